This is an optimization exercise on Yosys and OpenROAD, whose aim is small area, not a production implementation. RTL that was checked went through simulation tests only; none was proved equivalent to the original. Order is by start time. A run may have started before the one above it ended, and the first run may already hold edits. Not every run is shown, and edits may drop behaviour that the tests do not exercise. No functional check of the RTL was part of runs 12 and 14. The clock input has no modelled driver; a real chip could not lean on it and would need a root buffer or a full tree.

**constraint.sdc**
```tcl
create_clock -name core_clock -period 10.0 [get_ports {clk}]
set_input_delay 2.0000 -clock core_clock [delete_from_list [all_inputs] [get_ports {clk}]]
set_output_delay 2.0000 -clock core_clock [all_outputs]
set_load 0.01 [all_outputs]
```
**config.mk**
```make
export PLATFORM = sky130hd
export DESIGN_NAME = top
export DESIGN_NICKNAME = top
export VERILOG_FILES = /design/flow/design.v
export SDC_FILE = /design/flow/constraint.sdc
export NUM_CORES = 4
export LEC_CHECK = 0
export CAP_MARGIN = 20
export CORE_MARGIN = 2
export CORE_UTILIZATION = 40
export SLEW_MARGIN = 20
```
**design.v**
```verilog
module circular_buffer
#(
    parameter BUFFER_SIZE = 16,
    parameter BIT_PER_WORD = 7   
)
(
	input clk,
	input rst,
	input enableIn,
	input enableOut,
	input [BIT_PER_WORD: 0] dataIn,
	output [BIT_PER_WORD: 0] dataOut,
	output full,
	output empty
);
	reg [BIT_PER_WORD:0] bufferMemory [BUFFER_SIZE-1:0];
	reg [7:0]writeCnt;
	reg [7:0]readCnt;
	reg [BIT_PER_WORD:0]regOut;
	always @(posedge clk) begin
		if ((enableIn == 1) && (full == 0)) begin
			bufferMemory[writeCnt] <= dataIn;
		end
	end
	always @(posedge clk) begin
		if (rst) begin
			writeCnt <= 0;
			readCnt <= 0;
			regOut <= 0;
		end
		else begin
		if ((enableIn == 1) && (full == 0)) begin
			if (writeCnt == (BUFFER_SIZE-1)) begin
				writeCnt <= 0;
			end
			else begin
				writeCnt <= writeCnt + 1;
			end
		end
		if ((enableOut == 1) && (empty == 0)) begin
			regOut <= bufferMemory[readCnt];
			if (readCnt == (BUFFER_SIZE-1)) begin
				readCnt <= 0;
			end
			else begin
				readCnt <= readCnt + 1;
			end
		end
		end
	end
	assign empty = (writeCnt == readCnt);
	assign full = ((readCnt - 1) == writeCnt) || ((readCnt == 0) && (writeCnt == (BUFFER_SIZE - 1)));
	assign dataOut = regOut;
endmodule
module uart_rx
#(
    parameter DELAY_FRAMES = 2812,  
    parameter BIT_PER_WORD = 7 
)
(
    input rx_pin,
    output [3:0] led,
    input clk,
    input rst,
    output [BIT_PER_WORD:0] data,
    output data_ready,
    output comm_err
);
localparam HALF_DELAY_FRAMES = DELAY_FRAMES/2 - 1;
localparam UART_RX_STATE_WAIT       = 0;
localparam UART_RX_STATE_START_BIT  = 1;
localparam UART_RX_STATE_RECEIVE    = 2;
localparam UART_RX_STATE_STOP_BIT   = 3;
localparam UART_RX_STATE_DONE       = 4;
reg [3:0] state;
reg [24:0] rx_counter;
reg [7:0] bit_counter;
reg [BIT_PER_WORD:0] data_reg;
reg data_ready_reg;
reg [3:0] ledReg;
reg err_reg;
always @(posedge clk) begin
    if (rst) begin
        state <= UART_RX_STATE_WAIT;
        rx_counter <= 0;
        bit_counter <= 0;
        data_reg <= 0;
        data_ready_reg <= 0;
        ledReg <= 1;
        err_reg <= 0;
    end
    else
    case (state)
        UART_RX_STATE_WAIT: begin
            ledReg <= 2;
            if (rx_pin == 0) begin
                state <= UART_RX_STATE_START_BIT;
                rx_counter <= 0;
                bit_counter <= 0;
                ledReg <= 4;
            end
        end
        UART_RX_STATE_START_BIT: begin
            if ((rx_counter + 1) >= HALF_DELAY_FRAMES) begin
                if (rx_pin == 0) begin
                    state <= UART_RX_STATE_RECEIVE;
                end
                else begin
                    err_reg <= 1;
                    state <= UART_RX_STATE_STOP_BIT;
                    ledReg <= 8;
                end
                rx_counter <= 0;
                data_ready_reg <= 0;
            end else
                rx_counter <= rx_counter + 1;
        end
        UART_RX_STATE_RECEIVE : begin
            if ((rx_counter + 1) == DELAY_FRAMES) begin
                data_reg[bit_counter] <= rx_pin;
                if (bit_counter == BIT_PER_WORD) begin
                    state <= UART_RX_STATE_STOP_BIT;
                end else
                    bit_counter <= bit_counter + 1;
                rx_counter <= 0;
            end else
                rx_counter <= rx_counter + 1;
        end
        UART_RX_STATE_STOP_BIT : begin
            if ((rx_counter + 1) == DELAY_FRAMES) begin
                state <= UART_RX_STATE_WAIT;
                if (rx_pin == 1) begin
                    err_reg <= 0;
                    if (err_reg == 0) begin
                        data_ready_reg <= 1;
                    end
                end
                else
                    err_reg <= 1;
            end else
                rx_counter <= rx_counter + 1;
        end
    endcase
end
assign led = ledReg;
assign data_ready = data_ready_reg;
assign data = data_reg;
assign comm_err = err_reg;
endmodule
module uart_tx
#(
    parameter DELAY_FRAMES = 2812,  
    parameter BIT_PER_WORD = 7 
)
(
    output tx_pin,
    output [1:0] led,
    input clk,
    input rst,
    input [BIT_PER_WORD:0] data,
    input data_ready,
    output sampled
);
localparam DEBOUNCE_DELAY   = 23'b111111111111111111;
localparam UART_TX_STATE_WAIT       = 0;
localparam UART_TX_STATE_INIT       = 1;
localparam UART_TX_STATE_START_BIT  = 2;
localparam UART_TX_STATE_TRANSMIT   = 3;
localparam UART_TX_STATE_STOP_BIT   = 4;
localparam UART_TX_STATE_DONE       = 5;
reg [3:0] state;
reg [24:0] tx_counter;
reg [7:0] bit_counter;
reg [BIT_PER_WORD:0] data_reg;
reg out;
reg new_data;
reg [1:0] ledReg;
reg semple_reg;
reg old_data_ready;
always @(posedge clk) begin
    if (rst) begin
        state <= UART_TX_STATE_WAIT;
        tx_counter <= 0;
        bit_counter <= 0;
        data_reg <= 0;
        out <= 1;
        new_data <= 0;
        ledReg <= 0;
        semple_reg <= 0;
        old_data_ready <= 0;
    end
    else begin
    if (old_data_ready == 0 && data_ready == 1) begin
        new_data <= 1;
    end
    old_data_ready <= data_ready;
    case (state)
        UART_TX_STATE_WAIT: begin
            if (new_data == 1) begin
                state <= UART_TX_STATE_INIT;
            end
        end
        UART_TX_STATE_INIT: begin
            tx_counter <= 0;
            if (new_data == 1) begin
                data_reg <= data;
                state <= UART_TX_STATE_START_BIT;
                ledReg <= 2;
                new_data <= 0;
            end else begin
                ledReg <= 3;
                state <= UART_TX_STATE_WAIT;
            end
        end
        UART_TX_STATE_START_BIT : begin
            out <= 0;
            if ((tx_counter + 1) == DELAY_FRAMES) begin
                semple_reg <= 0;
                state <= UART_TX_STATE_TRANSMIT;
                tx_counter <= 0;
                bit_counter <= 0;
            end else begin
                semple_reg <= 1;
                tx_counter <= tx_counter + 1;
            end          
        end
        UART_TX_STATE_TRANSMIT : begin
            out <= data_reg[bit_counter];
            if ((tx_counter + 1) == DELAY_FRAMES) begin
                if (bit_counter == BIT_PER_WORD) begin
                    state <= UART_TX_STATE_STOP_BIT;
                end else
                    bit_counter <= bit_counter + 1;
                tx_counter <= 0;
            end else
                tx_counter <= tx_counter + 1;
        end
        UART_TX_STATE_STOP_BIT : begin
            out <= 1;
            if ((tx_counter + 1) == DELAY_FRAMES) begin
                state <= UART_TX_STATE_INIT;
                tx_counter <= 0;
            end else
                tx_counter <= tx_counter + 1;
        end
        UART_TX_STATE_DONE : begin
            if ((tx_counter + 1) == DEBOUNCE_DELAY) begin
                state <= UART_TX_STATE_WAIT;
                ledReg <= 1;
            end else
                tx_counter <= tx_counter + 1;
        end
    endcase
    end
end
assign tx_pin = out;
assign led = ledReg;
assign sampled = semple_reg;
endmodule
module top_tx
#(
    parameter BUFFER_SIZE = 16,
    parameter BIT_PER_WORD = 7,
	parameter DELAY_FRAMES = 2812  
)
(
    input clk,
    input rst,
    output [1:0] led,
    output uartTx,
	input [BIT_PER_WORD:0] dataIn,
	input data_clk,
	output busy,
	output idle,
	output [2:0] state_out
);
localparam STATE_INIT       = 0;
localparam STATE_LOAD       = 1;
localparam STATE_SEND       = 2;
localparam STATE_WAIT       = 3;
localparam STATE_END_CHK    = 4;
wire done;
wire newBuffer;
wire send;
reg new_data;
wire [BIT_PER_WORD:0] data;
reg [2:0] state;
reg old_data_clk;
reg old_done;
reg buffer_write;
reg buffer_read;
wire empty;
reg idle_reg;
uart_tx #(
	.BIT_PER_WORD(BIT_PER_WORD),
	.DELAY_FRAMES(DELAY_FRAMES)
)
u(  .clk(clk),
.rst(rst),
.led(led),
.tx_pin(uartTx),
.data(data),
.data_ready(new_data),
.sampled(done));
circular_buffer #(
	.BIT_PER_WORD(BIT_PER_WORD),
	.BUFFER_SIZE(BUFFER_SIZE)
)
buffer(.clk(clk),
.rst(rst),
.enableIn(buffer_write),
.enableOut(buffer_read),
.dataIn(dataIn),
.dataOut(data),
.full(busy),
.empty(empty)
);
always @(posedge clk) begin
    if (rst) begin
        new_data <= 0;
        state <= STATE_INIT;
        old_data_clk <= 0;
        old_done <= 0;
        buffer_write <= 0;
        buffer_read <= 0;
        idle_reg <= 1;
    end
    else begin
    old_data_clk <= data_clk;
	old_done <= done;
	if ((newBuffer == 1) && (busy == 0)) begin 
		buffer_write <= 1;
	end
	else begin
		buffer_write <= 0;
	end
    case (state)
        STATE_INIT: begin
            if (empty == 0) begin
                state <= STATE_LOAD;
				idle_reg <= 0;
            end
			else begin
				idle_reg <= 1;
			end
        end
		STATE_LOAD: begin
			if (buffer_read == 0) begin
				buffer_read <= 1;
			end
			else begin
				buffer_read <= 0;
				state <= STATE_SEND;
			end
		end
        STATE_SEND: begin
			state <= STATE_WAIT;
			new_data <= 1;
        end
        STATE_WAIT : begin
            if (send == 1 ) begin
                state <= STATE_END_CHK;
                new_data <= 0;
            end
        end
        STATE_END_CHK : begin
            if (empty == 1) begin
                state <= STATE_INIT;
            end else
                state <= STATE_LOAD;       
        end
    endcase
    end
end
assign newBuffer = data_clk && !old_data_clk;
assign send = done && !old_done;
assign state_out = state;
assign idle = idle_reg;
endmodule
module top
#(
    parameter TX_BUFFER_SIZE = 16,
    parameter BIT_PER_WORD = 7,
	parameter DELAY_FRAMES = 2812  
)
(
    input clk,
    input rst,
    output [5:0] led,
    output uartTx,
	input uartRx,
    input btn
);
localparam STATE_INIT       			= 0;
localparam STATE_LOAD_QUERY				= 1;
localparam STATE_SEND					= 2;
localparam STATE_RECIEVE_QUERY			= 3;
localparam STATE_COMPARE				= 4;
localparam STATE_LOAD_ANSWER_CORRECT	= 5;
localparam STATE_LOAD_ANSWER_WRONG		= 6;
localparam DELAY = 2;
localparam PASS_LENGTH = 4;
reg [7:0] passMemory [PASS_LENGTH-1:0];
localparam [8*PASS_LENGTH-1:0] PASS_CHECK = "1a2B";
localparam QUERY_LENGTH = 12;
localparam [8*QUERY_LENGTH-1:0] QUERY_TEXT = "Enter Pass: ";
localparam POSITIVE_ANS_LENGTH = 9;
localparam [8*POSITIVE_ANS_LENGTH-1:0] POSITIVE_ANS_TEXT = "Correct! ";
localparam NEGATIVE_ANS_LENGTH = 7;
localparam [8*NEGATIVE_ANS_LENGTH-1:0] NEGATIVE_ANS_TEXT = "Wrong! ";
integer i;
reg done_loading;
reg data_clk;
reg [7:0] data;
reg [5:0] load_cnt;
reg [5:0] pass_cnt;
reg [3:0] state;
reg [3:0] old_state;
reg old_btn;
wire new_click;
wire new_rx;
wire busy_tx;
wire idle_tx;
wire ready_rx;
reg old_ready_rx;
wire [7:0] dataOut;
reg pass_check;
wire [2:0] tx_state;
uart_rx
#(
	.BIT_PER_WORD(BIT_PER_WORD),
	.DELAY_FRAMES(DELAY_FRAMES)
) 
u2(  .clk(clk),
.rst(rst),
.led(led[5:2]),
.rx_pin(uartRx),
.data(dataOut),
.data_ready(ready_rx),
.comm_err());
top_tx
#(
	.BIT_PER_WORD(BIT_PER_WORD),
	.DELAY_FRAMES(DELAY_FRAMES),
	.BUFFER_SIZE(TX_BUFFER_SIZE)
) 
u1(  .clk(clk),
.rst(rst),
.led(led[1:0]),
.uartTx(uartTx),
.dataIn(data),
.data_clk(data_clk),
.busy(busy_tx),
.idle(idle_tx),
.state_out(tx_state));
always @(posedge clk) begin
    if (rst) begin
        done_loading <= 0;
        data_clk <= 0;
        data <= 0;
        load_cnt <= 0;
        pass_cnt <= 0;
        state <= STATE_INIT;
        old_state <= STATE_INIT;
        old_btn <= 1;
        old_ready_rx <= 1;
    end
    else begin
    old_btn <= btn;
	old_ready_rx <= ready_rx;
    case (state)
        STATE_INIT: begin
            if (new_click == 1) begin
                state <= STATE_LOAD_QUERY;
				load_cnt <= 0;
            end
        end
        STATE_LOAD_QUERY: begin
			if (busy_tx == 0) begin
				if (data_clk == 0) begin
					if (load_cnt < QUERY_LENGTH) begin
						load_cnt <= load_cnt + 1;
						data <= QUERY_TEXT[8*(QUERY_LENGTH-1-load_cnt) +: 8];
					end
					data_clk <=  1;
				end
				else begin
					data_clk <=  0;
					if (load_cnt == QUERY_LENGTH) begin
						old_state <= STATE_LOAD_QUERY;
						state <= STATE_SEND;
					end	
				end
			end
        end
        STATE_SEND: begin
            if (idle_tx == 1 ) begin
                if (old_state == STATE_LOAD_QUERY) begin
					state <= STATE_RECIEVE_QUERY;
					pass_cnt <= 0;
					pass_check <= 1;
					load_cnt <= 0;
				end else begin
					state <= STATE_INIT;
					load_cnt <= 0;
				end
            end
        end
        STATE_RECIEVE_QUERY: begin
            if (new_rx == 1) begin
				if ((dataOut >= " ") && (dataOut <= "~")) begin
        			passMemory[pass_cnt] <= dataOut;
					pass_cnt <= pass_cnt + 1;
					done_loading <= 0;
				end
				else
					state <= STATE_INIT;
			end
			if (pass_cnt == PASS_LENGTH) begin
				for (i = 0; i < PASS_LENGTH; i = i + 1) begin
					if (passMemory[i] != PASS_CHECK[8*(PASS_LENGTH-1-i) +: 8])
						pass_check <= 0;
				end
				state <= STATE_COMPARE;
			end
        end
		STATE_COMPARE: begin
			if (pass_check == 1)
				state <= STATE_LOAD_ANSWER_CORRECT;
			else
				state <= STATE_LOAD_ANSWER_WRONG;
			load_cnt <= 0;
		end
		STATE_LOAD_ANSWER_CORRECT: begin
			if (busy_tx == 0) begin
				if (data_clk == 0) begin
					load_cnt <= load_cnt + 1;
					data <= POSITIVE_ANS_TEXT[8*(POSITIVE_ANS_LENGTH-1-load_cnt) +: 8];
					data_clk <=  1;
				end
				else begin
					data_clk <=  0;
					if (load_cnt == POSITIVE_ANS_LENGTH) begin
						state <= STATE_SEND;
						old_state <= STATE_LOAD_ANSWER_CORRECT;
					end
				end
			end
        end
		STATE_LOAD_ANSWER_WRONG: begin
			if (busy_tx == 0) begin
				if (data_clk == 0) begin
					load_cnt <= load_cnt + 1;
					data <= NEGATIVE_ANS_TEXT[8*(NEGATIVE_ANS_LENGTH-1-load_cnt) +: 8];
					data_clk <=  1;
				end
				else begin
					data_clk <=  0;
					if (load_cnt == NEGATIVE_ANS_LENGTH) begin
						state <= STATE_SEND;
						old_state <= STATE_LOAD_ANSWER_WRONG;
					end
				end
			end
        end
    endcase
    end
end
assign new_click = !btn && old_btn;
assign new_rx = ready_rx && !old_ready_rx;
endmodule
```
**run.sh**
```bash
#!/bin/bash
# synth_recipe.tcl (not shown) runs the flow's synth.tcl, then flattens the netlist and writes it again
# the make line also repeats each setting of config.mk as NAME=value (left out here)
make -C /OpenROAD-flow-scripts/flow DESIGN_CONFIG=/design/flow/config.mk WORK_HOME=/design/flow/orfs CLKGATE_MAP_FILE= SYNTH_SCRIPT=/design/flow/synth_recipe.tcl finish
```
==> metrics.md, run 1 <==
| Metric | Value |
|---|---|
| Status | complete, no violations |
| WL final | 32800 µm |
| Post-synth top flop | dfxtp_1 |
| Post-Synthesis Cell Area | 0.0152 mm² |
| Pre-Repair DR Iteration Count | 5 |
| # rows | 71 |
| Library cells used by synthesis | 84 |
| Largest Register | u1.buffer.bufferMemory |
| DR vias | 11.0k |
| Worst-Margin Slew | 1050 ps |
| Maximum number of pins on one net before global-route repair | 47 |
| Port bufs | 10 |
| TritonCTS clock tree | yes |
| # IOs | 11 |
| Final Slew Violations | 0 |
| Layout area overhead | 10.2% |
| Vias in the first global route | 10.5k |
| Clock latency (worst-skew pair) | 530 ps |
| Busiest layer in global routing | met2 |
| Initial core utilization | 0.405 |
| Final Skew | 20.9 ps |
| Initial antenna violation count | 0 |
| Setup_tns | 0 ps |
| CTS resizes | 0 |
| Critical Path RT | 10160 ps |
| DIE AREA | 0.0396 mm² |
| DR WL/cell | 16.5 µm |
| Cells after synthesis | 1501 |
| Drt via density | 5.55 |
| First-pass GRT wire length | 54600 µm |
| Min-Delay Path Class | reg -> reg |
| Antenna diodes | 0 |
| Final Util | 0.446 |
| GRT met1 Usage | 0.232 |
| Global placer's final weighted congestion | 0.820 |
| Ratio of final minimum period to clock period | 0.413 |
| CP Class | reg -> reg |
| Max reg flops | 112 |
| DRC | 0 |
| Die height | 199 µm |
| Biggest regs | u1.buffer.bufferMemory (112), passMemory (32) |
| RSZ-0062 raised after global routing | false |
| Setup fix buffers added after clock tree synthesis | 0 |
| Share of cells above drive strength 1 | 0.0940 |
| EDFF count, synth | 145 |
| Met2 Usage GRT | 0.280 |
| Hold slack | 456 ps |
| Worst Path Max Fanout | 33 |
| GRT Util Overall | 0.170 |
| Seq/Total Area, Yosys | 0.494 |
| Register bit total from synthesis | 303 |
| Commonest cells after routing, fill and taps aside | 157 x nor2_1, 157 x dfxtp_1, 145 x edfxtp_1 |
| M3 GR Usage | 0.0261 |
| Fin crit period | 4130 ps |
| Fin. Hold Viols | 0 |
| Fin nets | 1485 |
| Worst-path clk slew | 60 ps |
| Clk buf depth | 3 |
| Synth warn | 5 |
| Initial drt markers | 858 |
| Remaining Overflow, GRT | 0 |
| CP Capture Type | flip-flop |
| Core area | 0.0376 mm² |
| Die width | 199 µm |
| Final ANT Viol Nets | 0 |
| Max Clk Rate | 0.242 GHz |
| Post-DP HPWL | 21400 µm |
| Relative slew slack | 0.302 |
| Final setup vio count | 0 |
| Ys async rst share | 0 |
| # hold bufs at CTS | 0 |
| Critical path data arrival time | 4300 ps |
| Clock sink count | 303 |
| Htree depth | 2 |
| CTS Buf Count | 35 |
| Post-synth net total | 1534 |
| Syn_area_per_cell | 10.1 µm² |
| Max-cap viol count | 0 |
| Root Driver | clkbuf_16 |
| Startpoint Class | flip-flop |
[per-stage QoR]
step / instance area [µm²] / std cells / setup slack, ps
2_1_floorplan: 15200 / 1501 / 6270
3_3_place_gp: 15500 / 1926 / 5550
4_1_cts: 16700 / 1990 / 5720
6_report: 16800 / 1990 / 5870
5_1_grt: 16800 / 1990 / 5420
3_5_place_dp: 15500 / 1926 / 5780
[Yosys cell counts (all sizes together) (8+ instances only)]
| master | number | share of area |
|---|---|---|
| a211oi | 19 | 0.0097 |
| a21o | 8 | 0.0040 |
| a21oi | 74 | 0.025 |
| a31oi | 9 | 0.0037 |
| and2 | 14 | 0.0058 |
| and3 | 20 | 0.0082 |
| and4 | 8 | 0.0046 |
| buf | 40 | 0.014 |
| clkbuf | 60 | 0.015 |
| dfxtp | 158 | 0.21 |
| edfxtp | 145 | 0.29 |
| ha | 29 | 0.024 |
| inv | 38 | 0.0094 |
| mux2i | 26 | 0.017 |
| mux4 | 36 | 0.053 |
| nand2 | 137 | 0.034 |
| nand2b | 22 | 0.0091 |
| nand3 | 57 | 0.020 |
| nand3b | 8 | 0.0040 |
| nand4 | 36 | 0.017 |
| nor2 | 157 | 0.039 |
| nor2b | 11 | 0.0045 |
| nor3 | 47 | 0.016 |
| nor3b | 10 | 0.0049 |
| nor4 | 19 | 0.011 |
| nor4b | 10 | 0.0062 |
| o211ai | 11 | 0.0058 |
| o21ai | 83 | 0.027 |
| o311ai | 9 | 0.0052 |
| or2 | 9 | 0.0037 |
| or3 | 22 | 0.0091 |
| or4 | 10 | 0.0054 |
| xnor2 | 44 | 0.025 |
| xor2 | 28 | 0.016 |
[logic make-up (layout without fill, tap and decap cells)]
kind of cell,after synthesis,after routing,share of synthesized area
fa+ha+maj,29,29,0.0239
simple gates,608,608,0.208
mux,64,64,0.0719
flops,303,303,0.494
buf+inv,139,117,0.0384
xor+xnor,72,72,0.0415
compound gates,286,286,0.121
[cell type report]
cell class              instances  area [µm²]
clock inverters                22         273
fillers                      3501       20800
repair buffers                 14         128
inverters                      39         146
flip-flops and latches        303        7520
multi-input cells            1059        7120
well taps                     511         639
clock buffers                  42         926
[layer usage]
| layer | part of all wire | vias up |
|---|---|---|
| met4 | 0.020 | 0 |
| met3 | 0.041 | 47 |
| met5 | 0 | - |
| met2 | 0.47 | 214 |
| li1 | - | 5448 |
| met1 | 0.47 | 5336 |
[critical path, cell delays in order, from the launching register on]
cell and delay [ps]:
dfxtp_1 290, buf_4 280, inv_1 130, ha_1 220
nor3b_1 540, mux2i_1 160, mux2i_1 140, o21ai_0 90
a31oi_1 390, and2_1 460, nand2_1 270, nor3_1 770
[worst paths after layout]
check | start | end | slack, ps | cells after the start
max | u1.buffer.readCnt[1] | u1.buffer.bufferMemory[3][5] | 5870 | 11
min | u1.u.data_reg[1] | u1.u.data_reg[1] | 460 | 2
max reg2reg | u1.buffer.readCnt[1] | u1.buffer.bufferMemory[3][5] | 5870 | 11
min reg2reg | u1.u.data_reg[1] | u1.u.data_reg[1] | 460 | 2
Power of run 1 is not shown: the default activity estimate is doubtful for this run.
==> run 2: changes to the inputs <==
==> design.v (replaced) <==
module top (
    input clk,
    input rst,
    output [5:0] led,
    output uartTx,
    input uartRx,
    input btn
);
localparam R_W1  = 4'b0000;   
localparam R_W2  = 4'b0001;   
localparam R_W4  = 4'b0010;   
localparam R_W4G = 4'b0011;   
localparam R_W8  = 4'b0100;   
localparam R_P8  = 4'b0101;   
localparam R_ST  = 4'b0110;   
localparam R_P4  = 4'b0111;   
localparam [11:0] R_T = 12'h288;    
localparam [11:0] R_M = 12'hff8;    
localparam [11:0] R_A = 12'h03d;    
localparam [11:0] R_B = 12'h67f;    
reg [3:0] r_st;
reg [11:0] r_cnt;
reg r_err;
reg r_mc;    
reg r_a;     
reg r_o;     
wire r_wait = (r_st[3:2] == 2'b00) || (r_st == R_W8);
wire r_hit = ((r_cnt ^ R_T) & R_M) == 12'd0;
wire new_rx = (r_st == R_W4G);
localparam T_INIT  = 3'd0;
localparam T_LOADQ = 3'd1;
localparam T_SENDQ = 3'd2;
localparam T_RECV  = 3'd3;
localparam T_CMP   = 3'd4;
localparam T_LOADA = 3'd5;
localparam T_SENDA = 3'd6;
reg [2:0] t_st;
reg [2:0] k;       
reg pc;            
reg old_btn;
wire [1:0] j = (t_st == T_RECV) ? k[1:0] : 2'd0;
reg pbit;
always @* begin
    case ({j, r_st[2:0]})
        5'b00_000: pbit = 1'b1; 5'b00_001: pbit = 1'b0; 5'b00_010: pbit = 1'b0; 5'b00_011: pbit = 1'b0;
        5'b00_100: pbit = 1'b1; 5'b00_101: pbit = 1'b1; 5'b00_110: pbit = 1'b0; 5'b00_111: pbit = 1'b0;
        5'b01_000: pbit = 1'b1; 5'b01_001: pbit = 1'b0; 5'b01_010: pbit = 1'b0; 5'b01_011: pbit = 1'b0;
        5'b01_100: pbit = 1'b0; 5'b01_101: pbit = 1'b1; 5'b01_110: pbit = 1'b1; 5'b01_111: pbit = 1'b0;
        5'b10_000: pbit = 1'b0; 5'b10_001: pbit = 1'b1; 5'b10_010: pbit = 1'b0; 5'b10_011: pbit = 1'b0;
        5'b10_100: pbit = 1'b1; 5'b10_101: pbit = 1'b1; 5'b10_110: pbit = 1'b0; 5'b10_111: pbit = 1'b0;
        5'b11_000: pbit = 1'b0; 5'b11_001: pbit = 1'b1; 5'b11_010: pbit = 1'b0; 5'b11_011: pbit = 1'b0;
        5'b11_100: pbit = 1'b0; 5'b11_101: pbit = 1'b0; 5'b11_110: pbit = 1'b1; 5'b11_111: pbit = 1'b0;
    endcase
end
always @(posedge clk) begin
    if (rst) begin
        r_st <= R_W1;
        r_err <= 1'b0;
    end else begin
        case (r_st)
            R_W1, R_W2, R_W4, R_W4G, R_W8:
                r_st <= uartRx ? R_W2 : R_ST;
            R_ST:
                if (r_hit) begin
                    if (uartRx) begin
                        r_st <= R_P8;
                        r_err <= 1'b1;
                    end else
                        r_st <= 4'b1000;
                end
            R_P4:
                if (r_hit) begin
                    r_st <= (uartRx && !r_err) ? R_W4G : R_W4;
                    r_err <= !uartRx;
                end
            R_P8:
                if (r_hit) begin
                    r_st <= R_W8;
                    r_err <= !uartRx;
                end
            default:   
                if (r_hit)
                    r_st <= (r_st[2:0] == 3'd7) ? R_P4 : r_st + 4'd1;
        endcase
    end
end
always @(posedge clk) begin
    if (r_wait || r_hit)
        r_cnt <= r_wait ? R_A : R_B;
    else
        r_cnt <= {r_cnt[10:0], r_cnt[11] ^ r_cnt[0]};
end
always @(posedge clk) begin
    if (r_st == R_ST) begin
        r_mc <= 1'b1;
        r_a <= 1'b1;
        r_o <= 1'b0;
    end else if (r_st[3] && r_hit) begin
        r_mc <= r_mc & (uartRx ~^ pbit);
        r_a <= r_a & uartRx;
        case (r_st[2:0])
            3'd5: r_o <= uartRx;
            3'd6: r_o <= uartRx ? !r_a : r_o;
            3'd7: r_o <= uartRx ? 1'b0 : r_o;
            default: r_o <= r_o;
        endcase
    end
end
assign led[5:2] = (r_st == R_W1) ? 4'b0001 :
                  (r_st == R_W2) ? 4'b0010 :
                  (r_st == R_W8 || r_st == R_P8) ? 4'b1000 : 4'b0100;
localparam U_WAIT0 = 4'b0000;   
localparam U_INIT0 = 4'b0001;   
localparam U_WAIT3 = 4'b0010;   
localparam U_INIT3 = 4'b0011;   
localparam U_INIT2 = 4'b0100;   
localparam U_START = 4'b0101;   
localparam U_STOP  = 4'b0110;   
localparam [11:0] U_T  = 12'h288;
localparam [11:0] U_M  = 12'hff8;
localparam [11:0] U_S0 = 12'h67f;
localparam [11:0] S4   = 12'h7fb;
localparam [11:0] S4_M = 12'h004;
reg [3:0] u_st;
reg [11:0] u_cnt;
reg [3:0] rc;      
reg out;
wire t_send = (t_st == T_SENDQ) || (t_st == T_SENDA);
wire msg_q = (t_st == T_SENDQ);
wire last = msg_q ? (rc == 4'd12) : pc ? (rc == 4'd9) : (rc == 4'd7);
wire req = t_send && !last;
wire u_active = (u_st == U_START) || (u_st == U_STOP) || u_st[3];
wire u_init = (u_st == U_INIT0) || (u_st == U_INIT2) || (u_st == U_INIT3);
wire u_hit = ((u_cnt ^ U_T) & U_M) == 12'd0;
wire tx_idle = (u_st == U_START) && (((u_cnt ^ S4) & S4_M) == 12'd0) && last;
reg [6:0] rom;
always @* begin
    case ({msg_q, pc, rc})
            6'b110000: rom = 7'h20;
            6'b110001: rom = 7'h45;
            6'b110010: rom = 7'h6e;
            6'b110011: rom = 7'h74;
            6'b110100: rom = 7'h65;
            6'b110101: rom = 7'h72;
            6'b110110: rom = 7'h20;
            6'b110111: rom = 7'h50;
            6'b111000: rom = 7'h61;
            6'b111001: rom = 7'h73;
            6'b111010: rom = 7'h73;
            6'b111011: rom = 7'h3a;
            6'b111100: rom = 7'h20;
            6'b100000: rom = 7'h20;
            6'b100001: rom = 7'h45;
            6'b100010: rom = 7'h6e;
            6'b100011: rom = 7'h74;
            6'b100100: rom = 7'h65;
            6'b100101: rom = 7'h72;
            6'b100110: rom = 7'h20;
            6'b100111: rom = 7'h50;
            6'b101000: rom = 7'h61;
            6'b101001: rom = 7'h73;
            6'b101010: rom = 7'h73;
            6'b101011: rom = 7'h3a;
            6'b101100: rom = 7'h20;
            6'b010000: rom = 7'h20;
            6'b010001: rom = 7'h43;
            6'b010010: rom = 7'h6f;
            6'b010011: rom = 7'h72;
            6'b010100: rom = 7'h72;
            6'b010101: rom = 7'h65;
            6'b010110: rom = 7'h63;
            6'b010111: rom = 7'h74;
            6'b011000: rom = 7'h21;
            6'b011001: rom = 7'h20;
            6'b000000: rom = 7'h20;
            6'b000001: rom = 7'h57;
            6'b000010: rom = 7'h72;
            6'b000011: rom = 7'h6f;
            6'b000100: rom = 7'h6e;
            6'b000101: rom = 7'h67;
            6'b000110: rom = 7'h21;
            6'b000111: rom = 7'h20;
        default: rom = 7'h20;
    endcase
end
always @(posedge clk) begin
    if (rst) begin
        u_st <= U_WAIT0;
        out <= 1'b1;
    end else begin
        case (u_st)
            U_WAIT0: if (req) u_st <= U_INIT0;
            U_WAIT3: if (req) u_st <= U_INIT3;
            U_INIT0, U_INIT2, U_INIT3:
                u_st <= req ? U_START : U_WAIT3;
            U_START: begin
                out <= 1'b0;
                if (u_hit) u_st <= 4'b1000;
            end
            U_STOP: begin
                out <= 1'b1;
                if (u_hit) u_st <= U_INIT2;
            end
            default: begin
                out <= (u_st[2:0] == 3'd7) ? 1'b0 : rom[u_st[2:0]];
                if (u_hit) u_st <= (u_st[2:0] == 3'd7) ? U_STOP : u_st + 4'd1;
            end
        endcase
    end
end
always @(posedge clk) begin
    if (!u_active || u_hit)
        u_cnt <= U_S0;
    else
        u_cnt <= {u_cnt[10:0], u_cnt[11] ^ u_cnt[0]};
end
always @(posedge clk) begin
    if (rst || !t_send)
        rc <= 4'd0;
    else if (u_init && req)
        rc <= rc + 4'd1;
end
assign uartTx = out;
assign led[1:0] = (u_st == U_WAIT0 || u_st == U_INIT0) ? 2'b00 :
                  (u_st == U_WAIT3 || u_st == U_INIT3) ? 2'b11 : 2'b10;
always @(posedge clk) begin
    if (rst) begin
        t_st <= T_INIT;
        k <= 3'd0;
        pc <= 1'b0;
        old_btn <= 1'b1;
    end else begin
        old_btn <= btn;
        case (t_st)
            T_INIT: begin
                k <= 3'd0;
                if (old_btn && !btn) t_st <= T_LOADQ;
            end
            T_LOADQ: begin
                k <= k + 3'd1;
                if (k == 3'd7) t_st <= T_SENDQ;
            end
            T_SENDQ:
                if (tx_idle) begin
                    t_st <= T_RECV;
                    pc <= 1'b1;
                end
            T_RECV: begin
                if (new_rx) begin
                    if (r_o) begin
                        k <= k + 3'd1;
                        if (!k[2]) pc <= pc & r_mc;
                    end else
                        t_st <= T_INIT;
                end
                if (k[2]) t_st <= T_CMP;
            end
            T_CMP: begin
                k <= 3'd0;
                t_st <= T_LOADA;
            end
            T_LOADA: begin
                k <= k + 3'd1;
                if (k == 3'd7) t_st <= T_SENDA;
            end
            T_SENDA:
                if (tx_idle) t_st <= T_INIT;
            default: t_st <= T_INIT;
        endcase
    end
end
endmodule
==> run 2 against run 1 <==
  * Register-to-register slack better by 1700 ps
  * Non-clock buffer count down 4
  * Maximum frequency down 0.69%
  * Synthesized cell count down 75%
  * Global-route usage down 0.49 points
  * Final cell count down 76%
  * Clock skew down 8.0 ps
  * Hold slack worse by 39 ps
  * Count of clock-buffer cells in the layout down 36
==> metrics.md, run 2 <==
| Metric | Value |
|---|---|
| Status | complete, no violations |
| Htree depth | 2 |
| Library cells used by synthesis | 62 |
| Adder-cell share of the synthesized area | 0.0777 |
| Count leader, synth | dfxtp_1 |
| Seq/Total Area, Yosys | 0.321 |
| Commonest cells after routing, fill and taps aside | 49 x dfxtp_1, 39 x nor2_1, 27 x o21ai_0 |
| Synth warn | 1 |
| Filler Cells Inserted | 741 |
| Synth top cells by count | 49 x dfxtp_1, 39 x nor2_1, 27 x o21ai_0 |
| Setup fix buffers added after clock tree synthesis | 0 |
| Clk buf depth | 2 |
| Storage cell area | 981 µm² |
| Cells after synthesis | 377 |
| Footprint of the multi-input gates | 0.00190 mm² |
| Fin crit period | 4160 ps |
| Clock sink count | 49 |
| GRT Util Overall | 0.165 |
| EDFF count, synth | 0 |
| Final setup vio count | 0 |
| WL final | 6740 µm |
| Root Driver | clkbuf_8 |
| Compound-Gate Fraction of Synth Area | 0.239 |
| Max Clk Rate | 0.240 GHz |
| Worst-path clk slew | 100 ps |
| Clock latency (worst-skew pair) | 300 ps |
| DIE AREA | 0.00836 mm² |
| Maximum number of pins on one net before global-route repair | 23 |
| Synth Area in XOR/XNOR | 0.0143 |
| Worst Path Max Fanout | 14 |
| Port bufs | 10 |
| Share of cells above drive strength 1 | 0.0588 |
| Relative slew slack | 0.469 |
| CP Class | reg -> out |
| Final ANT Viol Nets | 0 |
| Core area | 0.00733 mm² |
| Initial drt markers | 177 |
| Initial antenna violation count | 0 |
| # rows | 31 |
| DP Cell Count | 465 |
| Die height | 91.5 µm |
| Global placer's final weighted congestion | 0.904 |
| Post-DP HPWL | 4850 µm |
| Largest family of logic cells by synthesized area | simple AND/OR/NAND/NOR gates |
| # IOs | 11 |
| Biggest regs | r_cnt (12), u_cnt (12) |
| Initial core utilization | 0.417 |
| Final Slew Violations | 0 |
| Vias in the first global route | 2456 |
| DR WL/cell | 14.3 µm |
| Yosys top cell area share | 0.321 |
| TritonCTS clock tree | yes |
| Worst-Margin Slew | 796 ps |
| Post-synth net total | 400 |
| # hold bufs at CTS | 0 |
| Syn_area_per_cell | 8.11 µm² |
| CTS resizes | 0 |
| Post-synth top area cell | dfxtp_1 |
| Layout area overhead | 6.99% |
| Ratio of final minimum period to clock period | 0.416 |
| CP Capture Type | output pin |
| Fin nets | 396 |
| Fin. Hold Viols | 0 |
| Most area-consuming cells after synthesis | dfxtp_1 32%, ha_1 7.8%, nor2_1 4.8% |
| Min-Delay Path Class | reg -> reg |
| Drt via density | 5.67 |
| Die width | 91.5 µm |
| Post-synth top flop | dfxtp_1 |
| Setup_tns | 0 ps |
| Mux cell area share after synthesis | 0.0335 |
| Remaining Overflow, GRT | 0 |
| Final Skew | 12.8 ps |
| Ys async rst share | 0 |
| Critical Path RT | 8000 ps |
| CTS Buf Count | 5 |
| Max-cap viol count | 0 |
| RSZ-0062 raised after global routing | false |
| Critical path data arrival time | 2160 ps |
| Post-Layout Cell Count | 473 |
| DR vias | 2684 |
| Startpoint Class | flip-flop |
| DRC | 0 |
| Post-Synthesis Cell Area | 0.00306 mm² |
| Antenna diodes | 0 |
| First-pass GRT wire length | 11600 µm |
| Pre-Repair DR Iteration Count | 4 |
| Register bit total from synthesis | 49 |
| Simple-gate portion of the synthesized area | 0.256 |
| Commonest non-fill, non-tap cell in the layout | dfxtp_1 |
## run 2: layout make-up
type / count / share of cell area
multi-input combinational: 285 / 0.580
clock inverter: 2 / 0.00420
clock buffer: 6 / 0.0222
inverter: 22 / 0.0252
sequential: 49 / 0.300
timing repair buffer: 10 / 0.0306
tap: 99 / 0.0378
## run 2: worst max-delay path, stage by stage (launching register included)
cell	delay [ps]
dfxtp_1	590
inv_1	200
ha_1	320
nor3_1	190
clkdlybuf4s50_1	560
## run 2: per-stage QoR
step,instance area [µm²],util,hold slack (ps),worst slack [ps]
global placement,3190,0.435,389,6190
global route,3270,0.446,443,5630
CTS,3270,0.446,420,5840
finish,3270,0.446,417,5840
detailed placement,3190,0.435,396,6130
floorplan,3060,-,386,6840
## run 2: per-layer routing
layer,wire (µm),vias to the layer above,track usage,part of all wire
li1,-,1341,-,-
met1,3350,1277,0.230,0.50
met2,3080,60,0.259,0.46
met3,264,6,0.0282,0.039
met4,46,0,0.0505,0.0068
met5,0,-,0,0
## run 2: cells by family after synthesis
logic type               Yosys count
multiplexers                      10
XOR/XNOR                           5
AO/OA/AOI/OAI                    106
AND/OR/NAND/NOR                  145
buffers and inverters             43
adder cells (fa/ha/maj)           19
flip-flops                        49
## run 2: path summary, 6_finish.rpt
kind / from / end / slack [ps] / cells past startpoint
max: u_st[0] / led[0] / 5840 / 4
min: u_cnt[1] / u_cnt[2] / 420 / 1
max reg2reg: u_st[0] / u_st[1] / 7570 / 6
min reg2reg: u_cnt[1] / u_cnt[2] / 420 / 1
Power of run 2 is not shown: the default activity estimate is doubtful for this run.
==> run 3: changes to the inputs <==
--- a/config.mk
+++ b/config.mk
@@ -5,6 +5,7 @@
 export SDC_FILE = /design/flow/constraint.sdc
 export NUM_CORES = 4
 export LEC_CHECK = 0
+export ABC_AREA = 1
 export CAP_MARGIN = 20
 export CORE_MARGIN = 2
 export CORE_UTILIZATION = 40
==> run 3 against run 2 <==
  * Final cell count increased by 16%
  * First-iteration DRC count down 64%
  * Count of clock-buffer cells in the layout shrank 1
  * Non-clock buffer count did not move
  * Synthesized cell count increased by 17%
  * Setup slack got worse by 28 ps
  * Maximum frequency shrank 0.68%
  * Wire length decreased by 6.0%
  * Via count is 1.5% higher
  * Die area fell by 3.5%
  * Synthesized area decreased by 3.6%
  * Design area down 2.2%
  * Critical path type unchanged
  * Highest routed layer unchanged
==> metrics.md, run 3 <==
| Metric | Value |
|---|---|
| Status | complete, no violations |
| Count leader, synth | nand2_1 |
| CP Class | reg -> out |
| Worst Path Max Fanout | 10 |
| Initial core utilization | 0.411 |
| Synth top cells by count | 107 x nand2_1, 60 x inv_1, 49 x dfxtp_1, 49 x nor2_1, 30 x nand3_1 |
| Remaining Overflow, GRT | 0 |
| Ratio of final minimum period to clock period | 0.419 |
| Vias in the first global route | 2549 |
| Setup_tns | 0 ps |
| Final instance area | 0.00320 mm² |
| Register bit total from synthesis | 49 |
| Max-cap viol count | 0 |
| Worst r2r path cells | 16 |
| Final Skew | 6.98 ps |
| DR WL/cell | 11.6 µm |
| First-pass GRT wire length | 11000 µm |
| Fin crit period | 4190 ps |
| Max Clk Rate | 0.239 GHz |
| Initial antenna violation count | 0 |
| Commonest non-fill, non-tap cell in the layout | nand2_1 |
| EDFF count, synth | 0 |
| Area of placed instances | 0.00311 mm² |
| DRC | 0 |
| Die height | 89.8 µm |
| GRT Util Overall | 0.160 |
| # rows | 31 |
| RSZ-0062 raised after global routing | false |
| # IOs | 11 |
| Pre-Repair DR Iteration Count | 4 |
| Post-synth top flop | dfxtp_1 |
| Critical Path RT | 8000 ps |
| Min-Delay Path Class | reg -> reg |
| Hold slack | 416 ps |
| R2R Path Start | rc[0] |
| Final setup vio count | 0 |
| Initial drt markers | 64 |
| Global placer's final weighted congestion | 0.937 |
| Post-synth top area cell | dfxtp_1 |
| Maximum number of pins on one net before global-route repair | 17 |
| Port bufs | 10 |
| Core area | 0.00718 mm² |
| Worst-Margin Slew | 596 ps |
| CTS resizes | 0 |
| CTS Buf Count | 5 |
| Syn_area_per_cell | 6.70 µm² |
| FF-to-FF setup slack | 7810 ps |
| Setup fix buffers added after clock tree synthesis | 0 |
| Final Slew Violations | 0 |
| Commonest cells after routing, fill and taps aside | 107 x nand2_1, 60 x inv_1, 49 x nor2_1, 49 x dfxtp_1, 30 x nand3_1 |
| WHS Path Cells | 1 |
| DIE AREA | 0.00807 mm² |
| Worst-path clk slew | 100 ps |
| Final ANT Viol Nets | 0 |
| Seq/Total Area, Yosys | 0.333 |
| Fin nets | 470 |
| Hold worst-path end | r_cnt[3] |
| Library cells used by synthesis | 40 |
| R2R Path End | out |
| Post-Synthesis Cell Area | 0.00295 mm² |
| Biggest regs | r_cnt (12), u_cnt (12) |
| Ys async rst share | 0 |
| Relative slew slack | 0.602 |
| Share of cells above drive strength 1 | 0.0804 |
| Worst hold path startpoint | r_cnt[2] |
| DR vias | 2723 |
| Synth warn | 1 |
| Post-DP HPWL | 4800 µm |
| # hold bufs at CTS | 0 |
| Startpoint Class | flip-flop |
| Root Driver | clkbuf_8 |
| Clock sink count | 49 |
| WL final | 6340 µm |
| Clock latency (worst-skew pair) | 300 ps |
| Htree depth | 2 |
| Antenna diodes | 0 |
| Fin. Hold Viols | 0 |
| Die width | 89.8 µm |
| Layout area overhead | 8.62% |
| TritonCTS clock tree | yes |
| Drt via density | 4.98 |
| Cells after synthesis | 440 |
| Critical path data arrival time | 2190 ps |
| Most area-consuming cells after synthesis | dfxtp_1 33%, nand2_1 14%, ha_1 8.1% |
| Yosys top cell area share | 0.333 |
| CP Capture Type | output pin |
| Final Util | 0.446 |
| Clk buf depth | 2 |
| Post-synth net total | 463 |
run 3: cell count changes after synthesis, sizes merged, moves of 9 or more:
cell	change
nand2	+86
inv	+44
nand3	+22
nand2b	-14
nor2	+14
a211oi	-11
clkbuf	-9
or3	-9
run 3: worst max path at each step:
stage / from / endpoint / slack, ps / depth (start not counted)
global route: u_st[0] / led[0] / 5680 / 5
floorplan: u_st[0] / led[0] / 6460 / 5
finish: u_st[0] / led[0] / 5810 / 5
global placement: u_st[0] / led[0] / 6170 / 5
detailed placement: u_st[0] / led[0] / 6140 / 5
CTS: u_st[0] / led[0] / 5790 / 5
run 3: cell type report:
type	count	area, µm²
Clock buffer	5	68.8
Clock inverter	3	21.3
Fill cell	784	3970
Inverter	66	249
Multi-Input combinational cell	315	1660
Sequential cell	49	981
Tap cell	99	124
Timing Repair Buffer	10	100
run 3: logic make-up (layout without fill, tap and decap cells):
logic type / Yosys count / after routing / synth area share
AOI/OAI and AO/OA: 68 / 68 / 0.132
xor gates and xnor gates: 5 / 5 / 0.0149
adders and majority gates: 19 / 19 / 0.0806
buffers and inverters: 76 / 84 / 0.105
DFF: 49 / 49 / 0.333
and+or+nand+nor: 223 / 223 / 0.335
run 3: critical path, stage by stage, from the launching register on:
cell and delay, ps:
dfxtp_1 520, inv_1 200, ha_1 270, o21ai_0 200, o211a_1 170, clkdlybuf4s50_1 520
run 3: routing by layer:
metal	global-route usage	wire (µm)	up-vias
met3	0.0285	205	10
met2	0.271	2910	57
met5	0	0	-
met1	0.201	3110	1234
li1	-	-	1422
met4	0.0641	110	0
run 3: metrics by stage:
| step | setup WS (ps) | std cells |
|---|---|---|
| finish | 5810 | 547 |
| global route | 5680 | 547 |
| CTS | 5790 | 547 |
| detailed placement | 6140 | 539 |
| global placement | 6170 | 539 |
| floorplan | 6460 | 440 |
Power of run 3 is not shown: the default activity estimate is doubtful for this run.
==> run 4: changes to the inputs <==
==> flow/run.sh (new file) <==
#!/bin/bash
# Standard ORFS layout, with the combinational logic of the standard synthesis re-mapped by an
# area-oriented ABC script (flow/area.abc) before floorplanning. Registers are left untouched.
set -euo pipefail
W=$(pwd)
R=$W/orfs/results/$FLOW_PLATFORM/top/base
LIB=$FLOW_HOME/platforms/$FLOW_PLATFORM/lib/sky130_fd_sc_hd__tt_025C_1v80.lib

bash standard.sh synth > $W/standard_synth.log 2>&1
cp $R/1_2_yosys.v $W/1_2_yosys.std.v
REMAP_LIB=$LIB REMAP_NET=$W/1_2_yosys.std.v REMAP_ABC=$W/flow/area.abc \
  REMAP_STAT=$W/remap_stat.txt REMAP_OUT=$W/1_2_yosys.remap.v \
  yosys -c $W/flow/remap.tcl > $W/remap.log 2>&1
cp $W/1_2_yosys.remap.v $R/1_2_yosys.v
rm -f $R/1_synth.odb $R/1_synth.sdc
bash standard.sh > $W/standard_finish.log 2>&1
==> flow/area.abc (new file) <==
strash
dch -f
map -a
topo
==> flow/remap.tcl (new file) <==
# Re-map the combinational logic of the standard synthesis with an area-oriented ABC script.
# Registers (and every other sequential cell) are kept as they are, under their names.
set lib $::env(REMAP_LIB)
set net $::env(REMAP_NET)
set script $::env(REMAP_ABC)
yosys read_liberty -ignore_miss_func $lib
yosys read_verilog $net
yosys hierarchy -top top
yosys setattr -mod -set keep_hierarchy 1 =sky130_fd_sc_hd__df*
yosys flatten
yosys opt -purge
yosys abc -script $script -liberty $lib -dont_use *lpflow* -dont_use *probe*
yosys opt_clean -purge
yosys hilomap -singleton -hicell sky130_fd_sc_hd__conb_1 HI -locell sky130_fd_sc_hd__conb_1 LO
yosys insbuf -buf sky130_fd_sc_hd__buf_4 A X
yosys splitnets
yosys opt_clean -purge
yosys tee -o $::env(REMAP_STAT) stat -liberty $lib
yosys write_verilog -noattr -noexpr -nohex -nodec -selected $::env(REMAP_OUT).full
yosys select top
yosys write_verilog -noattr -noexpr -nohex -nodec -selected $::env(REMAP_OUT)
==> standard.sh (new file) <==
#!/bin/bash
# synth_recipe.tcl (not shown) runs the flow's synth.tcl, then flattens the netlist and writes it again
# the make line also repeats each setting of config.mk as NAME=value (left out here)
make -C /OpenROAD-flow-scripts/flow DESIGN_CONFIG=/design/flow/config.mk WORK_HOME=/design/flow/orfs CLKGATE_MAP_FILE= SYNTH_SCRIPT=/design/flow/synth_recipe.tcl "${@:-finish}"
removed: run.sh
==> run 4 against run 3 <==
  * Clock skew fell by 3.1 ps
  * Synthesized area is 17% lower
  * Global-route usage is 2.3 points higher
  * Largest cell class unchanged
  * Register-to-register slack lost 1100 ps
  * Still clean on timing, DRC and antenna
  * Setup slack improved by 330 ps
  * Sequential cell count stayed put
  * Synthesized cell count decreased by 18%
  * Sequential share of layout area increased by 5.1 points
==> metrics.md, run 4 <==
| Metric | Value |
|---|---|
| Status | complete, no violations |
| Critical path data arrival time | 1860 ps |
| TritonCTS clock tree | yes |
| Startpoint Class | flip-flop |
| Vias in the first global route | 2129 |
| Worst setup path end | led[3] |
| Max-cap viol count | 0 |
| Ratio of final minimum period to clock period | 0.386 |
| Maximum number of pins on one net before global-route repair | 16 |
| RSZ-0062 raised after global routing | false |
| Cells after synthesis | 360 |
| # IOs | 11 |
| Worst r2r path cells | 13 |
| Worst-Margin Slew | 619 ps |
| Final ANT Viol Nets | 0 |
| DR WL/cell | 12.6 µm |
| # hold bufs at CTS | 0 |
| GRT met1 Usage | 0.243 |
| First-pass GRT wire length | 9650 µm |
| Fin nets | 381 |
| Min-Delay Path Class | reg -> reg |
| FF-to-FF setup slack | 6680 ps |
| DRC | 0 |
| Post-Synthesis Cell Area | 0.00244 mm² |
| Fin. Hold Viols | 0 |
| Setup fix buffers added after clock tree synthesis | 0 |
| CTS resizes | 0 |
| Worst path slowest cell | clkdlybuf4s50_1 |
| CTS Buf Count | 5 |
| DIE AREA | 0.00675 mm² |
| CP Capture Type | output pin |
| Worst path max stage delay | 540 ps |
| Synth warn | 1 |
| Post-synth net total | 364 |
| Post-DP HPWL | 4300 µm |
| Die height | 82.2 µm |
| Fin crit period | 3860 ps |
| Pre-Repair DR Iteration Count | 5 |
| Final setup vio count | 0 |
| Clock latency (worst-skew pair) | 300 ps |
| WL final | 5690 µm |
| M3 GR Usage | 0.0337 |
| Global placer's final weighted congestion | 0.906 |
| Storage cell area | 981 µm² |
| GRT Util Overall | 0.182 |
| Drt via density | 5.42 |
| Initial core utilization | 0.413 |
| # rows | 28 |
| Layout area overhead | 12.3% |
| Clk buf depth | 2 |
| Root Driver | clkbuf_8 |
| CP Launch Point | r_st[0] |
| R2R Path End | u_st[2] |
| Commonest non-fill, non-tap cell in the layout | nor2_1 |
| Port bufs | 10 |
| Final Skew | 3.86 ps |
| DR vias | 2449 |
| R2R Path Start | t_st[1] |
| Filler Cells Inserted | 583 |
| CP Class | reg -> out |
| Relative slew slack | 0.586 |
| Initial antenna violation count | 0 |
| Remaining Overflow, GRT | 0 |
| Critical path, cell by cell | clkinv_1 > nor2_1 > clkinv_1 > nor2_1 > clkdlybuf4s50_1 |
| Core area | 0.00592 mm² |
| Syn_area_per_cell | 6.79 µm² |
| Clock sink count | 49 |
| Final Slew Violations | 0 |
| Footprint of the multi-input gates | 0.00120 mm² |
| Share of cells above drive strength 1 | 0.0451 |
| Met2 Usage GRT | 0.289 |
| Initial drt markers | 173 |
| Worst Path Max Fanout | 5 |
| Max Clk Rate | 0.259 GHz |
| Worst-path clk slew | 90 ps |
| Commonest cells after routing, fill and taps aside | 83 x nor2_1, 69 x clkinv_1, 49 x dfxtp_1 |
| Biggest regs | r_cnt (12), u_cnt (12) |
| Antenna diodes | 0 |
| Setup_tns | 0 ps |
| Busiest layer in global routing | met2 |
| Htree depth | 2 |
| Die width | 82.2 µm |
| Critical Path RT | 8000 ps |
[run 4: cell types whose count changed in the layout (fill, tap and decap cells not counted), sizes merged, moves of 3 or more]
cell and delta:
nor2 +30, xor2 -3, ha -19, a21oi +10, o21ai -3, nand4 -3
a31oi +3, a211oi +4, nand2 -83, nor4 +3, clkinv +67, nand3 -23
inv -65
[run 4: stage by stage]
stage / instances / area (µm²) / setup WS, ps / hold slack, ps / util
after floorplan: 360 / 2440 / 7090 / 393 / -
after CTS: 452 / 2750 / 6120 / 423 / 0.464
after detailed placement: 445 / 2640 / 6450 / 401 / 0.445
after global routing: 452 / 2750 / 5940 / 434 / 0.464
after global placement: 445 / 2640 / 6450 / 395 / 0.445
final: 452 / 2750 / 6140 / 421 / 0.464
[run 4: layout make-up]
cell class / instances / share of cell area
Clock inverter: 2 / 0.0141
Inverter: 69 / 0.0943
Sequential cell: 49 / 0.357
Timing Repair Buffer: 10 / 0.0365
Tap cell: 75 / 0.0342
Multi-Input combinational cell: 242 / 0.438
Clock buffer: 5 / 0.0251
[run 4: routing by layer]
metal	wire length, µm	up-vias
li1	-	1260
met1	2670	1071
met2	2550	103
met3	353	15
met4	125	0
met5	0	-
[run 4: critical path: cells and delay by family, from the launching register on]
kind / cells / cell delay, ps
buffers and inverters: 3 / 820
and+or+nand+nor: 2 / 330
DFF: 1 / 410
[run 4: worst min path at each step]
stage                to     start  cells after the start  slack (ps)
4_1_cts        u_cnt[2]  u_cnt[1]                      1         420
2_1_floorplan  r_cnt[2]  r_cnt[1]                      1         390
3_5_place_dp   u_cnt[2]  u_cnt[1]                      1         400
6_report       u_cnt[2]  u_cnt[1]                      1         420
3_3_place_gp   u_cnt[2]  u_cnt[1]                      1         390
5_1_grt        r_cnt[3]  r_cnt[2]                      1         430
Power of run 4 is not shown: the default activity estimate is doubtful for this run.
==> run 5: changes to the inputs <==
--- a/design.v
+++ b/design.v
@@ -14,10 +14,10 @@
 localparam R_P8  = 4'b0101;   
 localparam R_ST  = 4'b0110;   
 localparam R_P4  = 4'b0111;   
-localparam [11:0] R_T = 12'h288;    
-localparam [11:0] R_M = 12'hff8;    
-localparam [11:0] R_A = 12'h03d;    
-localparam [11:0] R_B = 12'h67f;    
+localparam [11:0] R_T = 12'h059;    
+localparam [11:0] R_M = 12'h7ef;    
+localparam [11:0] R_A = 12'h75b;    
+localparam [11:0] R_B = 12'h000;    
 reg [3:0] r_st;
 reg [11:0] r_cnt;
 reg r_err;
@@ -88,7 +88,7 @@
     if (r_wait || r_hit)
         r_cnt <= r_wait ? R_A : R_B;
     else
-        r_cnt <= {r_cnt[10:0], r_cnt[11] ^ r_cnt[0]};
+        r_cnt <= {~r_cnt[10:0], r_cnt[11] ^ r_cnt[0]};
 end
 always @(posedge clk) begin
     if (r_st == R_ST) begin
@@ -116,11 +116,11 @@
 localparam U_INIT2 = 4'b0100;   
 localparam U_START = 4'b0101;   
 localparam U_STOP  = 4'b0110;   
-localparam [11:0] U_T  = 12'h288;
-localparam [11:0] U_M  = 12'hff8;
-localparam [11:0] U_S0 = 12'h67f;
-localparam [11:0] S4   = 12'h7fb;
-localparam [11:0] S4_M = 12'h004;
+localparam [11:0] U_T  = 12'h059;
+localparam [11:0] U_M  = 12'h7ef;
+localparam [11:0] U_S0 = 12'h000;
+localparam [11:0] S4   = 12'h00c;
+localparam [11:0] S4_M = 12'h006;
 reg [3:0] u_st;
 reg [11:0] u_cnt;
 reg [3:0] rc;      
@@ -212,7 +212,7 @@
     if (!u_active || u_hit)
         u_cnt <= U_S0;
     else
-        u_cnt <= {u_cnt[10:0], u_cnt[11] ^ u_cnt[0]};
+        u_cnt <= {~u_cnt[10:0], u_cnt[11] ^ u_cnt[0]};
 end
 always @(posedge clk) begin
     if (rst || !t_send)
--- a/flow/run.sh
+++ b/flow/run.sh
@@ -13,4 +13,4 @@
   yosys -c $W/flow/remap.tcl > $W/remap.log 2>&1
 cp $W/1_2_yosys.remap.v $R/1_2_yosys.v
 rm -f $R/1_synth.odb $R/1_synth.sdc
-bash standard.sh > $W/standard_finish.log 2>&1
+bash standard.sh "BUFFER_PORTS_ARGS=-buffer_cell sky130_fd_sc_hd__buf_1" finish > $W/standard_finish.log 2>&1
==> flow/area.abc (replaced) <==
strash
&get -n
&deepsyn -T 20
&put
dch -f
amap
topo
--- a/config.mk
+++ b/config.mk
@@ -6,7 +6,7 @@
 export NUM_CORES = 4
 export LEC_CHECK = 0
 export ABC_AREA = 1
-export CAP_MARGIN = 20
+export CAP_MARGIN = 0
 export CORE_MARGIN = 2
 export CORE_UTILIZATION = 40
-export SLEW_MARGIN = 20
+export SLEW_MARGIN = 0
==> run 5 against run 4 <==
  * Still clean
  * Utilization shrank 0.24 points
  * Wire length shrank 19%
  * Sequential cell count is the same
  * First-iteration DRC count shrank 24%
==> metrics.md, run 5 <==
| Metric | Value |
|---|---|
| Status | complete, no violations |
| Final Skew | 5.25 ps |
| Worst-path clk slew | 90 ps |
| Pre-Repair DR Iteration Count | 4 |
| Post-Synthesis Cell Area | 0.00217 mm² |
| Commonest non-fill, non-tap cell in the layout | nor2_1 |
| Root Driver | clkbuf_8 |
| Syn_area_per_cell | 7.50 µm² |
| DIE AREA | 0.00602 mm² |
| Met1 Wirelength | 2370 µm |
| DR vias | 2046 |
| # rows | 26 |
| Max layer used | met4 |
| Commonest cells after routing, fill and taps aside | 65 x nor2_1, 49 x dfxtp_1, 34 x clkinv_1 |
| Max-cap viol count | 0 |
| Initial core utilization | 0.419 |
| Initial drt markers | 132 |
| Critical path data arrival time | 1590 ps |
| Biggest regs | r_cnt (12), u_cnt (12) |
| Relative slew slack | 0.615 |
| Final ANT Viol Nets | 0 |
| DRC | 0 |
| WL final | 4620 µm |
| # hold bufs at CTS | 0 |
| GRT Util Overall | 0.166 |
| DR WL/cell | 12.2 µm |
| Met3 WL | 240 µm |
| Antenna diodes | 0 |
| Clock latency (worst-skew pair) | 310 ps |
| CTS Buf Count | 5 |
| Layout area overhead | 10.1% |
| Worst path max stage delay | 430 ps |
| Ratio of final minimum period to clock period | 0.359 |
| Startpoint Class | flip-flop |
| Port bufs | 10 |
| Met2 wire length | 1930 µm |
| Worst Path Max Fanout | 6 |
| Post-DP HPWL | 3350 µm |
| Fin. Hold Viols | 0 |
| Critical Path RT | 8000 ps |
| Drt via density | 5.41 |
| Worst-Margin Slew | 577 ps |
| Clk buf depth | 2 |
| Clock sink count | 49 |
| CTS resizes | 0 |
| Initial antenna violation count | 0 |
| Htree depth | 2 |
| Global placer's final weighted congestion | 0.895 |
| First-pass GRT wire length | 8090 µm |
| Vias in the first global route | 1753 |
| Max Clk Rate | 0.279 GHz |
| Final Slew Violations | 0 |
| CP Class | reg -> out |
| Critical path, cell by cell | clkinv_1 > nor2_1 > clkinv_1 > nor2_1 > buf_1 |
| Maximum number of pins on one net before global-route repair | 16 |
| TritonCTS clock tree | yes |
| # IOs | 11 |
| Die width | 77.6 µm |
| Remaining Overflow, GRT | 0 |
| Setup_tns | 0 ps |
| Cells after synthesis | 289 |
| Final setup vio count | 0 |
| Share of cells above drive strength 1 | 0.0260 |
| Core area | 0.00517 mm² |
| Fin nets | 311 |
| Synth warn | 1 |
| RSZ-0062 raised after global routing | false |
| Fin crit period | 3590 ps |
| Die height | 77.6 µm |
| Setup fix buffers added after clock tree synthesis | 0 |
| Min-Delay Path Class | reg -> reg |
| Worst path slowest cell | dfxtp_1 |
| Post-synth net total | 293 |
| CP Capture Type | output pin |
-- run 5: per-stage QoR --
| step | cell area (µm²) | util | setup WS (ps) | hold slack, ps | std cells |
|---|---|---|---|---|---|
| global route | 2390 | 0.461 | 6250 | 398 | 378 |
| finish | 2390 | 0.461 | 6410 | 387 | 378 |
| CTS | 2390 | 0.461 | 6440 | 389 | 378 |
| detailed placement | 2300 | 0.445 | 6710 | 375 | 370 |
| floorplan | 2170 | - | 6980 | 358 | 289 |
| global placement | 2300 | 0.445 | 6760 | 365 | 370 |
-- run 5: routing by layer --
metal,global-route usage,vias up
li1,-,1055
met1,0.235,914
met2,0.241,70
met3,0.0326,7
met4,0.0786,0
met5,0,-
-- run 5: final cells by class --
cell class	instances	area, µm²
Fill cell	535	2790
Multi-Input combinational cell	206	1060
Timing Repair Buffer	11	45.0
Inverter	34	128
Clock buffer	6	72.6
Sequential cell	49	981
Clock inverter	2	13.8
Tap cell	70	87.6
-- run 5: critical path: cells and delay by family, from the launching register on --
kind | cells | cell delay, ps
buffers and inverters | 3 | 480
flip-flops | 1 | 430
AND/OR/NAND/NOR | 2 | 370
-- run 5: worst paths after layout --
| path | startpoint | end | slack (ps) | cells past startpoint |
|---|---|---|---|---|
| worst min register to register | u_cnt[4] | u_cnt[5] | 390 | 1 |
| worst max register to register | t_st[0] | rc[3] | 7130 | 16 |
| worst min-delay path | u_cnt[4] | u_cnt[5] | 390 | 1 |
| worst max-delay path | r_st[0] | led[3] | 6410 | 5 |
Power of run 5 is not shown: the default activity estimate is doubtful for this run.
==> run 6: changes to the inputs <==
--- a/config.mk
+++ b/config.mk
@@ -9,4 +9,7 @@
 export CAP_MARGIN = 0
 export CORE_MARGIN = 2
 export CORE_UTILIZATION = 40
+export CTS_BUF_LIST = sky130_fd_sc_hd__clkbuf_16
+export CTS_CLUSTER_DIAMETER = 200
+export CTS_CLUSTER_SIZE = 50
 export SLEW_MARGIN = 0
==> run 6 against run 5 <==
  * Setup slack improved by 4.4 ps
  * Hold slack got worse by 3.4 ps
  * Clock skew is 1.5 ps lower
  * Utilization increased by 1.1 points
  * Wire length grew 3.2%
  * First-iteration DRC count up 37%
  * Via count is 0.39% lower
  * Global-route usage up 0.44 points
  * Register-to-register slack about the same
  * Count of clock-buffer cells in the layout down 1
  * Final cell count did not move
  * Synthesized area did not move
==> metrics.md, run 6 <==
| Metric | Value |
|---|---|
| Status | complete, no violations |
| # IOs | 11 |
| Post-synth net total | 293 |
| Synth warn | 1 |
| Global placer's final weighted congestion | 0.895 |
| GRT Util Overall | 0.170 |
| Fin. Hold Viols | 0 |
| CTS resizes | 0 |
| RSZ-0062 raised after global routing | false |
| Drt via density | 5.39 |
| Critical Path RT | 8000 ps |
| WL final | 4770 µm |
| Commonest non-fill, non-tap cell in the layout | nor2_1 |
| Ratio of final minimum period to clock period | 0.358 |
| CP Class | reg -> out |
| # hold bufs at CTS | 0 |
| Post-DP HPWL | 3350 µm |
| Worst path slowest cell | dfxtp_1 |
| CTS Buf Count | 5 |
| DIE AREA | 0.00602 mm² |
| Vias in the first global route | 1765 |
| Biggest regs | r_cnt (12), u_cnt (12) |
| Htree depth | 2 |
| Critical path, cell by cell | clkinv_1 > nor2_1 > clkinv_1 > nor2_1 > buf_1 |
| Setup_tns | 0 ps |
| Initial core utilization | 0.419 |
| CP Capture Type | output pin |
| Critical path data arrival time | 1580 ps |
| Maximum number of pins on one net before global-route repair | 16 |
| Worst path max stage delay | 430 ps |
| Clock latency (worst-skew pair) | 280 ps |
| Port bufs | 10 |
| Commonest cells after routing, fill and taps aside | 65 x nor2_1, 49 x dfxtp_1, 34 x clkinv_1 |
| Layout area overhead | 12.7% |
| Final setup vio count | 0 |
| Clock sink count | 49 |
| Top Family by Delay on Critical Path | buffers and inverters |
| First-pass GRT wire length | 8400 µm |
| DR vias | 2038 |
| Cells after synthesis | 289 |
| Final Skew | 3.76 ps |
| Min-Delay Path Class | reg -> reg |
| Share of cells above drive strength 1 | 0.0260 |
| Setup fix buffers added after clock tree synthesis | 0 |
| Root Driver | clkbuf_16 |
| Remaining Overflow, GRT | 0 |
| Post-Synthesis Cell Area | 0.00217 mm² |
| Worst-Margin Slew | 564 ps |
| Pre-Repair DR Iteration Count | 4 |
| Final ANT Viol Nets | 0 |
| Relative slew slack | 0.624 |
| Fin crit period | 3580 ps |
| Initial antenna violation count | 0 |
| TritonCTS clock tree | yes |
| Die width | 77.6 µm |
| DR WL/cell | 12.6 µm |
| Bufs and invs on worst path | 3 |
| Worst-path clk slew | 60 ps |
| Initial drt markers | 181 |
| Final Slew Violations | 0 |
| Worst Path Max Fanout | 6 |
| Clk buf depth | 2 |
| Filler Cells Inserted | 524 |
| Antenna diodes | 0 |
| DRC | 0 |
| Syn_area_per_cell | 7.50 µm² |
| Die height | 77.6 µm |
| # rows | 26 |
| Max-cap viol count | 0 |
| Fin nets | 311 |
| Core area | 0.00517 mm² |
| Max Clk Rate | 0.279 GHz |
| Startpoint Class | flip-flop |
-- run 6: changes by cell type in the layout (fill, tap and decap cells not counted) --
cell,delta
clkbuf_16,+5
clkbuf_8,-5
clkbuf_1,-1
inv_1,+1
-- run 6: per-stage QoR --
stage          instance area, µm²  instances  hold slack (ps)  worst slack [ps]  utilization
2_1_floorplan                2170        289              358              6980            -
3_3_place_gp                 2300        370              365              6760        0.445
3_5_place_dp                 2300        370              375              6710        0.445
4_1_cts                      2440        378              384              6460        0.472
5_1_grt                      2440        378              394              6280        0.472
6_report                     2440        378              383              6420        0.472
-- run 6: layout make-up --
| cell class | instances | area, µm² | share of cell area |
|---|---|---|---|
| sequential | 49 | 981 | 0.402 |
| clock buffer | 5 | 125 | 0.0512 |
| timing repair buffer | 11 | 45.0 | 0.0184 |
| tap | 70 | 87.6 | 0.0359 |
| clock inverter | 3 | 17.5 | 0.00717 |
| multi-input combinational | 206 | 1060 | 0.433 |
| inverter | 34 | 128 | 0.0523 |
-- run 6: metal layers --
metal	GRT usage	vias to the layer above	wire (µm)
li1	-	1057	-
met1	0.248	923	2430
met2	0.248	52	2060
met3	0.0326	6	215
met4	0.0625	0	67
met5	0	-	0
-- run 6: final timing paths --
kind                            endpoint     start  slack [ps]  cells past startpoint
worst min-delay path            u_cnt[5]  u_cnt[4]         380                      1
worst min register to register  u_cnt[5]  u_cnt[4]         380                      1
worst max register to register     rc[3]   t_st[0]        7140                     16
worst max-delay path              led[3]   r_st[0]        6420                      5
Power of run 6 is not shown: the default activity estimate is doubtful for this run.
==> run 7: changes to the inputs <==
--- a/config.mk
+++ b/config.mk
@@ -9,7 +9,7 @@
 export CAP_MARGIN = 0
 export CORE_MARGIN = 2
 export CORE_UTILIZATION = 40
-export CTS_BUF_LIST = sky130_fd_sc_hd__clkbuf_16
+export CTS_BUF_LIST = sky130_fd_sc_hd__clkbuf_8
 export CTS_CLUSTER_DIAMETER = 200
 export CTS_CLUSTER_SIZE = 50
 export SLEW_MARGIN = 0
==> run 7 against run 6 <==
  * Register-to-register slack hardly changed
  * Sequential share of layout area is 0.95 points higher
  * Critical path depth stayed put
  * Utilization is 1.1 points lower
  * Still clean
  * Global-route usage is 0.44 points lower
  * Maximum frequency is 0.32% higher
  * Design area is 2.3% lower
  * Count of clock-buffer cells in the layout stayed put
  * Highest routed layer unchanged
  * Setup slack better by 12 ps
  * Via count is 0.25% lower
  * Sequential cell count stayed put
==> metrics.md, run 7 <==
| Metric | Value |
|---|---|
| Initial drt markers | 132 |
| Setup_tns | 0 ps |
| Critical path data arrival time | 1570 ps |
| CP Capture Type | output pin |
| Fin. Hold Viols | 0 |
| First-pass GRT wire length | 8090 µm |
| TritonCTS clock tree | yes |
| Clk buf depth | 2 |
| WL final | 4630 µm |
| CTS Buf Count | 5 |
| CP Class | reg -> out |
| Ratio of final minimum period to clock period | 0.357 |
| Startpoint Class | flip-flop |
| Bufs and invs on worst path | 3 |
| Critical Path RT | 8000 ps |
| Global placer's final weighted congestion | 0.895 |
| Clock sink count | 49 |
| Setup fix buffers added after clock tree synthesis | 0 |
| Storage cell area | 981 µm² |
| DR WL/cell | 12.2 µm |
| Root Driver | clkbuf_8 |
| Die width | 77.6 µm |
| DRC | 0 |
| Layout area overhead | 10.1% |
| DIE AREA | 0.00602 mm² |
| Worst path slowest cell | dfxtp_1 |
| # IOs | 11 |
| Post-synth net total | 293 |
| Biggest regs | r_cnt (12), u_cnt (12) |
| Pre-Repair DR Iteration Count | 4 |
| Clock latency (worst-skew pair) | 310 ps |
| Port bufs | 10 |
| Relative slew slack | 0.613 |
| Worst hold path startpoint | u_cnt[4] |
| Commonest cells after routing, fill and taps aside | 65 x nor2_1, 49 x dfxtp_1, 34 x clkinv_1 |
| Final ANT Viol Nets | 0 |
| Core area | 0.00517 mm² |
| Worst-Margin Slew | 580 ps |
| Status | complete, no violations |
| Syn_area_per_cell | 7.50 µm² |
| DR vias | 2033 |
| Worst-path clk slew | 90 ps |
| R2R Path Start | t_st[0] |
| Final setup vio count | 0 |
| Remaining Overflow, GRT | 0 |
| Drt via density | 5.38 |
| CP Launch Point | r_st[0] |
| Critical path, cell by cell | clkinv_1 > nor2_1 > clkinv_1 > nor2_1 > buf_1 |
| Synth warn | 1 |
| R2R Path End | rc[3] |
| Initial antenna violation count | 0 |
| Footprint of the multi-input gates | 0.00106 mm² |
| Worst Path Max Fanout | 6 |
| Maximum number of pins on one net before global-route repair | 16 |
| Initial core utilization | 0.419 |
| Max Clk Rate | 0.280 GHz |
| RSZ-0062 raised after global routing | false |
| Filler Cells Inserted | 535 |
| GRT Util Overall | 0.166 |
| Min-Delay Path Class | reg -> reg |
| # hold bufs at CTS | 0 |
| FF-to-FF setup slack | 7130 ps |
| Fin crit period | 3570 ps |
| Final Slew Violations | 0 |
| # rows | 26 |
| Antenna diodes | 0 |
| Worst setup path end | led[3] |
| Final Skew | 5.25 ps |
| Cells after synthesis | 289 |
| Top Family by Delay on Critical Path | buffers and inverters |
| Post-DP HPWL | 3350 µm |
| CTS resizes | 0 |
| Die height | 77.6 µm |
| Worst path max stage delay | 430 ps |
| Htree depth | 2 |
| Worst r2r path cells | 16 |
| Post-Synthesis Cell Area | 0.00217 mm² |
| Commonest non-fill, non-tap cell in the layout | nor2_1 |
| Vias in the first global route | 1753 |
| Critical Path Stages | 5 |
| Max-cap viol count | 0 |
| Share of cells above drive strength 1 | 0.0260 |
| Fin nets | 311 |
| Final Util | 0.461 |
==> run 7: metrics by stage <==
stage / hold slack (ps) / setup WS, ps / cell area (µm²) / cells
4_1_cts: 390 / 6440 / 2390 / 378
6_report: 387 / 6430 / 2390 / 378
3_5_place_dp: 375 / 6710 / 2300 / 370
5_1_grt: 398 / 6250 / 2390 / 378
3_3_place_gp: 365 / 6760 / 2300 / 370
2_1_floorplan: 358 / 6980 / 2170 / 289
==> run 7: layer usage <==
layer  wire, µm  track usage  part of all wire
met2       1940        0.241              0.42
met5          0            0                 0
met1       2380        0.235              0.51
met4         84       0.0786             0.018
met3        224       0.0326             0.048
==> run 7: worst min path at each step <==
| stage | end | slack (ps) | cells after the start |
|---|---|---|---|
| after floorplan | r_cnt[4] | 360 | 1 |
| after global placement | r_cnt[4] | 370 | 1 |
| after detailed placement | r_cnt[4] | 380 | 1 |
| after CTS | u_cnt[5] | 390 | 1 |
| after global routing | u_cnt[5] | 400 | 1 |
| final | u_cnt[5] | 390 | 1 |
==> run 7: cell type report <==
class / instances / area share
clock inverters: 3 / 0.00734
multi-input cells: 206 / 0.444
clock buffers: 5 / 0.0288
repair buffers: 11 / 0.0189
inverters: 34 / 0.0535
well taps: 70 / 0.0367
flip-flops and latches: 49 / 0.411
Power of run 7 is not shown: the default activity estimate is doubtful for this run.
==> run 8: changes to the inputs <==
--- a/flow/run.sh
+++ b/flow/run.sh
@@ -1,6 +1,7 @@
 #!/bin/bash
 # Standard ORFS layout, with the combinational logic of the standard synthesis re-mapped by an
 # area-oriented ABC script (flow/area.abc) before floorplanning. Registers are left untouched.
+# flow/make_args holds extra make variables for the layout steps, one per line.
 set -euo pipefail
 W=$(pwd)
 R=$W/orfs/results/$FLOW_PLATFORM/top/base
@@ -13,4 +14,8 @@
   yosys -c $W/flow/remap.tcl > $W/remap.log 2>&1
 cp $W/1_2_yosys.remap.v $R/1_2_yosys.v
 rm -f $R/1_synth.odb $R/1_synth.sdc
-bash standard.sh "BUFFER_PORTS_ARGS=-buffer_cell sky130_fd_sc_hd__buf_1" finish > $W/standard_finish.log 2>&1
+ARGS=()
+if [[ -f $W/flow/make_args ]]; then
+  while IFS= read -r line; do [[ -n "$line" ]] && ARGS+=("$line"); done < $W/flow/make_args
+fi
+bash standard.sh "${ARGS[@]}" finish > $W/standard_finish.log 2>&1
==> flow/make_args (new file) <==
BUFFER_PORTS_ARGS=-buffer_cell sky130_fd_sc_hd__buf_1
CTS_ARGS=-root_buf sky130_fd_sc_hd__clkbuf_16 -buf_list sky130_fd_sc_hd__clkbuf_16 -sink_clustering_enable -sink_clustering_size 64 -sink_clustering_max_diameter 1000 -repair_clock_nets
--- a/config.mk
+++ b/config.mk
@@ -9,7 +9,4 @@
 export CAP_MARGIN = 0
 export CORE_MARGIN = 2
 export CORE_UTILIZATION = 40
-export CTS_BUF_LIST = sky130_fd_sc_hd__clkbuf_8
-export CTS_CLUSTER_DIAMETER = 200
-export CTS_CLUSTER_SIZE = 50
 export SLEW_MARGIN = 0
==> run 8 against run 7 <==
  * Register-to-register slack about the same
  * Sequential share of layout area decreased by 0.95 points
  * Hold slack got worse by 3.4 ps
  * Wire length grew 3.0%
  * Via count up 0.25%
  * Clock skew down 1.5 ps
  * Utilization up 1.1 points
  * Synthesized area unchanged
  * Final cell count did not move
  * Count of clock-buffer cells in the layout did not move
==> metrics.md, run 8 <==
| Metric | Value |
|---|---|
| Status | complete, no violations |
| Min-Delay Path Class | reg -> reg |
| Top Family by Delay on Critical Path | buffers and inverters |
| Fin crit period | 3580 ps |
| Die width | 77.6 µm |
| Post-synth net total | 293 |
| RSZ-0062 raised after global routing | false |
| CTS resizes | 0 |
| Post-Layout Cell Count | 378 |
| # rows | 26 |
| CTS Buf Count | 5 |
| Critical Path RT | 8000 ps |
| Worst setup path end | led[3] |
| TritonCTS clock tree | yes |
| CP Launch Point | r_st[0] |
| Worst path slowest cell | dfxtp_1 |
| GRT Util Overall | 0.170 |
| Antenna diodes | 0 |
| Initial antenna violation count | 0 |
| DP Cell Count | 370 |
| Fin. Hold Viols | 0 |
| CP Capture Type | output pin |
| Critical path data arrival time | 1580 ps |
| Root Driver | clkbuf_16 |
| Worst r2r path cells | 16 |
| Share of cells above drive strength 1 | 0.0260 |
| Final setup vio count | 0 |
| Syn_area_per_cell | 7.50 µm² |
| Fin nets | 311 |
| CP Class | reg -> out |
| Setup ws final | 6420 ps |
| Synth warn | 1 |
| Commonest non-fill, non-tap cell in the layout | nor2_1 |
| WL final | 4770 µm |
| Vias in the first global route | 1765 |
| Initial core utilization | 0.419 |
| Worst-path clk slew | 60 ps |
| Pre-Repair DR Iteration Count | 4 |
| Core area | 0.00517 mm² |
| Post-DP HPWL | 3350 µm |
| Setup fix buffers added after clock tree synthesis | 0 |
| Layout area overhead | 12.7% |
| Drt via density | 5.39 |
| DR vias | 2038 |
| Final instance area | 0.00244 mm² |
| Global placer's final weighted congestion | 0.895 |
| Bufs and invs on worst path | 3 |
| FF-to-FF setup slack | 7140 ps |
| Worst-Margin Slew | 564 ps |
| Maximum number of pins on one net before global-route repair | 16 |
| Worst Path Max Fanout | 6 |
| Final Slew Violations | 0 |
| Cells after synthesis | 289 |
| # hold bufs at CTS | 0 |
| R2R Path End | rc[3] |
| Clock sink count | 49 |
| Clk buf depth | 2 |
| R2R Path Start | t_st[0] |
| DIE AREA | 0.00602 mm² |
| Ratio of final minimum period to clock period | 0.358 |
| Clock latency (worst-skew pair) | 280 ps |
| Die height | 77.6 µm |
| Critical path, cell by cell | clkinv_1 > nor2_1 > clkinv_1 > nor2_1 > buf_1 |
| # IOs | 11 |
| DR WL/cell | 12.6 µm |
| Relative slew slack | 0.624 |
| First-pass GRT wire length | 8400 µm |
| Startpoint Class | flip-flop |
| Max-cap viol count | 0 |
| Post-Synthesis Cell Area | 0.00217 mm² |
| Htree depth | 2 |
| Initial drt markers | 181 |
| Area of placed instances | 0.00230 mm² |
| Final Skew | 3.76 ps |
| Setup_tns | 0 ps |
| Critical Path Stages | 5 |
| Biggest regs | r_cnt (12), u_cnt (12) |
| Final ANT Viol Nets | 0 |
| Post-Place Worst Slack | 6710 ps |
| Remaining Overflow, GRT | 0 |
| Worst path max stage delay | 430 ps |
| Max Clk Rate | 0.279 GHz |
| Commonest cells after routing, fill and taps aside | 65 x nor2_1, 49 x dfxtp_1, 34 x clkinv_1 |
| DRC | 0 |
| Port bufs | 10 |
run 8: final cells by class:
type | instances | area, µm²
inverter | 34 | 128
multi-input combinational | 206 | 1060
timing repair buffer | 11 | 45.0
fill | 524 | 2730
tap | 70 | 87.6
clock buffer | 5 | 125
clock inverter | 3 | 17.5
sequential | 49 | 981
run 8: worst min path at each step:
stage / from / endpoint / slack (ps) / cells past startpoint
floorplan: r_cnt[3] / r_cnt[4] / 360 / 1
global placement: r_cnt[3] / r_cnt[4] / 370 / 1
detailed placement: r_cnt[3] / r_cnt[4] / 380 / 1
CTS: r_cnt[3] / r_cnt[4] / 380 / 1
global route: u_cnt[4] / u_cnt[5] / 390 / 1
finish: u_cnt[4] / u_cnt[5] / 380 / 1
run 8: routing by layer:
layer / track usage / up-vias / share of wire / wire length [µm]
met1: 0.248 / 923 / 0.51 / 2430
met2: 0.248 / 52 / 0.43 / 2060
met4: 0.0625 / 0 / 0.014 / 67
met5: 0 / - / 0 / 0
met3: 0.0326 / 6 / 0.045 / 215
li1: - / 1057 / - / -
run 8: through the flow:
step                      hold WS (ps)  utilization
final                              383        0.472
after global routing               394        0.472
after CTS                          384        0.472
after detailed placement           375        0.445
after global placement             365        0.445
after floorplan                    358            -
Power of run 8 is not shown: the default activity estimate is doubtful for this run.
==> run 9: changes to the inputs <==
==> flow/make_args (replaced) <==
BUFFER_PORTS_ARGS=-buffer_cell sky130_fd_sc_hd__buf_1
CTS_ARGS=-sink_clustering_enable -repair_clock_nets -dont_use_dummy_load -buf_list sky130_fd_sc_hd__clkbuf_8
==> run 9 against run 8 <==
  * Synthesized cell count stayed put
  * First-iteration DRC count is 22% lower
  * Synthesized area unchanged
  * Wire length is 3.6% lower
  * Maximum frequency grew 0.55%
  * Via count down 0.15%
  * Register-to-register slack worse by 20 ps
  * Largest cell class unchanged
==> metrics.md, run 9 <==
| Metric | Value |
|---|---|
| Status | complete, no violations |
| # rows | 26 |
| Root Driver | clkbuf_8 |
| Post-Synthesis Cell Area | 0.00217 mm² |
| Worst path slowest cell | dfxtp_1 |
| Area of placed instances | 0.00230 mm² |
| Port bufs | 10 |
| WL final | 4600 µm |
| Critical path data arrival time | 1560 ps |
| Commonest non-fill, non-tap cell in the layout | nor2_1 |
| Max-cap viol count | 0 |
| Core area | 0.00517 mm² |
| Post-synth net total | 293 |
| # hold bufs at CTS | 0 |
| Post-DP HPWL | 3350 µm |
| Setup fix buffers added after clock tree synthesis | 0 |
| Cells after synthesis | 289 |
| Worst-Margin Slew | 577 ps |
| Die height | 77.6 µm |
| Commonest cells after routing, fill and taps aside | 65 x nor2_1, 49 x dfxtp_1, 34 x clkinv_1 |
| Fin crit period | 3560 ps |
| First-pass GRT wire length | 8100 µm |
| Layout area overhead | 9.30% |
| Maximum number of pins on one net before global-route repair | 16 |
| Worst-path clk slew | 80 ps |
| TritonCTS clock tree | yes |
| DR vias | 2035 |
| Final ANT Viol Nets | 0 |
| Final instance area | 0.00237 mm² |
| Relative slew slack | 0.615 |
| Initial drt markers | 141 |
| Pre-Repair DR Iteration Count | 4 |
| Bufs and invs on worst path | 3 |
| Ratio of final minimum period to clock period | 0.356 |
| CTS resizes | 0 |
| Initial core utilization | 0.419 |
| Drt via density | 5.43 |
| CP Class | reg -> out |
| Final Skew | 16.0 ps |
| GRT Util Overall | 0.165 |
| Setup_tns | 0 ps |
| Global placer's final weighted congestion | 0.895 |
| Startpoint Class | flip-flop |
| Remaining Overflow, GRT | 0 |
| Antenna diodes | 0 |
| Fin. Hold Viols | 0 |
| Worst path max stage delay | 430 ps |
| DRC | 0 |
| Clock sink count | 49 |
| Vias in the first global route | 1766 |
| Syn_area_per_cell | 7.50 µm² |
| RSZ-0062 raised after global routing | false |
| Htree depth | 2 |
| CTS Buf Count | 5 |
| Critical path, cell by cell | clkinv_1 > nor2_1 > clkinv_1 > nor2_1 > buf_1 |
| Min-Delay Path Class | reg -> reg |
| Synth warn | 1 |
| Share of cells above drive strength 1 | 0.0197 |
| Clock latency (worst-skew pair) | 300 ps |
| Critical Path RT | 8000 ps |
| Worst Path Max Fanout | 6 |
| DR WL/cell | 12.3 µm |
| CP Capture Type | output pin |
| Initial antenna violation count | 0 |
| Final setup vio count | 0 |
| Biggest regs | r_cnt (12), u_cnt (12) |
| # IOs | 11 |
| Die width | 77.6 µm |
| DIE AREA | 0.00602 mm² |
| Max Clk Rate | 0.281 GHz |
| Fin nets | 311 |
| Final Slew Violations | 0 |
| Clk buf depth | 2 |
| Top Family by Delay on Critical Path | buffers and inverters |
-- run 9: cell type report --
| class | count | area [µm²] |
|---|---|---|
| clock buffer | 5 | 68.8 |
| inverter | 34 | 128 |
| fill | 532 | 2800 |
| timing repair buffer | 11 | 45.0 |
| multi-input combinational | 206 | 1060 |
| sequential | 49 | 981 |
| tap | 70 | 87.6 |
-- run 9: worst paths after layout --
check,slack [ps],cells after the start,from,endpoint
max,6440,5,r_st[0],led[3]
min,380,1,u_cnt[4],u_cnt[5]
max reg2reg,7120,16,t_st[0],rc[3]
min reg2reg,380,1,u_cnt[4],u_cnt[5]
-- run 9: metal layers --
| metal | routed length (µm) | GRT usage |
|---|---|---|
| met1 | 2380 | 0.234 |
| met2 | 1920 | 0.243 |
| met3 | 220 | 0.0326 |
| met4 | 76 | 0.0679 |
| met5 | 0 | 0 |
-- run 9: metrics by stage --
stage                     std cells  utilization  setup WS, ps  hold slack (ps)
after detailed placement        370        0.445          6710              375
after CTS                       375        0.458          6450              388
after floorplan                 289            -          6980              358
after global routing            375        0.458          6260              397
after global placement          370        0.445          6760              365
final                           375        0.458          6440              385
Power of run 9 is not shown: the default activity estimate is doubtful for this run.
==> run 10: changes to the inputs <==
==> flow/make_args (replaced) <==
BUFFER_PORTS_ARGS=-buffer_cell sky130_fd_sc_hd__buf_1
CTS_ARGS=-sink_clustering_enable -repair_clock_nets -dont_use_dummy_load -buf_list sky130_fd_sc_hd__clkbuf_8 -sink_clustering_size 64 -sink_clustering_max_diameter 1000 -sink_clustering_levels 1
==> run 10 against run 9 <==
  * Count of clock-buffer cells in the layout unchanged
  * Register-to-register slack is essentially flat
  * First-iteration DRC count did not move
  * Setup slack is the same
  * Largest cell class unchanged
  * Highest routed layer unchanged
==> metrics.md, run 10 <==
| Metric | Value |
|---|---|
| Status | complete, no violations |
| Global placer's final weighted congestion | 0.895 |
| Max Clk Rate | 0.281 GHz |
| # IOs | 11 |
| WHS Path Cells | 1 |
| Critical path data arrival time | 1560 ps |
| Commonest non-fill, non-tap cell in the layout | nor2_1 |
| Filler Cells Inserted | 532 |
| Final Util | 0.458 |
| Die width | 77.6 µm |
| Critical Path Stages | 5 |
| DR vias | 2035 |
| Commonest cells after routing, fill and taps aside | 65 x nor2_1, 49 x dfxtp_1, 34 x clkinv_1 |
| Initial drt markers | 141 |
| Worst-path clk slew | 80 ps |
| Final Skew | 16.0 ps |
| RSZ-0062 raised after global routing | false |
| Clock sink count | 49 |
| Worst Path Max Fanout | 6 |
| Final setup vio count | 0 |
| Post-DP HPWL | 3350 µm |
| Pre-Repair DR Iteration Count | 4 |
| Max-cap viol count | 0 |
| Maximum number of pins on one net before global-route repair | 16 |
| Post-Synthesis Cell Area | 0.00217 mm² |
| Top Family by Delay on Critical Path | buffers and inverters |
| Port bufs | 10 |
| Antenna diodes | 0 |
| CP Class | reg -> out |
| Die height | 77.6 µm |
| Initial antenna violation count | 0 |
| CP Capture Type | output pin |
| Setup fix buffers added after clock tree synthesis | 0 |
| Fin crit period | 3560 ps |
| Drt via density | 5.43 |
| CTS Buf Count | 5 |
| Root Driver | clkbuf_8 |
| DIE AREA | 0.00602 mm² |
| Vias in the first global route | 1766 |
| # hold bufs at CTS | 0 |
| Startpoint Class | flip-flop |
| Bufs and invs on worst path | 3 |
| Core area | 0.00517 mm² |
| Remaining Overflow, GRT | 0 |
| Worst path max stage delay | 430 ps |
| Fin nets | 311 |
| Clock latency (worst-skew pair) | 300 ps |
| Htree depth | 2 |
| Worst-Margin Slew | 577 ps |
| DR WL/cell | 12.3 µm |
| WL final | 4600 µm |
| Hold slack | 385 ps |
| Post-Place Worst Slack | 6710 ps |
| Clk buf depth | 2 |
| First-pass GRT wire length | 8100 µm |
| CTS resizes | 0 |
| Worst path slowest cell | dfxtp_1 |
| Worst r2r path cells | 16 |
| Min-Delay Path Class | reg -> reg |
| Initial core utilization | 0.419 |
| Post-synth net total | 293 |
| TritonCTS clock tree | yes |
| Syn_area_per_cell | 7.50 µm² |
| Ratio of final minimum period to clock period | 0.356 |
| Final Slew Violations | 0 |
| Setup_tns | 0 ps |
| Cells after synthesis | 289 |
| # rows | 26 |
| Share of cells above drive strength 1 | 0.0197 |
| Critical Path RT | 8000 ps |
| Final ANT Viol Nets | 0 |
| Layout area overhead | 9.30% |
| DRC | 0 |
| Fin. Hold Viols | 0 |
| Biggest regs | r_cnt (12), u_cnt (12) |
| Synth warn | 1 |
| Relative slew slack | 0.615 |
| Critical path, cell by cell | clkinv_1 > nor2_1 > clkinv_1 > nor2_1 > buf_1 |
| GRT Util Overall | 0.165 |
| Setup ws final | 6440 ps |
## run 10: area by class of cell
type                    instances  area, µm²  area share
multi-input cells             206       1060       0.447
flip-flops and latches         49        981       0.414
clock buffers                   5       68.8      0.0291
repair buffers                 11       45.0      0.0190
well taps                      70       87.6      0.0370
inverters                      34        128      0.0539
## run 10: path summary, 6_finish.rpt
path                 start        to  slack [ps]
setup / recovery   r_st[0]    led[3]        6440
hold / removal    u_cnt[4]  u_cnt[5]         380
setup reg to reg   t_st[0]     rc[3]        7120
hold reg to reg   u_cnt[4]  u_cnt[5]         380
## run 10: through the flow
stage / cell area (µm²) / cells
floorplan: 2170 / 289
global placement: 2300 / 370
detailed placement: 2300 / 370
CTS: 2370 / 375
global route: 2370 / 375
finish: 2370 / 375
## run 10: worst reg2reg max path: cells and delay by family (launching register included)
kind	cells	cell delay [ps]
AOI/OAI and AO/OA	4	680
DFF	1	390
and+or+nand+nor	9	1440
buffers and inverters	3	300
## run 10: per-layer routing
| metal | GRT usage | up-vias | part of all wire |
|---|---|---|---|
| li1 | - | 1058 | - |
| met1 | 0.234 | 916 | 0.52 |
| met2 | 0.243 | 52 | 0.42 |
| met3 | 0.0326 | 9 | 0.048 |
| met4 | 0.0679 | 0 | 0.017 |
| met5 | 0 | - | 0 |
Power of run 10 is not shown: the default activity estimate is doubtful for this run.
==> run 11: changes to the inputs <==
==> flow/make_args (replaced) <==
BUFFER_PORTS_ARGS=-buffer_cell sky130_fd_sc_hd__buf_1
CTS_ARGS=-repair_clock_nets -dont_use_dummy_load -root_buf sky130_fd_sc_hd__clkbuf_16 -buf_list sky130_fd_sc_hd__clkbuf_16
==> run 11 against run 10 <==
  * Via count is 0.88% lower
  * First-iteration DRC count is 0.71% lower
  * Synthesized area did not move
  * Design area increased by 2.4%
  * Register-to-register slack hardly changed
  * Critical path depth stayed put
  * Clock skew decreased by 4.6 ps
  * Critical endpoint unchanged
  * Still clean on timing, DRC and antenna
==> metrics.md, run 11 <==
| Metric | Value |
|---|---|
| Global placer's final weighted congestion | 0.895 |
| Critical path, cell by cell | clkinv_1 > nor2_1 > clkinv_1 > nor2_1 > buf_1 |
| Pre-Repair DR Iteration Count | 4 |
| Relative slew slack | 0.620 |
| CTS resizes | 0 |
| DR WL/cell | 12.3 µm |
| Max-cap viol count | 0 |
| Antenna diodes | 0 |
| Worst path max stage delay | 420 ps |
| Drt via density | 5.38 |
| Top Family by Delay on Critical Path | buffers and inverters |
| Worst-Margin Slew | 570 ps |
| Commonest non-fill, non-tap cell in the layout | nor2_1 |
| Biggest regs | r_cnt (12), u_cnt (12) |
| WL final | 4590 µm |
| Clk buf depth | 2 |
| FF-to-FF setup slack | 7130 ps |
| Final Slew Violations | 0 |
| CP Capture Type | output pin |
| RSZ-0062 raised after global routing | false |
| Clock latency (worst-skew pair) | 280 ps |
| Worst Path Max Fanout | 6 |
| Hold slack | 382 ps |
| Clock sink count | 49 |
| Post-DP HPWL | 3350 µm |
| Root Driver | clkbuf_16 |
| Initial drt markers | 140 |
| First-pass GRT wire length | 8180 µm |
| Share of cells above drive strength 1 | 0.0197 |
| Setup fix buffers added after clock tree synthesis | 0 |
| Startpoint Class | flip-flop |
| Worst-path clk slew | 60 ps |
| Maximum number of pins on one net before global-route repair | 16 |
| Remaining Overflow, GRT | 0 |
| Core area | 0.00517 mm² |
| Fin. Hold Viols | 0 |
| Setup_tns | 0 ps |
| Fin crit period | 3550 ps |
| Cells after synthesis | 289 |
| DRC | 0 |
| Critical Path RT | 8000 ps |
| Die width | 77.6 µm |
| Commonest cells after routing, fill and taps aside | 65 x nor2_1, 49 x dfxtp_1, 34 x clkinv_1 |
| Post-synth net total | 293 |
| Worst path slowest cell | dfxtp_1 |
| Port bufs | 10 |
| # hold bufs at CTS | 0 |
| Initial antenna violation count | 0 |
| Fin nets | 311 |
| Filler Cells Inserted | 521 |
| Final setup vio count | 0 |
| Max Clk Rate | 0.281 GHz |
| Layout area overhead | 11.9% |
| Bufs and invs on worst path | 3 |
| TritonCTS clock tree | yes |
| Ratio of final minimum period to clock period | 0.355 |
| CP Class | reg -> out |
| GRT Util Overall | 0.167 |
| Critical path data arrival time | 1550 ps |
| Die height | 77.6 µm |
| # IOs | 11 |
| Min-Delay Path Class | reg -> reg |
| DIE AREA | 0.00602 mm² |
| Htree depth | 2 |
| Final Skew | 11.3 ps |
| Post-Synthesis Cell Area | 0.00217 mm² |
| Initial core utilization | 0.419 |
| Final ANT Viol Nets | 0 |
| Syn_area_per_cell | 7.50 µm² |
| CTS Buf Count | 5 |
| Status | complete, no violations |
| Vias in the first global route | 1766 |
| Synth warn | 1 |
| # rows | 26 |
| DR vias | 2017 |
==> run 11: cell count changes in the layout (fill, tap and decap cells not counted) <==
cell,previous run,this run
clkbuf_8,5,0
clkbuf_16,0,5
==> run 11: final timing paths <==
path / from / endpoint / cells after the start
worst min register to register: u_cnt[4] / u_cnt[5] / 1
worst max register to register: t_st[0] / rc[3] / 16
worst max-delay path: r_st[0] / led[3] / 5
worst min-delay path: u_cnt[4] / u_cnt[5] / 1
==> run 11: layout make-up <==
type | count | area (µm²) | share of cell area
multi-input cells | 206 | 1060 | 0.437
clock buffers | 5 | 125 | 0.0516
well taps | 70 | 87.6 | 0.0361
inverters | 34 | 128 | 0.0526
flip-flops and latches | 49 | 981 | 0.405
repair buffers | 11 | 45.0 | 0.0186
==> run 11: per-layer routing <==
metal | track usage | part of all wire
met5 | 0 | 0
met4 | 0.0714 | 0.022
met3 | 0.0349 | 0.051
met2 | 0.243 | 0.42
met1 | 0.237 | 0.50
==> run 11: stage by stage <==
stage | util | setup WS [ps] | instance area (µm²) | instances
after floorplan | - | 6980 | 2170 | 289
after global placement | 0.445 | 6760 | 2300 | 370
after detailed placement | 0.445 | 6710 | 2300 | 370
after CTS | 0.469 | 6470 | 2420 | 375
after global routing | 0.469 | 6290 | 2420 | 375
final | 0.469 | 6450 | 2420 | 375
Power of run 11 is not shown: the default activity estimate is doubtful for this run.
==> run 12: changes to the inputs <==
--- a/design.v
+++ b/design.v
@@ -184,27 +184,26 @@
     endcase
 end
 always @(posedge clk) begin
+    if (rst)
+        out <= 1'b1;
+    else
+        out <= (u_st != U_START) && (!u_st[3] || ((u_st[2:0] != 3'd7) && rom[u_st[2:0]]));
+end
+always @(posedge clk) begin
     if (rst) begin
         u_st <= U_WAIT0;
-        out <= 1'b1;
     end else begin
         case (u_st)
             U_WAIT0: if (req) u_st <= U_INIT0;
             U_WAIT3: if (req) u_st <= U_INIT3;
             U_INIT0, U_INIT2, U_INIT3:
                 u_st <= req ? U_START : U_WAIT3;
-            U_START: begin
-                out <= 1'b0;
+            U_START:
                 if (u_hit) u_st <= 4'b1000;
-            end
-            U_STOP: begin
-                out <= 1'b1;
+            U_STOP:
                 if (u_hit) u_st <= U_INIT2;
-            end
-            default: begin
-                out <= (u_st[2:0] == 3'd7) ? 1'b0 : rom[u_st[2:0]];
+            default:
                 if (u_hit) u_st <= (u_st[2:0] == 3'd7) ? U_STOP : u_st + 4'd1;
-            end
         endcase
     end
 end
==> flow/run.sh (replaced) <==
#!/bin/bash
# Standard ORFS layout, with the combinational logic of the standard synthesis re-mapped by
# area-oriented ABC scripts (flow/s*.abc; the smallest result is kept) before floorplanning.
# Registers are left untouched. flow/make_args holds extra make variables for the layout steps,
# one per line.
set -euo pipefail
W=$(pwd)
R=$W/orfs/results/$FLOW_PLATFORM/top/base
LIB=$FLOW_HOME/platforms/$FLOW_PLATFORM/lib/sky130_fd_sc_hd__tt_025C_1v80.lib

bash standard.sh synth > $W/standard_synth.log 2>&1
cp $R/1_2_yosys.v $W/1_2_yosys.std.v
best=""; best_area=""
for s in $W/flow/s*.abc; do
  n=$(basename $s .abc)
  REMAP_LIB=$LIB REMAP_NET=$W/1_2_yosys.std.v REMAP_ABC=$s \
    REMAP_STAT=$W/remap_stat_$n.txt REMAP_OUT=$W/1_2_yosys.remap_$n.v \
    yosys -c $W/flow/remap.tcl > $W/remap_$n.log 2>&1 || continue
  a=$(awk '/Chip area for module/ {print $NF}' $W/remap_stat_$n.txt | head -1)
  echo "$n $a" >> $W/remap_areas.txt
  if [[ -z "$best" ]] || awk "BEGIN{exit !($a < $best_area)}"; then best=$n; best_area=$a; fi
done
echo "chosen $best $best_area" >> $W/remap_areas.txt
cp $W/1_2_yosys.remap_$best.v $R/1_2_yosys.v
rm -f $R/1_synth.odb $R/1_synth.sdc
ARGS=()
if [[ -f $W/flow/make_args ]]; then
  while IFS= read -r line; do [[ -n "$line" ]] && ARGS+=("$line"); done < $W/flow/make_args
fi
bash standard.sh "${ARGS[@]}" finish > $W/standard_finish.log 2>&1
==> flow/make_args (replaced) <==
BUFFER_PORTS_ARGS=-buffer_cell sky130_fd_sc_hd__buf_1
CTS_ARGS=-sink_clustering_enable -repair_clock_nets -dont_use_dummy_load -buf_list sky130_fd_sc_hd__clkbuf_8
==> flow/s1.abc (new file) <==
strash
&get -n
&deepsyn -T 20
&put
dch -f
amap
topo
==> flow/s2.abc (new file) <==
strash
&get -n
&deepsyn -T 20
&put
dch -f
amap -m
topo
==> flow/s3.abc (new file) <==
strash
&get -n
&dch -f
&nf -p -R 1000
&put
topo
==> flow/s4.abc (new file) <==
strash
&get -n
&deepsyn -T 30 -S 7
&put
dch -f
amap
topo
removed: flow/area.abc
==> run 12 against run 11 <==
  * Still clean
  * First-iteration DRC count fell by 17%
  * Synthesized cell count rose by 1.4%
  * Sequential share of layout area rose by 0.94 points
  * Count of clock-buffer cells in the layout did not move
  * Sequential cell count did not move
  * Clock skew rose by 12 ps
  * Critical path depth fell by 1
  * Highest routed layer unchanged
==> metrics.md, run 12 <==
| Metric | Value |
|---|---|
| Status | complete, no violations |
| Htree depth | 2 |
| Fin. Hold Viols | 0 |
| Share of cells above drive strength 1 | 0.0194 |
| Drt via density | 5.34 |
| R2R Path End | rc[3] |
| CTS resizes | 0 |
| Cells after synthesis | 293 |
| Pre-Repair DR Iteration Count | 4 |
| # IOs | 11 |
| Worst r2r path cells | 12 |
| DR WL/cell | 12.1 µm |
| Post-Place Worst Slack | 6780 ps |
| Setup ws final | 6640 ps |
| Clk buf depth | 2 |
| DIE AREA | 0.00603 mm² |
| Area of placed instances | 0.00230 mm² |
| Final instance area | 0.00237 mm² |
| Max-cap viol count | 0 |
| Post-DP HPWL | 3490 µm |
| Ratio of final minimum period to clock period | 0.336 |
| Maximum number of pins on one net before global-route repair | 17 |
| DRC | 0 |
| Commonest non-fill, non-tap cell in the layout | nor2_1 |
| Hold worst-path end | r_cnt[5] |
| CTS Buf Count | 5 |
| First-pass GRT wire length | 8170 µm |
| Port bufs | 10 |
| Clock sink count | 49 |
| Die width | 77.6 µm |
| FF-to-FF setup slack | 7420 ps |
| DR vias | 2022 |
| Startpoint Class | flip-flop |
| Root Driver | clkbuf_8 |
| Final Skew | 22.9 ps |
| WL final | 4580 µm |
| Post-Synthesis Cell Area | 0.00217 mm² |
| Remaining Overflow, GRT | 0 |
| Relative slew slack | 0.221 |
| Max Clk Rate | 0.298 GHz |
| Commonest cells after routing, fill and taps aside | 74 x nor2_1, 49 x dfxtp_1, 34 x clkinv_1 |
| Critical path data arrival time | 1360 ps |
| Post-synth net total | 297 |
| CP Class | reg -> out |
| Hold slack | 389 ps |
| Layout area overhead | 9.29% |
| Biggest regs | r_cnt (12), u_cnt (12) |
| R2R Path Start | u_st[0] |
| Fin nets | 315 |
| # hold bufs at CTS | 0 |
| Worst-path clk slew | 80 ps |
| Final ANT Viol Nets | 0 |
| Final setup vio count | 0 |
| # rows | 26 |
| Critical Path RT | 8000 ps |
| Initial drt markers | 116 |
| Syn_area_per_cell | 7.40 µm² |
| Worst hold path startpoint | r_cnt[4] |
| GRT Util Overall | 0.165 |
| Global placer's final weighted congestion | 0.891 |
| Worst Path Max Fanout | 9 |
| Filler Cells Inserted | 521 |
| Synth warn | 1 |
| Initial core utilization | 0.419 |
| Initial antenna violation count | 0 |
| Worst-Margin Slew | 1160 ps |
| Setup_tns | 0 ps |
| Die height | 77.6 µm |
| Antenna diodes | 0 |
| Final Slew Violations | 0 |
| Setup fix buffers added after clock tree synthesis | 0 |
| Vias in the first global route | 1837 |
| Core area | 0.00517 mm² |
| Clock latency (worst-skew pair) | 300 ps |
| RSZ-0062 raised after global routing | false |
| CP Capture Type | output pin |
| TritonCTS clock tree | yes |
| Fin crit period | 3360 ps |
| WHS Path Cells | 1 |
| Min-Delay Path Class | reg -> reg |
[run 12: changes by cell type in the layout (fill, tap and decap cells not counted), moves of 5 or more]
| cell | previous run | this run |
|---|---|---|
| nor2_1 | 65 | 74 |
| a31oi_1 | 3 | 9 |
| o32ai_1 | 6 | 0 |
| clkbuf_16 | 5 | 0 |
| clkbuf_8 | 0 | 5 |
| or4_1 | 6 | 1 |
[run 12: layout make-up]
| type | instances | area (µm²) | area share |
|---|---|---|---|
| clock buffer | 5 | 68.8 | 0.0290 |
| inverter | 34 | 128 | 0.0539 |
| multi-input combinational | 210 | 1060 | 0.447 |
| sequential | 49 | 981 | 0.414 |
| tap | 70 | 87.6 | 0.0370 |
| timing repair buffer | 11 | 45.0 | 0.0190 |
[run 12: critical path, stage by stage (launching register included)]
cell and delay, ps:
dfxtp_1 500, clkinv_1 210, nand2_1 170, nor3_1 60, buf_1 130
[run 12: metrics by stage]
stage               utilization  std cells
finish                    0.458        379
global route              0.458        379
CTS                       0.458        379
detailed placement        0.445        374
global placement          0.445        374
floorplan                     -        293
[run 12: metal layers]
layer / vias up / GRT usage / routed length (µm)
li1: 1063 / - / -
met4: 0 / 0.0571 / 55
met3: 8 / 0.0395 / 213
met2: 43 / 0.246 / 1920
met5: - / 0 / 0
met1: 908 / 0.233 / 2390
[run 12: worst max-delay path by stage]
stage / startpoint / to / slack [ps] / cells after the start
final: r_st[3] / led[2] / 6640 / 4
after CTS: r_st[3] / led[2] / 6640 / 4
after detailed placement: rst / u_st[2] / 6780 / 5
after global routing: u_st[1] / led[0] / 6470 / 3
after floorplan: r_st[3] / led[2] / 7130 / 3
after global placement: rst / u_st[2] / 6790 / 5
Power of run 12 is not shown: the default activity estimate is doubtful for this run.
==> run 13: changes to the inputs <==
--- a/design.v
+++ b/design.v
@@ -35,10 +35,10 @@
 localparam T_LOADA = 3'd5;
 localparam T_SENDA = 3'd6;
 reg [2:0] t_st;
-reg [2:0] k;       
 reg pc;            
 reg old_btn;
-wire [1:0] j = (t_st == T_RECV) ? k[1:0] : 2'd0;
+reg [3:0] rc;
+wire [1:0] j = (t_st == T_RECV) ? rc[1:0] : 2'd0;
 reg pbit;
 always @* begin
     case ({j, r_st[2:0]})
@@ -123,7 +123,6 @@
 localparam [11:0] S4_M = 12'h006;
 reg [3:0] u_st;
 reg [11:0] u_cnt;
-reg [3:0] rc;      
 reg out;
 wire t_send = (t_st == T_SENDQ) || (t_st == T_SENDA);
 wire msg_q = (t_st == T_SENDQ);
@@ -187,7 +186,7 @@
     if (rst)
         out <= 1'b1;
     else
-        out <= (u_st != U_START) && (!u_st[3] || ((u_st[2:0] != 3'd7) && rom[u_st[2:0]]));
+        out <= (u_st != U_START) && (!u_st[3] || (t_send ? ((u_st[2:0] != 3'd7) && rom[u_st[2:0]]) : (u_st[2:0] == 3'd5)));
 end
 always @(posedge clk) begin
     if (rst) begin
@@ -213,57 +212,50 @@
     else
         u_cnt <= {~u_cnt[10:0], u_cnt[11] ^ u_cnt[0]};
 end
-always @(posedge clk) begin
-    if (rst || !t_send)
-        rc <= 4'd0;
-    else if (u_init && req)
-        rc <= rc + 4'd1;
-end
 assign uartTx = out;
 assign led[1:0] = (u_st == U_WAIT0 || u_st == U_INIT0) ? 2'b00 :
                   (u_st == U_WAIT3 || u_st == U_INIT3) ? 2'b11 : 2'b10;
 always @(posedge clk) begin
     if (rst) begin
         t_st <= T_INIT;
-        k <= 3'd0;
+        rc <= 4'd0;
         pc <= 1'b0;
         old_btn <= 1'b1;
     end else begin
         old_btn <= btn;
         case (t_st)
             T_INIT: begin
-                k <= 3'd0;
+                rc <= 4'd0;
                 if (old_btn && !btn) t_st <= T_LOADQ;
             end
-            T_LOADQ: begin
-                k <= k + 3'd1;
-                if (k == 3'd7) t_st <= T_SENDQ;
-            end
-            T_SENDQ:
+            T_LOADQ, T_LOADA: begin
+                if (rc[2:0] == 3'd7) begin
+                    rc <= 4'd0;
+                    t_st <= (t_st == T_LOADQ) ? T_SENDQ : T_SENDA;
+                end else
+                    rc <= rc + 4'd1;
+            end
+            T_SENDQ, T_SENDA:
                 if (tx_idle) begin
-                    t_st <= T_RECV;
+                    rc <= 4'd0;
+                    t_st <= (t_st == T_SENDQ) ? T_RECV : T_INIT;
                     pc <= 1'b1;
-                end
+                end else if (u_init && req)
+                    rc <= rc + 4'd1;
             T_RECV: begin
                 if (new_rx) begin
                     if (r_o) begin
-                        k <= k + 3'd1;
-                        if (!k[2]) pc <= pc & r_mc;
+                        rc <= rc + 4'd1;
+                        if (!rc[2]) pc <= pc & r_mc;
                     end else
                         t_st <= T_INIT;
                 end
-                if (k[2]) t_st <= T_CMP;
+                if (rc[2]) t_st <= T_CMP;
             end
             T_CMP: begin
-                k <= 3'd0;
+                rc <= 4'd0;
                 t_st <= T_LOADA;
             end
-            T_LOADA: begin
-                k <= k + 3'd1;
-                if (k == 3'd7) t_st <= T_SENDA;
-            end
-            T_SENDA:
-                if (tx_idle) t_st <= T_INIT;
             default: t_st <= T_INIT;
         endcase
     end
==> run 13 against run 12 <==
  * Still clean
  * Non-clock buffer count is the same
  * Synthesized cell count shrank 5.1%
  * Critical path depth shrank 1
  * Setup slack gained 24 ps
  * Die area shrank 4.9%
  * Synthesized area shrank 5.1%
  * Hold slack is essentially flat
  * Maximum frequency grew 0.71%
  * First-iteration DRC count grew 9.5%
  * Sequential cell count shrank 3
==> metrics.md, run 13 <==
| Metric | Value |
|---|---|
| Status | complete, no violations |
| Pre-Repair DR Iteration Count | 4 |
| Htree depth | 2 |
| Max Clk Rate | 0.300 GHz |
| CP Launch Point | r_st[0] |
| Ratio of final minimum period to clock period | 0.334 |
| Die height | 75.7 µm |
| Post-synth net total | 282 |
| Worst setup path end | led[3] |
| Startpoint Class | flip-flop |
| Worst Path Max Fanout | 7 |
| Final Skew | 16.0 ps |
| Initial drt markers | 127 |
| CTS resizes | 0 |
| CTS Buf Count | 5 |
| # hold bufs at CTS | 0 |
| RSZ-0062 raised after global routing | false |
| Final ANT Viol Nets | 0 |
| Share of cells above drive strength 1 | 0.0204 |
| Cells after synthesis | 278 |
| Worst-Margin Slew | 1080 ps |
| Initial core utilization | 0.408 |
| DR vias | 1934 |
| Commonest non-fill, non-tap cell in the layout | nor2_1 |
| Setup fix buffers added after clock tree synthesis | 0 |
| Remaining Overflow, GRT | 0 |
| Fin nets | 300 |
| DIE AREA | 0.00573 mm² |
| Die width | 75.7 µm |
| Worst path slowest cell | dfxtp_1 |
| R2R Path End | rc[3] |
| Post-DP HPWL | 3430 µm |
| CP Class | reg -> out |
| Global placer's final weighted congestion | 0.917 |
| Biggest regs | r_cnt (12), u_cnt (12) |
| Critical Path RT | 8000 ps |
| Port bufs | 10 |
| Setup_tns | 0 ps |
| Worst-path clk slew | 80 ps |
| CP Capture Type | output pin |
| DR WL/cell | 12.6 µm |
| # IOs | 11 |
| Antenna diodes | 0 |
| Max-cap viol count | 0 |
| R2R Path Start | rc[1] |
| Clk buf depth | 2 |
| Worst path max stage delay | 480 ps |
| Worst r2r path cells | 14 |
| Final Util | 0.448 |
| Syn_area_per_cell | 7.40 µm² |
| Core area | 0.00504 mm² |
| Synth warn | 1 |
| Fin crit period | 3340 ps |
| First-pass GRT wire length | 7920 µm |
| Maximum number of pins on one net before global-route repair | 15 |
| Relative slew slack | 0.272 |
| Post-Synthesis Cell Area | 0.00206 mm² |
| Filler Cells Inserted | 509 |
| Layout area overhead | 9.79% |
| Final Slew Violations | 0 |
| Root Driver | clkbuf_8 |
| GRT Util Overall | 0.180 |
| Initial antenna violation count | 0 |
| TritonCTS clock tree | yes |
| DRC | 0 |
| # rows | 26 |
| Clock latency (worst-skew pair) | 290 ps |
| Clock sink count | 46 |
| Final setup vio count | 0 |
| WHS Path Cells | 1 |
| Critical path, cell by cell | clkinv_1 > nor3_1 > buf_1 |
| Min-Delay Path Class | reg -> reg |
| Drt via density | 5.31 |
| Vias in the first global route | 1726 |
| FF-to-FF setup slack | 7030 ps |
| Commonest cells after routing, fill and taps aside | 69 x nor2_1, 46 x dfxtp_1, 33 x clkinv_1 |
| Critical path data arrival time | 1340 ps |
| Fin. Hold Viols | 0 |
| WL final | 4580 µm |
==> run 13: final cells by class <==
cell class,count,area [µm²],share of cell area
well taps,70,87.6,0.0388
inverters,33,124,0.0548
flip-flops and latches,46,921,0.408
multi-input cells,199,1010,0.448
repair buffers,11,45.0,0.0199
clock buffers,5,68.8,0.0305
==> run 13: worst min-delay path by stage <==
stage          slack [ps]      from        to
2_1_floorplan         350  r_cnt[3]  r_cnt[4]
3_3_place_gp          370  r_cnt[3]  r_cnt[4]
3_5_place_dp          370  r_cnt[3]  r_cnt[4]
4_1_cts               390  r_cnt[3]  r_cnt[4]
5_1_grt               390  u_cnt[4]  u_cnt[5]
6_report              390  r_cnt[3]  r_cnt[4]
==> run 13: stage by stage <==
step	worst slack, ps	hold slack, ps	std cells	area [µm²]
detailed placement	6870	366	359	2190
floorplan	7140	353	278	2060
finish	6660	389	364	2260
global placement	6900	365	359	2190
global route	6530	388	364	2260
CTS	6650	386	364	2260
==> run 13: metal layers <==
layer	track usage	up-vias	share of wire
met5	0	-	0
met4	0.0468	0	0.012
met3	0.0357	5	0.044
li1	-	1007	-
met2	0.275	49	0.44
met1	0.260	873	0.51
==> run 13: worst max-delay path, delay by kind of cell, from the launching register on <==
| family | cells | cell delay [ps] |
|---|---|---|
| buffers and inverters | 2 | 350 |
| DFF | 1 | 480 |
| and+or+nand+nor | 1 | 210 |
Power of run 13 is not shown: the default activity estimate is doubtful for this run.
==> run 14: changes to the inputs <==
--- a/design.v
+++ b/design.v
@@ -31,7 +31,6 @@
 localparam T_LOADQ = 3'd1;
 localparam T_SENDQ = 3'd2;
 localparam T_RECV  = 3'd3;
-localparam T_CMP   = 3'd4;
 localparam T_LOADA = 3'd5;
 localparam T_SENDA = 3'd6;
 reg [2:0] t_st;
@@ -225,11 +224,11 @@
         old_btn <= btn;
         case (t_st)
             T_INIT: begin
-                rc <= 4'd0;
+                rc <= 4'd1;
                 if (old_btn && !btn) t_st <= T_LOADQ;
             end
             T_LOADQ, T_LOADA: begin
-                if (rc[2:0] == 3'd7) begin
+                if (rc[3]) begin
                     rc <= 4'd0;
                     t_st <= (t_st == T_LOADQ) ? T_SENDQ : T_SENDA;
                 end else
@@ -250,11 +249,10 @@
                     end else
                         t_st <= T_INIT;
                 end
-                if (rc[2]) t_st <= T_CMP;
-            end
-            T_CMP: begin
-                rc <= 4'd0;
-                t_st <= T_LOADA;
+                if (rc[2]) begin
+                    rc <= 4'd0;
+                    t_st <= T_LOADA;
+                end
             end
             default: t_st <= T_INIT;
         endcase
==> run 14 against run 13 <==
  * Still clean
  * Design area up 2.2%
  * First-iteration DRC count up 46%
  * Register-to-register slack worse by 140 ps
  * Synthesized cell count up 2.5%
  * Count of clock-buffer cells in the layout unchanged
  * Critical path type unchanged
  * Utilization up 0.38 points
  * Global-route usage down 0.65 points
  * Clock skew down 2.4 ps
  * Synthesized area up 2.4%
  * Wire length up 6.9%
  * Highest routed layer unchanged
  * Maximum frequency down 5.1%
  * Final cell count up 1.9%
==> metrics.md, run 14 <==
| Metric | Value |
|---|---|
| Status | complete, no violations |
| Setup_tns | 0 ps |
| Initial drt markers | 185 |
| Vias in the first global route | 1781 |
| Fin nets | 307 |
| Pre-Repair DR Iteration Count | 4 |
| TritonCTS clock tree | yes |
| First-pass GRT wire length | 8310 µm |
| Critical Path RT | 8000 ps |
| CTS Buf Count | 5 |
| Max-cap viol count | 0 |
| Final Skew | 13.6 ps |
| Biggest regs | r_cnt (12), u_cnt (12) |
| Htree depth | 2 |
| Syn_area_per_cell | 7.39 µm² |
| Post-Synthesis Cell Area | 0.00211 mm² |
| DR vias | 2025 |
| Initial core utilization | 0.412 |
| # rows | 26 |
| DIE AREA | 0.00586 mm² |
| Core area | 0.00511 mm² |
| Maximum number of pins on one net before global-route repair | 15 |
| Commonest non-fill, non-tap cell in the layout | nor2_1 |
| Final Slew Violations | 0 |
| Worst-path clk slew | 80 ps |
| Cells after synthesis | 285 |
| Drt via density | 5.46 |
| WL final | 4890 µm |
| Fin crit period | 3510 ps |
| Setup fix buffers added after clock tree synthesis | 0 |
| RSZ-0062 raised after global routing | false |
| Global placer's final weighted congestion | 0.878 |
| CP Class | reg -> out |
| Clk buf depth | 2 |
| Worst-Margin Slew | 700 ps |
| Commonest cells after routing, fill and taps aside | 77 x nor2_1, 46 x dfxtp_1, 36 x clkinv_1 |
| Startpoint Class | flip-flop |
| # hold bufs at CTS | 0 |
| Final setup vio count | 0 |
| Fin. Hold Viols | 0 |
| Initial antenna violation count | 0 |
| CTS resizes | 0 |
| CP Capture Type | output pin |
| FF-to-FF setup slack | 6890 ps |
| DR WL/cell | 13.2 µm |
| Max Clk Rate | 0.285 GHz |
| Min-Delay Path Class | reg -> reg |
| Critical path data arrival time | 1510 ps |
| DRC | 0 |
| Antenna diodes | 0 |
| # IOs | 11 |
| Port bufs | 10 |
| Die height | 76.6 µm |
| Post-DP HPWL | 3750 µm |
| Clock sink count | 46 |
| Die width | 76.6 µm |
| Clock latency (worst-skew pair) | 290 ps |
| Remaining Overflow, GRT | 0 |
| Post-synth net total | 289 |
| Layout area overhead | 9.57% |
| Final ANT Viol Nets | 0 |
| GRT Util Overall | 0.173 |
| Share of cells above drive strength 1 | 0.0199 |
| Synth warn | 1 |
| Ratio of final minimum period to clock period | 0.351 |
| Relative slew slack | 0.522 |
| Worst Path Max Fanout | 5 |
| Root Driver | clkbuf_8 |
run 14: cell types whose count changed in the layout (fill, tap and decap cells not counted), moves of 3 or more:
cell,before,now
o22ai_1,0,3
nor4_1,6,1
a211oi_1,6,3
o311ai_0,0,3
a221oi_1,0,3
clkinv_1,33,36
nor2_1,69,77
nand3_1,9,6
o21a_1,1,4
o21ai_0,22,16
nand4_1,1,4
run 14: final cells by class:
class	instances	area, µm²
clock buffer	5	68.8
sequential	46	921
inverter	36	135
fill	536	2800
multi-input combinational	203	1050
tap	70	87.6
timing repair buffer	11	45.0
run 14: worst paths after layout:
kind                 start  cells after the start       end
setup / recovery   r_st[0]                      5    led[3]
hold / removal    r_cnt[4]                      1  r_cnt[5]
setup reg to reg   t_st[2]                     12     rc[0]
hold reg to reg   r_cnt[4]                      1  r_cnt[5]
run 14: stage by stage:
step | area, µm² | worst slack (ps) | hold slack (ps) | utilization | std cells
4_1_cts | 2310 | 6480 | 383 | 0.452 | 371
5_1_grt | 2310 | 6320 | 397 | 0.452 | 371
2_1_floorplan | 2110 | 7010 | 358 | - | 285
6_report | 2310 | 6490 | 382 | 0.452 | 371
3_3_place_gp | 2240 | 6850 | 370 | 0.438 | 366
3_5_place_dp | 2240 | 6810 | 380 | 0.438 | 366
run 14: critical path: stages (launching register included):
cell,delay (ps)
dfxtp_1,410
clkinv_1,130
nor2_1,250
clkinv_1,160
nor2_1,120
buf_1,160
run 14: per-layer routing:
layer,GRT usage,share of wire
met3,0.0379,0.053
met5,0,0
met2,0.269,0.45
met1,0.233,0.48
met4,0.0709,0.020
Power of run 14 is not shown: the default activity estimate is doubtful for this run.
==> run 15: changes to the inputs <==
--- a/design.v
+++ b/design.v
@@ -35,7 +35,6 @@
 localparam T_SENDA = 3'd6;
 reg [2:0] t_st;
 reg pc;            
-reg old_btn;
 reg [3:0] rc;
 wire [1:0] j = (t_st == T_RECV) ? rc[1:0] : 2'd0;
 reg pbit;
@@ -217,15 +216,16 @@
 always @(posedge clk) begin
     if (rst) begin
         t_st <= T_INIT;
-        rc <= 4'd0;
+        rc <= 4'd1;
         pc <= 1'b0;
-        old_btn <= 1'b1;
     end else begin
-        old_btn <= btn;
         case (t_st)
             T_INIT: begin
-                rc <= 4'd1;
-                if (old_btn && !btn) t_st <= T_LOADQ;
+                rc <= {3'd0, btn};
+                if (rc[0] && !btn) begin
+                    rc <= 4'd1;
+                    t_st <= T_LOADQ;
+                end
             end
             T_LOADQ, T_LOADA: begin
                 if (rc[3]) begin
@@ -236,7 +236,7 @@
             end
             T_SENDQ, T_SENDA:
                 if (tx_idle) begin
-                    rc <= 4'd0;
+                    rc <= {3'd0, btn && (t_st == T_SENDA)};
                     t_st <= (t_st == T_SENDQ) ? T_RECV : T_INIT;
                     pc <= 1'b1;
                 end else if (u_init && req)
@@ -246,8 +246,10 @@
                     if (r_o) begin
                         rc <= rc + 4'd1;
                         if (!rc[2]) pc <= pc & r_mc;
-                    end else
+                    end else begin
+                        rc <= {3'd0, btn};
                         t_st <= T_INIT;
+                    end
                 end
                 if (rc[2]) begin
                     rc <= 4'd0;
--- a/flow/run.sh
+++ b/flow/run.sh
@@ -10,12 +10,18 @@
 
 bash standard.sh synth > $W/standard_synth.log 2>&1
 cp $R/1_2_yosys.v $W/1_2_yosys.std.v
+remap() {
+  n=$(basename $1 .abc)
+  REMAP_LIB=$LIB REMAP_NET=$W/1_2_yosys.std.v REMAP_ABC=$1 \
+    REMAP_STAT=$W/remap_stat_$n.txt REMAP_OUT=$W/1_2_yosys.remap_$n.v \
+    yosys -c $W/flow/remap.tcl > $W/remap_$n.log 2>&1 || true
+}
+export -f remap; export W LIB
+ls $W/flow/s*.abc | xargs -P ${NUM_CORES:-4} -I{} bash -c 'remap {}'
 best=""; best_area=""
 for s in $W/flow/s*.abc; do
   n=$(basename $s .abc)
-  REMAP_LIB=$LIB REMAP_NET=$W/1_2_yosys.std.v REMAP_ABC=$s \
-    REMAP_STAT=$W/remap_stat_$n.txt REMAP_OUT=$W/1_2_yosys.remap_$n.v \
-    yosys -c $W/flow/remap.tcl > $W/remap_$n.log 2>&1 || continue
+  [[ -f $W/remap_stat_$n.txt ]] || continue
   a=$(awk '/Chip area for module/ {print $NF}' $W/remap_stat_$n.txt | head -1)
   echo "$n $a" >> $W/remap_areas.txt
   if [[ -z "$best" ]] || awk "BEGIN{exit !($a < $best_area)}"; then best=$n; best_area=$a; fi
==> flow/s1.abc (replaced) <==
strash
&get -n
&deepsyn -T 30 -S 1
&put
dch -f
amap
topo
==> flow/s2.abc (replaced) <==
strash
&get -n
&deepsyn -T 30 -S 2
&put
dch -f
amap
topo
==> flow/s3.abc (replaced) <==
strash
&get -n
&deepsyn -T 30 -S 3
&put
dch -f
amap
topo
==> flow/s4.abc (replaced) <==
strash
&get -n
&deepsyn -T 30 -S 4
&put
dch -f
amap
topo
==> flow/s5.abc (new file) <==
strash
&get -n
&deepsyn -T 30 -S 5
&put
dch -f
amap
topo
==> flow/s6.abc (new file) <==
strash
&get -n
&deepsyn -T 30 -S 6
&put
dch -f
amap
topo
==> flow/s7.abc (new file) <==
strash
&get -n
&deepsyn -T 30 -S 7
&put
dch -f
amap
topo
==> flow/s8.abc (new file) <==
strash
&get -n
&deepsyn -T 30 -S 8
&put
dch -f
amap
topo
==> flow/s9.abc (new file) <==
strash
&get -n
&deepsyn -T 30 -S 9
&put
dch -f
map -a
topo
==> run 15 against run 14 <==
  * Setup slack better by 8.9 ps
  * Clock skew rose by 6.5 ps
  * Wire length down 5.9%
  * Largest cell class unchanged
  * Critical path depth unchanged
  * Sequential cell count shrank 1
  * Design area shrank 2.1%
  * Utilization decreased by 0.36 points
==> metrics.md, run 15 <==
| Metric | Value |
|---|---|
| Status | complete, no violations |
| Fin crit period | 3510 ps |
| Final Skew | 20.1 ps |
| WL final | 4610 µm |
| Initial drt markers | 129 |
| Syn_area_per_cell | 7.30 µm² |
| Biggest regs | r_cnt (12), u_cnt (12) |
| Remaining Overflow, GRT | 0 |
| CP Class | reg -> out |
| Fin nets | 304 |
| Max-cap viol count | 0 |
| Ratio of final minimum period to clock period | 0.351 |
| Initial core utilization | 0.407 |
| Startpoint Class | flip-flop |
| Antenna diodes | 0 |
| Clock latency (worst-skew pair) | 300 ps |
| DRC | 0 |
| Top Family by Delay on Critical Path | flip-flops |
| Htree depth | 2 |
| First-pass GRT wire length | 8000 µm |
| Post-Synthesis Cell Area | 0.00205 mm² |
| Worst-Margin Slew | 517 ps |
| Max Clk Rate | 0.285 GHz |
| DIE AREA | 0.00572 mm² |
| Setup fix buffers added after clock tree synthesis | 0 |
| Final Slew Violations | 0 |
| Final ANT Viol Nets | 0 |
| Relative slew slack | 0.655 |
| Cells after synthesis | 281 |
| Worst path max stage delay | 460 ps |
| Global placer's final weighted congestion | 0.900 |
| # IOs | 11 |
| Post-synth net total | 285 |
| Setup_tns | 0 ps |
| Core area | 0.00504 mm² |
| CP Capture Type | output pin |
| Die width | 75.6 µm |
| Min-Delay Path Class | reg -> reg |
| Clock sink count | 45 |
| Critical path, cell by cell | clkinv_1 > nor2_1 > clkinv_1 > nor2_1 > buf_1 |
| Pre-Repair DR Iteration Count | 4 |
| Clk buf depth | 2 |
| Maximum number of pins on one net before global-route repair | 16 |
| Initial antenna violation count | 0 |
| # hold bufs at CTS | 0 |
| TritonCTS clock tree | yes |
| Die height | 75.6 µm |
| Drt via density | 5.27 |
| Worst path slowest cell | dfxtp_1 |
| Critical path data arrival time | 1510 ps |
| DR WL/cell | 12.5 µm |
| CTS resizes | 0 |
| Bufs and invs on worst path | 3 |
| Worst Path Max Fanout | 8 |
| Share of cells above drive strength 1 | 0.0235 |
| Hold slack | 367 ps |
| Port bufs | 10 |
| Synth warn | 1 |
| Commonest non-fill, non-tap cell in the layout | nor2_1 |
| Vias in the first global route | 1830 |
| RSZ-0062 raised after global routing | false |
| Root Driver | clkbuf_8 |
| Fin. Hold Viols | 0 |
| Final setup vio count | 0 |
| # rows | 26 |
| Post-DP HPWL | 3400 µm |
| Layout area overhead | 10.2% |
| GRT Util Overall | 0.184 |
| Commonest cells after routing, fill and taps aside | 76 x nor2_1, 45 x dfxtp_1, 31 x o21ai_0 |
| DR vias | 1941 |
| CTS Buf Count | 5 |
| Critical Path RT | 8000 ps |
| Worst-path clk slew | 90 ps |
==> run 15: worst paths after layout <==
path	start	endpoint	slack, ps	cells after the start
setup / recovery	r_st[0]	led[3]	6490	5
hold / removal	u_cnt[4]	u_cnt[5]	370	1
setup reg to reg	t_st[2]	rc[3]	6630	18
hold reg to reg	u_cnt[4]	u_cnt[5]	370	1
==> run 15: stage by stage <==
| stage | cell area (µm²) | instances | utilization | setup slack (ps) |
|---|---|---|---|---|
| global placement | 2190 | 363 | 0.434 | 6740 |
| detailed placement | 2190 | 363 | 0.434 | 6690 |
| global route | 2260 | 368 | 0.448 | 6160 |
| floorplan | 2050 | 281 | - | 7030 |
| CTS | 2260 | 368 | 0.448 | 6490 |
| finish | 2260 | 368 | 0.448 | 6490 |
==> run 15: cell type report <==
cell class                      count  area [µm²]
Fill cell                         532        2780
Multi-Input combinational cell    208        1040
Sequential cell                    45         901
Inverter                           28         105
Tap cell                           70        87.6
Clock buffer                        5        68.8
Timing Repair Buffer               12        52.6
==> run 15: routing by layer <==
metal	GRT usage	vias up	wire, µm
li1	-	1022	-
met1	0.242	856	2250
met2	0.286	51	2040
met3	0.0423	12	214
met4	0.0858	0	105
met5	0	-	0
Power of run 15 is not shown: the default activity estimate is doubtful for this run.
==> run 16: changes to the inputs <==
--- a/design.v
+++ b/design.v
@@ -31,10 +31,12 @@
 localparam T_LOADQ = 3'd1;
 localparam T_SENDQ = 3'd2;
 localparam T_RECV  = 3'd3;
+localparam T_CMP   = 3'd4;
 localparam T_LOADA = 3'd5;
 localparam T_SENDA = 3'd6;
 reg [2:0] t_st;
 reg pc;            
+reg old_btn;
 reg [3:0] rc;
 wire [1:0] j = (t_st == T_RECV) ? rc[1:0] : 2'd0;
 reg pbit;
@@ -216,19 +218,18 @@
 always @(posedge clk) begin
     if (rst) begin
         t_st <= T_INIT;
-        rc <= 4'd1;
+        rc <= 4'd0;
         pc <= 1'b0;
+        old_btn <= 1'b1;
     end else begin
+        old_btn <= btn;
         case (t_st)
             T_INIT: begin
-                rc <= {3'd0, btn};
-                if (rc[0] && !btn) begin
-                    rc <= 4'd1;
-                    t_st <= T_LOADQ;
-                end
+                rc <= 4'd0;
+                if (old_btn && !btn) t_st <= T_LOADQ;
             end
             T_LOADQ, T_LOADA: begin
-                if (rc[3]) begin
+                if (rc[2:0] == 3'd7) begin
                     rc <= 4'd0;
                     t_st <= (t_st == T_LOADQ) ? T_SENDQ : T_SENDA;
                 end else
@@ -236,7 +237,7 @@
             end
             T_SENDQ, T_SENDA:
                 if (tx_idle) begin
-                    rc <= {3'd0, btn && (t_st == T_SENDA)};
+                    rc <= 4'd0;
                     t_st <= (t_st == T_SENDQ) ? T_RECV : T_INIT;
                     pc <= 1'b1;
                 end else if (u_init && req)
@@ -246,15 +247,14 @@
                     if (r_o) begin
                         rc <= rc + 4'd1;
                         if (!rc[2]) pc <= pc & r_mc;
-                    end else begin
-                        rc <= {3'd0, btn};
+                    end else
                         t_st <= T_INIT;
-                    end
-                end
-                if (rc[2]) begin
-                    rc <= 4'd0;
-                    t_st <= T_LOADA;
-                end
+                end
+                if (rc[2]) t_st <= T_CMP;
+            end
+            T_CMP: begin
+                rc <= 4'd0;
+                t_st <= T_LOADA;
             end
             default: t_st <= T_INIT;
         endcase
==> run 16 against run 15 <==
  * Synthesized area grew 0.31%
  * Hold slack gained 22 ps
  * Count of clock-buffer cells in the layout is the same
  * Via count shrank 0.36%
  * Clock skew shrank 4.1 ps
  * Wire length shrank 0.63%
  * Sequential share of layout area grew 0.91 points
  * Final cell count shrank 1.1%
  * Sequential cell count grew 1
  * Non-clock buffer count shrank 1
  * Global-route usage shrank 0.37 points
  * Synthesized cell count shrank 1.1%
  * Critical endpoint unchanged
==> metrics.md, run 16 <==
| Metric | Value |
|---|---|
| Status | complete, no violations |
| Startpoint Class | flip-flop |
| DRC | 0 |
| Bufs and invs on worst path | 2 |
| DR WL/cell | 12.6 µm |
| Max-cap viol count | 0 |
| DIE AREA | 0.00573 mm² |
| # rows | 26 |
| Pre-Repair DR Iteration Count | 4 |
| Commonest non-fill, non-tap cell in the layout | nor2_1 |
| Drt via density | 5.31 |
| Maximum number of pins on one net before global-route repair | 15 |
| Critical path, cell by cell | clkinv_1 > nor3_1 > buf_1 |
| Max Clk Rate | 0.300 GHz |
| # IOs | 11 |
| Syn_area_per_cell | 7.40 µm² |
| CP Capture Type | output pin |
| Critical Path RT | 8000 ps |
| Worst-path clk slew | 80 ps |
| Vias in the first global route | 1726 |
| Die width | 75.7 µm |
| Synth warn | 1 |
| WL final | 4580 µm |
| CTS resizes | 0 |
| DR vias | 1934 |
| Ratio of final minimum period to clock period | 0.334 |
| Post-synth net total | 282 |
| Global placer's final weighted congestion | 0.917 |
| Clock sink count | 46 |
| Final ANT Viol Nets | 0 |
| Worst path max stage delay | 480 ps |
| Critical path data arrival time | 1340 ps |
| Post-Synthesis Cell Area | 0.00206 mm² |
| Cells after synthesis | 278 |
| Layout area overhead | 9.79% |
| Post-DP HPWL | 3430 µm |
| Remaining Overflow, GRT | 0 |
| Filler Cells Inserted | 509 |
| Worst path slowest cell | dfxtp_1 |
| Worst Path Max Fanout | 7 |
| Htree depth | 2 |
| Biggest regs | r_cnt (12), u_cnt (12) |
| RSZ-0062 raised after global routing | false |
| Final Skew | 16.0 ps |
| Antenna diodes | 0 |
| Fin nets | 300 |
| Share of cells above drive strength 1 | 0.0204 |
| Setup_tns | 0 ps |
| Root Driver | clkbuf_8 |
| Worst-Margin Slew | 1080 ps |
| Initial antenna violation count | 0 |
| Final setup vio count | 0 |
| Top Family by Delay on Critical Path | flip-flops |
| Final Slew Violations | 0 |
| Port bufs | 10 |
| TritonCTS clock tree | yes |
| Setup fix buffers added after clock tree synthesis | 0 |
| Core area | 0.00504 mm² |
| CP Class | reg -> out |
| Clock latency (worst-skew pair) | 290 ps |
| Min-Delay Path Class | reg -> reg |
| Relative slew slack | 0.272 |
| Clk buf depth | 2 |
| Initial drt markers | 127 |
| Commonest cells after routing, fill and taps aside | 69 x nor2_1, 46 x dfxtp_1, 33 x clkinv_1 |
| Initial core utilization | 0.408 |
| Die height | 75.7 µm |
| First-pass GRT wire length | 7920 µm |
| GRT Util Overall | 0.180 |
| Fin. Hold Viols | 0 |
| # hold bufs at CTS | 0 |
| CTS Buf Count | 5 |
| Fin crit period | 3340 ps |
-- run 16: final timing paths --
| check | slack, ps | end | startpoint | cells past startpoint |
|---|---|---|---|---|
| setup / recovery | 6660 | led[3] | r_st[0] | 3 |
| hold reg to reg | 390 | r_cnt[4] | r_cnt[3] | 1 |
| hold / removal | 390 | r_cnt[4] | r_cnt[3] | 1 |
| setup reg to reg | 7030 | rc[3] | rc[1] | 14 |
-- run 16: area by class of cell --
| cell class | count | area, µm² | area share |
|---|---|---|---|
| clock buffers | 5 | 68.8 | 0.0305 |
| inverters | 33 | 124 | 0.0548 |
| multi-input cells | 199 | 1010 | 0.448 |
| flip-flops and latches | 46 | 921 | 0.408 |
| well taps | 70 | 87.6 | 0.0388 |
| repair buffers | 11 | 45.0 | 0.0199 |
-- run 16: per-stage QoR --
step / utilization / hold slack (ps) / worst slack [ps] / cell area (µm²) / instances
after global placement: 0.434 / 365 / 6900 / 2190 / 359
final: 0.448 / 389 / 6660 / 2260 / 364
after detailed placement: 0.434 / 366 / 6870 / 2190 / 359
after global routing: 0.448 / 388 / 6530 / 2260 / 364
after floorplan: - / 353 / 7140 / 2060 / 278
after CTS: 0.448 / 386 / 6650 / 2260 / 364
-- run 16: per-layer routing --
metal | track usage | up-vias | part of all wire
li1 | - | 1007 | -
met1 | 0.260 | 873 | 0.51
met2 | 0.275 | 49 | 0.44
met3 | 0.0357 | 5 | 0.044
met4 | 0.0468 | 0 | 0.012
met5 | 0 | - | 0
-- run 16: worst reg2reg max path: stages (launching register included) --
cell	delay, ps
dfxtp_1	540
clkinv_1	280
nor2_1	260
nor2_1	70
nor2_1	170
nor3_1	90
nor2_1	190
nand3_1	150
nor2_1	280
nor3_1	110
nor2_1	170
nand2_1	110
nor2_1	150
clkinv_1	100
a211oi_1	230
Power of run 16 is not shown: the default activity estimate is doubtful for this run.
==> run 17: changes to the inputs <==
==> flow/make_args (replaced) <==
BUFFER_PORTS_ARGS=-buffer_cell sky130_fd_sc_hd__buf_1
CTS_ARGS=-sink_clustering_enable -repair_clock_nets -dont_use_dummy_load -buf_list sky130_fd_sc_hd__clkbuf_16 -sink_buffer_max_cap_derate 1.0
==> run 17 against run 16 <==
  * Highest routed layer unchanged
  * Non-clock buffer count stayed put
  * Largest cell class unchanged
  * Synthesized area stayed put
  * Clock skew fell by 5.2 ps
==> metrics.md, run 17 <==
| Metric | Value |
|---|---|
| Status | complete, no violations |
| Fin. Hold Viols | 0 |
| DIE AREA | 0.00573 mm² |
| Worst-Margin Slew | 1070 ps |
| WL final | 4610 µm |
| Relative slew slack | 0.279 |
| Worst path max stage delay | 470 ps |
| Final Skew | 10.9 ps |
| CP Capture Type | output pin |
| RSZ-0062 raised after global routing | false |
| Core area | 0.00504 mm² |
| Storage cell area | 921 µm² |
| Commonest non-fill, non-tap cell in the layout | nor2_1 |
| FF-to-FF setup slack | 7040 ps |
| Critical path data arrival time | 1320 ps |
| Ratio of final minimum period to clock period | 0.332 |
| Port bufs | 10 |
| Startpoint Class | flip-flop |
| R2R Path Start | rc[1] |
| Global placer's final weighted congestion | 0.917 |
| Post-Synthesis Cell Area | 0.00206 mm² |
| Share of cells above drive strength 1 | 0.0204 |
| Max Clk Rate | 0.302 GHz |
| DR vias | 1956 |
| Clock sink count | 46 |
| Layout area overhead | 12.5% |
| DR WL/cell | 12.7 µm |
| Vias in the first global route | 1734 |
| Worst Path Max Fanout | 7 |
| Initial antenna violation count | 0 |
| CTS Buf Count | 5 |
| Max-cap viol count | 0 |
| Initial core utilization | 0.408 |
| Clk buf depth | 2 |
| Htree depth | 2 |
| Worst-path clk slew | 60 ps |
| Remaining Overflow, GRT | 0 |
| Initial drt markers | 113 |
| Setup fix buffers added after clock tree synthesis | 0 |
| Pre-Repair DR Iteration Count | 4 |
| Post-synth net total | 282 |
| Cells after synthesis | 278 |
| DRC | 0 |
| Area of placed instances | 0.00219 mm² |
| GRT Util Overall | 0.180 |
| Die height | 75.7 µm |
| Final setup vio count | 0 |
| Final ANT Viol Nets | 0 |
| Min-Delay Path Class | reg -> reg |
| CTS resizes | 0 |
| Syn_area_per_cell | 7.40 µm² |
| Maximum number of pins on one net before global-route repair | 15 |
| CP Class | reg -> out |
| First-pass GRT wire length | 7960 µm |
| Worst hold path startpoint | r_cnt[3] |
| Final instance area | 0.00231 mm² |
| Clock latency (worst-skew pair) | 280 ps |
| TritonCTS clock tree | yes |
| Worst path slowest cell | dfxtp_1 |
| Final Slew Violations | 0 |
| Antenna diodes | 0 |
| Commonest cells after routing, fill and taps aside | 69 x nor2_1, 46 x dfxtp_1, 33 x clkinv_1 |
| Critical Path RT | 8000 ps |
| CP Launch Point | r_st[0] |
| Post-DP HPWL | 3430 µm |
| Critical path, cell by cell | clkinv_1 > nor3_1 > buf_1 |
| Biggest regs | r_cnt (12), u_cnt (12) |
| Drt via density | 5.37 |
| Setup_tns | 0 ps |
| Filler Cells Inserted | 506 |
| Footprint of the multi-input gates | 0.00101 mm² |
| Fin crit period | 3320 ps |
| Die width | 75.7 µm |
| # rows | 26 |
| # hold bufs at CTS | 0 |
| # IOs | 11 |
| Fin nets | 300 |
| Synth warn | 1 |
| Root Driver | clkbuf_16 |
## run 17: path summary, 6_finish.rpt
check                           endpoint  cells after the start
worst max register to register     rc[3]                     14
worst max-delay path              led[3]                      3
worst min register to register  r_cnt[4]                      1
worst min-delay path            r_cnt[4]                      1
## run 17: metal layers
layer  share of wire  global-route usage  up-vias
li1                -                   -     1013
met1            0.50               0.265      891
met2            0.44               0.271       47
met3           0.052              0.0357        5
met4          0.0078              0.0468        0
met5               0                   0        -
## run 17: area by class of cell
type,count,area share
Sequential cell,46,0.398
Timing Repair Buffer,11,0.0195
Inverter,33,0.0535
Clock buffer,5,0.0541
Multi-Input combinational cell,199,0.437
Tap cell,70,0.0378
## run 17: critical path: cells and delay by family, from the launching register on
kind | cells | cell delay [ps]
buffers and inverters | 2 | 360
and+or+nand+nor | 1 | 210
DFF | 1 | 470
## run 17: metrics by stage
| stage | utilization | hold WS, ps | cells | setup slack [ps] |
|---|---|---|---|---|
| 5_1_grt | 0.459 | 385 | 364 | 6550 |
| 6_report | 0.459 | 383 | 364 | 6680 |
| 3_3_place_gp | 0.434 | 365 | 359 | 6900 |
| 2_1_floorplan | - | 353 | 278 | 7140 |
| 4_1_cts | 0.459 | 380 | 364 | 6680 |
| 3_5_place_dp | 0.434 | 366 | 359 | 6870 |
Power of run 17 is not shown: the default activity estimate is doubtful for this run.
==> run 18: changes to the inputs <==
==> flow/make_args (replaced) <==
BUFFER_PORTS_ARGS=-buffer_cell sky130_fd_sc_hd__buf_1
CTS_ARGS=-sink_clustering_enable -repair_clock_nets -dont_use_dummy_load -buf_list sky130_fd_sc_hd__clkbuf_8 -sink_buffer_max_cap_derate 1.0
==> run 18 against run 17 <==
  * Maximum frequency down 0.58%
  * Final cell count did not move
  * Still clean
  * Utilization is 1.1 points lower
  * Critical path depth stayed put
  * Critical path type unchanged
  * Design area shrank 2.4%
  * Synthesized cell count unchanged
  * Synthesized area stayed put
==> metrics.md, run 18 <==
| Metric | Value |
|---|---|
| Cells after synthesis | 278 |
| Drt via density | 5.31 |
| Final Skew | 16.0 ps |
| Clock latency (worst-skew pair) | 290 ps |
| Relative slew slack | 0.272 |
| Htree depth | 2 |
| GRT met1 Usage | 0.260 |
| Maximum number of pins on one net before global-route repair | 15 |
| Synth warn | 1 |
| Min-Delay Path Class | reg -> reg |
| CP Class | reg -> out |
| Antenna diodes | 0 |
| Critical path data arrival time | 1340 ps |
| Port bufs | 10 |
| # rows | 26 |
| Startpoint Class | flip-flop |
| Status | complete, no violations |
| Post-Synthesis Cell Area | 0.00206 mm² |
| Share of cells above drive strength 1 | 0.0204 |
| Pre-Repair DR Iteration Count | 4 |
| Biggest regs | r_cnt (12), u_cnt (12) |
| Worst-path clk slew | 80 ps |
| CTS resizes | 0 |
| TritonCTS clock tree | yes |
| Root Driver | clkbuf_8 |
| RSZ-0062 raised after global routing | false |
| DR WL/cell | 12.6 µm |
| DIE AREA | 0.00573 mm² |
| GRT Util Overall | 0.180 |
| # hold bufs at CTS | 0 |
| Syn_area_per_cell | 7.40 µm² |
| DRC | 0 |
| Post-synth net total | 282 |
| Setup_tns | 0 ps |
| Ratio of final minimum period to clock period | 0.334 |
| Clk buf depth | 2 |
| First-pass GRT wire length | 7920 µm |
| Fin crit period | 3340 ps |
| Commonest non-fill, non-tap cell in the layout | nor2_1 |
| Final instance area | 0.00226 mm² |
| Busiest layer in global routing | met2 |
| Fin. Hold Viols | 0 |
| Commonest cells after routing, fill and taps aside | 69 x nor2_1, 46 x dfxtp_1, 33 x clkinv_1 |
| Core area | 0.00504 mm² |
| Final setup vio count | 0 |
| Die width | 75.7 µm |
| M3 GR Usage | 0.0357 |
| Max-cap viol count | 0 |
| Fin nets | 300 |
| CP Capture Type | output pin |
| Remaining Overflow, GRT | 0 |
| DR vias | 1934 |
| Die height | 75.7 µm |
| Layout area overhead | 9.79% |
| Setup fix buffers added after clock tree synthesis | 0 |
| Worst Path Max Fanout | 7 |
| Initial antenna violation count | 0 |
| Vias in the first global route | 1726 |
| Final Slew Violations | 0 |
| Met2 Usage GRT | 0.275 |
| Initial core utilization | 0.408 |
| Final ANT Viol Nets | 0 |
| CTS Buf Count | 5 |
| Global placer's final weighted congestion | 0.917 |
| Post-DP HPWL | 3430 µm |
| Filler Cells Inserted | 509 |
| Initial drt markers | 127 |
| Worst-Margin Slew | 1080 ps |
| Clock sink count | 46 |
| Critical Path RT | 8000 ps |
| # IOs | 11 |
| Max Clk Rate | 0.300 GHz |
| WL final | 4580 µm |
| Area of placed instances | 0.00219 mm² |
-- run 18: cell types whose count changed in the layout (fill, tap and decap cells not counted) --
cell / change
clkbuf_8: +5
clkbuf_16: -5
-- run 18: per-layer routing --
metal / up-vias / wire (µm)
met2: 49 / 2000
met3: 5 / 202
met4: 0 / 55
met1: 873 / 2320
li1: 1007 / -
met5: - / 0
-- run 18: area by class of cell --
class | instances | area [µm²] | area share
well taps | 70 | 87.6 | 0.0388
repair buffers | 11 | 45.0 | 0.0199
multi-input cells | 199 | 1010 | 0.448
inverters | 33 | 124 | 0.0548
clock buffers | 5 | 68.8 | 0.0305
flip-flops and latches | 46 | 921 | 0.408
-- run 18: final timing paths --
| path | startpoint | end | slack, ps | depth (start not counted) |
|---|---|---|---|---|
| worst min-delay path | r_cnt[3] | r_cnt[4] | 390 | 1 |
| worst max register to register | rc[1] | rc[3] | 7030 | 14 |
| worst max-delay path | r_st[0] | led[3] | 6660 | 3 |
| worst min register to register | r_cnt[3] | r_cnt[4] | 390 | 1 |
-- run 18: stage by stage --
step                      setup WS [ps]   util  hold slack, ps  instances
after floorplan                    7140      -             353        278
after global placement             6900  0.434             365        359
after detailed placement           6870  0.434             366        359
after CTS                          6650  0.448             386        364
after global routing               6530  0.448             388        364
final                              6660  0.448             389        364
-- run 18: critical path, stage by stage (launching register included) --
cell	delay, ps
dfxtp_1	480
clkinv_1	180
nor3_1	210
buf_1	170
Power of run 18 is not shown: the default activity estimate is doubtful for this run.
==> run 19: changes to the inputs <==
--- a/flow/run.sh
+++ b/flow/run.sh
@@ -1,7 +1,7 @@
 #!/bin/bash
 # Standard ORFS layout, with the combinational logic of the standard synthesis re-mapped by
 # area-oriented ABC scripts (flow/s*.abc; the smallest result is kept) before floorplanning.
-# Registers are left untouched. flow/make_args holds extra make variables for the layout steps,
+# Registers are left untouched. After CTS, the clock tree is trimmed (flow/flatclk.tcl). flow/make_args holds extra make variables for the layout steps,
 # one per line.
 set -euo pipefail
 W=$(pwd)
@@ -33,4 +33,9 @@
 if [[ -f $W/flow/make_args ]]; then
   while IFS= read -r line; do [[ -n "$line" ]] && ARGS+=("$line"); done < $W/flow/make_args
 fi
+bash standard.sh "${ARGS[@]}" cts > $W/standard_cts.log 2>&1
+# a smaller clock tree than CTS builds (see flow/flatclk.tcl)
+FLATCLK_IN=$R/4_cts.odb FLATCLK_OUT=$W/4_cts.flat.odb FLATCLK_ROOT=$(cat $W/flow/flatclk_root) FLATCLK_LEAVES=$(cat $W/flow/flatclk_leaves) \
+  openroad -no_init -exit $W/flow/flatclk.tcl > $W/flatclk.log 2>&1
+cp $W/4_cts.flat.odb $R/4_cts.odb
 bash standard.sh "${ARGS[@]}" finish > $W/standard_finish.log 2>&1
==> flow/flatclk.tcl (new file) <==
# Rework the clock tree CTS built: the root buffer becomes the cell named in flow/flatclk_root,
# and leaf buffers are merged (the one with fewest registers into the nearest other) until
# flow/flatclk_leaves remain (0: every register hangs on the root buffer).
read_db $::env(FLATCLK_IN)
set block [ord::get_db_block]
set db [ord::get_db]
set roots {}
foreach it [[$block findNet clk] getITerms] { lappend roots [$it getInst] }
if {[llength $roots] != 1} { error "clock port drives [llength $roots] cells" }
set root [lindex $roots 0]
set rootnet [[$root findITerm X] getNet]

proc leaves {} {
  global root rootnet
  set l {}
  foreach it [$rootnet getITerms] {
    set inst [$it getInst]
    if {$inst != $root && [string match "*clkbuf*" [[$inst getMaster] getName]]} { lappend l $inst }
  }
  return $l
}
proc sinks {inst} {
  set n 0
  foreach s [[[$inst findITerm X] getNet] getITerms] { if {[$s getInst] != $inst} { incr n } }
  return $n
}
proc merge {from to} {
  set fnet [[$from findITerm X] getNet]
  set tnet [$to findITerm X]
  set tnet [$tnet getNet]
  set moved 0
  foreach s [$fnet getITerms] {
    if {[$s getInst] == $from} continue
    $s disconnect
    $s connect $tnet
    incr moved
  }
  [$from findITerm A] disconnect
  [$from findITerm X] disconnect
  odb::dbInst_destroy $from
  odb::dbNet_destroy $fnet
  return $moved
}

set want $::env(FLATCLK_LEAVES)
while {[llength [leaves]] > $want} {
  set ls [leaves]
  set small [lindex $ls 0]
  foreach l $ls { if {[sinks $l] < [sinks $small]} { set small $l } }
  if {$want == 0} {
    set target $root
  } else {
    set xy [$small getLocation]
    set best ""; set bd 1e18
    foreach l $ls {
      if {$l == $small} continue
      set p [$l getLocation]
      set d [expr {abs([lindex $p 0] - [lindex $xy 0]) + abs([lindex $p 1] - [lindex $xy 1])}]
      if {$d < $bd} { set bd $d; set best $l }
    }
    set target $best
  }
  puts "flatclk: [merge $small $target] registers from [$small getName] to [$target getName]"
}
$root swapMaster [$db findMaster $::env(FLATCLK_ROOT)]
foreach l [leaves] { puts "flatclk: leaf [$l getName] [[$l getMaster] getName] drives [sinks $l]" }
puts "flatclk: root [$root getName] [[$root getMaster] getName]"
detailed_placement
check_placement
write_db $::env(FLATCLK_OUT)
==> flow/flatclk_leaves (new file) <==
3
==> flow/flatclk_root (new file) <==
sky130_fd_sc_hd__clkbuf_2
==> flow/make_args (replaced) <==
BUFFER_PORTS_ARGS=-buffer_cell sky130_fd_sc_hd__buf_1
CTS_ARGS=-sink_clustering_enable -repair_clock_nets -dont_use_dummy_load -buf_list sky130_fd_sc_hd__clkbuf_8
==> run 19 against run 18 <==
  * Global-route usage down 0.30 points
  * Setup slack got worse by 69 ps
  * Utilization down 0.45 points
  * Final cell count is 0.27% lower
  * Clock skew rose by 28 ps
  * Die area did not move
  * Critical endpoint unchanged
  * Largest cell class unchanged
==> metrics.md, run 19 <==
| Metric | Value |
|---|---|
| Status | complete, no violations |
| DP Cell Count | 359 |
| CP Launch Point | r_st[0] |
| DRC | 0 |
| WL final | 4520 µm |
| Commonest cells after routing, fill and taps aside | 69 x nor2_1, 46 x dfxtp_1, 33 x clkinv_1 |
| Setup ws final | 6600 ps |
| Final Skew | 43.8 ps |
| Post-DP HPWL | 3430 µm |
| Initial drt markers | 162 |
| Ratio of final minimum period to clock period | 0.340 |
| Final Slew Violations | 0 |
| Fin. Hold Viols | 0 |
| Fin crit period | 3400 ps |
| Worst hold path startpoint | u_cnt[3] |
| # IOs | 11 |
| CTS resizes | 0 |
| DIE AREA | 0.00573 mm² |
| Pre-Repair DR Iteration Count | 4 |
| DR WL/cell | 12.5 µm |
| Critical Path RT | 8000 ps |
| First-pass GRT wire length | 7890 µm |
| Die height | 75.7 µm |
| Synth warn | 1 |
| Layout area overhead | 8.70% |
| Startpoint Class | flip-flop |
| Post-synth net total | 282 |
| Relative slew slack | 0.277 |
| Biggest regs | r_cnt (12), u_cnt (12) |
| Max Clk Rate | 0.294 GHz |
| Min-Delay Path Class | reg -> reg |
| RSZ-0062 raised after global routing | false |
| Fin nets | 299 |
| Drt via density | 5.34 |
| Post-Place Worst Slack | 6870 ps |
| Antenna diodes | 0 |
| # hold bufs at CTS | 0 |
| Final Util | 0.443 |
| Port bufs | 10 |
| Worst-path clk slew | 130 ps |
| CP Capture Type | output pin |
| Worst Path Max Fanout | 7 |
| Final setup vio count | 0 |
| Share of cells above drive strength 1 | 0.0171 |
| Maximum number of pins on one net before global-route repair | 24 |
| Critical path data arrival time | 1400 ps |
| Initial core utilization | 0.408 |
| Setup fix buffers added after clock tree synthesis | 0 |
| Initial antenna violation count | 0 |
| Remaining Overflow, GRT | 0 |
| Vias in the first global route | 1723 |
| Global placer's final weighted congestion | 0.917 |
| Clock sink count | 46 |
| Die width | 75.7 µm |
| DR vias | 1937 |
| Post-Synthesis Cell Area | 0.00206 mm² |
| R2R Path Start | rc[1] |
| Commonest non-fill, non-tap cell in the layout | nor2_1 |
| Worst-Margin Slew | 1070 ps |
| Clock latency (worst-skew pair) | 350 ps |
| Final ANT Viol Nets | 0 |
| Syn_area_per_cell | 7.40 µm² |
| Max-cap viol count | 0 |
| # rows | 26 |
| CP Class | reg -> out |
| Core area | 0.00504 mm² |
| Cells after synthesis | 278 |
| Setup_tns | 0 ps |
| GRT Util Overall | 0.177 |
| Post-Layout Cell Count | 363 |
-- run 19: through the flow --
| stage | area, µm² | hold WS (ps) |
|---|---|---|
| after floorplan | 2060 | 353 |
| after global placement | 2190 | 365 |
| after detailed placement | 2190 | 366 |
| after CTS | 2260 | 386 |
| after global routing | 2240 | 388 |
| final | 2240 | 378 |
-- run 19: critical path, stage by stage, from the launching register on --
cell	delay, ps
dfxtp_1	490
clkinv_1	180
nor3_1	210
buf_1	170
-- run 19: metal layers --
| layer | part of all wire | vias to the layer above | GRT usage | routed length, µm |
|---|---|---|---|---|
| met2 | 0.44 | 48 | 0.275 | 2010 |
| met1 | 0.50 | 876 | 0.261 | 2270 |
| met5 | 0 | - | 0 | 0 |
| met4 | 0.0080 | 0 | 0.0351 | 36 |
| met3 | 0.046 | 4 | 0.0278 | 210 |
| li1 | - | 1009 | - | - |
-- run 19: path summary, 6_finish.rpt --
path               to  slack [ps]  cells past startpoint
max            led[3]        6600                      3
min          u_cnt[4]         380                      1
max reg2reg     rc[3]        6930                     14
min reg2reg  u_cnt[4]         380                      1
-- run 19: area by class of cell --
class,count,area (µm²)
flip-flops and latches,46,921
clock buffers,4,46.3
well taps,70,87.6
repair buffers,11,45.0
fillers,515,2810
multi-input cells,199,1010
inverters,33,124
Power of run 19 is not shown: the default activity estimate is doubtful for this run.
==> run 20: changes to the inputs <==
--- a/flow/flatclk.tcl
+++ b/flow/flatclk.tcl
@@ -1,5 +1,6 @@
 # Rework the clock tree CTS built: the root buffer becomes the cell named in flow/flatclk_root,
-# and leaf buffers are merged (the one with fewest registers into the nearest other) until
+# and the leaf buffer with fewest registers is removed, each of its registers moving to the
+# nearest remaining leaf, until
 # flow/flatclk_leaves remain (0: every register hangs on the root buffer).
 read_db $::env(FLATCLK_IN)
 set block [ord::get_db_block]
@@ -24,15 +25,21 @@
   foreach s [[[$inst findITerm X] getNet] getITerms] { if {[$s getInst] != $inst} { incr n } }
   return $n
 }
-proc merge {from to} {
+# move the registers of leaf "from" each to the nearest of the leaves in "tos", then drop "from"
+proc merge {from tos} {
   set fnet [[$from findITerm X] getNet]
-  set tnet [$to findITerm X]
-  set tnet [$tnet getNet]
   set moved 0
   foreach s [$fnet getITerms] {
     if {[$s getInst] == $from} continue
+    set xy [[$s getInst] getLocation]
+    set best ""; set bd 1e18
+    foreach t $tos {
+      set p [$t getLocation]
+      set d [expr {abs([lindex $p 0] - [lindex $xy 0]) + abs([lindex $p 1] - [lindex $xy 1])}]
+      if {$d < $bd} { set bd $d; set best $t }
+    }
     $s disconnect
-    $s connect $tnet
+    $s connect [[$best findITerm X] getNet]
     incr moved
   }
   [$from findITerm A] disconnect
@@ -47,20 +54,42 @@
   set ls [leaves]
   set small [lindex $ls 0]
   foreach l $ls { if {[sinks $l] < [sinks $small]} { set small $l } }
+  set tos {}
   if {$want == 0} {
-    set target $root
+    set tos [list $root]
   } else {
-    set xy [$small getLocation]
+    foreach l $ls { if {$l != $small} { lappend tos $l } }
+  }
+  puts "flatclk: moved [merge $small $tos] registers from [$small getName]"
+}
+# spread the registers evenly over the leaves left: each goes to the nearest leaf that has room
+set ls [leaves]
+if {[llength $ls] > 1} {
+  set all {}
+  foreach l $ls {
+    foreach it [[[$l findITerm X] getNet] getITerms] { if {[$it getInst] != $l} { lappend all $it } }
+  }
+  set cap [expr {int(ceil(double([llength $all]) / [llength $ls]))}]
+  set order {}
+  foreach it $all {
+    set xy [[$it getInst] getLocation]
+    set ds {}
+    foreach l $ls {
+      set p [$l getLocation]
+      lappend ds [expr {abs([lindex $p 0] - [lindex $xy 0]) + abs([lindex $p 1] - [lindex $xy 1])}]
+    }
+    set sd [lsort -real $ds]
+    lappend order [list [expr {[lindex $sd 1] - [lindex $sd 0]}] $it $ds]
+  }
+  foreach l $ls { set used($l) 0 }
+  foreach e [lsort -real -decreasing -index 0 $order] {
+    set it [lindex $e 1]; set ds [lindex $e 2]
     set best ""; set bd 1e18
-    foreach l $ls {
-      if {$l == $small} continue
-      set p [$l getLocation]
-      set d [expr {abs([lindex $p 0] - [lindex $xy 0]) + abs([lindex $p 1] - [lindex $xy 1])}]
-      if {$d < $bd} { set bd $d; set best $l }
-    }
-    set target $best
+    foreach l $ls d $ds { if {$used($l) < $cap && $d < $bd} { set bd $d; set best $l } }
+    incr used($best)
+    $it disconnect
+    $it connect [[$best findITerm X] getNet]
   }
-  puts "flatclk: [merge $small $target] registers from [$small getName] to [$target getName]"
 }
 $root swapMaster [$db findMaster $::env(FLATCLK_ROOT)]
 foreach l [leaves] { puts "flatclk: leaf [$l getName] [[$l getMaster] getName] drives [sinks $l]" }
==> run 20 against run 19 <==
  * Sequential cell count is the same
  * Utilization stayed put
  * Critical endpoint unchanged
  * Final cell count is the same
  * Global-route usage increased by 0.25 points
  * Critical path depth did not move
  * Maximum frequency up 0.89%
  * Die area did not move
  * Sequential share of layout area did not move
  * Design area unchanged
==> metrics.md, run 20 <==
| Metric | Value |
|---|---|
| Antenna diodes | 0 |
| First-pass GRT wire length | 7960 µm |
| Share of cells above drive strength 1 | 0.0171 |
| Core area | 0.00504 mm² |
| CP Class | reg -> out |
| Die height | 75.7 µm |
| DIE AREA | 0.00573 mm² |
| Post-Synthesis Cell Area | 0.00206 mm² |
| Status | complete, no violations |
| Initial core utilization | 0.408 |
| CP Capture Type | output pin |
| Final Slew Violations | 0 |
| Fin crit period | 3370 ps |
| Critical path data arrival time | 1370 ps |
| Synth warn | 1 |
| Min-Delay Path Class | reg -> reg |
| Commonest non-fill, non-tap cell in the layout | nor2_1 |
| Layout area overhead | 8.70% |
| Initial antenna violation count | 0 |
| Setup fix buffers added after clock tree synthesis | 0 |
| Final ANT Viol Nets | 0 |
| Ratio of final minimum period to clock period | 0.337 |
| # rows | 26 |
| Port bufs | 10 |
| RSZ-0062 raised after global routing | false |
| Pre-Repair DR Iteration Count | 5 |
| Vias in the first global route | 1717 |
| Post-synth net total | 282 |
| DR vias | 1924 |
| DRC | 0 |
| Startpoint Class | flip-flop |
| Worst-Margin Slew | 1080 ps |
| Max Clk Rate | 0.296 GHz |
| Critical Path RT | 8000 ps |
| Relative slew slack | 0.275 |
| Biggest regs | r_cnt (12), u_cnt (12) |
| Remaining Overflow, GRT | 0 |
| Max-cap viol count | 0 |
| Setup_tns | 0 ps |
| Clock latency (worst-skew pair) | 330 ps |
| Setup ws final | 6630 ps |
| Clock sink count | 46 |
| Syn_area_per_cell | 7.40 µm² |
| # IOs | 11 |
| Worst Path Max Fanout | 7 |
| Global placer's final weighted congestion | 0.917 |
| Drt via density | 5.30 |
| Fin nets | 299 |
| GRT Util Overall | 0.179 |
| Worst-path clk slew | 100 ps |
| Final Skew | 15.9 ps |
| DR WL/cell | 12.7 µm |
| Final setup vio count | 0 |
| # hold bufs at CTS | 0 |
| CTS resizes | 0 |
| Commonest cells after routing, fill and taps aside | 69 x nor2_1, 46 x dfxtp_1, 33 x clkinv_1 |
| Fin. Hold Viols | 0 |
| Maximum number of pins on one net before global-route repair | 17 |
| Die width | 75.7 µm |
| Initial drt markers | 150 |
| WL final | 4610 µm |
| Post-DP HPWL | 3430 µm |
| Filler Cells Inserted | 515 |
| Post-Place Worst Slack | 6870 ps |
| Cells after synthesis | 278 |
-- run 20: cell counts in the layout (fill, tap and decap cells not counted) --
Identical to the previous run, type by type.
-- run 20: worst paths after layout --
kind,start,end,slack [ps],depth (start not counted)
setup / recovery,r_st[0],led[3],6630,3
hold / removal,r_cnt[3],r_cnt[4],390,1
setup reg to reg,rc[1],rc[3],7030,14
hold reg to reg,r_cnt[3],r_cnt[4],390,1
-- run 20: stage by stage --
stage,utilization,hold slack (ps),instances,cell area [µm²]
after floorplan,-,353,278,2060
after global placement,0.434,365,359,2190
after detailed placement,0.434,366,359,2190
after CTS,0.448,386,364,2260
after global routing,0.443,398,363,2240
final,0.443,391,363,2240
-- run 20: area by class of cell --
type / instances / area, µm² / share of cell area
Timing Repair Buffer: 11 / 45.0 / 0.0201
Clock buffer: 4 / 46.3 / 0.0207
Multi-Input combinational cell: 199 / 1010 / 0.453
Sequential cell: 46 / 921 / 0.412
Inverter: 33 / 124 / 0.0554
Tap cell: 70 / 87.6 / 0.0392
-- run 20: metal layers --
layer,share of wire,wire [µm],global-route usage,vias to the layer above
li1,-,-,-,1010
met1,0.49,2280,0.266,850
met2,0.44,2030,0.276,60
met3,0.058,268,0.0304,4
met4,0.0078,36,0.0351,0
met5,0,0,0,-
-- run 20: worst max-delay path: stages, from the launching register on --
cell	delay [ps]
dfxtp_1	480
clkinv_1	180
nor3_1	210
buf_1	170
Power of run 20 is not shown: the default activity estimate is doubtful for this run.
==> run 21: changes to the inputs <==
--- a/design.v
+++ b/design.v
@@ -31,12 +31,10 @@
 localparam T_LOADQ = 3'd1;
 localparam T_SENDQ = 3'd2;
 localparam T_RECV  = 3'd3;
-localparam T_CMP   = 3'd4;
 localparam T_LOADA = 3'd5;
 localparam T_SENDA = 3'd6;
 reg [2:0] t_st;
 reg pc;            
-reg old_btn;
 reg [3:0] rc;
 wire [1:0] j = (t_st == T_RECV) ? rc[1:0] : 2'd0;
 reg pbit;
@@ -218,18 +216,19 @@
 always @(posedge clk) begin
     if (rst) begin
         t_st <= T_INIT;
-        rc <= 4'd0;
+        rc <= 4'd1;
         pc <= 1'b0;
-        old_btn <= 1'b1;
     end else begin
-        old_btn <= btn;
         case (t_st)
             T_INIT: begin
-                rc <= 4'd0;
-                if (old_btn && !btn) t_st <= T_LOADQ;
+                rc <= {3'd0, btn};
+                if (rc[0] && !btn) begin
+                    rc <= 4'd1;
+                    t_st <= T_LOADQ;
+                end
             end
             T_LOADQ, T_LOADA: begin
-                if (rc[2:0] == 3'd7) begin
+                if (rc[3]) begin
                     rc <= 4'd0;
                     t_st <= (t_st == T_LOADQ) ? T_SENDQ : T_SENDA;
                 end else
@@ -237,7 +236,7 @@
             end
             T_SENDQ, T_SENDA:
                 if (tx_idle) begin
-                    rc <= 4'd0;
+                    rc <= {3'd0, btn && (t_st == T_SENDA)};
                     t_st <= (t_st == T_SENDQ) ? T_RECV : T_INIT;
                     pc <= 1'b1;
                 end else if (u_init && req)
@@ -247,14 +246,15 @@
                     if (r_o) begin
                         rc <= rc + 4'd1;
                         if (!rc[2]) pc <= pc & r_mc;
-                    end else
+                    end else begin
+                        rc <= {3'd0, btn};
                         t_st <= T_INIT;
-                end
-                if (rc[2]) t_st <= T_CMP;
-            end
-            T_CMP: begin
-                rc <= 4'd0;
-                t_st <= T_LOADA;
+                    end
+                end
+                if (rc[2]) begin
+                    rc <= 4'd0;
+                    t_st <= T_LOADA;
+                end
             end
             default: t_st <= T_INIT;
         endcase
==> run 21 against run 20 <==
  * Clock skew shrank 3.2 ps
  * Count of clock-buffer cells in the layout did not move
  * Utilization is 0.33 points higher
  * Die area increased by 1.8%
  * Maximum frequency is 1.7% lower
  * Critical path type unchanged
==> metrics.md, run 21 <==
| Metric | Value |
|---|---|
| Worst-Margin Slew | 1060 ps |
| CP Capture Type | output pin |
| Post-synth net total | 303 |
| Startpoint Class | flip-flop |
| Ratio of final minimum period to clock period | 0.343 |
| Top Family by Delay on Critical Path | flip-flops |
| Maximum number of pins on one net before global-route repair | 16 |
| Critical path, cell by cell | clkinv_1 > nor3_1 > buf_1 |
| FF-to-FF setup slack | 7080 ps |
| Global placer's final weighted congestion | 0.863 |
| Initial core utilization | 0.413 |
| Worst hold path startpoint | u_cnt[4] |
| CP Class | reg -> out |
| Final ANT Viol Nets | 0 |
| Clock latency (worst-skew pair) | 340 ps |
| Final setup vio count | 0 |
| DR vias | 2060 |
| Busiest layer in global routing | met2 |
| Synth warn | 1 |
| Hold worst-path end | u_cnt[5] |
| Final Slew Violations | 0 |
| # rows | 26 |
| DRC | 0 |
| DIE AREA | 0.00583 mm² |
| Critical Path RT | 8000 ps |
| # IOs | 11 |
| Fin nets | 319 |
| Clock sink count | 45 |
| Biggest regs | r_cnt (12), u_cnt (12) |
| Worst path max stage delay | 490 ps |
| WL final | 4790 µm |
| Met2 Usage GRT | 0.265 |
| Worst-path clk slew | 90 ps |
| M3 GR Usage | 0.0320 |
| R2R Path Start | rc[3] |
| First-pass GRT wire length | 8360 µm |
| Remaining Overflow, GRT | 0 |
| Fin crit period | 3430 ps |
| Share of cells above drive strength 1 | 0.0192 |
| WHS Path Cells | 1 |
| Core area | 0.00507 mm² |
| Hold slack | 387 ps |
| Die width | 76.4 µm |
| Drt via density | 5.38 |
| Commonest cells after routing, fill and taps aside | 64 x nor2_1, 45 x dfxtp_1, 40 x clkinv_1 |
| Final Skew | 12.7 ps |
| Initial antenna violation count | 0 |
| GRT Util Overall | 0.171 |
| Setup_tns | 0 ps |
| Post-Place Worst Slack | 6930 ps |
| Worst r2r path cells | 14 |
| Setup fix buffers added after clock tree synthesis | 0 |
| Cells after synthesis | 299 |
| Post-Synthesis Cell Area | 0.00210 mm² |
| RSZ-0062 raised after global routing | false |
| Worst path slowest cell | dfxtp_1 |
| Max-cap viol count | 0 |
| Setup ws final | 6570 ps |
| Fin. Hold Viols | 0 |
| GRT met1 Usage | 0.245 |
| Relative slew slack | 0.287 |
| # hold bufs at CTS | 0 |
| Max Clk Rate | 0.291 GHz |
| Worst Path Max Fanout | 8 |
| R2R Path End | rc[3] |
| DR WL/cell | 12.5 µm |
| Commonest non-fill, non-tap cell in the layout | nor2_1 |
| Layout area overhead | 8.18% |
| Pre-Repair DR Iteration Count | 5 |
| Post-DP HPWL | 3580 µm |
| Min-Delay Path Class | reg -> reg |
| Bufs and invs on worst path | 2 |
| Vias in the first global route | 1817 |
| Initial drt markers | 157 |
| CTS resizes | 0 |
| Filler Cells Inserted | 538 |
| Syn_area_per_cell | 7.01 µm² |
| Die height | 76.4 µm |
| Port bufs | 10 |
| Critical path data arrival time | 1430 ps |
| Status | complete, no violations |
| Antenna diodes | 0 |
## run 21: layer usage
metal / up-vias / wire length, µm
met4: 0 / 60
met1: 917 / 2380
met5: - / 0
li1: 1068 / -
met2: 66 / 2090
met3: 9 / 254
## run 21: area by class of cell
| type | instances | area [µm²] | area share |
|---|---|---|---|
| Timing Repair Buffer | 10 | 37.5 | 0.0166 |
| Sequential cell | 45 | 901 | 0.397 |
| Clock buffer | 4 | 46.3 | 0.0204 |
| Inverter | 40 | 150 | 0.0662 |
| Tap cell | 70 | 87.6 | 0.0386 |
| Multi-Input combinational cell | 214 | 1040 | 0.461 |
## run 21: worst max path at each step
stage	startpoint	end	slack, ps	depth (start not counted)
after floorplan	u_st[1]	led[0]	7120	2
after global placement	u_st[1]	led[0]	6960	3
after detailed placement	u_st[1]	led[0]	6930	3
after CTS	u_st[1]	led[0]	6610	3
after global routing	u_st[1]	led[0]	6440	3
final	u_st[1]	led[0]	6570	3
## run 21: worst register-to-register path, stage by stage, from the launching register on
cell,delay (ps)
dfxtp_1,510
clkinv_1,220
nor2_1,170
clkinv_1,90
o21ai_0,330
o21ai_0,200
nor4_1,230
clkinv_1,130
a21oi_1,180
clkinv_1,140
nand3_1,170
nand2_1,140
nor2_1,170
nor2_1,60
nor3_1,120
## run 21: per-stage QoR
step,cells,util,cell area [µm²]
6_report,383,0.447,2270
2_1_floorplan,299,-,2100
3_5_place_dp,379,0.438,2220
5_1_grt,383,0.447,2270
3_3_place_gp,379,0.438,2220
4_1_cts,384,0.451,2290
Power of run 21 is not shown: the default activity estimate is doubtful for this run.
==> run 22: changes to the inputs <==
--- a/design.v
+++ b/design.v
@@ -31,10 +31,12 @@
 localparam T_LOADQ = 3'd1;
 localparam T_SENDQ = 3'd2;
 localparam T_RECV  = 3'd3;
+localparam T_CMP   = 3'd4;
 localparam T_LOADA = 3'd5;
 localparam T_SENDA = 3'd6;
 reg [2:0] t_st;
 reg pc;            
+reg old_btn;
 reg [3:0] rc;
 wire [1:0] j = (t_st == T_RECV) ? rc[1:0] : 2'd0;
 reg pbit;
@@ -216,19 +218,18 @@
 always @(posedge clk) begin
     if (rst) begin
         t_st <= T_INIT;
-        rc <= 4'd1;
+        rc <= 4'd0;
         pc <= 1'b0;
+        old_btn <= 1'b1;
     end else begin
+        old_btn <= btn;
         case (t_st)
             T_INIT: begin
-                rc <= {3'd0, btn};
-                if (rc[0] && !btn) begin
-                    rc <= 4'd1;
-                    t_st <= T_LOADQ;
-                end
+                rc <= 4'd0;
+                if (old_btn && !btn) t_st <= T_LOADQ;
             end
             T_LOADQ, T_LOADA: begin
-                if (rc[3]) begin
+                if (rc[2:0] == 3'd7) begin
                     rc <= 4'd0;
                     t_st <= (t_st == T_LOADQ) ? T_SENDQ : T_SENDA;
                 end else
@@ -236,7 +237,7 @@
             end
             T_SENDQ, T_SENDA:
                 if (tx_idle) begin
-                    rc <= {3'd0, btn && (t_st == T_SENDA)};
+                    rc <= 4'd0;
                     t_st <= (t_st == T_SENDQ) ? T_RECV : T_INIT;
                     pc <= 1'b1;
                 end else if (u_init && req)
@@ -246,15 +247,14 @@
                     if (r_o) begin
                         rc <= rc + 4'd1;
                         if (!rc[2]) pc <= pc & r_mc;
-                    end else begin
-                        rc <= {3'd0, btn};
+                    end else
                         t_st <= T_INIT;
-                    end
-                end
-                if (rc[2]) begin
-                    rc <= 4'd0;
-                    t_st <= T_LOADA;
-                end
+                end
+                if (rc[2]) t_st <= T_CMP;
+            end
+            T_CMP: begin
+                rc <= 4'd0;
+                t_st <= T_LOADA;
             end
             default: t_st <= T_INIT;
         endcase
==> flow/s1.abc (replaced) <==
strash
&get -n
&deepsyn -J 300 -S 1 -T 300
&put
dch -f
amap
topo
==> flow/s2.abc (replaced) <==
strash
&get -n
&deepsyn -J 300 -S 2 -T 300
&put
dch -f
amap
topo
==> flow/s3.abc (replaced) <==
strash
&get -n
&deepsyn -J 300 -S 3 -T 300
&put
dch -f
amap
topo
==> flow/s4.abc (replaced) <==
strash
&get -n
&deepsyn -J 300 -S 4 -T 300
&put
dch -f
amap
topo
==> flow/s5.abc (replaced) <==
strash
&get -n
&deepsyn -J 300 -S 5 -T 300
&put
dch -f
amap
topo
==> flow/s6.abc (replaced) <==
strash
&get -n
&deepsyn -J 300 -S 6 -T 300
&put
dch -f
amap
topo
==> flow/s7.abc (replaced) <==
strash
&get -n
&deepsyn -J 300 -S 7 -T 300
&put
dch -f
amap
topo
==> flow/s8.abc (replaced) <==
strash
&get -n
&deepsyn -J 300 -S 8 -T 300
&put
dch -f
amap
topo
==> flow/s9.abc (replaced) <==
strash
&get -n
&deepsyn -J 300 -S 9 -T 300
&put
dch -f
map -a
topo
--- a/config.mk
+++ b/config.mk
@@ -9,4 +9,6 @@
 export CAP_MARGIN = 0
 export CORE_MARGIN = 2
 export CORE_UTILIZATION = 40
+export GPL_ROUTABILITY_DRIVEN = 0
+export GPL_TIMING_DRIVEN = 0
 export SLEW_MARGIN = 0
==> run 22 against run 21 <==
  * Via count decreased by 7.3%
  * First-iteration DRC count decreased by 9.6%
  * Utilization decreased by 0.48 points
  * Sequential cell count increased by 1
  * Still clean on timing, DRC and antenna
==> metrics.md, run 22 <==
| Metric | Value |
|---|---|
| Worst Path Max Fanout | 9 |
| Worst r2r path cells | 8 |
| Initial antenna violation count | 0 |
| Fin nets | 298 |
| Maximum number of pins on one net before global-route repair | 17 |
| Post-synth net total | 282 |
| Post-Synthesis Cell Area | 0.00206 mm² |
| Initial core utilization | 0.408 |
| Worst-Margin Slew | 1270 ps |
| Startpoint Class | flip-flop |
| DR WL/cell | 12.6 µm |
| Worst-path clk slew | 100 ps |
| Critical path data arrival time | 3680 ps |
| Cells after synthesis | 278 |
| Port bufs | 10 |
| DR vias | 1909 |
| CTS resizes | 0 |
| Post-DP HPWL | 3400 µm |
| Initial drt markers | 142 |
| Drt via density | 5.27 |
| Final Skew | 10.4 ps |
| Max-cap viol count | 0 |
| DIE AREA | 0.00573 mm² |
| Commonest cells after routing, fill and taps aside | 69 x nor2_1, 46 x dfxtp_1, 33 x clkinv_1 |
| DRC | 0 |
| RSZ-0062 raised after global routing | false |
| CP Capture Type | flip-flop |
| Fin crit period | 3450 ps |
| Worst hold path startpoint | u_cnt[4] |
| Layout area overhead | 8.33% |
| Max Clk Rate | 0.290 GHz |
| Clock sink count | 46 |
| Final setup vio count | 0 |
| R2R Path End | r_err |
| Syn_area_per_cell | 7.40 µm² |
| First-pass GRT wire length | 8000 µm |
| Die width | 75.7 µm |
| Die height | 75.7 µm |
| Pre-Repair DR Iteration Count | 4 |
| Relative slew slack | 0.141 |
| WHS Path Cells | 1 |
| Clock latency (worst-skew pair) | 350 ps |
| Remaining Overflow, GRT | 0 |
| Setup_tns | 0 ps |
| # hold bufs at CTS | 0 |
| Synth warn | 1 |
| Ratio of final minimum period to clock period | 0.345 |
| Worst setup path end | r_err |
| Fin. Hold Viols | 0 |
| Antenna diodes | 0 |
| Filler Cells Inserted | 525 |
| Critical Path RT | 10230 ps |
| CP Launch Point | r_cnt[10] |
| WL final | 4570 µm |
| Setup fix buffers added after clock tree synthesis | 0 |
| Final Slew Violations | 0 |
| Final ANT Viol Nets | 0 |
| Share of cells above drive strength 1 | 0.0137 |
| GRT Util Overall | 0.180 |
| Core area | 0.00504 mm² |
| R2R Path Start | r_cnt[10] |
| Status | complete, no violations |
| Commonest non-fill, non-tap cell in the layout | nor2_1 |
| # IOs | 11 |
| CP Class | reg -> reg |
| Min-Delay Path Class | reg -> reg |
| Vias in the first global route | 1712 |
| Biggest regs | r_cnt (12), u_cnt (12) |
| # rows | 26 |
| FF-to-FF setup slack | 6550 ps |
==> run 22: cell type report <==
cell class	instances	area [µm²]	share of cell area
inverters	33	124	0.0556
clock buffers	4	46.3	0.0208
repair buffers	10	37.5	0.0168
well taps	70	87.6	0.0393
multi-input cells	199	1010	0.454
flip-flops and latches	46	921	0.413
==> run 22: how the worst min path moves through the flow <==
stage | end | slack (ps)
2_1_floorplan | r_cnt[4] | 350
3_3_place_gp | r_cnt[4] | 370
3_5_place_dp | r_cnt[4] | 370
4_1_cts | r_cnt[4] | 390
5_1_grt | u_cnt[5] | 400
6_report | u_cnt[5] | 380
==> run 22: metal layers <==
layer  routed length [µm]  GRT usage
met5                    0          0
met4                   82     0.0682
met2                 1980      0.275
met1                 2280      0.251
met3                  229     0.0344
==> run 22: critical path: stages, from the launching register on <==
cell and delay [ps]:
dfxtp_1 320, or4b_1 510, nor4b_1 1080, clkinv_1 350, nor2_1 390, clkinv_1 150
nor3_1 290, nand2b_1 160, a31oi_1 80
==> run 22: through the flow <==
stage	hold slack (ps)	cell area, µm²	setup slack [ps]	util	std cells
final	380	2230	6550	0.442	362
after global routing	395	2230	6260	0.442	362
after CTS	390	2250	6600	0.446	363
after detailed placement	372	2180	6640	0.433	358
after global placement	367	2180	6560	0.433	358
after floorplan	353	2060	7140	-	278
Power of run 22 is not shown: the default activity estimate is doubtful for this run.
==> run 23: changes to the inputs <==
--- a/config.mk
+++ b/config.mk
@@ -9,6 +9,5 @@
 export CAP_MARGIN = 0
 export CORE_MARGIN = 2
 export CORE_UTILIZATION = 40
-export GPL_ROUTABILITY_DRIVEN = 0
 export GPL_TIMING_DRIVEN = 0
 export SLEW_MARGIN = 0
==> run 23 against run 22 <==
  * Still clean
  * Register-to-register slack barely moved
  * Clock skew did not move
  * Synthesized cell count did not move
  * First-iteration DRC count did not move
  * Non-clock buffer count did not move
  * Hold slack did not move
  * Utilization did not move
  * Synthesized area did not move
  * Wire length did not move
  * Die area did not move
  * Sequential share of layout area did not move
  * Maximum frequency did not move
==> metrics.md, run 23 <==
| Metric | Value |
|---|---|
| Status | complete, no violations |
| Final Util | 0.442 |
| Max-cap viol count | 0 |
| Pre-Repair DR Iteration Count | 4 |
| Fin crit period | 3450 ps |
| M3 GR Usage | 0.0344 |
| Layout area overhead | 8.33% |
| # hold bufs at CTS | 0 |
| Antenna diodes | 0 |
| WL final | 4570 µm |
| Die height | 75.7 µm |
| RSZ-0062 raised after global routing | false |
| Core area | 0.00504 mm² |
| Syn_area_per_cell | 7.40 µm² |
| Worst-path clk slew | 100 ps |
| Final Slew Violations | 0 |
| Post-Synthesis Cell Area | 0.00206 mm² |
| First-pass GRT wire length | 8000 µm |
| Cells after synthesis | 278 |
| Final Skew | 10.4 ps |
| Ratio of final minimum period to clock period | 0.345 |
| GRT Util Overall | 0.180 |
| DR WL/cell | 12.6 µm |
| Synth warn | 1 |
| DR vias | 1909 |
| CP Class | reg -> reg |
| Clock latency (worst-skew pair) | 350 ps |
| Drt via density | 5.27 |
| Met2 Usage GRT | 0.275 |
| Post-DP HPWL | 3400 µm |
| Global placer's final weighted congestion | 0.892 |
| Vias in the first global route | 1712 |
| Die width | 75.7 µm |
| Initial core utilization | 0.408 |
| Min-Delay Path Class | reg -> reg |
| Port bufs | 10 |
| Critical Path RT | 10230 ps |
| Commonest non-fill, non-tap cell in the layout | nor2_1 |
| Share of cells above drive strength 1 | 0.0137 |
| Setup_tns | 0 ps |
| CP Capture Type | flip-flop |
| DRC | 0 |
| CTS resizes | 0 |
| Remaining Overflow, GRT | 0 |
| Final setup vio count | 0 |
| Commonest cells after routing, fill and taps aside | 69 x nor2_1, 46 x dfxtp_1, 33 x clkinv_1 |
| Hold slack | 380 ps |
| Worst-Margin Slew | 1270 ps |
| DIE AREA | 0.00573 mm² |
| Critical path data arrival time | 3680 ps |
| GRT met1 Usage | 0.251 |
| Relative slew slack | 0.141 |
| Initial drt markers | 142 |
| Final instance area | 0.00223 mm² |
| Startpoint Class | flip-flop |
| Area of placed instances | 0.00218 mm² |
| Initial antenna violation count | 0 |
| Biggest regs | r_cnt (12), u_cnt (12) |
| # rows | 26 |
| Max Clk Rate | 0.290 GHz |
| Final ANT Viol Nets | 0 |
| Fin nets | 298 |
| Post-synth net total | 282 |
| Worst Path Max Fanout | 9 |
| Fin. Hold Viols | 0 |
| Maximum number of pins on one net before global-route repair | 17 |
| Setup fix buffers added after clock tree synthesis | 0 |
| Clock sink count | 46 |
| # IOs | 11 |
| Busiest layer in global routing | met2 |
==> run 23: critical path, cell delays in order (launching register included) <==
cell and delay [ps]:
dfxtp_1 320, or4b_1 510, nor4b_1 1080, clkinv_1 350
nor2_1 390, clkinv_1 150, nor3_1 290, nand2b_1 160
a31oi_1 80
==> run 23: final timing paths <==
path	slack, ps	startpoint	end	cells past startpoint
max	6550	r_cnt[10]	r_err	8
min	380	u_cnt[4]	u_cnt[5]	1
max reg2reg	6550	r_cnt[10]	r_err	8
min reg2reg	380	u_cnt[4]	u_cnt[5]	1
==> run 23: per-stage QoR <==
step,setup slack [ps],instances
after floorplan,7140,278
after global routing,6260,362
after global placement,6560,358
after detailed placement,6640,358
final,6550,362
after CTS,6600,363
==> run 23: routing by layer <==
layer	wire length, µm	share of wire
met1	2280	0.50
met2	1980	0.43
met3	229	0.050
met4	82	0.018
met5	0	0
==> run 23: area by class of cell <==
type | count | area, µm²
multi-input cells | 199 | 1010
clock buffers | 4 | 46.3
repair buffers | 10 | 37.5
inverters | 33 | 124
well taps | 70 | 87.6
fillers | 525 | 2810
flip-flops and latches | 46 | 921
Power of run 23 is not shown: the default activity estimate is doubtful for this run.
==> run 24: changes to the inputs <==
--- a/design.v
+++ b/design.v
@@ -31,12 +31,10 @@
 localparam T_LOADQ = 3'd1;
 localparam T_SENDQ = 3'd2;
 localparam T_RECV  = 3'd3;
-localparam T_CMP   = 3'd4;
 localparam T_LOADA = 3'd5;
 localparam T_SENDA = 3'd6;
 reg [2:0] t_st;
 reg pc;            
-reg old_btn;
 reg [3:0] rc;
 wire [1:0] j = (t_st == T_RECV) ? rc[1:0] : 2'd0;
 reg pbit;
@@ -218,18 +216,19 @@
 always @(posedge clk) begin
     if (rst) begin
         t_st <= T_INIT;
-        rc <= 4'd0;
+        rc <= 4'd1;
         pc <= 1'b0;
-        old_btn <= 1'b1;
     end else begin
-        old_btn <= btn;
         case (t_st)
             T_INIT: begin
-                rc <= 4'd0;
-                if (old_btn && !btn) t_st <= T_LOADQ;
+                rc <= {3'd0, btn};
+                if (rc[0] && !btn) begin
+                    rc <= 4'd1;
+                    t_st <= T_LOADQ;
+                end
             end
             T_LOADQ, T_LOADA: begin
-                if (rc[2:0] == 3'd7) begin
+                if (rc[3]) begin
                     rc <= 4'd0;
                     t_st <= (t_st == T_LOADQ) ? T_SENDQ : T_SENDA;
                 end else
@@ -237,7 +236,7 @@
             end
             T_SENDQ, T_SENDA:
                 if (tx_idle) begin
-                    rc <= 4'd0;
+                    rc <= {3'd0, btn && (t_st == T_SENDA)};
                     t_st <= (t_st == T_SENDQ) ? T_RECV : T_INIT;
                     pc <= 1'b1;
                 end else if (u_init && req)
@@ -247,14 +246,15 @@
                     if (r_o) begin
                         rc <= rc + 4'd1;
                         if (!rc[2]) pc <= pc & r_mc;
-                    end else
+                    end else begin
+                        rc <= {3'd0, btn};
                         t_st <= T_INIT;
-                end
-                if (rc[2]) t_st <= T_CMP;
-            end
-            T_CMP: begin
-                rc <= 4'd0;
-                t_st <= T_LOADA;
+                    end
+                end
+                if (rc[2]) begin
+                    rc <= 4'd0;
+                    t_st <= T_LOADA;
+                end
             end
             default: t_st <= T_INIT;
         endcase
==> flow/flatclk_root (replaced) <==
sky130_fd_sc_hd__clkbuf_1
==> run 24 against run 23 <==
  * Still clean
  * Hold slack gained 8.1 ps
  * Sequential share of layout area shrank 0.76 points
  * Setup slack lost 260 ps
  * Non-clock buffer count is the same
  * Wire length shrank 0.59%
  * First-iteration DRC count shrank 54%
  * Final cell count grew 0.83%
  * Clock skew shrank 5.7 ps
  * Design area shrank 0.34%
  * Critical path type is now reg -> out
  * Largest cell class unchanged
==> metrics.md, run 24 <==
| Metric | Value |
|---|---|
| Commonest cells after routing, fill and taps aside | 76 x nor2_1, 45 x dfxtp_1, 31 x o21ai_0 |
| DR vias | 1895 |
| First-pass GRT wire length | 7660 µm |
| Final Skew | 4.69 ps |
| Hold worst-path end | u_cnt[5] |
| Critical path, cell by cell | clkinv_1 > nor2_1 > clkinv_1 > nor2_1 > buf_1 |
| DR WL/cell | 12.5 µm |
| Layout area overhead | 8.30% |
| Fin. Hold Viols | 0 |
| Max-cap viol count | 0 |
| Max Clk Rate | 0.270 GHz |
| # hold bufs at CTS | 0 |
| Final Slew Violations | 0 |
| Biggest regs | r_cnt (12), u_cnt (12) |
| Antenna diodes | 0 |
| FF-to-FF setup slack | 6530 ps |
| Maximum number of pins on one net before global-route repair | 16 |
| Post-synth net total | 285 |
| # IOs | 11 |
| Min-Delay Path Class | reg -> reg |
| DRC | 0 |
| Initial drt markers | 65 |
| Critical Path RT | 8000 ps |
| Critical path data arrival time | 1710 ps |
| Clock latency (worst-skew pair) | 420 ps |
| RSZ-0062 raised after global routing | false |
| Vias in the first global route | 1745 |
| Filler Cells Inserted | 545 |
| Setup fix buffers added after clock tree synthesis | 0 |
| WHS Path Cells | 1 |
| Cells after synthesis | 281 |
| Core area | 0.00504 mm² |
| Final ANT Viol Nets | 0 |
| Clock sink count | 45 |
| R2R Path End | rc[3] |
| Initial antenna violation count | 0 |
| Worst Path Max Fanout | 8 |
| Status | complete, no violations |
| Pre-Repair DR Iteration Count | 4 |
| Global placer's final weighted congestion | 0.899 |
| Syn_area_per_cell | 7.30 µm² |
| DIE AREA | 0.00572 mm² |
| Commonest non-fill, non-tap cell in the layout | nor2_1 |
| Top Family by Delay on Critical Path | flip-flops |
| Worst-Margin Slew | 1080 ps |
| Die width | 75.6 µm |
| GRT Util Overall | 0.172 |
| CTS resizes | 0 |
| Ratio of final minimum period to clock period | 0.371 |
| Drt via density | 5.19 |
| Die height | 75.6 µm |
| Setup_tns | 0 ps |
| Relative slew slack | 0.275 |
| Worst-path clk slew | 100 ps |
| Synth warn | 1 |
| Remaining Overflow, GRT | 0 |
| CP Capture Type | output pin |
| Fin nets | 301 |
| R2R Path Start | t_st[2] |
| Share of cells above drive strength 1 | 0.0102 |
| Port bufs | 10 |
| Worst path max stage delay | 490 ps |
| Final setup vio count | 0 |
| Fin crit period | 3710 ps |
| Startpoint Class | flip-flop |
| WL final | 4550 µm |
| Bufs and invs on worst path | 3 |
| CP Class | reg -> out |
| # rows | 26 |
| Post-Synthesis Cell Area | 0.00205 mm² |
| Worst r2r path cells | 18 |
| Initial core utilization | 0.407 |
| Worst hold path startpoint | u_cnt[4] |
| Post-DP HPWL | 3360 µm |
| Worst path slowest cell | dfxtp_1 |
-- run 24: per-layer routing --
layer / vias to the layer above / global-route usage / wire [µm] / share of wire
li1: 1020 / - / - / -
met1: 843 / 0.235 / 2390 / 0.53
met2: 27 / 0.278 / 2000 / 0.44
met3: 5 / 0.0317 / 111 / 0.024
met4: 0 / 0.0448 / 36 / 0.0079
met5: - / 0 / 0 / 0
-- run 24: stage by stage --
step | setup slack (ps) | cells | hold slack (ps) | instance area, µm² | utilization
2_1_floorplan | 7030 | 281 | 358 | 2050 | -
3_3_place_gp | 6560 | 361 | 376 | 2180 | 0.432
3_5_place_dp | 6580 | 361 | 372 | 2180 | 0.432
4_1_cts | 6440 | 366 | 388 | 2240 | 0.445
5_1_grt | 6120 | 365 | 411 | 2220 | 0.440
6_report | 6290 | 365 | 388 | 2220 | 0.440
-- run 24: area by class of cell --
cell class / count / area, µm² / area share
repair buffers: 10 / 37.5 / 0.0169
inverters: 28 / 105 / 0.0473
clock buffers: 4 / 45.0 / 0.0203
multi-input cells: 208 / 1040 / 0.470
well taps: 70 / 87.6 / 0.0394
flip-flops and latches: 45 / 901 / 0.406
-- run 24: worst max path at each step --
stage	from	endpoint	slack, ps	depth (start not counted)
floorplan	r_st[0]	led[3]	7030	4
global placement	t_st[2]	rc[3]	6560	18
detailed placement	t_st[2]	rc[3]	6580	18
CTS	r_st[0]	led[3]	6440	5
global route	r_st[0]	led[3]	6120	5
finish	r_st[0]	led[3]	6290	5
Power of run 24 is not shown: the default activity estimate is doubtful for this run.

-- static timing again, ports no longer ideal --
In the flow no input, the clock included, has a driving cell. The finished layouts below were timed again as built, in two steps. Step 1 (the two cells are an assumption about what drives the block):
set clk [get_ports {clk}]
set_driving_cell -lib_cell sky130_fd_sc_hd__clkbuf_16 $clk
set_driving_cell -lib_cell sky130_fd_sc_hd__buf_2 [delete_from_list [all_inputs] $clk]
Step 2 adds t to the input delays and takes it off the output delays; t is the mean of the earliest and latest rising clock arrival at the registers after step 1. Input paths then give back, and output paths get back, about the clock's delay inside the block. a / b / c = ideal / step 1 / step 2; a / b = the first two.
run	shift t [ns]	setup WS [ns]	hold WS [ns]
run 1	0.579	5.865 / 5.865 / 5.811	0.456 / 0.456 / 0.456
run 2	0.322	5.837 / 5.809 / 6.131	0.417 / 0.417 / 0.417
run 3	0.323	5.808 / 5.779 / 6.102	0.416 / 0.416 / 0.416
run 4	0.332	6.136 / 6.104 / 6.435	0.421 / 0.421 / 0.421
run 5	0.332	6.413 / 6.384 / 6.716	0.387 / 0.387 / 0.387
run 6	0.313	6.418 / 6.385 / 6.698	0.383 / 0.383 / 0.383
run 7	0.332	6.429 / 6.400 / 6.725	0.387 / 0.387 / 0.387
run 8	0.313	6.418 / 6.385 / 6.698	0.383 / 0.383 / 0.383
run 9	0.322	6.437 / 6.408 / 6.729	0.385 / 0.385 / 0.385
run 10	0.322	6.437 / 6.408 / 6.729	0.385 / 0.385 / 0.385
run 11	0.310	6.446 / 6.414 / 6.724	0.382 / 0.382 / 0.382
run 12	0.319	6.641 / 6.614 / 6.746	0.389 / 0.389 / 0.389
run 13	0.311	6.664 / 6.637 / 6.820	0.389 / 0.389 / 0.389
run 14	0.314	6.486 / 6.456 / 6.770	0.382 / 0.382 / 0.382
run 15	0.322	6.495 / 6.467 / 6.628	0.367 / 0.367 / 0.367
run 16	0.311	6.664 / 6.637 / 6.820	0.389 / 0.389 / 0.389
run 17	0.306	6.684 / 6.651 / 6.846	0.383 / 0.383 / 0.383
run 18	0.311	6.664 / 6.637 / 6.820	0.389 / 0.389 / 0.389
run 19	0.351	6.595 / 6.570 / 6.807	0.378 / 0.378 / 0.378
run 20	0.349	6.625 / 6.600 / 6.846	0.391 / 0.391 / 0.391
run 21	0.358	6.566 / 6.541 / 6.890	0.387 / 0.387 / 0.387
run 22	0.372	6.552 / 6.552 / 6.552	0.380 / 0.380 / 0.380
run 23	0.372	6.552 / 6.552 / 6.552	0.380 / 0.380 / 0.380
run 24	0.445	6.290 / 6.264 / 6.529	0.388 / 0.388 / 0.388
After both steps every run listed still meets setup and hold. For run 1, which loses most, drivers alone change the setup slack by 0.000 ns; drivers and shift together by -0.054 ns.
